This is an optimization exercise on Yosys and OpenROAD, whose aim is small area, not a production implementation.
At most, simulation tests tie the RTL to the original design; equivalence was not proved.
Order is by start time. A run may have started before the one above it ended, and the first run may already hold edits.
Not every run is shown, and edits may drop behaviour that the tests do not exercise.
No functional check of the RTL was part of run 2.
The flow treats the clock pin as an ideal source, which a real chip does not have.
Power is estimated from default activity; no workload was simulated.

File: flow/run.sh
#!/bin/bash
# synth_recipe.tcl (not shown) runs the flow's synth.tcl, then flattens the netlist and writes it again
# the make line also repeats each setting of config.mk as NAME=value (left out here)
make -C /OpenROAD-flow-scripts/flow DESIGN_CONFIG=/design/flow/config.mk WORK_HOME=/design/flow/orfs CLKGATE_MAP_FILE= SYNTH_SCRIPT=/design/flow/synth_recipe.tcl finish
File: flow/config.mk
export PLATFORM = sky130hd
export DESIGN_NAME = yqc_jisuanqi
export DESIGN_NICKNAME = yqc_jisuanqi
export VERILOG_FILES = /design/flow/design.v
export SDC_FILE = /design/flow/constraint.sdc
export NUM_CORES = 4
export LEC_CHECK = 0
export CAP_MARGIN = 20
export CORE_MARGIN = 2
export CORE_UTILIZATION = 40
export CTS_BUF_LIST = sky130_fd_sc_hd__clkbuf_8
export SLEW_MARGIN = 20
export SYNTH_HIERARCHICAL = 1
File: flow/constraint.sdc
create_clock -name core_clock -period 33.0 [get_ports {clk}]
set_input_delay 6.6000 -clock core_clock [delete_from_list [all_inputs] [get_ports {clk}]]
set_output_delay 6.6000 -clock core_clock [all_outputs]
set_load 0.01 [all_outputs]
File: flow/design.v
module dp_fa(input x, input y, input ci, output s, output co);
    assign s  = x ^ y ^ ci;
    assign co = (x & y) | (x & ci) | (y & ci);
endmodule
module dp_maj(input x, input y, input z, output co);
    assign co = (x & y) | (x & z) | (y & z);
endmodule
module dp_nand(input a, input b, output y);
    assign y = ~(a & b);
endmodule
module dp_and(input a, input b, output y);
    assign y = a & b;
endmodule
module dp_or(input a, input b, output y);
    assign y = a | b;
endmodule
module dp_xor(input a, input b, output y);
    assign y = a ^ b;
endmodule
module dp_xnor(input a, input b, output y);
    assign y = ~(a ^ b);
endmodule
module dp_muxi(input s, input d1, input d0, output y);
    assign y = ~(s ? d1 : d0);
endmodule
module dp_a22o(input a1, input a2, input b1, input b2, output y);
    assign y = (a1 & a2) | (b1 & b2);
endmodule
module dp_a21o(input a1, input a2, input b1, output y);
    assign y = (a1 & a2) | b1;
endmodule
module dp_a222oi(input a1, input a2, input b1, input b2, input c1, input c2, output y);
    assign y = ~((a1 & a2) | (b1 & b2) | (c1 & c2));
endmodule
module dp_mul8(input [7:0] a, input [7:0] b, output [7:0] prod_lo, output [7:0] nprod_hi);
    genvar i, j;
    wire [63:0] npp;                 
    generate
        for (i = 0; i < 8; i = i + 1) begin : g_pi
            for (j = 0; j < 8; j = j + 1) begin : g_pj
                if (i == 0 && j == 0) begin : g_p0
                    dp_and u(.a(a[0]), .b(b[0]), .y(prod_lo[0]));
                end else begin : g_pn
                    dp_nand u(.a(a[j]), .b(b[i]), .y(npp[8*i+j]));
                end
            end
        end
    endgenerate
    wire [71:0] nc;                  
    wire [63:0] ns;                  
    generate
        for (i = 1; i < 8; i = i + 1) begin : g_row
            wire [7:0] nacc;
            if (i == 1) begin : g_a1
                assign nacc = {1'b1, npp[7:1]};
            end else begin : g_an
                assign nacc = {nc[9*(i-1)+8], ns[8*(i-1)+1 +: 7]};
            end
            dp_xor  ux(.a(nacc[0]), .b(npp[8*i]), .y(prod_lo[i]));
            dp_or   uo(.a(nacc[0]), .b(npp[8*i]), .y(nc[9*i+1]));
            for (j = 1; j < 7; j = j + 1) begin : g_col
                if (i == 7) begin : g_last
                    dp_fa u(.x(nacc[j]), .y(npp[8*i+j]), .ci(nc[9*i+j]),
                            .s(nprod_hi[j-1]), .co(nc[9*i+j+1]));
                end else begin : g_mid
                    dp_fa u(.x(nacc[j]), .y(npp[8*i+j]), .ci(nc[9*i+j]),
                            .s(ns[8*i+j]), .co(nc[9*i+j+1]));
                end
            end
            if (i == 1) begin : g_top1
                dp_xnor ux7(.a(npp[8*i+7]), .b(nc[9*i+7]), .y(ns[8*i+7]));
                dp_or   uo7(.a(npp[8*i+7]), .b(nc[9*i+7]), .y(nc[9*i+8]));
            end else if (i == 7) begin : g_top7
                dp_fa u7(.x(nacc[7]), .y(npp[8*i+7]), .ci(nc[9*i+7]),
                         .s(nprod_hi[6]), .co(nprod_hi[7]));
            end else begin : g_top
                dp_fa u7(.x(nacc[7]), .y(npp[8*i+7]), .ci(nc[9*i+7]),
                         .s(ns[8*i+7]), .co(nc[9*i+8]));
            end
        end
    endgenerate
endmodule
module dp_div8(input [7:0] a, input [7:0] b, output [7:0] q);
    genvar r, j;
    wire [7:0] nb = ~b;
    wire [8:0] hz;
    assign hz[8] = 1'b1;
    generate
        for (j = 7; j >= 0; j = j - 1) begin : g_hz
            assign hz[j] = hz[j+1] & ~b[j];
        end
    endgenerate
    wire bnz = ~hz[0];
    wire [63:0] rem;
    assign q[7] = a[7] & hz[1] & b[0];
    assign rem[8*7] = a[7] & ~(hz[1] & b[0]);
    generate
        for (r = 6; r >= 1; r = r - 1) begin : g_row
            localparam integer W = 8 - r;
            localparam integer POS = (r % 2 == 0);
            wire [W-1:0] t;
            wire [W:0]   c;
            wire [W-1:0] d;
            assign t = {rem[8*(r+1) +: W-1], a[r]};
            if (POS) begin : g_p
                assign c[1] = a[r] | ~b[0];
                for (j = 1; j < W; j = j + 1) begin : g_b
                    dp_fa u(.x(t[j]), .y(nb[j]), .ci(c[j]), .s(d[j]), .co(c[j+1]));
                end
                assign q[r] = hz[W] & c[W] & bnz;
                assign rem[8*r] = ~(a[r] ^ (q[r] & b[0]));
            end else begin : g_n
                assign c[1] = ~a[r] & b[0];
                for (j = 1; j < W; j = j + 1) begin : g_b
                    dp_fa u(.x(t[j]), .y(b[j]), .ci(c[j]), .s(d[j]), .co(c[j+1]));
                end
                assign q[r] = hz[W] & ~c[W] & bnz;
                assign rem[8*r] = a[r] ^ (q[r] & b[0]);
            end
            for (j = 1; j < W; j = j + 1) begin : g_m
                dp_muxi um(.s(q[r]), .d1(d[j]), .d0(t[j]), .y(rem[8*r+j]));
            end
        end
    endgenerate
    wire [8:0] c0;
    wire [7:0] t0 = {rem[8*1 +: 7], a[0]};
    assign c0[1] = a[0] | ~b[0];
    generate
        for (j = 1; j < 8; j = j + 1) begin : g_r0
            dp_maj u(.x(t0[j]), .y(nb[j]), .z(c0[j]), .co(c0[j+1]));
        end
    endgenerate
    assign q[0] = c0[8] & bnz;
endmodule
module dp_addsub8(input [7:0] a, input [7:0] b, input sub, output [7:0] s, output co);
    genvar j;
    wire [7:0] y;
    wire [7:0] c;
    generate
        for (j = 0; j < 8; j = j + 1) begin : g_b
            dp_xor ux(.a(b[j]), .b(sub), .y(y[j]));
            if (j == 0) begin : g_0
                dp_fa u(.x(a[j]), .y(y[j]), .ci(sub), .s(s[j]), .co(c[j]));
            end else if (j == 7) begin : g_7
                dp_fa u(.x(a[j]), .y(y[j]), .ci(c[j-1]), .s(s[j]), .co(co));
            end else begin : g_n
                dp_fa u(.x(a[j]), .y(y[j]), .ci(c[j-1]), .s(s[j]), .co(c[j]));
            end
        end
    endgenerate
endmodule
module operation_control(
    input clk,
    input rst,
    input [3:0] key,
    input [7:0] data_in,
    output reg [1:0] operation,
    output clear,
    output [7:0] as_sum,
    output as_co,
    output [7:0] prod_lo,
    output [7:0] nprod_hi,
    output [7:0] quo
);
    reg [7:0] num1;
    reg [7:0] num2;
    wire ld1  = (key == 4'b0000);
    wire ld2  = (key == 4'b0001);
    wire ldop = ~key[3] & (key[2] ^ key[1]);     
    assign clear = (key == 4'b1000);
    wire hold1  = ~(ld1 | clear);
    wire hold2  = ~(ld2 | clear);
    wire holdop = ~(ldop | clear);
    wire [7:0] num1_d, num2_d;
    wire [1:0] op_d;
    genvar j;
    generate
        for (j = 0; j < 8; j = j + 1) begin : g_d
            dp_a22o u1(.a1(ld1), .a2(data_in[j]), .b1(hold1), .b2(num1[j]), .y(num1_d[j]));
            dp_a22o u2(.a1(ld2), .a2(data_in[j]), .b1(hold2), .b2(num2[j]), .y(num2_d[j]));
        end
    endgenerate
    dp_a22o uo1(.a1(ldop), .a2(key[2]), .b1(holdop), .b2(operation[1]), .y(op_d[1]));
    dp_a22o uo0(.a1(ldop), .a2(key[0]), .b1(holdop), .b2(operation[0]), .y(op_d[0]));
    always @(posedge clk or posedge rst) begin
        if (rst) begin
            num1 <= 0;
            num2 <= 0;
            operation <= 0;
        end else begin
            num1 <= num1_d;
            num2 <= num2_d;
            operation <= op_d;
        end
    end
    dp_addsub8 u_as(.a(num1), .b(num2), .sub(operation[0]), .s(as_sum), .co(as_co));
    dp_mul8    u_mul(.a(num1), .b(num2), .prod_lo(prod_lo), .nprod_hi(nprod_hi));
    dp_div8    u_div(.a(num1), .b(num2), .q(quo));
endmodule
module nib_class(input [3:0] n, output reg [2:0] e);
    always @(*) begin
        case (n)
            4'd0: e = 3'b001;
            4'd2: e = 3'b010;
            4'd3: e = 3'b110;
            4'd4: e = 3'b101;
            4'd5, 4'd9: e = 3'b100;
            4'd6, 4'd8: e = 3'b000;
            default: e = 3'b111;
        endcase
    end
endmodule
module display_control(
    input clk,
    input rst,
    input [1:0] operation,
    input clear,
    input [7:0] as_sum,
    input as_co,
    input [7:0] prod_lo,
    input [7:0] nprod_hi,
    input [7:0] quo,
    output reg [7:0] data_out,
    output [3:0] seg,
    output [3:0] dig
);
    reg [7:0] dmask;
    reg       hi15;
    reg       overflow;
    reg [2:0] ncode;
    reg [2:0] dcode;
    reg [2:0] scode;
    reg [1:0] scan_count;
    reg       started;
    wire o1 = operation[1], o0 = operation[0];
    wire sel_as  = ~o1;
    wire sel_mul = o1 & ~o0;
    wire sel_div = o1 & o0;
    wire ovf_next = (~o1 & ~o0 & hi15) | (o1 & o0 & overflow & ~clear);
    wire hi15_next = (~o1 & o0 & ~as_co) | (o1 & ~o0 & ~nprod_hi[7]);
    wire [7:0] nres_lo, dmask_d;
    genvar j;
    generate
        for (j = 0; j < 8; j = j + 1) begin : g_lo
            dp_a222oi u(.a1(sel_as), .a2(as_sum[j]), .b1(sel_mul), .b2(prod_lo[j]),
                        .c1(sel_div), .c2(quo[j]), .y(nres_lo[j]));
            dp_nand   um(.a(~ovf_next), .b(nres_lo[j]), .y(dmask_d[j]));
        end
    endgenerate
    wire pick_b74  = (scan_count == 2'd0);
    wire pick_b118 = (scan_count == 2'd1);
    wire pick_hi   = scan_count[1] ^ scan_count[0];
    wire borrow    = ~o1 & o0 & ~as_co;                  
    wire carry8    = ~o1 & ~o0 & as_co & pick_b118;      
    wire [3:0] lo_nib, p_nib, hi_nib, nnib;
    generate
        for (j = 0; j < 4; j = j + 1) begin : g_nib
            dp_muxi ul(.s(pick_b74), .d1(nres_lo[4+j]), .d0(nres_lo[j]), .y(lo_nib[j]));
            dp_muxi up(.s(pick_b118), .d1(nprod_hi[j]), .d0(nprod_hi[4+j]), .y(p_nib[j]));
            if (j == 0) begin : g_h0
                dp_a21o uh(.a1(sel_mul), .a2(p_nib[j]), .b1(borrow | carry8), .y(hi_nib[j]));
            end else begin : g_hn
                dp_a21o uh(.a1(sel_mul), .a2(p_nib[j]), .b1(borrow), .y(hi_nib[j]));
            end
            dp_muxi un(.s(pick_hi), .d1(hi_nib[j]), .d0(lo_nib[j]), .y(nnib[j]));
        end
    endgenerate
    wire [2:0] ncode_d;
    nib_class u_class(.n(~nnib), .e(ncode_d));
    always @(posedge clk or posedge rst) begin
        if (rst) begin
            data_out <= 0;
            dmask <= 0;
            hi15 <= 0;
            overflow <= 0;
            ncode <= 3'b001;
            dcode <= 3'b001;
            scode <= 3'b000;
            scan_count <= 0;
            started <= 0;
        end else begin
            overflow <= ovf_next;
            dmask <= dmask_d;
            hi15 <= hi15_next;
            data_out <= dmask;
            ncode <= ncode_d;
            dcode <= ncode;
            scode <= dcode;
            scan_count <= scan_count + 1;
            started <= 1'b1;
        end
    end
    assign seg = {scode[2] & scode[0], scode[2], scode[1], scode[0] & (scode[1] | ~scode[2])};
    assign dig = {started & (scan_count != 2'd1), started & (scan_count != 2'd2),
                  started & (scan_count != 2'd3), started & (scan_count != 2'd0)};
endmodule
module yqc_jisuanqi(
    input clk,
    input rst,
    input [3:0] key,
    input [7:0] data_in,
    output wire [7:0] data_out,
    output wire [3:0] seg,
    output wire [3:0] dig
);
    wire [1:0]  operation;
    wire        clear;
    wire [7:0]  as_sum;
    wire        as_co;
    wire [7:0] prod_lo;
    wire [7:0] nprod_hi;
    wire [7:0]  quo;
    operation_control u_operation_control(
     .clk(clk),
     .rst(rst),
     .key(key),
     .data_in(data_in),
     .operation(operation),
     .clear(clear),
     .as_sum(as_sum),
     .as_co(as_co),
     .prod_lo(prod_lo),
     .nprod_hi(nprod_hi),
     .quo(quo)
    );
    display_control u_display_control(
     .clk(clk),
     .rst(rst),
     .operation(operation),
     .clear(clear),
     .as_sum(as_sum),
     .as_co(as_co),
     .prod_lo(prod_lo),
     .nprod_hi(nprod_hi),
     .quo(quo),
     .data_out(data_out),
     .seg(seg),
     .dig(dig)
    );
endmodule
==> metrics.csv, run 1 <==
metric,value,unit
wl_per_cell,17.1,um
dpl_worst_slack,17.85,ns
synth_edf_count,0,
grtUsageTotal,17.4,%
ant_nets,0,
coreArea,0.0113,mm2
end_kind,register,
hpwlAfterDp,7.80,mm
n_antenna_cell,0,
max-vdd-ir-drop,31.6,uV
synth_ff_type,dfrtp_1,
netlist_area,0.00460,mm2
initial_utilization,40.6,%
htree_levels,2,
period_minus_slack,15.26,ns
grt_busiest_layer,met2,
cts_buffer_depth,2,
layout_setup_ws,17.74,ns
slew_violations,0,
grt_max_degree,31,
cts_sinks,48,
drtPass1Iterations,5,
grt_pass1_wl,17.4,mm
crit_fanout,14,
synth_top_area_cell,fa_1,
die_h,111,um
setup-tns-final,0,ns
drc,0,
tightest_slew,0.878,ns
finalHoldViolCount,0,
worstSetupPathType,register to register,
area_growth,12.7,%
gp_congestion,0.787,
cts_setup_buffers,0,
power.total,324,uW
status,no timing/DRC/antenna violations,
setup_violations,0,
tritoncts,built,
synth_nets,499,
first_global_vias,3491,
grtUsageMet3,2.52,%
synth_top_area_share,33.5,%
cts_root_buffer,clkbuf_8,
cp.arrival,15.46,ns
seq_area_frac_synth,26.2,%
synthTopCellsByArea,"fa_1, dfrtp_1, mux2i_1",
antenna_found_initial,0,
use_met1,23.6,%
portBuffers,29,
fp.dieW,111,um
ys_ff_latch,48,
grt_setup_unrepaired,false,
ys_warn_count,9,
reg2regPathDepth,54,
slew_headroom,41.4,%
post-route-util,45.8,%
fp-row-count,39,
io-pin-count,30,
cpPeakStageDelay,0.71,ns
synth_cell_types,47,
power.density,62.4,mW/mm2
fin_skew,0.00740,ns
dr.first_iter.drc_count,167,
synthCells,401,
cpMostUsedCell,fa_1,
min_path_type,register to register,
min_path_cells,0,
finalCritPeriodShare,46.3,%
synth.most_common_cell,fa_1,
clkLatencyLatePin,0.30,ns
nNetsFinal,537,
wirelength,9.98,mm
cpMaxStageDelayCell,dfrtp_1,
ys_async_sr_fraction,100,%
overflow,0,
cts_made_buffers,5,
leakage,0.00194,uW
post_cts_resized,0,
die_area,0.0124,mm2
use_met2,30.3,%
vias,3128,
clock.fmax,65.5,MHz
syn_area_per_cell,11.5,um2
netlist_top_cells_count,"fa_1, nand2_1, dfrtp_1",
clk_pin_slew_worst_paths,0.09,ns
drt-vias-per-instance,5.37,
maxCapViolations,0,
ctsHoldBuffers,0,
worstPathRequired,33.20,ns
drive_gt1_share,7.50,%
startpoint_type,register,
[kinds of logic (layout without fill, tap and decap cells)]
family | after synthesis | count (layout) | share of synthesized area, %
compound gates | 42 | 42 | 7.84
xor+xnor | 25 | 25 | 4.76
fa+ha+maj | 91 | 91 | 37.1
buf+inv | 28 | 67 | 2.48
flops | 48 | 48 | 26.2
mux | 35 | 35 | 7.65
other cells | 1 | 1 | 0.0816
simple gates | 131 | 131 | 13.9
[state kept, by name, indices dropped and copies added, names as in the netlist]
register                       count
u_display_control.dmask            8
u_display_control.data_out         8
u_display_control.ncode            3
u_operation_control.num1           8
u_operation_control.operation      2
u_display_control.scan_count       2
u_display_control.overflow         1
u_display_control.dcode            3
u_display_control.started          1
u_operation_control.num2           8
u_display_control.hi15             1
u_display_control.scode            3
[per-module statistics from Yosys (local to each module, per instance), a selection]
module | cells inside | cell area (um2)
dp_xnor | 1 | 8.76
dp_a21o | 1 | 7.51
dp_and | 1 | 6.26
dp_maj | 1 | 11.3
display_control | 63 | 971
dp_a222oi | 1 | 10.0
dp_fa | 1 | 20.0
dp_div8 | 49 | 299
dp_nand | 1 | 3.75
dp_muxi | 1 | 10.0
[path summary, 6_finish.rpt]
check	startpoint	endpoint	slack [ns]
min reg2reg	u_display_control.ncode[1]	u_display_control.dcode[1]	0.35
max reg2reg	u_operation_control.num2[6]	u_display_control.ncode[1]	17.74
min	u_display_control.ncode[1]	u_display_control.dcode[1]	0.35
max in group asynchronous	rst	u_operation_control.num1[0]	25.78
min in group asynchronous	rst	u_display_control.hi15	6.71
max	u_operation_control.num2[6]	u_display_control.ncode[1]	17.74
[layout by cell type (no fill, tap or decap), types with 11 or more instances in the layout]
cell type / n
fa_1: 77
nand2_1: 76
dfrtp_1: 46
mux2i_1: 34
clkdlybuf4s50_1: 29
inv_1: 24
xor2_1: 19
a22o_1: 18
nor2_1: 11
[stage by stage]
stage	std cells	hold WS [ns]	cell area (um2)
3_3_place_gp	575	0.332	5090
5_1_grt	583	0.365	5180
4_1_cts	583	0.355	5180
6_report	583	0.354	5180
3_5_place_dp	575	0.335	5090
2_1_floorplan	401	0.331	4600
[routing by layer]
metal | part of all wire, % | wire length, um
met1 | 44 | 4350
met2 | 51 | 5120
met3 | 4.1 | 408
met4 | 1.0 | 101
met5 | 0 | 0
[worst max-delay path: cells and delay by family, from the launching register on]
family	cells	cell delay [ns]
compound gates	3	0.80
xor+xnor	5	0.74
fa+ha+maj	28	10.21
buf+inv	2	0.17
flops	1	0.71
mux	4	0.66
simple gates	12	1.83
[area by class of cell]
type | count | area (um2)
multi-input combinational | 325 | 3280
fill | 1102 | 6140
sequential | 48 | 1200
inverter | 24 | 90.1
tap | 143 | 179
timing repair buffer | 35 | 335
clock inverter | 2 | 12.5
clock buffer | 6 | 82.6
[where the power goes]
| part | total (uW) | switching, uW | leakage (uW) | internal, uW |
|---|---|---|---|---|
| registers | 92.9 | 15.0 | 0.000593 | 77.9 |
| clock network | 36.6 | 19.7 | 0.0000526 | 16.9 |
| logic | 194 | 101 | 0.00130 | 92.9 |
==> inputs of run 2 (changes only) <==
--- a/flow/design.v
+++ b/flow/design.v
@@ -32,6 +32,33 @@
 module dp_a222oi(input a1, input a2, input b1, input b2, input c1, input c2, output y);
     assign y = ~((a1 & a2) | (b1 & b2) | (c1 & c2));
 endmodule
+module dp_inv(input a, output y);
+    assign y = ~a;
+endmodule
+module dp_nor(input a, input b, output y);
+    assign y = ~(a | b);
+endmodule
+module dp_nor3(input a, input b, input c, output y);
+    assign y = ~(a | b | c);
+endmodule
+module dp_and3(input a, input b, input c, output y);
+    assign y = a & b & c;
+endmodule
+module dp_nand3(input a, input b, input c, output y);
+    assign y = ~(a & b & c);
+endmodule
+module dp_nand2b(input an, input b, output y);
+    assign y = an | ~b;
+endmodule
+module dp_o21ai(input a1, input a2, input b1, output y);
+    assign y = ~((a1 | a2) & b1);
+endmodule
+module dp_a21oi(input a1, input a2, input b1, output y);
+    assign y = ~((a1 & a2) | b1);
+endmodule
+module dp_o21a(input a1, input a2, input b1, output y);
+    assign y = (a1 | a2) & b1;
+endmodule
 module dp_mul8(input [7:0] a, input [7:0] b, output [7:0] prod_lo, output [7:0] nprod_hi);
     genvar i, j;
     wire [63:0] npp;                 
@@ -82,18 +109,27 @@
 endmodule
 module dp_div8(input [7:0] a, input [7:0] b, output [7:0] q);
     genvar r, j;
-    wire [7:0] nb = ~b;
-    wire [8:0] hz;
-    assign hz[8] = 1'b1;
+    wire [7:0] nb;
     generate
-        for (j = 7; j >= 0; j = j - 1) begin : g_hz
-            assign hz[j] = hz[j+1] & ~b[j];
+        for (j = 0; j < 8; j = j + 1) begin : g_nb
+            dp_inv u(.a(b[j]), .y(nb[j]));
         end
     endgenerate
-    wire bnz = ~hz[0];
+    wire hz6, nz5, hz4, nz3, hz2, nz1, bz, bnz;
+    dp_nor  uz6(.a(b[7]), .b(b[6]), .y(hz6));
+    dp_nand uz5(.a(hz6),  .b(nb[5]), .y(nz5));
+    dp_nor  uz4(.a(nz5),  .b(b[4]), .y(hz4));
+    dp_nand uz3(.a(hz4),  .b(nb[3]), .y(nz3));
+    dp_nor  uz2(.a(nz3),  .b(b[2]), .y(hz2));
+    dp_nand uz1(.a(hz2),  .b(nb[1]), .y(nz1));
+    dp_nor  uz0(.a(nz1),  .b(b[0]), .y(bz));
+    dp_inv  uzn(.a(bz), .y(bnz));
     wire [63:0] rem;
-    assign q[7] = a[7] & hz[1] & b[0];
-    assign rem[8*7] = a[7] & ~(hz[1] & b[0]);
+    wire b_is1, na7;
+    dp_nor  u7e(.a(nz1), .b(nb[0]), .y(b_is1));
+    dp_and  u7q(.a(a[7]), .b(b_is1), .y(q[7]));
+    dp_inv  u7i(.a(a[7]), .y(na7));
+    dp_nor  u7r(.a(na7), .b(b_is1), .y(rem[8*7]));
     generate
         for (r = 6; r >= 1; r = r - 1) begin : g_row
             localparam integer W = 8 - r;
@@ -101,21 +137,35 @@
             wire [W-1:0] t;
             wire [W:0]   c;
             wire [W-1:0] d;
+            wire         qb;
             assign t = {rem[8*(r+1) +: W-1], a[r]};
+            dp_nand uqb(.a(q[r]), .b(b[0]), .y(qb));
             if (POS) begin : g_p
-                assign c[1] = a[r] | ~b[0];
+                dp_or  uc(.a(a[r]), .b(nb[0]), .y(c[1]));
                 for (j = 1; j < W; j = j + 1) begin : g_b
                     dp_fa u(.x(t[j]), .y(nb[j]), .ci(c[j]), .s(d[j]), .co(c[j+1]));
                 end
-                assign q[r] = hz[W] & c[W] & bnz;
-                assign rem[8*r] = ~(a[r] ^ (q[r] & b[0]));
+                if (W == 2) begin : g_q2
+                    dp_and3 uq(.a(hz2), .b(c[W]), .c(bnz), .y(q[r]));
+                end else if (W == 4) begin : g_q4
+                    dp_and3 uq(.a(hz4), .b(c[W]), .c(bnz), .y(q[r]));
+                end else begin : g_q6
+                    dp_and3 uq(.a(hz6), .b(c[W]), .c(bnz), .y(q[r]));
+                end
+                dp_xor ur(.a(a[r]), .b(qb), .y(rem[8*r]));
             end else begin : g_n
-                assign c[1] = ~a[r] & b[0];
+                dp_nor uc(.a(a[r]), .b(nb[0]), .y(c[1]));
                 for (j = 1; j < W; j = j + 1) begin : g_b
                     dp_fa u(.x(t[j]), .y(b[j]), .ci(c[j]), .s(d[j]), .co(c[j+1]));
                 end
-                assign q[r] = hz[W] & ~c[W] & bnz;
-                assign rem[8*r] = a[r] ^ (q[r] & b[0]);
+                if (W == 3) begin : g_q3
+                    dp_nor3 uq(.a(nz3), .b(c[W]), .c(bz), .y(q[r]));
+                end else if (W == 5) begin : g_q5
+                    dp_nor3 uq(.a(nz5), .b(c[W]), .c(bz), .y(q[r]));
+                end else begin : g_q7
+                    dp_nor3 uq(.a(b[7]), .b(c[W]), .c(bz), .y(q[r]));
+                end
+                dp_xnor ur(.a(a[r]), .b(qb), .y(rem[8*r]));
             end
             for (j = 1; j < W; j = j + 1) begin : g_m
                 dp_muxi um(.s(q[r]), .d1(d[j]), .d0(t[j]), .y(rem[8*r+j]));
@@ -124,13 +174,13 @@
     endgenerate
     wire [8:0] c0;
     wire [7:0] t0 = {rem[8*1 +: 7], a[0]};
-    assign c0[1] = a[0] | ~b[0];
+    dp_or u0c(.a(a[0]), .b(nb[0]), .y(c0[1]));
     generate
         for (j = 1; j < 8; j = j + 1) begin : g_r0
             dp_maj u(.x(t0[j]), .y(nb[j]), .z(c0[j]), .co(c0[j+1]));
         end
     endgenerate
-    assign q[0] = c0[8] & bnz;
+    dp_and u0q(.a(c0[8]), .b(bnz), .y(q[0]));
 endmodule
 module dp_addsub8(input [7:0] a, input [7:0] b, input sub, output [7:0] s, output co);
     genvar j;
@@ -155,7 +205,7 @@
     input [3:0] key,
     input [7:0] data_in,
     output reg [1:0] operation,
-    output clear,
+    output nclear,
     output [7:0] as_sum,
     output as_co,
     output [7:0] prod_lo,
@@ -167,7 +217,8 @@
     wire ld1  = (key == 4'b0000);
     wire ld2  = (key == 4'b0001);
     wire ldop = ~key[3] & (key[2] ^ key[1]);     
-    assign clear = (key == 4'b1000);
+    wire clear = (key == 4'b1000);
+    assign nclear = ~clear;
     wire hold1  = ~(ld1 | clear);
     wire hold2  = ~(ld2 | clear);
     wire holdop = ~(ldop | clear);
@@ -197,24 +248,24 @@
     dp_mul8    u_mul(.a(num1), .b(num2), .prod_lo(prod_lo), .nprod_hi(nprod_hi));
     dp_div8    u_div(.a(num1), .b(num2), .q(quo));
 endmodule
-module nib_class(input [3:0] n, output reg [2:0] e);
-    always @(*) begin
-        case (n)
-            4'd0: e = 3'b001;
-            4'd2: e = 3'b010;
-            4'd3: e = 3'b110;
-            4'd4: e = 3'b101;
-            4'd5, 4'd9: e = 3'b100;
-            4'd6, 4'd8: e = 3'b000;
-            default: e = 3'b111;
-        endcase
-    end
+module nib_class(input [3:0] m, output [2:0] y);
+    wire p2, x1, n3, x0, y10, y11, x01;
+    dp_muxi   u2m(.s(m[1]), .d1(m[2]), .d0(m[3]), .y(p2));
+    dp_nand2b u2 (.an(p2), .b(m[0]), .y(y[2]));
+    dp_o21ai  u1a(.a1(m[1]), .a2(m[0]), .b1(m[3]), .y(x1));
+    dp_inv    u1i(.a(m[3]), .y(n3));
+    dp_o21ai  u1b(.a1(m[0]), .a2(n3), .b1(m[1]), .y(x0));
+    dp_muxi   u1m(.s(m[2]), .d1(x0), .d0(x1), .y(y[1]));
+    dp_xnor   u0a(.a(m[1]), .b(m[0]), .y(y10));
+    dp_nand2b u0b(.an(y10), .b(m[3]), .y(y11));
+    dp_xnor   u0c(.a(m[3]), .b(m[1]), .y(x01));
+    dp_muxi   u0m(.s(m[2]), .d1(x01), .d0(y11), .y(y[0]));
 endmodule
 module display_control(
     input clk,
     input rst,
     input [1:0] operation,
-    input clear,
+    input nclear,
     input [7:0] as_sum,
     input as_co,
     input [7:0] prod_lo,
@@ -233,49 +284,63 @@
     reg [1:0] scan_count;
     reg       started;
     wire o1 = operation[1], o0 = operation[0];
-    wire sel_as  = ~o1;
-    wire sel_mul = o1 & ~o0;
-    wire sel_div = o1 & o0;
-    wire ovf_next = (~o1 & ~o0 & hi15) | (o1 & o0 & overflow & ~clear);
-    wire hi15_next = (~o1 & o0 & ~as_co) | (o1 & ~o0 & ~nprod_hi[7]);
+    wire sc1 = scan_count[1], sc0 = scan_count[0];
+    wire no1, no0, is_add, nsel_mul, sel_mul, sel_div, nis_sub;
+    dp_inv  ud1(.a(o1), .y(no1));
+    dp_inv  ud0(.a(o0), .y(no0));
+    dp_nor  ud2(.a(o1), .b(o0), .y(is_add));
+    dp_nand ud3(.a(o1), .b(no0), .y(nsel_mul));
+    dp_inv  ud4(.a(nsel_mul), .y(sel_mul));
+    dp_and  ud5(.a(o1), .b(o0), .y(sel_div));
+    dp_nand ud6(.a(no1), .b(o0), .y(nis_sub));
+    wire ov_a, ov_d, novf_next, ovf_next, borrow, pm15, hi15_next;
+    dp_nand  uo1(.a(is_add), .b(hi15), .y(ov_a));
+    dp_nand3 uo2(.a(sel_div), .b(overflow), .c(nclear), .y(ov_d));
+    dp_and   uo3(.a(ov_a), .b(ov_d), .y(novf_next));
+    dp_inv   uo4(.a(novf_next), .y(ovf_next));
+    dp_nor   uh1(.a(nis_sub), .b(as_co), .y(borrow));
+    dp_nor   uh2(.a(nsel_mul), .b(nprod_hi[7]), .y(pm15));
+    dp_or    uh3(.a(borrow), .b(pm15), .y(hi15_next));
     wire [7:0] nres_lo, dmask_d;
     genvar j;
     generate
         for (j = 0; j < 8; j = j + 1) begin : g_lo
-            dp_a222oi u(.a1(sel_as), .a2(as_sum[j]), .b1(sel_mul), .b2(prod_lo[j]),
+            dp_a222oi u(.a1(no1), .a2(as_sum[j]), .b1(sel_mul), .b2(prod_lo[j]),
                         .c1(sel_div), .c2(quo[j]), .y(nres_lo[j]));
-            dp_nand   um(.a(~ovf_next), .b(nres_lo[j]), .y(dmask_d[j]));
+            dp_nand   um(.a(novf_next), .b(nres_lo[j]), .y(dmask_d[j]));
         end
     endgenerate
-    wire pick_b74  = (scan_count == 2'd0);
-    wire pick_b118 = (scan_count == 2'd1);
-    wire pick_hi   = scan_count[1] ^ scan_count[0];
-    wire borrow    = ~o1 & o0 & ~as_co;                  
-    wire carry8    = ~o1 & ~o0 & as_co & pick_b118;      
+    wire nsc0, sc1_next, pick_b74, pick_b118, carry8, bc8;
+    dp_inv  us0(.a(sc0), .y(nsc0));
+    dp_xor  us1(.a(sc1), .b(sc0), .y(sc1_next));      
+    dp_nor  up1(.a(sc1), .b(sc0), .y(pick_b74));
+    dp_nor  up2(.a(sc1), .b(nsc0), .y(pick_b118));
+    dp_and3 up3(.a(is_add), .b(as_co), .c(pick_b118), .y(carry8));
+    dp_or   up4(.a(borrow), .b(carry8), .y(bc8));
     wire [3:0] lo_nib, p_nib, hi_nib, nnib;
     generate
         for (j = 0; j < 4; j = j + 1) begin : g_nib
             dp_muxi ul(.s(pick_b74), .d1(nres_lo[4+j]), .d0(nres_lo[j]), .y(lo_nib[j]));
             dp_muxi up(.s(pick_b118), .d1(nprod_hi[j]), .d0(nprod_hi[4+j]), .y(p_nib[j]));
             if (j == 0) begin : g_h0
-                dp_a21o uh(.a1(sel_mul), .a2(p_nib[j]), .b1(borrow | carry8), .y(hi_nib[j]));
+                dp_a21o uh(.a1(sel_mul), .a2(p_nib[j]), .b1(bc8), .y(hi_nib[j]));
             end else begin : g_hn
                 dp_a21o uh(.a1(sel_mul), .a2(p_nib[j]), .b1(borrow), .y(hi_nib[j]));
             end
-            dp_muxi un(.s(pick_hi), .d1(hi_nib[j]), .d0(lo_nib[j]), .y(nnib[j]));
+            dp_muxi un(.s(sc1_next), .d1(hi_nib[j]), .d0(lo_nib[j]), .y(nnib[j]));
         end
     endgenerate
     wire [2:0] ncode_d;
-    nib_class u_class(.n(~nnib), .e(ncode_d));
+    nib_class u_class(.m(nnib), .y(ncode_d));
     always @(posedge clk or posedge rst) begin
         if (rst) begin
             data_out <= 0;
             dmask <= 0;
             hi15 <= 0;
             overflow <= 0;
-            ncode <= 3'b001;
-            dcode <= 3'b001;
-            scode <= 3'b000;
+            ncode <= 3'b010;         
+            dcode <= 3'b010;
+            scode <= 3'b011;         
             scan_count <= 0;
             started <= 0;
         end else begin
@@ -286,13 +351,22 @@
             ncode <= ncode_d;
             dcode <= ncode;
             scode <= dcode;
-            scan_count <= scan_count + 1;
+            scan_count <= {sc1_next, nsc0};
             started <= 1'b1;
         end
     end
-    assign seg = {scode[2] & scode[0], scode[2], scode[1], scode[0] & (scode[1] | ~scode[2])};
-    assign dig = {started & (scan_count != 2'd1), started & (scan_count != 2'd2),
-                  started & (scan_count != 2'd3), started & (scan_count != 2'd0)};
+    wire nx2;
+    dp_inv   ug2(.a(scode[2]), .y(nx2));
+    dp_nor   ug3(.a(nx2), .b(scode[0]), .y(seg[3]));
+    assign seg[2] = scode[2];
+    dp_inv   ug1(.a(scode[1]), .y(seg[1]));
+    dp_a21oi ug0(.a1(scode[1]), .a2(scode[2]), .b1(scode[0]), .y(seg[0]));
+    wire nsc1;
+    dp_inv   ui1(.a(sc1), .y(nsc1));
+    dp_o21a  ug7(.a1(sc1),  .a2(nsc0), .b1(started), .y(dig[3]));
+    dp_o21a  ug6(.a1(nsc1), .a2(sc0),  .b1(started), .y(dig[2]));
+    dp_o21a  ug5(.a1(nsc1), .a2(nsc0), .b1(started), .y(dig[1]));
+    dp_o21a  ug4(.a1(sc1),  .a2(sc0),  .b1(started), .y(dig[0]));
 endmodule
 module yqc_jisuanqi(
     input clk,
@@ -304,7 +378,7 @@
     output wire [3:0] dig
 );
     wire [1:0]  operation;
-    wire        clear;
+    wire        nclear;
     wire [7:0]  as_sum;
     wire        as_co;
     wire [7:0] prod_lo;
@@ -316,7 +390,7 @@
      .key(key),
      .data_in(data_in),
      .operation(operation),
-     .clear(clear),
+     .nclear(nclear),
      .as_sum(as_sum),
      .as_co(as_co),
      .prod_lo(prod_lo),
@@ -327,7 +401,7 @@
      .clk(clk),
      .rst(rst),
      .operation(operation),
-     .clear(clear),
+     .nclear(nclear),
      .as_sum(as_sum),
      .as_co(as_co),
      .prod_lo(prod_lo),
==> metrics.csv, run 2 <==
metric,value,unit
coreArea,0.0109,mm2
n_antenna_cell,0,
ctsHoldBuffers,0,
drive_gt1_share,6.05,%
netlist_area,0.00447,mm2
cts_sinks,48,
power.total,322,uW
cts_setup_buffers,0,
synth_edf_count,0,
cts_buffer_depth,2,
first_global_vias,3441,
cpMaxStageDelayCell,dfrtp_1,
io-pin-count,30,
worstSetupPathType,register to register,
fp.dieW,110,um
synth_top_area_share,34.5,%
cpPeakStageDelay,0.68,ns
final-seq-area,0.00121,mm2
worstPathRequired,33.22,ns
cts_root_buffer,clkbuf_8,
dpl_worst_slack,15.41,ns
grt_max_degree,31,
dp.cells,562,
ys_ff_latch,48,
switching_share,42.2,%
finalHoldViolCount,0,
leakage,0.00185,uW
crit_fanout,12,
reg2reg_slack,15.30,ns
vias,3050,
power.density,64.2,mW/mm2
synth_cell_types,33,
period_minus_slack,17.70,ns
post-route-util,46.1,%
die_h,110,um
overflow,0,
slew_violations,0,
timing.rr.end,u_display_control.ncode[0],
ys_warn_count,8,
hpwlAfterDp,7.24,mm
drc,0,
netlist_top_cells_count,"nand2_1, fa_1, dfrtp_1",
layout_setup_ws,15.30,ns
synth_nets,486,
gp_congestion,0.853,
cts_made_buffers,5,
startpoint_type,register,
startpoint,u_operation_control.num2[5],
end_kind,register,
layout_commonest_cell,nand2_1,
clock.fmax,56.5,MHz
tritoncts,built,
p_comb_share,58.3,%
grt_pass1_wl,16.9,mm
clkLatencyLatePin,0.29,ns
crit_end,u_display_control.ncode[0],
wl_per_cell,16.6,um
drtPass1Iterations,6,
wirelength,9.44,mm
dr.first_iter.drc_count,117,
fin_skew,0.00950,ns
stdcell_count,570,
synthTopCellsByArea,"fa_1, dfrtp_1, mux2i_1",
fp-row-count,38,
seqPwrFrac,30.2,%
timing.rr.start,u_operation_control.num2[5],
seq_area_frac_synth,27.0,%
initial_utilization,41.1,%
ys_async_sr_fraction,100,%
nFillCells,1026,
synth_top_area_cell,fa_1,
status,no timing/DRC/antenna violations,
die_area,0.0120,mm2
reg2regPathDepth,61,
synth_ff_type,dfrtp_1,
maxCapViolations,0,
p_int,186,uW
slew_headroom,44.0,%
portBuffers,29,
min_path_type,register to register,
cp.arrival,17.92,ns
max-vdd-ir-drop,31.7,uV
antenna_found_initial,0,
switchingPower,136,uW
post_cts_resized,0,
layout_common_cells,"nand2_1, fa_1, dfrtp_1, mux2i_1, clkdlybuf4s50_1",
p_clk_share,11.5,%
tightest_slew,0.837,ns
finalCritPeriodShare,53.6,%
multiInputGateArea,0.00316,mm2
setup_violations,0,
ant_nets,0,
drt-vias-per-instance,5.35,
cpMostUsedCell,fa_1,
area_growth,12.3,%
synth.most_common_cell,nand2_1,
clk_pin_slew_worst_paths,0.09,ns
grt_setup_unrepaired,false,
synthCells,395,
grtUsageTotal,18.3,%
htree_levels,2,
syn_area_per_cell,11.3,um2
setup-tns-final,0,ns
nNetsFinal,520,
[run 2: changes by cell type after synthesis, moves of 3 or more]
| cell | delta |
|---|---|
| ha_1 | -7 |
| nand2_1 | +8 |
| nand2b_1 | -4 |
| nand3_1 | -3 |
| nor2_1 | +5 |
| nor2b_1 | -7 |
| nor3_2 | +3 |
| o21a_1 | +3 |
| or2_1 | +6 |
[run 2: worst max-delay path: cells and delay by family, from the launching register on]
family          cells  cell delay (ns)
flops               1             0.68
compound gates      1             0.36
simple gates       21             4.21
fa+ha+maj          28            10.41
buf+inv             1             0.20
mux                 3             0.59
xor+xnor            7             1.15
[run 2: how the worst min path moves through the flow]
stage,start,to,slack [ns],depth (start not counted)
2_1_floorplan,u_display_control.dmask[0],u_display_control.data_out[0],0.33,0
3_3_place_gp,u_display_control.ncode[0],u_display_control.dcode[0],0.33,0
3_5_place_dp,u_display_control.ncode[0],u_display_control.dcode[0],0.33,0
4_1_cts,u_display_control.ncode[1],u_display_control.dcode[1],0.36,0
5_1_grt,u_display_control.ncode[1],u_display_control.dcode[1],0.35,0
6_report,u_display_control.ncode[1],u_display_control.dcode[1],0.35,0
[run 2: metrics by stage]
| stage | cell area [um2] | hold WS, ns |
|---|---|---|
| after floorplan | 4470 | 0.331 |
| after global placement | 4920 | 0.332 |
| after detailed placement | 4920 | 0.335 |
| after CTS | 5020 | 0.357 |
| after global routing | 5020 | 0.353 |
| final | 5020 | 0.353 |
[run 2: cell type report]
cell class | instances | share of cell area, %
Timing Repair Buffer | 30 | 5.93
Clock inverter | 2 | 0.274
Inverter | 22 | 1.64
Tap cell | 140 | 3.49
Sequential cell | 48 | 24.0
Multi-Input combinational cell | 322 | 63.0
Clock buffer | 6 | 1.64
[run 2: power groups by stage]
stage | Clock, uW | Sequential (uW) | Combinational (uW)
finish | 37.1 | 97.4 | 188
global route | 41.1 | 101 | 215
CTS | 39.0 | 98.0 | 189
detailed placement | 0 | 99.3 | 188
global placement | 0 | 98.3 | 181
floorplan | 0 | 94.1 | 140
[run 2: Yosys stat by module (local to each module, per instance), a selection]
module | flops+latches | cell area, um2
dp_nand3 | 0 | 5.00
dp_maj | 0 | 11.3
dp_a22o | 0 | 8.76
operation_control | 18 | 554
dp_inv | 0 | 3.75
dp_fa | 0 | 20.0
dp_o21ai | 0 | 5.00
display_control | 30 | 771
dp_nor3 | 0 | 10.0
dp_nand2b | 0 | 6.26
dp_a222oi | 0 | 10.0
dp_a21o | 0 | 7.51
dp_or | 0 | 6.26
dp_and | 0 | 6.26
[run 2: per-layer routing]
layer	up-vias	GRT usage, %	wire length, um
met1	1582	23.9	4160
met3	6	2.55	416
met5	-	0	0
li1	1387	-	-
met2	75	32.5	4760
met4	0	3.98	99
[run 2: cell families (layout without fill, tap and decap cells)]
| family | count (synthesis) | after routing | share of synthesized area [%] |
|---|---|---|---|
| simple gates | 135 | 135 | 13.7 |
| fa+ha+maj | 84 | 84 | 36.2 |
| flops | 48 | 48 | 27.0 |
| compound gates | 39 | 39 | 7.36 |
| mux | 36 | 36 | 8.06 |
| xor+xnor | 27 | 27 | 5.29 |
| buf+inv | 25 | 60 | 2.29 |
| other cells | 1 | 1 | 0.0839 |
==> inputs of run 3 (changes only) <==
--- a/flow/design.v
+++ b/flow/design.v
@@ -214,14 +214,20 @@
 );
     reg [7:0] num1;
     reg [7:0] num2;
-    wire ld1  = (key == 4'b0000);
-    wire ld2  = (key == 4'b0001);
-    wire ldop = ~key[3] & (key[2] ^ key[1]);     
-    wire clear = (key == 4'b1000);
-    assign nclear = ~clear;
-    wire hold1  = ~(ld1 | clear);
-    wire hold2  = ~(ld2 | clear);
-    wire holdop = ~(ldop | clear);
+    wire z21, nk0, nk3, hold1, ld1, nld2, ld2, hold2, xn21, ldop, clear, holdop;
+    dp_nor   uk0(.a(key[2]), .b(key[1]), .y(z21));
+    dp_inv   uk1(.a(key[0]), .y(nk0));
+    dp_inv   uk2(.a(key[3]), .y(nk3));
+    dp_nand  uk3(.a(z21), .b(nk0), .y(hold1));               
+    dp_nor   uk4(.a(key[3]), .b(hold1), .y(ld1));
+    dp_nand3 uk5(.a(z21), .b(key[3]), .c(nk0), .y(nclear));
+    dp_inv   uk6(.a(nclear), .y(clear));
+    dp_nand3 uk7(.a(z21), .b(nk3), .c(key[0]), .y(nld2));
+    dp_inv   uk8(.a(nld2), .y(ld2));
+    dp_and   uk9(.a(nld2), .b(nclear), .y(hold2));           
+    dp_xnor  uka(.a(key[2]), .b(key[1]), .y(xn21));
+    dp_nor   ukb(.a(key[3]), .b(xn21), .y(ldop));
+    dp_nor   ukc(.a(ldop), .b(clear), .y(holdop));
     wire [7:0] num1_d, num2_d;
     wire [1:0] op_d;
     genvar j;
--- a/flow/config.mk
+++ b/flow/config.mk
@@ -9,5 +9,7 @@
 export CORE_MARGIN = 2
 export CORE_UTILIZATION = 40
 export CTS_BUF_LIST = sky130_fd_sc_hd__clkbuf_8
+export CTS_CLUSTER_DIAMETER = 500
+export CTS_CLUSTER_SIZE = 50
 export SLEW_MARGIN = 20
 export SYNTH_HIERARCHICAL = 1
==> metrics.csv, run 3 <==
metric,value,unit
status,no timing/DRC/antenna violations,
slew_headroom,49.9,%
dr.first_iter.drc_count,159,
n_antenna_cell,0,
cts_sinks,48,
p_clk_share,11.0,%
clk_pin_slew_worst_paths,0.09,ns
p_comb_share,60.0,%
max-vdd-ir-drop,27.9,uV
synth_nets,484,
cp.arrival,17.74,ns
fp-row-count,38,
clock.fmax,57.1,MHz
grtUsageTotal,16.5,%
die_area,0.0119,mm2
first_global_vias,3061,
setup-tns-final,0,ns
worstPathRequired,33.23,ns
layout_common_cells,"nand2_1, fa_1, dfrtp_1, mux2i_1, clkdlybuf4s50_1",
startpoint_type,register,
gp_congestion,0.857,
postPlaceCellArea,0.00491,mm2
switchingPower,138,uW
tightest_slew,0.751,ns
drc,0,
die_h,109,um
power.density,65.5,mW/mm2
syn_area_per_cell,11.3,um2
drtPass1Iterations,5,
hpwlAfterDp,7.11,mm
io-pin-count,30,
clkLatencyLatePin,0.30,ns
worstSetupPathType,register to register,
cpMostUsedCell,fa_1,
end_kind,register,
p_int,191,uW
nNetsFinal,522,
ys_async_sr_fraction,100,%
drt-vias-per-instance,5.12,
grt_max_degree,31,
synth_edf_count,0,
finalCritPeriodShare,53.1,%
area_growth,13.0,%
maxCapViolations,0,
overflow,0,
cts_setup_buffers,0,
seqPwrFrac,28.9,%
cts_made_buffers,5,
wl_per_cell,15.5,um
tritoncts,built,
setup_violations,0,
cpMaxStageDelayCell,nor3_2,
synthTopCellsByArea,"fa_1, dfrtp_1, mux2i_1",
synth_top_area_cell,fa_1,
slew_violations,0,
initial_utilization,40.9,%
power.total,328,uW
grt_pass1_wl,15.2,mm
synth.most_common_cell,nand2_1,
fp.dieW,109,um
crit_fanout,13,
synthCells,393,
ant_nets,0,
cts_root_buffer,clkbuf_8,
portBuffers,29,
netlist_top_cells_count,"nand2_1, fa_1, dfrtp_1",
fin_skew,0.00369,ns
layout_setup_ws,15.48,ns
min_path_type,register to register,
netlist_area,0.00443,mm2
leakage,0.00187,uW
coreArea,0.0108,mm2
htree_levels,2,
post_cts_resized,0,
synth_cell_types,24,
ys_warn_count,8,
synth_ff_type,dfrtp_1,
synth_top_area_share,34.8,%
period_minus_slack,17.52,ns
vias,2928,
antenna_found_initial,0,
layout_commonest_cell,nand2_1,
seq_area_frac_synth,27.2,%
ys_ff_latch,48,
nFillCells,1030,
final_area,0.00501,mm2
grt_setup_unrepaired,false,
switching_share,42.0,%
ctsHoldBuffers,0,
finalHoldViolCount,0,
cpPeakStageDelay,0.62,ns
wirelength,8.87,mm
dpl_worst_slack,15.55,ns
cts_buffer_depth,2,
drive_gt1_share,6.25,%
-- run 3: path summary, 6_finish.rpt --
| kind | endpoint | cells after the start | slack (ns) | start |
|---|---|---|---|---|
| max | u_display_control.ncode[0] | 61 | 15.48 | u_operation_control.num2[6] |
| min | u_display_control.data_out[3] | 0 | 0.35 | u_display_control.dmask[3] |
| max reg2reg | u_display_control.ncode[0] | 61 | 15.48 | u_operation_control.num2[6] |
| min reg2reg | u_display_control.data_out[3] | 0 | 0.35 | u_display_control.dmask[3] |
| max in group asynchronous | u_operation_control.num1[1] | 2 | 25.83 | rst |
| min in group asynchronous | u_display_control.hi15 | 2 | 6.71 | rst |
-- run 3: power groups by stage --
stage	clock network [uW]	registers (uW)	logic (uW)
after global routing	40.9	98.4	223
final	36.2	95.0	197
after CTS	37.8	95.5	199
after floorplan	0	95.4	144
after detailed placement	0	96.8	198
after global placement	0	96.4	193
-- run 3: Yosys stat by module (local to each module, per instance), excerpt --
module / flops+latches / times used / cells inside
dp_and3: 0 / 4 / 1
dp_and: 0 / 6 / 1
dp_xnor: 0 / 7 / 1
dp_a21o: 0 / 4 / 1
dp_xor: 0 / 19 / 1
dp_muxi: 0 / 36 / 1
dp_o21a: 0 / 4 / 1
dp_a22o: 0 / 18 / 1
display_control: 30 / 1 / 33
-- run 3: cell type report --
class                           instances  area [um2]  share of cell area (%)
Multi-Input combinational cell        319        3120                    62.4
Sequential cell                        48        1210                    24.1
Timing Repair Buffer                   32         313                    6.25
Tap cell                              140         175                    3.50
Inverter                               25        93.8                    1.87
Clock buffer                            6        82.6                    1.65
Clock inverter                          2        15.0                   0.300
-- run 3: metal layers --
layer / track usage [%] / wire [um]
met5: 0 / 0
met4: 2.80 / 119
met3: 2.87 / 331
met2: 27.0 / 4270
met1: 23.6 / 4150
-- run 3: per-stage QoR --
stage | std cells | hold slack (ns) | util [%]
final | 572 | 0.352 | 46.2
after global placement | 564 | 0.336 | 45.3
after detailed placement | 564 | 0.337 | 45.3
after global routing | 572 | 0.365 | 46.2
after CTS | 572 | 0.356 | 46.2
after floorplan | 393 | 0.331 | -
-- run 3: kinds of logic after synthesis --
| family | share of synthesized area, % |
|---|---|
| fa+ha+maj | 36.6 |
| compound gates | 7.15 |
| xor+xnor | 5.14 |
| mux | 8.13 |
| simple gates | 13.4 |
| buf+inv | 2.29 |
| other cells | 0.0846 |
| flops | 27.2 |
-- run 3: critical path: cells and delay by family (launching register included) --
family                   cells  cell delay, ns
flip-flops                   1            0.57
AND/OR/NAND/NOR             22            4.36
AO/OA/AOI/OAI                1            0.36
adder cells (fa/ha/maj)     28           10.61
XOR/XNOR                     7            0.95
multiplexers                 3            0.59
==> inputs of run 4 (changes only) <==
==> flow/flow/run.sh (new file) <==
#!/bin/bash
export BUFFER_PORTS_ARGS="-buffer_cell sky130_fd_sc_hd__buf_1"
export CTS_ARGS="-repair_clock_nets -buf_list sky130_fd_sc_hd__clkbuf_16 -dont_use_dummy_load"
bash standard.sh > standard.log 2>&1
==> flow/standard.sh (new file) <==
#!/bin/bash
# synth_recipe.tcl (not shown) runs the flow's synth.tcl, then flattens the netlist and writes it again
# the make line also repeats each setting of config.mk as NAME=value (left out here)
make -C /OpenROAD-flow-scripts/flow DESIGN_CONFIG=/design/flow/config.mk WORK_HOME=/design/flow/orfs CLKGATE_MAP_FILE= SYNTH_SCRIPT=/design/flow/synth_recipe.tcl "${@:-finish}"
--- a/flow/config.mk
+++ b/flow/config.mk
@@ -8,8 +8,6 @@
 export CAP_MARGIN = 20
 export CORE_MARGIN = 2
 export CORE_UTILIZATION = 40
-export CTS_BUF_LIST = sky130_fd_sc_hd__clkbuf_8
-export CTS_CLUSTER_DIAMETER = 500
-export CTS_CLUSTER_SIZE = 50
+export GPL_TIMING_DRIVEN = 0
 export SLEW_MARGIN = 20
 export SYNTH_HIERARCHICAL = 1
removed: flow/run.sh
==> metrics.csv, run 4 <==
metric,value,unit
cpMostUsedCell,fa_1,
grt_setup_unrepaired,false,
wl_per_cell,15.4,um
cts_setup_buffers,0,
layout_common_cells,"nand2_1, fa_1, dfrtp_1, mux2i_1, buf_1",
period_minus_slack,17.90,ns
nNetsFinal,520,
coreArea,0.0108,mm2
grt_max_degree,31,
grt_pass1_wl,15.1,mm
timing.rr.end,u_display_control.ncode[0],
drtPass1Iterations,7,
tritoncts,built,
gp_congestion,0.841,
clkLatencyLatePin,0.29,ns
clock.fmax,55.9,MHz
synth_cell_types,24,
final_area,0.00484,mm2
seq_area_frac_synth,27.2,%
clk_pin_slew_worst_paths,0.07,ns
dr.first_iter.drc_count,114,
netlist_top_cells_count,"nand2_1, fa_1, dfrtp_1",
startpoint,u_operation_control.num2[5],
crit_end,u_display_control.ncode[0],
drc,0,
crit_fanout,12,
startpoint_type,register,
grtUsageTotal,16.4,%
layout_commonest_cell,nand2_1,
synthCells,393,
synthTopCellsByArea,"fa_1, dfrtp_1, mux2i_1",
max-vdd-ir-drop,29.2,uV
vias,2967,
cp.arrival,18.06,ns
maxCapViolations,0,
fin_skew,0.0138,ns
whs,0.347,ns
cts_sinks,48,
end_kind,register,
ys_async_sr_fraction,100,%
min_path_type,register to register,
synth_top_area_share,34.8,%
setup-tns-final,0,ns
cts_made_buffers,5,
reg2reg_slack,15.10,ns
syn_area_per_cell,11.3,um2
ctsHoldBuffers,0,
die_area,0.0119,mm2
postPlaceCellArea,0.00471,mm2
fp-row-count,38,
synth.most_common_cell,nand2_1,
cpPeakStageDelay,0.68,ns
hpwlAfterDp,7.06,mm
worstPathRequired,33.17,ns
post_cts_resized,0,
io-pin-count,30,
htree_levels,2,
die_h,109,um
synth_ff_type,dfrtp_1,
finalCritPeriodShare,54.2,%
portBuffers,29,
cts_root_buffer,clkbuf_16,
ys_ff_latch,48,
wirelength,8.74,mm
ys_warn_count,8,
synth_top_area_cell,fa_1,
setup_violations,0,
tightest_slew,0.791,ns
overflow,0,
drt-vias-per-instance,5.23,
cts_buffer_depth,2,
leakage,0.00180,uW
antenna_found_initial,0,
drive_gt1_share,5.15,%
worstSetupPathType,register to register,
timing.rr.start,u_operation_control.num2[5],
first_global_vias,3168,
ant_nets,0,
status,no timing/DRC/antenna violations,
slew_violations,0,
slew_headroom,46.9,%
cpMaxStageDelayCell,nor3_2,
netlist_area,0.00443,mm2
synth_edf_count,0,
power.total,324,uW
finalHoldViolCount,0,
synth_nets,484,
initial_utilization,40.9,%
n_antenna_cell,0,
fp.dieW,109,um
area_growth,9.23,%
power.density,66.9,mW/mm2
reg2regPathDepth,61,
[run 4: kinds of logic (layout without fill, tap and decap cells)]
group,count (synthesis),in the layout,share of synthesized area (%)
other,1,1,0.0846
multiplexers,36,36,8.13
XOR/XNOR,26,26,5.14
buffers and inverters,26,60,2.29
AO/OA/AOI/OAI,37,37,7.15
flip-flops,48,48,27.2
adder cells (fa/ha/maj),84,84,36.6
AND/OR/NAND/NOR,135,135,13.4
[run 4: where the power goes]
part,internal [uW],switching [uW],total [uW]
combinational,84.2,96.7,181
clock,26.7,18.4,45.1
sequential,78.8,19.0,97.8
[run 4: modules after synthesis, one instance, submodules excluded, a selection]
module | flops+latches | times used | cells
dp_nor3 | 0 | 3 | 1
dp_xnor | 0 | 7 | 1
dp_a22o | 0 | 18 | 1
dp_a21o | 0 | 4 | 1
dp_o21a | 0 | 4 | 1
dp_nor | 0 | 19 | 1
dp_inv | 0 | 23 | 1
[run 4: layout make-up]
| cell class | count | area [um2] |
|---|---|---|
| fillers | 1067 | 6000 |
| multi-input cells | 319 | 3120 |
| flip-flops and latches | 48 | 1210 |
| well taps | 140 | 175 |
| clock buffers | 5 | 125 |
| repair buffers | 29 | 109 |
| inverters | 25 | 93.8 |
| plain buffers | 1 | 7.51 |
[run 4: through the flow]
step	util, %	setup WS (ns)	cells
floorplan	-	17.01	393
global placement	43.5	15.26	562
detailed placement	43.5	15.00	562
CTS	44.6	14.94	567
global route	44.6	14.11	567
finish	44.6	15.10	567
[run 4: metal layers]
| metal | track usage [%] | share of wire, % | wire length, um |
|---|---|---|---|
| met4 | 4.25 | 1.0 | 90 |
| met5 | 0 | 0 | 0 |
| met1 | 22.1 | 46 | 4030 |
| met2 | 27.8 | 50 | 4360 |
| met3 | 2.57 | 2.9 | 256 |
[run 4: worst min-delay path by stage]
| stage | start | to | slack [ns] | cells past startpoint |
|---|---|---|---|---|
| detailed placement | u_display_control.dcode[2] | u_display_control.scode[2] | 0.33 | 0 |
| CTS | u_display_control.dmask[0] | u_display_control.data_out[0] | 0.35 | 0 |
| global placement | u_display_control.ncode[0] | u_display_control.dcode[0] | 0.33 | 0 |
| global route | u_display_control.dcode[1] | u_display_control.scode[1] | 0.36 | 0 |
| finish | u_display_control.dmask[0] | u_display_control.data_out[0] | 0.35 | 0 |
| floorplan | u_display_control.dmask[0] | u_display_control.data_out[0] | 0.33 | 0 |
[run 4: critical path: cells and delay by family (launching register included)]
| kind | cells | cell delay [ns] |
|---|---|---|
| adder cells (fa/ha/maj) | 28 | 10.73 |
| AND/OR/NAND/NOR | 21 | 4.30 |
| XOR/XNOR | 7 | 1.09 |
| flip-flops | 1 | 0.56 |
| multiplexers | 3 | 0.54 |
| AO/OA/AOI/OAI | 1 | 0.36 |
| buffers and inverters | 1 | 0.21 |
==> inputs of run 5 (changes only) <==
==> flow/flow/run.sh (replaced) <==
#!/bin/bash
export BUFFER_PORTS_ARGS="-buffer_cell sky130_fd_sc_hd__buf_1"
export CTS_ARGS="-sink_clustering_enable -repair_clock_nets -buf_list sky130_fd_sc_hd__clkbuf_8 -dont_use_dummy_load"
bash standard.sh > standard.log 2>&1
==> metrics.csv, run 5 <==
metric,value,unit
first_global_vias,3132,
min_path_type,register to register,
ys_async_sr_fraction,100,%
synthTopCellsByArea,"fa_1, dfrtp_1, mux2i_1",
synth_top_family_by_area,adder cells,
htree_levels,2,
cp.arrival,18.15,ns
ctsHoldBuffers,0,
setup-tns-final,0,ns
synth_ff_type,dfrtp_1,
finalCritPeriodShare,54.3,%
worstSetupPathType,register to register,
grt_max_degree,31,
cpMaxStageDelayCell,nor3_2,
route.met2.wl,4.28,mm
grtUsageTotal,16.2,%
finalHoldViolCount,0,
crit_fanout,12,
layout_commonest_cell,nand2_1,
initial_utilization,40.9,%
ant_nets,0,
synth_compound_area_share,7.14,%
drc,0,
max-vdd-ir-drop,29.1,uV
slew_headroom,47.1,%
synth_top_area_share,34.8,%
vias,2962,
top_layer,met4,
startpoint_type,register,
synth_nets,484,
grt_pass1_wl,14.9,mm
synth_top_area_cell,fa_1,
area_growth,7.96,%
worstPathRequired,33.24,ns
postPlaceCellArea,0.00471,mm2
critPathTopFamily,adder cells,
nNetsFinal,520,
maxCapViolations,0,
drt-vias-per-instance,5.22,
synth_edf_count,0,
dpl_worst_slack,15.00,ns
clkLatencyLatePin,0.30,ns
period_minus_slack,17.91,ns
grt_setup_unrepaired,false,
cts_sinks,48,
muxShareOfSynthArea,8.13,%
tightest_slew,0.790,ns
leakage,0.00177,uW
seq_area_frac_synth,27.2,%
layout_setup_ws,15.09,ns
dr.first_iter.drc_count,122,
cpMostUsedCell,fa_1,
wl_per_cell,15.2,um
tritoncts,built,
synthCells,393,
cpPeakStageDelay,0.67,ns
synth_xor_area_share,5.14,%
clock.fmax,55.8,MHz
post_cts_resized,0,
fp-row-count,38,
wirelength,8.60,mm
nFillCells,1070,
ys_ff_latch,48,
power.density,64.5,mW/mm2
fin_skew,0.0228,ns
layout_common_cells,"nand2_1, fa_1, dfrtp_1, mux2i_1, buf_1",
cts_root_buffer,clkbuf_8,
fp.dieW,109,um
status,no timing/DRC/antenna violations,
netlist_area,0.00443,mm2
drtPass1Iterations,4,
cts_buffer_depth,2,
portBuffers,29,
drive_gt1_share,5.15,%
io-pin-count,30,
gp_congestion,0.841,
cts_setup_buffers,0,
netlist_top_cells_count,"nand2_1, fa_1, dfrtp_1",
final_area,0.00478,mm2
end_kind,register,
die_h,109,um
syn_area_per_cell,11.3,um2
cts_made_buffers,5,
hpwlAfterDp,7.06,mm
setup_violations,0,
cp_num_buf_inv,1,
synth.most_common_cell,nand2_1,
slew_violations,0,
ys_warn_count,8,
synth_cell_types,24,
clk_pin_slew_worst_paths,0.09,ns
synth_simple_gate_area_share,13.4,%
synth-adder-area-share,36.6,%
wl_met3,295,um
power.total,308,uW
antenna_found_initial,0,
overflow,0,
die_area,0.0119,mm2
n_antenna_cell,0,
coreArea,0.0108,mm2
wl_met1,3.94,mm
whs,0.353,ns
-- run 5: layout make-up --
class | count | area [um2] | share of cell area (%)
Multi-Input combinational cell | 319 | 3120 | 65.3
Tap cell | 140 | 175 | 3.66
Inverter | 25 | 93.8 | 1.96
Buffer | 1 | 7.51 | 0.157
Timing Repair Buffer | 29 | 109 | 2.28
Clock buffer | 5 | 68.8 | 1.44
Sequential cell | 48 | 1210 | 25.2
-- run 5: worst reg2reg max path: cells and delay by family (launching register included) --
family          cells  cell delay (ns)
mux                 3             0.60
flops               1             0.57
fa+ha+maj          28            10.72
xor+xnor            7             1.04
simple gates       21             4.35
buf+inv             1             0.22
compound gates      1             0.37
-- run 5: power breakdown --
part	switching, uW	internal (uW)	leakage [uW]
Clock	16.6	13.7	0.0000359
Combinational	96.4	84.1	0.00114
Sequential	18.9	78.7	0.000592
Total	132	176	0.00177
-- run 5: cell families after synthesis --
family,count (synthesis)
simple gates,135
fa+ha+maj,84
flops,48
compound gates,37
mux,36
xor+xnor,26
buf+inv,26
other cells,1
-- run 5: worst paths after layout --
| kind | startpoint | cells past startpoint | endpoint | slack, ns |
|---|---|---|---|---|
| max in group asynchronous | rst | 2 | u_operation_control.num1[3] | 26.16 |
| setup / recovery | u_operation_control.num2[5] | 61 | u_display_control.ncode[0] | 15.09 |
| hold reg to reg | u_display_control.dmask[2] | 0 | u_display_control.data_out[2] | 0.35 |
| hold / removal | u_display_control.dmask[2] | 0 | u_display_control.data_out[2] | 0.35 |
| min in group asynchronous | rst | 2 | u_display_control.overflow | 6.34 |
| setup reg to reg | u_operation_control.num2[5] | 61 | u_display_control.ncode[0] | 15.09 |
-- run 5: per-layer routing --
metal,vias to the layer above,global-route usage (%)
met5,-,0
met4,0,3.35
met3,8,2.39
met2,59,27.6
met1,1532,22.0
li1,1363,-
-- run 5: per-module statistics from Yosys (local to each module, per instance), a selection --
module / cell area, um2 / copies in the design / flip-flops and latches / cells inside
display_control: 771 / 1 / 30 / 33
operation_control: 454 / 1 / 18 / 19
dp_a21oi: 8.76 / 1 / 0 / 1
dp_xor: 8.76 / 19 / 0 / 1
dp_a21o: 7.51 / 4 / 0 / 1
dp_o21a: 7.51 / 4 / 0 / 1
dp_nand2b: 6.26 / 2 / 0 / 1
dp_o21ai: 5.00 / 2 / 0 / 1
dp_nand: 3.75 / 84 / 0 / 1
dp_inv: 3.75 / 23 / 0 / 1
-- run 5: through the flow --
step,utilization (%),instances
6_report,44.1,567
3_3_place_gp,43.5,562
4_1_cts,44.1,567
2_1_floorplan,-,393
5_1_grt,44.1,567
3_5_place_dp,43.5,562
==> inputs of run 6 (changes only) <==
==> flow/flow/run.sh (replaced) <==
#!/bin/bash
export BUFFER_PORTS_ARGS="-buffer_cell sky130_fd_sc_hd__buf_1"
export CTS_ARGS="-sink_clustering_enable -sink_clustering_size 48 -sink_clustering_max_diameter 400 -repair_clock_nets -buf_list sky130_fd_sc_hd__clkbuf_8 -dont_use_dummy_load"
bash standard.sh > standard.log 2>&1
==> metrics.csv, run 6 <==
metric,value,unit
setup-tns-final,0,ns
synthTopCellsByArea,"fa_1, dfrtp_1, mux2i_1",
ant_nets,0,
netlist_area,0.00443,mm2
drive_gt1_share,5.15,%
fp-row-count,38,
coreArea,0.0108,mm2
die_area,0.0119,mm2
p_clk_share,9.8,%
grt_max_degree,31,
htree_levels,2,
end_kind,register,
ys_async_sr_fraction,100,%
wl_per_cell,15.2,um
status,no timing/DRC/antenna violations,
synthCells,393,
clkLatencyLatePin,0.30,ns
post_cts_resized,0,
worstSetupPathType,register to register,
cts_buffer_depth,2,
area_growth,7.96,%
startpoint_type,register,
antenna_found_initial,0,
drtPass1Iterations,4,
max-vdd-ir-drop,29.1,uV
holdCritStartpoint,u_display_control.dmask[2],
hpwlAfterDp,7.06,mm
p_int,176,uW
drt-vias-per-instance,5.22,
ctsHoldBuffers,0,
crit_fanout,12,
timing.rr.start,u_operation_control.num2[5],
seqPwrFrac,31.6,%
layout_common_cells,"nand2_1, fa_1, dfrtp_1, mux2i_1, buf_1",
synth_top_area_share,34.8,%
cts_made_buffers,5,
layout_commonest_cell,nand2_1,
synth_nets,484,
overflow,0,
ys_warn_count,8,
switchingPower,132,uW
ys_ff_latch,48,
layout_setup_ws,15.09,ns
cts_setup_buffers,0,
initial_utilization,40.9,%
synth_ff_type,dfrtp_1,
io-pin-count,30,
tritoncts,built,
fp.dieW,109,um
whs,0.353,ns
setup_violations,0,
netlist_top_cells_count,"nand2_1, fa_1, dfrtp_1",
period_minus_slack,17.91,ns
cts_sinks,48,
post-route-util,44.1,%
synth_top_area_cell,fa_1,
leakage,0.00177,uW
switching_share,42.8,%
cpPeakStageDelay,0.67,ns
power.density,64.5,mW/mm2
first_global_vias,3132,
slew_headroom,47.1,%
cpMostUsedCell,fa_1,
clock.fmax,55.8,MHz
grt_pass1_wl,14.9,mm
gp_congestion,0.841,
cp.arrival,18.15,ns
finalCritPeriodShare,54.3,%
cpMaxStageDelayCell,nor3_2,
maxCapViolations,0,
reg2regPathDepth,61,
p_comb_share,58.6,%
n_antenna_cell,0,
die_h,109,um
finalHoldViolCount,0,
slew_violations,0,
startpoint,u_operation_control.num2[5],
clk_pin_slew_worst_paths,0.09,ns
wirelength,8.60,mm
seq_area_frac_synth,27.2,%
portBuffers,29,
dr.first_iter.drc_count,122,
min_path_cells,0,
power.total,308,uW
grt_setup_unrepaired,false,
nNetsFinal,520,
grtUsageTotal,16.2,%
synth_cell_types,24,
syn_area_per_cell,11.3,um2
dpl_worst_slack,15.00,ns
cts_root_buffer,clkbuf_8,
tightest_slew,0.790,ns
drc,0,
synth.most_common_cell,nand2_1,
vias,2962,
worstPathRequired,33.24,ns
synth_edf_count,0,
fin_skew,0.0228,ns
min_path_type,register to register,
==> run 6: metrics by stage <==
step                      cells  cell area, um2
after floorplan             393            4430
after global placement      562            4710
after detailed placement    562            4710
after CTS                   567            4780
after global routing        567            4780
final                       567            4780
==> run 6: Yosys stat by module, one instance, submodules excluded, excerpt <==
module	flops+latches	area (um2)	cells inside
dp_xnor	0	8.76	1
dp_xor	0	8.76	1
operation_control	18	454	19
dp_o21ai	0	5.00	1
dp_fa	0	20.0	1
dp_or	0	6.26	1
dp_a21o	0	7.51	1
dp_a21oi	0	8.76	1
display_control	30	771	33
dp_o21a	0	7.51	1
dp_and	0	6.26	1
dp_and3	0	6.26	1
dp_inv	0	3.75	1
==> run 6: layout make-up <==
| class | count | area (um2) |
|---|---|---|
| clock buffers | 5 | 68.8 |
| inverters | 25 | 93.8 |
| multi-input cells | 319 | 3120 |
| fillers | 1070 | 6060 |
| plain buffers | 1 | 7.51 |
| repair buffers | 29 | 109 |
| well taps | 140 | 175 |
| flip-flops and latches | 48 | 1210 |
==> run 6: power by group through the flow <==
stage | Combinational [uW] | Clock [uW] | Sequential, uW
final | 181 | 30.3 | 97.5
after global routing | 208 | 34.2 | 101
after CTS | 185 | 31.7 | 97.9
after detailed placement | 184 | 0 | 99.2
after global placement | 179 | 0 | 98.6
after floorplan | 144 | 0 | 95.4
==> run 6: worst max-delay path, delay by kind of cell (launching register included) <==
kind	cells	cell delay [ns]
AOI/OAI and AO/OA	1	0.37
xor gates and xnor gates	7	1.04
muxes	3	0.60
adders and majority gates	28	10.72
DFF	1	0.57
and+or+nand+nor	21	4.35
buffers and inverters	1	0.21
==> run 6: path summary, 6_finish.rpt <==
path | endpoint | slack (ns)
max | u_display_control.ncode[0] | 15.09
min | u_display_control.data_out[2] | 0.35
max reg2reg | u_display_control.ncode[0] | 15.09
min reg2reg | u_display_control.data_out[2] | 0.35
max in group asynchronous | u_operation_control.num1[3] | 26.16
min in group asynchronous | u_display_control.overflow | 6.34
==> run 6: layer usage <==
layer	wire length, um	track usage, %	up-vias
met3	295	2.39	8
met4	82	3.35	0
met1	3940	22.0	1532
li1	-	-	1363
met2	4280	27.6	59
met5	0	0	-
==> run 6: kinds of logic after synthesis <==
logic type	Yosys count	share of synthesized area, %
buffers and inverters	26	2.29
other	1	0.0846
flip-flops	48	27.2
XOR/XNOR	26	5.14
adder cells (fa/ha/maj)	84	36.6
AO/OA/AOI/OAI	37	7.15
multiplexers	36	8.13
AND/OR/NAND/NOR	135	13.4
==> inputs of run 7 (changes only) <==
--- a/flow/design.v
+++ b/flow/design.v
@@ -205,6 +205,7 @@
     input [3:0] key,
     input [7:0] data_in,
     output reg [1:0] operation,
+    output add_next,             
     output nclear,
     output [7:0] as_sum,
     output as_co,
@@ -239,6 +240,7 @@
     endgenerate
     dp_a22o uo1(.a1(ldop), .a2(key[2]), .b1(holdop), .b2(operation[1]), .y(op_d[1]));
     dp_a22o uo0(.a1(ldop), .a2(key[0]), .b1(holdop), .b2(operation[0]), .y(op_d[0]));
+    dp_nor  uoa(.a(op_d[1]), .b(op_d[0]), .y(add_next));
     always @(posedge clk or posedge rst) begin
         if (rst) begin
             num1 <= 0;
@@ -271,6 +273,7 @@
     input clk,
     input rst,
     input [1:0] operation,
+    input add_next,
     input nclear,
     input [7:0] as_sum,
     input as_co,
@@ -282,8 +285,7 @@
     output [3:0] dig
 );
     reg [7:0] dmask;
-    reg       hi15;
-    reg       overflow;
+    reg       ovh;
     reg [2:0] ncode;
     reg [2:0] dcode;
     reg [2:0] scode;
@@ -299,14 +301,13 @@
     dp_inv  ud4(.a(nsel_mul), .y(sel_mul));
     dp_and  ud5(.a(o1), .b(o0), .y(sel_div));
     dp_nand ud6(.a(no1), .b(o0), .y(nis_sub));
-    wire ov_a, ov_d, novf_next, ovf_next, borrow, pm15, hi15_next;
-    dp_nand  uo1(.a(is_add), .b(hi15), .y(ov_a));
-    dp_nand3 uo2(.a(sel_div), .b(overflow), .c(nclear), .y(ov_d));
-    dp_and   uo3(.a(ov_a), .b(ov_d), .y(novf_next));
-    dp_inv   uo4(.a(novf_next), .y(ovf_next));
+    wire ov_t, novf_next, borrow, pm15, nhi15_next, ovh_next;
+    dp_a21o  uo1(.a1(sel_div), .a2(nclear), .b1(is_add), .y(ov_t));
+    dp_nand  uo2(.a(ovh), .b(ov_t), .y(novf_next));
     dp_nor   uh1(.a(nis_sub), .b(as_co), .y(borrow));
     dp_nor   uh2(.a(nsel_mul), .b(nprod_hi[7]), .y(pm15));
-    dp_or    uh3(.a(borrow), .b(pm15), .y(hi15_next));
+    dp_nor   uh3(.a(borrow), .b(pm15), .y(nhi15_next));
+    dp_muxi  uh4(.s(add_next), .d1(nhi15_next), .d0(novf_next), .y(ovh_next));
     wire [7:0] nres_lo, dmask_d;
     genvar j;
     generate
@@ -342,17 +343,15 @@
         if (rst) begin
             data_out <= 0;
             dmask <= 0;
-            hi15 <= 0;
-            overflow <= 0;
+            ovh <= 0;
             ncode <= 3'b010;         
             dcode <= 3'b010;
             scode <= 3'b011;         
             scan_count <= 0;
             started <= 0;
         end else begin
-            overflow <= ovf_next;
             dmask <= dmask_d;
-            hi15 <= hi15_next;
+            ovh <= ovh_next;
             data_out <= dmask;
             ncode <= ncode_d;
             dcode <= ncode;
@@ -384,6 +383,7 @@
     output wire [3:0] dig
 );
     wire [1:0]  operation;
+    wire        add_next;
     wire        nclear;
     wire [7:0]  as_sum;
     wire        as_co;
@@ -396,6 +396,7 @@
      .key(key),
      .data_in(data_in),
      .operation(operation),
+     .add_next(add_next),
      .nclear(nclear),
      .as_sum(as_sum),
      .as_co(as_co),
@@ -407,6 +408,7 @@
      .clk(clk),
      .rst(rst),
      .operation(operation),
+     .add_next(add_next),
      .nclear(nclear),
      .as_sum(as_sum),
      .as_co(as_co),
==> flow/flow/run.sh (replaced) <==
#!/bin/bash
export BUFFER_PORTS_ARGS="-buffer_cell sky130_fd_sc_hd__buf_1"
export CTS_ARGS="-sink_clustering_enable -repair_clock_nets -buf_list sky130_fd_sc_hd__clkbuf_8 -dont_use_dummy_load"
bash standard.sh > standard.log 2>&1
==> metrics.csv, run 7 <==
metric,value,unit
status,no timing/DRC/antenna violations,
cts_made_buffers,5,
ys_async_sr_fraction,100,%
synth_cell_types,24,
drive_gt1_share,5.16,%
crit_fanout,12,
grtUsageTotal,16.3,%
ys_ff_latch,47,
layout_commonest_cell,nand2_1,
netlist_area,0.00441,mm2
wl_per_cell,15.3,um
drc,0,
htree_levels,2,
die_h,109,um
cts_sinks,47,
min_path_type,register to register,
nNetsFinal,519,
grt_max_degree,30,
post_cts_resized,0,
fp.dieW,109,um
synthCells,392,
fin_skew,0.0213,ns
layout_setup_ws,15.13,ns
drtPass1Iterations,5,
period_minus_slack,17.87,ns
slew_headroom,48.1,%
layout_common_cells,"nand2_1, fa_1, dfrtp_1, mux2i_1, buf_1",
overflow,0,
worstSetupPathType,register to register,
syn_area_per_cell,11.2,um2
cpMostUsedCell,fa_1,
cpPeakStageDelay,0.66,ns
dp.cells,561,
antenna_found_initial,0,
slew_violations,0,
io-pin-count,30,
netlist_top_cells_count,"nand2_1, fa_1, dfrtp_1",
startpoint_type,register,
dr.first_iter.drc_count,181,
worstPathRequired,33.23,ns
startpoint,u_operation_control.num2[5],
seq_area_frac_synth,26.8,%
synthTopCellsByArea,"fa_1, dfrtp_1, mux2i_1",
grt_pass1_wl,14.9,mm
power.density,64.8,mW/mm2
clock.fmax,56.0,MHz
final_area,0.00476,mm2
fp-row-count,38,
grt_setup_unrepaired,false,
setup-tns-final,0,ns
drt-vias-per-instance,5.25,
synth_ff_type,dfrtp_1,
stdcell_count,566,
tritoncts,built,
initial_utilization,40.9,%
die_area,0.0119,mm2
tightest_slew,0.774,ns
portBuffers,29,
clk_pin_slew_worst_paths,0.09,ns
finalHoldViolCount,0,
coreArea,0.0108,mm2
synth_edf_count,0,
first_global_vias,3096,
cts_root_buffer,clkbuf_8,
ys_warn_count,8,
area_growth,8.00,%
synth_top_area_cell,fa_1,
cts_buffer_depth,2,
postPlaceCellArea,0.00469,mm2
vias,2970,
synth.most_common_cell,nand2_1,
leakage,0.00176,uW
gp_congestion,0.828,
n_antenna_cell,0,
cts_setup_buffers,0,
timing.rr.start,u_operation_control.num2[5],
cpMaxStageDelayCell,nor3_2,
synth_nets,483,
ant_nets,0,
finalCritPeriodShare,54.1,%
end_kind,register,
dpl_worst_slack,15.09,ns
holdCritStartpoint,u_display_control.dmask[7],
setup_violations,0,
ctsHoldBuffers,0,
post-route-util,44.1,%
synth_top_area_share,35.0,%
max-vdd-ir-drop,26.2,uV
hpwlAfterDp,7.01,mm
maxCapViolations,0,
wirelength,8.64,mm
clkLatencyLatePin,0.30,ns
cp.arrival,18.10,ns
run 7: path summary, 6_finish.rpt:
kind	to	slack [ns]	depth (start not counted)
min in group asynchronous	u_display_control.scan_count[0]	6.34	2
max in group asynchronous	u_operation_control.num1[3]	26.16	2
min	u_display_control.data_out[7]	0.35	0
max reg2reg	u_display_control.ncode[0]	15.13	61
min reg2reg	u_display_control.data_out[7]	0.35	0
max	u_display_control.ncode[0]	15.13	61
run 7: power breakdown:
group	switching (uW)	total (uW)	internal, uW
sequential	18.8	96.0	77.1
clock	16.0	29.7	13.6
combinational	98.1	183	85.0
total	133	309	176
run 7: layer usage:
| metal | part of all wire [%] | vias to the layer above | track usage, % |
|---|---|---|---|
| met1 | 46 | 1510 | 22.6 |
| li1 | - | 1369 | - |
| met3 | 4.7 | 11 | 2.57 |
| met2 | 48 | 80 | 26.9 |
| met4 | 1.5 | 0 | 3.85 |
| met5 | 0 | - | 0 |
run 7: worst max-delay path: cells and delay by family, from the launching register on:
kind	cells	cell delay (ns)
adder cells (fa/ha/maj)	28	10.71
AND/OR/NAND/NOR	21	4.29
XOR/XNOR	7	1.01
multiplexers	3	0.59
flip-flops	1	0.57
AO/OA/AOI/OAI	1	0.37
buffers and inverters	1	0.21
run 7: layout make-up:
type                            instances  area (um2)
Fill cell                            1022        6030
Multi-Input combinational cell        320        3130
Sequential cell                        47        1180
Tap cell                              140         175
Timing Repair Buffer                   29         109
Inverter                               24        90.1
Clock buffer                            5        68.8
Buffer                                  1        7.51
run 7: logic make-up after synthesis:
family	synth area share, %
mux	8.40
other cells	0.0850
fa+ha+maj	36.7
buf+inv	2.21
simple gates	13.3
compound gates	7.35
xor+xnor	5.16
flops	26.8
run 7: modules after synthesis (local to each module, per instance), excerpt:
module             flip-flops and latches  cell area, um2  cells  times used
dp_a222oi                               0            10.0      1           8
dp_nand                                 0            3.75      1          84
dp_a22o                                 0            8.76      1          18
dp_nand3                                0            5.00      1           2
dp_nor                                  0            3.75      1          21
dp_or                                   0            6.26      1          13
display_control                        29             746     32           1
operation_control                      18             454     19           1
dp_fa                                   0            20.0      1          77
dp_xor                                  0            8.76      1          19
dp_a21o                                 0            7.51      1           5
dp_and3                                 0            6.26      1           4
dp_nand2b                               0            6.26      1           2
dp_o21a                                 0            7.51      1           4
dp_muxi                                 0            10.0      1          37
run 7: metrics by stage:
stage	hold WS [ns]	power, uW
after global routing	0.360	345
final	0.349	309
after global placement	0.333	276
after CTS	0.353	315
after detailed placement	0.338	284
after floorplan	0.331	238
==> inputs of run 8 (changes only) <==
--- a/flow/design.v
+++ b/flow/design.v
@@ -281,14 +281,16 @@
     input [7:0] nprod_hi,
     input [7:0] quo,
     output reg [7:0] data_out,
-    output [3:0] seg,
+    output seg3,                 
+    output reg seg2,             
+    output [1:0] seg10,          
     output [3:0] dig
 );
     reg [7:0] dmask;
     reg       ovh;
     reg [2:0] ncode;
     reg [2:0] dcode;
-    reg [2:0] scode;
+    reg [1:0] scode;             
     reg [1:0] scan_count;
     reg       started;
     wire o1 = operation[1], o0 = operation[0];
@@ -346,7 +348,8 @@
             ovh <= 0;
             ncode <= 3'b010;         
             dcode <= 3'b010;
-            scode <= 3'b011;         
+            scode <= 2'b11;          
+            seg2 <= 1'b0;
             scan_count <= 0;
             started <= 0;
         end else begin
@@ -355,17 +358,17 @@
             data_out <= dmask;
             ncode <= ncode_d;
             dcode <= ncode;
-            scode <= dcode;
+            scode <= dcode[1:0];
+            seg2 <= dcode[2];
             scan_count <= {sc1_next, nsc0};
             started <= 1'b1;
         end
     end
     wire nx2;
-    dp_inv   ug2(.a(scode[2]), .y(nx2));
-    dp_nor   ug3(.a(nx2), .b(scode[0]), .y(seg[3]));
-    assign seg[2] = scode[2];
-    dp_inv   ug1(.a(scode[1]), .y(seg[1]));
-    dp_a21oi ug0(.a1(scode[1]), .a2(scode[2]), .b1(scode[0]), .y(seg[0]));
+    dp_inv   ug2(.a(seg2), .y(nx2));
+    dp_nor   ug3(.a(nx2), .b(scode[0]), .y(seg3));
+    dp_inv   ug1(.a(scode[1]), .y(seg10[1]));
+    dp_a21oi ug0(.a1(scode[1]), .a2(seg2), .b1(scode[0]), .y(seg10[0]));
     wire nsc1;
     dp_inv   ui1(.a(sc1), .y(nsc1));
     dp_o21a  ug7(.a1(sc1),  .a2(nsc0), .b1(started), .y(dig[3]));
@@ -416,7 +419,9 @@
      .nprod_hi(nprod_hi),
      .quo(quo),
      .data_out(data_out),
-     .seg(seg),
+     .seg3(seg[3]),
+     .seg2(seg[2]),
+     .seg10(seg[1:0]),
      .dig(dig)
     );
 endmodule
==> metrics.csv, run 8 <==
metric,value,unit
status,no timing/DRC/antenna violations,
cp.arrival,18.17,ns
io-pin-count,30,
final-seq-area,0.00118,mm2
vias,2914,
reg2regPathDepth,61,
cpMostUsedCell,fa_1,
wirelength,8.56,mm
min_path_cells,0,
hpwlAfterDp,7.00,mm
fp-row-count,38,
dpl_worst_slack,15.15,ns
critPathTopFamily,adder cells,
finalHoldViolCount,0,
cts_sinks,47,
drc,0,
ys_warn_count,8,
netlist_top_cells_count,"nand2_1, fa_1, dfrtp_1",
drive_gt1_share,4.94,%
startpoint_type,register,
ant_nets,0,
nNetsFinal,518,
ys_async_sr_fraction,100,%
cts_buffer_depth,2,
ctsHoldBuffers,0,
tritoncts,built,
grt_pass1_wl,15.1,mm
cp_num_buf_inv,1,
coreArea,0.0108,mm2
htree_levels,2,
timing.rr.start,u_operation_control.num2[5],
synth_top_area_cell,fa_1,
layout_setup_ws,15.07,ns
slew_violations,0,
max-vdd-ir-drop,27.2,uV
fin_skew,0.0245,ns
crit_fanout,12,
setup_violations,0,
antenna_found_initial,0,
overflow,0,
drt-vias-per-instance,5.16,
grt_setup_unrepaired,false,
layout_common_cells,"nand2_1, fa_1, dfrtp_1, mux2i_1, buf_1",
portBuffers,29,
worstPathRequired,33.24,ns
min_path_type,register to register,
synthCells,391,
synth.most_common_cell,nand2_1,
leakage,0.00176,uW
post_cts_resized,0,
worstSetupPathType,register to register,
synth_edf_count,0,
synth_top_area_share,35.0,%
die_h,109,um
synth_cell_types,23,
seq_area_frac_synth,26.8,%
grt_max_degree,30,
setup-tns-final,0,ns
muxShareOfSynthArea,8.41,%
holdCritStartpoint,u_display_control.dmask[6],
fp.dieW,109,um
multiInputGateArea,0.00313,mm2
grtUsageTotal,16.5,%
synth_ff_type,dfrtp_1,
initial_utilization,40.8,%
die_area,0.0119,mm2
timing.rr.end,u_display_control.ncode[0],
wl_per_cell,15.1,um
hold_end,u_display_control.data_out[6],
synth_compound_area_share,7.36,%
synth_top_family_by_area,adder cells,
cts_root_buffer,clkbuf_8,
area_growth,8.02,%
cts_made_buffers,5,
maxCapViolations,0,
end_kind,register,
synth-adder-area-share,36.8,%
synth_xor_area_share,5.17,%
startpoint,u_operation_control.num2[5],
gp_congestion,0.815,
drtPass1Iterations,4,
cpPeakStageDelay,0.69,ns
reg2reg_slack,15.07,ns
tightest_slew,0.809,ns
cpMaxStageDelayCell,nor3_2,
period_minus_slack,17.93,ns
netlist_area,0.00440,mm2
power.density,64.9,mW/mm2
synth_nets,482,
finalCritPeriodShare,54.3,%
first_global_vias,3216,
synthTopCellsByArea,"fa_1, dfrtp_1, mux2i_1",
clock.fmax,55.8,MHz
clk_pin_slew_worst_paths,0.09,ns
syn_area_per_cell,11.3,um2
synth_simple_gate_area_share,13.3,%
n_antenna_cell,0,
slew_headroom,45.7,%
layout_commonest_cell,nand2_1,
cts_setup_buffers,0,
ys_ff_latch,47,
nFillCells,1036,
clkLatencyLatePin,0.31,ns
dr.first_iter.drc_count,135,
==> run 8: cell types whose count changed after synthesis <==
cell   previous run  this run
buf_4             1         0
==> run 8: metal layers <==
layer,global-route usage (%),up-vias,routed length [um]
met4,4.30,0,104
li1,-,1365,-
met2,27.6,65,4160
met3,2.21,9,348
met5,0,-,0
met1,22.6,1475,3940
==> run 8: cell families after synthesis <==
| logic type | count (synthesis) |
|---|---|
| other cells | 1 |
| flops | 47 |
| simple gates | 134 |
| mux | 37 |
| compound gates | 38 |
| buf+inv | 24 |
| xor+xnor | 26 |
| fa+ha+maj | 84 |
==> run 8: final cells by class <==
cell class,count,area share (%)
Tap cell,140,3.68
Multi-Input combinational cell,320,65.8
Clock buffer,5,1.45
Sequential cell,47,24.8
Timing Repair Buffer,29,2.29
Inverter,24,1.89
==> run 8: worst max path at each step <==
stage | end | depth (start not counted)
after global placement | u_display_control.ncode[0] | 61
after CTS | u_display_control.ncode[0] | 61
after floorplan | u_display_control.ncode[0] | 61
after detailed placement | u_display_control.ncode[0] | 61
final | u_display_control.ncode[0] | 61
after global routing | u_display_control.ncode[0] | 61
==> run 8: power breakdown <==
part / total (uW) / switching [uW] / leakage [uW] / internal (uW)
Sequential: 96.0 / 18.9 / 0.000581 / 77.2
Combinational: 183 / 98.5 / 0.00114 / 84.3
Clock: 29.9 / 16.3 / 0.0000359 / 13.6
==> run 8: modules after synthesis (local to each module, per instance), excerpt <==
| module | flip-flops and latches | area, um2 | cells |
|---|---|---|---|
| dp_nand3 | 0 | 5.00 | 1 |
| dp_nor | 0 | 3.75 | 1 |
| dp_maj | 0 | 11.3 | 1 |
| dp_xor | 0 | 8.76 | 1 |
| operation_control | 18 | 454 | 19 |
| dp_a21oi | 0 | 8.76 | 1 |
| dp_nor3 | 0 | 10.0 | 1 |
| display_control | 29 | 738 | 31 |
| dp_and3 | 0 | 6.26 | 1 |
| dp_muxi | 0 | 10.0 | 1 |
| dp_nand2b | 0 | 6.26 | 1 |
| dp_xnor | 0 | 8.76 | 1 |
| dp_o21a | 0 | 7.51 | 1 |
| dp_a21o | 0 | 7.51 | 1 |
| dp_a222oi | 0 | 10.0 | 1 |
==> run 8: through the flow <==
| stage | cells | instance area (um2) | power [uW] | util [%] | hold WS (ns) |
|---|---|---|---|---|---|
| after floorplan | 391 | 4400 | 238 | - | 0.331 |
| after global placement | 560 | 4690 | 276 | 43.4 | 0.333 |
| after detailed placement | 560 | 4690 | 283 | 43.4 | 0.335 |
| after CTS | 565 | 4750 | 314 | 44.1 | 0.332 |
| after global routing | 565 | 4750 | 341 | 44.1 | 0.343 |
| final | 565 | 4750 | 309 | 44.1 | 0.330 |
==> inputs of run 9 (changes only) <==
--- a/flow/design.v
+++ b/flow/design.v
@@ -41,6 +41,9 @@
 module dp_nor3(input a, input b, input c, output y);
     assign y = ~(a | b | c);
 endmodule
+module dp_or3(input a, input b, input c, output y);
+    assign y = a | b | c;
+endmodule
 module dp_and3(input a, input b, input c, output y);
     assign y = a & b & c;
 endmodule
@@ -292,7 +295,6 @@
     reg [2:0] dcode;
     reg [1:0] scode;             
     reg [1:0] scan_count;
-    reg       started;
     wire o1 = operation[1], o0 = operation[0];
     wire sc1 = scan_count[1], sc0 = scan_count[0];
     wire no1, no0, is_add, nsel_mul, sel_mul, sel_div, nis_sub;
@@ -348,10 +350,9 @@
             ovh <= 0;
             ncode <= 3'b010;         
             dcode <= 3'b010;
-            scode <= 2'b11;          
+            scode <= 2'b00;          
             seg2 <= 1'b0;
             scan_count <= 0;
-            started <= 0;
         end else begin
             dmask <= dmask_d;
             ovh <= ovh_next;
@@ -361,14 +362,16 @@
             scode <= dcode[1:0];
             seg2 <= dcode[2];
             scan_count <= {sc1_next, nsc0};
-            started <= 1'b1;
         end
     end
-    wire nx2;
+    wire nx2, s1a, s0a, started;
     dp_inv   ug2(.a(seg2), .y(nx2));
     dp_nor   ug3(.a(nx2), .b(scode[0]), .y(seg3));
-    dp_inv   ug1(.a(scode[1]), .y(seg10[1]));
-    dp_a21oi ug0(.a1(scode[1]), .a2(seg2), .b1(scode[0]), .y(seg10[0]));
+    dp_nor   ug1a(.a(seg2), .b(scode[0]), .y(s1a));
+    dp_nor   ug1(.a(scode[1]), .b(s1a), .y(seg10[1]));
+    dp_xnor  ug0a(.a(scode[1]), .b(seg2), .y(s0a));
+    dp_nor   ug0(.a(scode[0]), .b(s0a), .y(seg10[0]));
+    dp_or3   ust(.a(seg2), .b(scode[1]), .c(scode[0]), .y(started));
     wire nsc1;
     dp_inv   ui1(.a(sc1), .y(nsc1));
     dp_o21a  ug7(.a1(sc1),  .a2(nsc0), .b1(started), .y(dig[3]));
==> metrics.csv, run 9 <==
metric,value,unit
status,no timing/DRC/antenna violations,
area_growth,8.05,%
cts_setup_buffers,0,
grtUsageTotal,16.5,%
synth_compound_area_share,7.19,%
nNetsFinal,519,
setup_violations,0,
finalHoldViolCount,0,
slew_headroom,43.4,%
leakage,0.00174,uW
period_minus_slack,17.80,ns
tritoncts,built,
drtPass1Iterations,5,
drive_gt1_share,4.23,%
end_kind,register,
synth_top_area_cell,fa_1,
stdcell_count,566,
grt_setup_unrepaired,false,
cpMostUsedCell,fa_1,
overflow,0,
synth_nets,483,
startpoint_type,register,
initial_utilization,40.8,%
wl_per_cell,15.6,um
drc,0,
clock.fmax,56.2,MHz
synthTopCellsByArea,"fa_1, dfrtp_1, mux2i_1",
synth_top_area_share,35.2,%
cts_made_buffers,5,
ctsHoldBuffers,0,
wirelength,8.81,mm
dr.first_iter.drc_count,164,
worstPathRequired,33.21,ns
tightest_slew,0.844,ns
cts_sinks,46,
synth_simple_gate_area_share,13.7,%
ys_ff_latch,46,
synth_xor_area_share,5.39,%
syn_area_per_cell,11.2,um2
portBuffers,29,
cp.arrival,18.01,ns
power.total,312,uW
cpMaxStageDelayCell,dfrtp_1,
muxShareOfSynthArea,8.45,%
grt_pass1_wl,15.2,mm
fin_skew,0.0152,ns
maxCapViolations,0,
power.density,65.8,mW/mm2
first_global_vias,3109,
worstSetupPathType,register to register,
coreArea,0.0107,mm2
grt_max_degree,29,
synth_ff_type,dfrtp_1,
clkLatencyLatePin,0.29,ns
synth.most_common_cell,nand2_1,
ys_async_sr_fraction,100,%
clk_pin_slew_worst_paths,0.07,ns
max-vdd-ir-drop,27.4,uV
post_cts_resized,0,
gp_congestion,0.835,
cpPeakStageDelay,0.75,ns
synth_edf_count,0,
drt-vias-per-instance,5.22,
die_h,109,um
ant_nets,0,
fp.dieW,109,um
layout_common_cells,"nand2_1, fa_1, dfrtp_1, mux2i_1, buf_1",
dp.cells,561,
io-pin-count,30,
cts_root_buffer,clkbuf_8,
fp-row-count,38,
hpwlAfterDp,7.01,mm
slew_violations,0,
antenna_found_initial,0,
setup-tns-final,0,ns
vias,2955,
n_antenna_cell,0,
layout_commonest_cell,nand2_1,
synth_top_family_by_area,adder cells,
synthCells,392,
seq_area_frac_synth,26.3,%
synth-adder-area-share,37.0,%
synth_cell_types,22,
cts_buffer_depth,2,
netlist_top_cells_count,"nand2_1, fa_1, dfrtp_1",
netlist_area,0.00438,mm2
finalCritPeriodShare,53.9,%
min_path_type,register to register,
die_area,0.0118,mm2
htree_levels,2,
crit_fanout,13,
ys_warn_count,8,
-- run 9: per-layer routing --
metal / share of wire [%] / track usage [%]
met4: 0.72 / 2.47
met1: 47 / 23.0
met2: 48 / 28.0
met3: 4.4 / 2.39
met5: 0 / 0
-- run 9: final cells by class --
cell class | count | area (um2)
Multi-Input combinational cell | 323 | 3140
Sequential cell | 46 | 1150
Tap cell | 140 | 175
Timing Repair Buffer | 29 | 109
Clock buffer | 5 | 68.8
Inverter | 23 | 86.3
Fill cell | 1063 | 6010
-- run 9: cells by family after synthesis --
logic type | after synthesis
compound gates | 37
simple gates | 138
fa+ha+maj | 84
mux | 37
flops | 46
xor+xnor | 27
buf+inv | 23
-- run 9: stage by stage --
step	setup WS [ns]	hold WS, ns	util (%)	instance area (um2)
2_1_floorplan	17.01	0.331	-	4380
3_3_place_gp	15.32	0.333	43.4	4670
3_5_place_dp	15.25	0.335	43.4	4670
4_1_cts	15.17	0.352	44.1	4740
5_1_grt	14.12	0.363	44.1	4740
6_report	15.20	0.351	44.1	4740
-- run 9: modules after synthesis, one instance, submodules excluded, excerpt --
module / cells / flops+latches / copies in the design
operation_control: 19 / 18 / 1
dp_and3: 1 / 0 / 4
dp_o21ai: 1 / 0 / 2
dp_a22o: 1 / 0 / 18
dp_and: 1 / 0 / 5
display_control: 29 / 28 / 1
dp_muxi: 1 / 0 / 37
dp_xnor: 1 / 0 / 8
-- run 9: worst paths after layout --
kind,start,slack (ns),cells after the start,endpoint
setup / recovery,u_operation_control.num2[3],15.20,59,u_display_control.ncode[0]
max in group asynchronous,rst,26.15,2,u_operation_control.num1[0]
hold / removal,u_display_control.ncode[2],0.35,0,u_display_control.dcode[2]
hold reg to reg,u_display_control.ncode[2],0.35,0,u_display_control.dcode[2]
min in group asynchronous,rst,6.35,2,u_display_control.scan_count[1]
setup reg to reg,u_operation_control.num2[3],15.20,59,u_display_control.ncode[0]
-- run 9: power breakdown --
group	leakage, uW	internal [uW]	switching [uW]
clock network	0.0000359	13.7	16.0
registers	0.000572	75.0	19.4
logic	0.00114	86.3	101
-- run 9: critical path, delay by kind of cell (launching register included) --
kind            cells  cell delay [ns]
flops               1             0.75
simple gates       19             4.05
xor+xnor            7             1.10
buf+inv             1             0.29
mux                 3             0.62
fa+ha+maj          28            10.54
compound gates      1             0.35
==> inputs of run 10 (changes only) <==
==> flow/flow/run.sh (replaced) <==
#!/bin/bash
export BUFFER_PORTS_ARGS="-buffer_cell sky130_fd_sc_hd__buf_1"
export PRE_CTS_TCL="$PWD/flow/pre_cts.tcl"
export CTS_ARGS="-sink_clustering_enable -repair_clock_nets -buf_list sky130_fd_sc_hd__clkbuf_8 -dont_use_dummy_load"
bash standard.sh > standard.log 2>&1
==> flow/flow/manual_cts.tcl (new file) <==
# Clock buffering for a small design: split the flip-flops into K groups by
# location (k-means) and drive each group from one clock buffer placed at its
# centre; the clock port feeds only these K buffers.
proc manual_cts { K bufcell } {
  set block [ord::get_db_block]
  set pts {}
  foreach i [$block getInsts] {
    if {[[$i getMaster] isSequential]} {
      set bb [$i getBBox]
      lappend pts [list $i [expr {([$bb xMin] + [$bb xMax]) / 2.0}] [expr {([$bb yMin] + [$bb yMax]) / 2.0}]]
    }
  }
  set pts [lsort -real -index 1 $pts]
  set n [llength $pts]
  # initial centres: spread along x
  set cs {}
  for {set k 0} {$k < $K} {incr k} {
    set p [lindex $pts [expr {int(($k + 0.5) * $n / $K)}]]
    lappend cs [list [lindex $p 1] [lindex $p 2]]
  }
  for {set it 0} {$it < 50} {incr it} {
    set groups {}
    for {set k 0} {$k < $K} {incr k} { lappend groups {} }
    foreach p $pts {
      set best 0; set bd 1e30
      for {set k 0} {$k < $K} {incr k} {
        set c [lindex $cs $k]
        set d [expr {abs([lindex $p 1] - [lindex $c 0]) + abs([lindex $p 2] - [lindex $c 1])}]
        if {$d < $bd} { set bd $d; set best $k }
      }
      lset groups $best [concat [lindex $groups $best] [list $p]]
    }
    set ncs {}
    for {set k 0} {$k < $K} {incr k} {
      set g [lindex $groups $k]
      if {[llength $g] == 0} { lappend ncs [lindex $cs $k]; continue }
      set sx 0; set sy 0
      foreach p $g { set sx [expr {$sx + [lindex $p 1]}]; set sy [expr {$sy + [lindex $p 2]}] }
      lappend ncs [list [expr {$sx / [llength $g]}] [expr {$sy / [llength $g]}]]
    }
    set cs $ncs
  }
  set dbu [$block getDbUnitsPerMicron]
  for {set k 0} {$k < $K} {incr k} {
    set g [lindex $groups $k]
    if {[llength $g] == 0} continue
    set pins {}
    foreach p $g {
      set inst [lindex $p 0]
      foreach it [$inst getITerms] {
        if {[[$it getMTerm] getName] eq "CLK"} {
          lappend pins [get_pins -of_objects [get_cells [$inst getName]] -filter "name == CLK"]
        }
      }
    }
    set c [lindex $cs $k]
    set x [expr {[lindex $c 0] / $dbu}]; set y [expr {[lindex $c 1] / $dbu}]
    puts "clock group $k: [llength $g] flip-flops, buffer at $x $y"
    insert_buffer -buffer_cell $bufcell -net clk -load_pins $pins -location [list $x $y] -buffer_name clkbuf_leaf_$k
  }
}
==> flow/flow/pre_cts.tcl (new file) <==
# Runs inside ORFS's cts.tcl before clock_tree_synthesis: buffer the clock
# with three clock buffers, one per group of nearby flip-flops, so that the
# tree builder finds every clock net already buffered and leaves it as is.
source [file join [file dirname [info script]] manual_cts.tcl]
manual_cts 3 sky130_fd_sc_hd__clkbuf_8
==> metrics.csv, run 10 <==
metric,value,unit
ctsHoldBuffers,0,
synth_edf_count,0,
synth_cell_types,22,
synth_ff_type,dfrtp_1,
ant_nets,0,
end_kind,register,
synthCells,392,
drt-vias-per-instance,5.18,
die_h,109,um
antenna_found_initial,0,
nNetsFinal,517,
netlist_area,0.00438,mm2
fin_skew,0.0299,ns
timing.rr.start,u_operation_control.num2[3],
fp.dieW,109,um
netlist_top_cells_count,"nand2_1, fa_1, dfrtp_1",
initial_utilization,40.8,%
coreArea,0.0107,mm2
overflow,0,
dr.first_iter.drc_count,153,
clkLatencyLatePin,0.17,ns
min_path_type,register to register,
syn_area_per_cell,11.2,um2
clk_pin_slew_worst_paths,0.11,ns
setup_violations,0,
cpMaxStageDelayCell,dfrtp_1,
wirelength,8.81,mm
grt_pass1_wl,15.1,mm
ys_async_sr_fraction,100,%
synth_top_area_share,35.2,%
finalCritPeriodShare,54.1,%
ys_ff_latch,46,
cpPeakStageDelay,0.76,ns
min_path_cells,0,
setup-tns-final,0,ns
wl_per_cell,15.6,um
startpoint_type,register,
synth_top_area_cell,fa_1,
period_minus_slack,17.87,ns
drive_gt1_share,3.77,%
crit_fanout,13,
status,no timing/DRC/antenna violations,
n_antenna_cell,0,
holdCritStartpoint,u_display_control.ncode[2],
layout_commonest_cell,nand2_1,
hold_end,u_display_control.dcode[2],
io-pin-count,30,
cp.arrival,17.93,ns
reg2reg_slack,15.13,ns
grt_setup_unrepaired,false,
post_cts_resized,0,
drtPass1Iterations,4,
grtUsageTotal,15.9,%
tightest_slew,0.859,ns
whs,0.351,ns
fp-row-count,38,
first_global_vias,3078,
gp_congestion,0.835,
hpwlAfterDp,7.01,mm
cpMostUsedCell,fa_1,
vias,2921,
portBuffers,29,
die_area,0.0118,mm2
finalHoldViolCount,0,
synthTopCellsByArea,"fa_1, dfrtp_1, mux2i_1",
drc,0,
synth.most_common_cell,nand2_1,
reg2regPathDepth,59,
grt_max_degree,29,
cts_setup_buffers,0,
worstSetupPathType,register to register,
slew_violations,0,
timing.rr.end,u_display_control.ncode[0],
worstPathRequired,33.07,ns
maxCapViolations,0,
slew_headroom,42.4,%
max-vdd-ir-drop,37.4,uV
area_growth,7.42,%
clock.fmax,56.0,MHz
seq_area_frac_synth,26.3,%
power.density,64.6,mW/mm2
ys_warn_count,8,
leakage,0.00173,uW
layout_common_cells,"nand2_1, fa_1, dfrtp_1, mux2i_1, buf_1",
synth_nets,483,
## run 10: cell counts after synthesis
Identical to the previous run, type by type.
## run 10: power by group
part / internal [uW] / switching [uW]
registers: 75.0 / 19.3
logic: 86.3 / 102
clock network: 8.40 / 13.4
total: 170 / 134
## run 10: kinds of logic (layout without fill, tap and decap cells)
group	count (synthesis)	count (layout)	synth area share, %
compound gates	37	37	7.19
simple gates	138	138	13.7
buf+inv	23	55	1.97
fa+ha+maj	84	84	37.0
mux	37	37	8.45
flops	46	46	26.3
xor+xnor	27	27	5.39
## run 10: cell type report, clock buffers not listed
type / count / area, um2
sequential: 46 / 1150
multi-input combinational: 323 / 3140
timing repair buffer: 29 / 109
fill: 1074 / 6040
inverter: 23 / 86.3
tap: 140 / 175
## run 10: how the worst max path moves through the flow
stage / start / to / slack (ns) / cells past startpoint
floorplan: u_operation_control.num2[6] / u_display_control.ncode[0] / 17.01 / 61
global placement: u_operation_control.num2[5] / u_display_control.ncode[0] / 15.32 / 61
detailed placement: u_operation_control.num2[3] / u_display_control.ncode[0] / 15.25 / 59
CTS: u_operation_control.num2[3] / u_display_control.ncode[0] / 15.17 / 59
global route: u_operation_control.num2[5] / u_display_control.ncode[0] / 14.08 / 61
finish: u_operation_control.num2[3] / u_display_control.ncode[0] / 15.13 / 59
## run 10: worst max-delay path, delay by kind of cell, from the launching register on
| kind | cells | cell delay [ns] |
|---|---|---|
| and+or+nand+nor | 19 | 4.03 |
| muxes | 3 | 0.65 |
| xor gates and xnor gates | 7 | 1.10 |
| adders and majority gates | 28 | 10.54 |
| AOI/OAI and AO/OA | 1 | 0.35 |
| DFF | 1 | 0.76 |
| buffers and inverters | 1 | 0.28 |
## run 10: Yosys stat by module (local to each module, per instance), excerpt
module,cell area [um2],flip-flops and latches
dp_fa,20.0,0
dp_a222oi,10.0,0
dp_or,6.26,0
dp_nor,3.75,0
dp_nand,3.75,0
dp_a21o,7.51,0
dp_o21a,7.51,0
dp_nand3,5.00,0
dp_nand2b,6.26,0
dp_and3,6.26,0
dp_o21ai,5.00,0
dp_nor3,10.0,0
dp_xnor,8.76,0
dp_inv,3.75,0
dp_maj,11.3,0
## run 10: per-layer routing
| metal | global-route usage, % | vias up | part of all wire, % |
|---|---|---|---|
| met4 | 1.19 | 0 | 0.39 |
| met5 | 0 | - | 0 |
| met3 | 0.717 | 4 | 3.8 |
| met2 | 27.9 | 59 | 48 |
| li1 | - | 1364 | - |
| met1 | 23.1 | 1494 | 47 |
## run 10: stage by stage
stage / setup slack (ns) / util (%) / total power, uW / std cells / area (um2)
2_1_floorplan: 17.01 / - / 239 / 392 / 4380
3_3_place_gp: 15.32 / 43.4 / 279 / 561 / 4670
3_5_place_dp: 15.25 / 43.4 / 286 / 561 / 4670
4_1_cts: 15.17 / 43.8 / 303 / 564 / 4710
5_1_grt: 14.08 / 43.8 / 335 / 564 / 4710
6_report: 15.13 / 43.8 / 304 / 564 / 4710
==> inputs of run 11 (changes only) <==
--- a/flow/config.mk
+++ b/flow/config.mk
@@ -7,7 +7,7 @@
 export LEC_CHECK = 0
 export CAP_MARGIN = 20
 export CORE_MARGIN = 2
-export CORE_UTILIZATION = 40
+export CORE_UTILIZATION = 65
 export GPL_TIMING_DRIVEN = 0
 export SLEW_MARGIN = 20
 export SYNTH_HIERARCHICAL = 1
==> metrics.csv, run 11 <==
metric,value,unit
synth_ff_type,dfrtp_1,
min_path_type,register to register,
drc,0,
synth_nets,483,
setup-tns-final,0,ns
drive_gt1_share,3.54,%
clk_pin_slew_worst_paths,0.10,ns
wl_per_cell,16.9,um
cpMostUsedCell,fa_1,
synth_edf_count,0,
syn_area_per_cell,11.2,um2
clkLatencyLatePin,0.16,ns
first_global_vias,3103,
leakage,0.00173,uW
cp.arrival,17.98,ns
die_area,0.00742,mm2
slew_violations,0,
antenna_found_initial,0,
startpoint_type,register,
critPathTopFamily,adder cells,
grt_setup_unrepaired,false,
layout_common_cells,"nand2_1, fa_1, dfrtp_1, mux2i_1, buf_1",
dr.first_iter.drc_count,225,
multiInputGateArea,0.00314,mm2
synth_top_area_share,35.2,%
post_cts_resized,0,
ys_warn_count,8,
end_kind,register,
crit_fanout,12,
seq_area_frac_synth,26.3,%
fin_skew,0.0335,ns
layout_setup_ws,15.02,ns
ys_async_sr_fraction,100,%
cp_num_buf_inv,1,
synthCells,392,
hpwlAfterDp,6.69,mm
slew_headroom,40.3,%
tightest_slew,0.890,ns
synth_top_area_cell,fa_1,
cpMaxStageDelayCell,nor3_2,
period_minus_slack,17.98,ns
setup_violations,0,
status,no timing/DRC/antenna violations,
area_growth,5.62,%
cpPeakStageDelay,0.70,ns
wirelength,8.47,mm
portBuffers,29,
coreArea,0.00642,mm2
initial_utilization,68.3,%
nNetsFinal,517,
clock.fmax,55.6,MHz
power.density,65.9,mW/mm2
fp-row-count,29,
fp.dieW,86.1,um
netlist_top_cells_count,"nand2_1, fa_1, dfrtp_1",
finalCritPeriodShare,54.5,%
ys_ff_latch,46,
ant_nets,0,
n_antenna_cell,0,
synth_cell_types,22,
gp_congestion,0.820,
drt-vias-per-instance,6.05,
worstSetupPathType,register to register,
maxCapViolations,0,
cts_setup_buffers,0,
grtUsageTotal,24.4,%
grt_max_degree,29,
synth.most_common_cell,nand2_1,
max-vdd-ir-drop,31.8,uV
finalHoldViolCount,0,
io-pin-count,30,
layout_commonest_cell,nand2_1,
nFillCells,469,
netlist_area,0.00438,mm2
final-seq-area,0.00115,mm2
synthTopCellsByArea,"fa_1, dfrtp_1, mux2i_1",
ctsHoldBuffers,0,
die_h,86.1,um
drtPass1Iterations,5,
dpl_worst_slack,15.18,ns
worstPathRequired,33.00,ns
vias,3030,
grt_pass1_wl,14.5,mm
overflow,0,
run 11: cell counts after synthesis:
No cell type changed its count.
run 11: layout make-up, clock buffers not listed:
type / count / share of cell area (%)
tap: 77 / 2.08
sequential: 46 / 24.9
inverter: 23 / 1.86
multi-input combinational: 323 / 67.9
timing repair buffer: 29 / 2.35
run 11: cell families after synthesis:
logic type               after synthesis  synth area share, %
XOR/XNOR                              27                 5.39
adder cells (fa/ha/maj)               84                 37.0
AND/OR/NAND/NOR                      138                 13.7
multiplexers                          37                 8.45
AO/OA/AOI/OAI                         37                 7.19
buffers and inverters                 23                 1.97
flip-flops                            46                 26.3
run 11: per-layer routing:
metal | wire length, um | vias to the layer above | part of all wire (%) | GRT usage, %
li1 | - | 1363 | - | -
met1 | 3640 | 1566 | 43 | 34.9
met2 | 4430 | 93 | 52 | 43.2
met3 | 352 | 8 | 4.2 | 1.54
met4 | 55 | 0 | 0.65 | 2.02
met5 | 0 | - | 0 | 0
run 11: final timing paths:
| check | end | slack, ns | cells past startpoint | start |
|---|---|---|---|---|
| max | u_display_control.ncode[0] | 15.02 | 61 | u_operation_control.num2[5] |
| min | u_display_control.scode[0] | 0.32 | 0 | u_display_control.dcode[0] |
| max reg2reg | u_display_control.ncode[0] | 15.02 | 61 | u_operation_control.num2[5] |
| min reg2reg | u_display_control.scode[0] | 0.32 | 0 | u_display_control.dcode[0] |
| max in group asynchronous | u_operation_control.operation[1] | 26.03 | 2 | rst |
| min in group asynchronous | u_display_control.scan_count[0] | 6.50 | 2 | rst |
run 11: worst register-to-register path: cells and delay by family (launching register included):
kind,cells,cell delay (ns)
xor+xnor,7,1.19
flops,1,0.68
fa+ha+maj,28,10.61
simple gates,21,4.23
buf+inv,1,0.21
mux,3,0.53
compound gates,1,0.37
run 11: report_power, final:
group / internal, uW / total, uW / leakage, uW / switching, uW
Sequential: 75.0 / 94.2 / 0.000572 / 19.2
Combinational: 87.3 / 190 / 0.00113 / 102
Clock: 8.38 / 21.1 / 0.0000216 / 12.7
run 11: per-stage QoR:
stage	hold slack, ns	power, uW	utilization (%)	instance area (um2)	std cells
2_1_floorplan	0.331	239	-	4380	392
3_3_place_gp	0.332	276	71.5	4590	498
3_5_place_dp	0.336	286	71.5	4590	498
4_1_cts	0.336	304	72.1	4630	501
5_1_grt	0.319	335	72.1	4630	501
6_report	0.323	305	72.1	4630	501
run 11: modules after synthesis (local to each module, per instance), a selection:
module	flip-flops and latches	cell area (um2)
dp_nor3	0	10.0
dp_a21o	0	7.51
dp_nand	0	3.75
operation_control	18	454
dp_a222oi	0	10.0
dp_and3	0	6.26
dp_nand2b	0	6.26
dp_fa	0	20.0
dp_muxi	0	10.0
dp_a22o	0	8.76
dp_nor	0	3.75
==> inputs of run 12 (changes only) <==
--- a/flow/design.v
+++ b/flow/design.v
@@ -26,6 +26,9 @@
 module dp_a22o(input a1, input a2, input b1, input b2, output y);
     assign y = (a1 & a2) | (b1 & b2);
 endmodule
+module dp_a31o(input a1, input a2, input a3, input b1, output y);
+    assign y = (a1 & a2 & a3) | b1;
+endmodule
 module dp_a21o(input a1, input a2, input b1, output y);
     assign y = (a1 & a2) | b1;
 endmodule
@@ -110,7 +113,7 @@
         end
     endgenerate
 endmodule
-module dp_div8(input [7:0] a, input [7:0] b, output [7:0] q);
+module dp_div8(input [7:0] a, input [7:0] b, output [7:0] q, output bnz);
     genvar r, j;
     wire [7:0] nb;
     generate
@@ -118,7 +121,7 @@
             dp_inv u(.a(b[j]), .y(nb[j]));
         end
     endgenerate
-    wire hz6, nz5, hz4, nz3, hz2, nz1, bz, bnz;
+    wire hz6, nz5, hz4, nz3, hz2, nz1, bz;
     dp_nor  uz6(.a(b[7]), .b(b[6]), .y(hz6));
     dp_nand uz5(.a(hz6),  .b(nb[5]), .y(nz5));
     dp_nor  uz4(.a(nz5),  .b(b[4]), .y(hz4));
@@ -149,11 +152,11 @@
                     dp_fa u(.x(t[j]), .y(nb[j]), .ci(c[j]), .s(d[j]), .co(c[j+1]));
                 end
                 if (W == 2) begin : g_q2
-                    dp_and3 uq(.a(hz2), .b(c[W]), .c(bnz), .y(q[r]));
+                    dp_and uq(.a(hz2), .b(c[W]), .y(q[r]));
                 end else if (W == 4) begin : g_q4
-                    dp_and3 uq(.a(hz4), .b(c[W]), .c(bnz), .y(q[r]));
+                    dp_and uq(.a(hz4), .b(c[W]), .y(q[r]));
                 end else begin : g_q6
-                    dp_and3 uq(.a(hz6), .b(c[W]), .c(bnz), .y(q[r]));
+                    dp_and uq(.a(hz6), .b(c[W]), .y(q[r]));
                 end
                 dp_xor ur(.a(a[r]), .b(qb), .y(rem[8*r]));
             end else begin : g_n
@@ -162,11 +165,11 @@
                     dp_fa u(.x(t[j]), .y(b[j]), .ci(c[j]), .s(d[j]), .co(c[j+1]));
                 end
                 if (W == 3) begin : g_q3
-                    dp_nor3 uq(.a(nz3), .b(c[W]), .c(bz), .y(q[r]));
+                    dp_nor uq(.a(nz3), .b(c[W]), .y(q[r]));
                 end else if (W == 5) begin : g_q5
-                    dp_nor3 uq(.a(nz5), .b(c[W]), .c(bz), .y(q[r]));
+                    dp_nor uq(.a(nz5), .b(c[W]), .y(q[r]));
                 end else begin : g_q7
-                    dp_nor3 uq(.a(b[7]), .b(c[W]), .c(bz), .y(q[r]));
+                    dp_nor uq(.a(b[7]), .b(c[W]), .y(q[r]));
                 end
                 dp_xnor ur(.a(a[r]), .b(qb), .y(rem[8*r]));
             end
@@ -180,10 +183,13 @@
     dp_or u0c(.a(a[0]), .b(nb[0]), .y(c0[1]));
     generate
         for (j = 1; j < 8; j = j + 1) begin : g_r0
-            dp_maj u(.x(t0[j]), .y(nb[j]), .z(c0[j]), .co(c0[j+1]));
+            if (j == 7) begin : g_last
+                dp_maj u(.x(t0[j]), .y(nb[j]), .z(c0[j]), .co(q[0]));
+            end else begin : g_mid
+                dp_maj u(.x(t0[j]), .y(nb[j]), .z(c0[j]), .co(c0[j+1]));
+            end
         end
     endgenerate
-    dp_and u0q(.a(c0[8]), .b(bnz), .y(q[0]));
 endmodule
 module dp_addsub8(input [7:0] a, input [7:0] b, input sub, output [7:0] s, output co);
     genvar j;
@@ -214,7 +220,8 @@
     output as_co,
     output [7:0] prod_lo,
     output [7:0] nprod_hi,
-    output [7:0] quo
+    output [7:0] quo,
+    output div_ok                
 );
     reg [7:0] num1;
     reg [7:0] num2;
@@ -257,7 +264,7 @@
     end
     dp_addsub8 u_as(.a(num1), .b(num2), .sub(operation[0]), .s(as_sum), .co(as_co));
     dp_mul8    u_mul(.a(num1), .b(num2), .prod_lo(prod_lo), .nprod_hi(nprod_hi));
-    dp_div8    u_div(.a(num1), .b(num2), .q(quo));
+    dp_div8    u_div(.a(num1), .b(num2), .q(quo), .bnz(div_ok));
 endmodule
 module nib_class(input [3:0] m, output [2:0] y);
     wire p2, x1, n3, x0, y10, y11, x01;
@@ -282,7 +289,8 @@
     input as_co,
     input [7:0] prod_lo,
     input [7:0] nprod_hi,
-    input [7:0] quo,
+    input [7:0] quo,             
+    input div_ok,
     output reg [7:0] data_out,
     output seg3,                 
     output reg seg2,             
@@ -303,10 +311,10 @@
     dp_nor  ud2(.a(o1), .b(o0), .y(is_add));
     dp_nand ud3(.a(o1), .b(no0), .y(nsel_mul));
     dp_inv  ud4(.a(nsel_mul), .y(sel_mul));
-    dp_and  ud5(.a(o1), .b(o0), .y(sel_div));
+    dp_and3 ud5(.a(o1), .b(o0), .c(div_ok), .y(sel_div));      
     dp_nand ud6(.a(no1), .b(o0), .y(nis_sub));
     wire ov_t, novf_next, borrow, pm15, nhi15_next, ovh_next;
-    dp_a21o  uo1(.a1(sel_div), .a2(nclear), .b1(is_add), .y(ov_t));
+    dp_a31o  uo1(.a1(o1), .a2(o0), .a3(nclear), .b1(is_add), .y(ov_t));
     dp_nand  uo2(.a(ovh), .b(ov_t), .y(novf_next));
     dp_nor   uh1(.a(nis_sub), .b(as_co), .y(borrow));
     dp_nor   uh2(.a(nsel_mul), .b(nprod_hi[7]), .y(pm15));
@@ -396,6 +404,7 @@
     wire [7:0] prod_lo;
     wire [7:0] nprod_hi;
     wire [7:0]  quo;
+    wire        div_ok;
     operation_control u_operation_control(
      .clk(clk),
      .rst(rst),
@@ -408,7 +417,8 @@
      .as_co(as_co),
      .prod_lo(prod_lo),
      .nprod_hi(nprod_hi),
-     .quo(quo)
+     .quo(quo),
+     .div_ok(div_ok)
     );
     display_control u_display_control(
      .clk(clk),
@@ -421,6 +431,7 @@
      .prod_lo(prod_lo),
      .nprod_hi(nprod_hi),
      .quo(quo),
+     .div_ok(div_ok),
      .data_out(data_out),
      .seg3(seg[3]),
      .seg2(seg[2]),
--- a/flow/config.mk
+++ b/flow/config.mk
@@ -7,7 +7,7 @@
 export LEC_CHECK = 0
 export CAP_MARGIN = 20
 export CORE_MARGIN = 2
-export CORE_UTILIZATION = 65
+export CORE_UTILIZATION = 40
 export GPL_TIMING_DRIVEN = 0
 export SLEW_MARGIN = 20
 export SYNTH_HIERARCHICAL = 1
==> metrics.csv, run 12 <==
metric,value,unit
leakage,0.00173,uW
tightest_slew,0.913,ns
dp.cells,560,
ys_async_sr_fraction,100,%
grt_setup_unrepaired,false,
finalHoldViolCount,0,
status,no timing/DRC/antenna violations,
synth.most_common_cell,nand2_1,
cp.arrival,17.52,ns
cpMaxStageDelayCell,nor2_1,
switching_share,44.3,%
fp-row-count,38,
stdcell_count,563,
postPlaceCellArea,0.00464,mm2
p_clk_share,6.9,%
drc,0,
grtUsageTotal,16.2,%
nFillCells,1071,
max-vdd-ir-drop,31.3,uV
slew_headroom,38.7,%
end_kind,register,
hpwlAfterDp,7.09,mm
synth_xor_area_share,5.42,%
power.density,65.7,mW/mm2
clkLatencyLatePin,0.15,ns
overflow,0,
synth_nets,482,
final-seq-area,0.00115,mm2
synth-adder-area-share,37.2,%
ctsHoldBuffers,0,
vias,2909,
synth_top_area_cell,fa_1,
synth_cell_types,22,
synth_edf_count,0,
n_antenna_cell,0,
fin_skew,0.0138,ns
die_area,0.0118,mm2
dpl_worst_slack,15.51,ns
slew_violations,0,
cpPeakStageDelay,0.61,ns
antenna_found_initial,0,
initial_utilization,40.6,%
coreArea,0.0107,mm2
fp.dieW,108,um
grt_pass1_wl,15.4,mm
synth_compound_area_share,7.26,%
die_h,108,um
synth_simple_gate_area_share,13.2,%
drtPass1Iterations,5,
min_path_type,register to register,
drt-vias-per-instance,5.17,
nNetsFinal,516,
switchingPower,136,uW
netlist_area,0.00436,mm2
gp_congestion,0.838,
grt_max_degree,29,
seqPwrFrac,30.7,%
multiInputGateArea,0.00312,mm2
final_area,0.00469,mm2
wl_per_cell,15.7,um
drive_gt1_share,2.84,%
period_minus_slack,17.45,ns
p_comb_share,62.4,%
synth_top_area_share,35.4,%
synth_top_family_by_area,adder cells,
portBuffers,29,
layout_commonest_cell,nand2_1,
worstPathRequired,33.07,ns
crit_fanout,12,
ys_ff_latch,46,
netlist_top_cells_count,"nand2_1, fa_1, dfrtp_1",
layout_common_cells,"nand2_1, fa_1, dfrtp_1, mux2i_1, buf_1",
muxShareOfSynthArea,8.49,%
startpoint_type,register,
wirelength,8.86,mm
layout_setup_ws,15.55,ns
dr.first_iter.drc_count,137,
synthCells,391,
clock.fmax,57.3,MHz
ys_warn_count,8,
seq_area_frac_synth,26.5,%
post_cts_resized,0,
ant_nets,0,
syn_area_per_cell,11.2,um2
io-pin-count,30,
area_growth,7.46,%
cpMostUsedCell,fa_1,
synth_ff_type,dfrtp_1,
finalCritPeriodShare,52.9,%
maxCapViolations,0,
first_global_vias,3236,
setup_violations,0,
synthTopCellsByArea,"fa_1, dfrtp_1, mux2i_1",
clk_pin_slew_worst_paths,0.10,ns
power.total,308,uW
p_int,172,uW
worstSetupPathType,register to register,
setup-tns-final,0,ns
cts_setup_buffers,0,
==> run 12: worst paths after layout <==
path                                             startpoint                          endpoint  slack (ns)  cells past startpoint
worst max-delay path            u_operation_control.num2[5]        u_display_control.ncode[0]       15.55                     60
worst min-delay path             u_display_control.dmask[2]     u_display_control.data_out[2]        0.35                      0
max in group asynchronous                               rst  u_operation_control.operation[0]       26.03                      2
worst max register to register  u_operation_control.num2[5]        u_display_control.ncode[0]       15.55                     60
worst min register to register   u_display_control.dmask[2]     u_display_control.data_out[2]        0.35                      0
min in group asynchronous                               rst        u_display_control.dmask[4]        6.53                      2
==> run 12: cells by family (layout without fill, tap and decap cells) <==
family / count (synthesis) / count (layout)
simple gates: 137 / 137
fa+ha+maj: 84 / 84
flops: 46 / 46
compound gates: 37 / 37
mux: 37 / 37
xor+xnor: 27 / 27
buf+inv: 23 / 55
==> run 12: power by group through the flow <==
stage                     Combinational (uW)  Clock (uW)  Sequential (uW)
after global routing                     223        24.2             97.7
final                                    192        21.2             94.5
after floorplan                          152           0             92.1
after global placement                   188           0             95.4
after detailed placement                 195           0             96.4
after CTS                                196        16.7             96.5
==> run 12: cell type report, clock buffers not listed <==
cell class,instances,share of cell area (%)
inverters,23,1.84
repair buffers,29,2.32
well taps,140,3.74
flip-flops and latches,46,24.6
multi-input cells,322,66.6
==> run 12: per-layer routing <==
layer,vias up,part of all wire (%),track usage (%)
met1,1501,48,23.1
li1,1355,-,-
met4,0,1.4,1.65
met2,43,48,28.2
met5,-,0,0
met3,10,2.6,1.21
==> run 12: per-module statistics from Yosys (local to each module, per instance), excerpt <==
| module | flip-flops and latches | times used |
|---|---|---|
| dp_muxi | 0 | 37 |
| display_control | 28 | 1 |
| dp_a222oi | 0 | 8 |
| dp_and | 0 | 6 |
| dp_maj | 0 | 7 |
| dp_or3 | 0 | 1 |
| dp_a31o | 0 | 1 |
| dp_nand | 0 | 84 |
| dp_xor | 0 | 19 |
| dp_nor | 0 | 27 |
==> run 12: through the flow <==
stage	utilization, %	hold WS [ns]
3_3_place_gp	43.2	0.334
4_1_cts	43.6	0.335
6_report	43.6	0.355
2_1_floorplan	-	0.331
3_5_place_dp	43.2	0.335
5_1_grt	43.6	0.364
==> run 12: worst max-delay path: cells and delay by family (launching register included) <==
kind / cells / cell delay, ns
AOI/OAI and AO/OA: 1 / 0.38
xor gates and xnor gates: 7 / 1.02
adders and majority gates: 28 / 10.64
and+or+nand+nor: 20 / 3.92
buffers and inverters: 1 / 0.22
DFF: 1 / 0.58
muxes: 3 / 0.61
==> inputs of run 13 (changes only) <==
--- a/flow/design.v
+++ b/flow/design.v
@@ -26,6 +26,9 @@
 module dp_a22o(input a1, input a2, input b1, input b2, output y);
     assign y = (a1 & a2) | (b1 & b2);
 endmodule
+module dp_o22ai(input a1, input a2, input b1, input b2, output y);
+    assign y = ~((a1 | a2) & (b1 | b2));
+endmodule
 module dp_a31o(input a1, input a2, input a3, input b1, output y);
     assign y = (a1 & a2 & a3) | b1;
 endmodule
@@ -267,17 +270,15 @@
     dp_div8    u_div(.a(num1), .b(num2), .q(quo), .bnz(div_ok));
 endmodule
 module nib_class(input [3:0] m, output [2:0] y);
-    wire p2, x1, n3, x0, y10, y11, x01;
-    dp_muxi   u2m(.s(m[1]), .d1(m[2]), .d0(m[3]), .y(p2));
-    dp_nand2b u2 (.an(p2), .b(m[0]), .y(y[2]));
-    dp_o21ai  u1a(.a1(m[1]), .a2(m[0]), .b1(m[3]), .y(x1));
-    dp_inv    u1i(.a(m[3]), .y(n3));
-    dp_o21ai  u1b(.a1(m[0]), .a2(n3), .b1(m[1]), .y(x0));
-    dp_muxi   u1m(.s(m[2]), .d1(x0), .d0(x1), .y(y[1]));
-    dp_xnor   u0a(.a(m[1]), .b(m[0]), .y(y10));
-    dp_nand2b u0b(.an(y10), .b(m[3]), .y(y11));
-    dp_xnor   u0c(.a(m[3]), .b(m[1]), .y(x01));
-    dp_muxi   u0m(.s(m[2]), .d1(x01), .d0(y11), .y(y[0]));
+    wire t01, t23, t21, mx, t012;
+    dp_nor    u0(.a(m[0]), .b(m[1]), .y(t01));
+    dp_nand2b u1(.an(m[2]), .b(m[3]), .y(t23));
+    dp_nand   u2(.a(m[2]), .b(m[1]), .y(t21));
+    dp_o22ai  u3(.a1(t01), .a2(t23), .b1(t21), .b2(m[3]), .y(y[0]));
+    dp_muxi   u4(.s(m[1]), .d1(m[2]), .d0(m[3]), .y(mx));
+    dp_nand2b u5(.an(mx), .b(m[0]), .y(y[2]));
+    dp_a21o   u6(.a1(m[0]), .a2(m[1]), .b1(m[2]), .y(t012));
+    dp_and3   u7(.a(m[3]), .b(t21), .c(t012), .y(y[1]));
 endmodule
 module display_control(
     input clk,
@@ -356,9 +357,9 @@
             data_out <= 0;
             dmask <= 0;
             ovh <= 0;
-            ncode <= 3'b010;         
-            dcode <= 3'b010;
-            scode <= 2'b00;          
+            ncode <= 3'b000;         
+            dcode <= 3'b000;
+            scode <= 2'b11;          
             seg2 <= 1'b0;
             scan_count <= 0;
         end else begin
@@ -372,20 +373,20 @@
             scan_count <= {sc1_next, nsc0};
         end
     end
-    wire nx2, s1a, s0a, started;
-    dp_inv   ug2(.a(seg2), .y(nx2));
-    dp_nor   ug3(.a(nx2), .b(scode[0]), .y(seg3));
-    dp_nor   ug1a(.a(seg2), .b(scode[0]), .y(s1a));
-    dp_nor   ug1(.a(scode[1]), .b(s1a), .y(seg10[1]));
-    dp_xnor  ug0a(.a(scode[1]), .b(seg2), .y(s0a));
-    dp_nor   ug0(.a(scode[0]), .b(s0a), .y(seg10[0]));
-    dp_or3   ust(.a(seg2), .b(scode[1]), .c(scode[0]), .y(started));
+    wire nx2, x01, x21, started;
+    dp_inv   ug0(.a(seg2), .y(nx2));
+    dp_nor   ug1(.a(scode[0]), .b(scode[1]), .y(seg10[0]));
+    dp_xor   ug2(.a(scode[0]), .b(scode[1]), .y(x01));
+    dp_nor   ug3(.a(nx2), .b(x01), .y(seg3));
+    dp_nand3 ug4(.a(nx2), .b(scode[0]), .c(scode[1]), .y(started));
+    dp_nor   ug5(.a(seg2), .b(scode[1]), .y(x21));
+    dp_nor   ug6(.a(scode[0]), .b(x21), .y(seg10[1]));
     wire nsc1;
     dp_inv   ui1(.a(sc1), .y(nsc1));
-    dp_o21a  ug7(.a1(sc1),  .a2(nsc0), .b1(started), .y(dig[3]));
-    dp_o21a  ug6(.a1(nsc1), .a2(sc0),  .b1(started), .y(dig[2]));
-    dp_o21a  ug5(.a1(nsc1), .a2(nsc0), .b1(started), .y(dig[1]));
-    dp_o21a  ug4(.a1(sc1),  .a2(sc0),  .b1(started), .y(dig[0]));
+    dp_o21a  uq7(.a1(sc1),  .a2(nsc0), .b1(started), .y(dig[3]));
+    dp_o21a  uq6(.a1(nsc1), .a2(sc0),  .b1(started), .y(dig[2]));
+    dp_o21a  uq5(.a1(nsc1), .a2(nsc0), .b1(started), .y(dig[1]));
+    dp_o21a  uq4(.a1(sc1),  .a2(sc0),  .b1(started), .y(dig[0]));
 endmodule
 module yqc_jisuanqi(
     input clk,
==> metrics.csv, run 13 <==
metric,value,unit
status,no timing/DRC/antenna violations,
slew_headroom,38.3,%
dr.first_iter.drc_count,133,
use_met2,27.4,%
timing.rr.end,u_display_control.ncode[1],
hold_end,u_display_control.dcode[1],
holdCritStartpoint,u_display_control.ncode[1],
grt_max_degree,29,
wirelength,8.59,mm
reg2reg_slack,15.74,ns
fp.dieW,108,um
clock.fmax,57.9,MHz
netlist_top_cells_count,"nand2_1, fa_1, dfrtp_1",
gp_congestion,0.830,
switchingPower,134,uW
cp.arrival,17.32,ns
drc,0,
layout_commonest_cell,nand2_1,
synth_nets,480,
portBuffers,29,
leakage,0.00172,uW
end_kind,register,
setup_violations,0,
ys_warn_count,8,
wl_per_cell,15.3,um
seq_area_frac_synth,26.6,%
die_h,108,um
crit_fanout,13,
n_antenna_cell,0,
cts_setup_buffers,0,
coreArea,0.0107,mm2
clkLatencyLatePin,0.16,ns
drive_gt1_share,2.85,%
antenna_found_initial,0,
postPlaceCellArea,0.00462,mm2
worstPathRequired,33.06,ns
multiInputGateArea,0.00310,mm2
grt_setup_unrepaired,false,
seqPwrFrac,30.6,%
cpMostUsedCell,fa_1,
slew_violations,0,
synthTopCellsByArea,"fa_1, dfrtp_1, mux2i_1",
final-seq-area,0.00115,mm2
nFillCells,1074,
startpoint_type,register,
synthCells,389,
power.density,65.1,mW/mm2
synth_cell_types,21,
ys_ff_latch,46,
ys_async_sr_fraction,100,%
synth_top_area_share,35.6,%
p_clk_share,6.9,%
max-vdd-ir-drop,31.5,uV
ctsHoldBuffers,0,
fp-row-count,38,
cpMaxStageDelayCell,nor2_1,
first_global_vias,3074,
finalHoldViolCount,0,
use_met1,22.0,%
grt_busiest_layer,met2,
p_comb_share,62.5,%
die_area,0.0117,mm2
synth_top_area_cell,fa_1,
drt-vias-per-instance,5.15,
ant_nets,0,
p_int,169,uW
post_cts_resized,0,
min_path_type,register to register,
syn_area_per_cell,11.1,um2
layout_common_cells,"nand2_1, fa_1, dfrtp_1, mux2i_1, buf_1",
drtPass1Iterations,4,
finalCritPeriodShare,52.3,%
tightest_slew,0.920,ns
hpwlAfterDp,7.04,mm
grtUsageTotal,15.5,%
synth_edf_count,0,
worstSetupPathType,register to register,
grt_pass1_wl,14.5,mm
timing.rr.start,u_operation_control.num2[6],
io-pin-count,30,
clk_pin_slew_worst_paths,0.11,ns
initial_utilization,40.5,%
min_path_cells,0,
reg2regPathDepth,59,
fin_skew,0.0384,ns
area_growth,7.50,%
switching_share,44.3,%
vias,2891,
synth.most_common_cell,nand2_1,
maxCapViolations,0,
netlist_area,0.00434,mm2
grtUsageMet3,0.784,%
setup-tns-final,0,ns
nNetsFinal,514,
synth_ff_type,dfrtp_1,
final_area,0.00466,mm2
overflow,0,
period_minus_slack,17.26,ns
cpPeakStageDelay,0.65,ns
-- run 13: final cells by class, clock buffers not listed --
| class | count | area share, % |
|---|---|---|
| flip-flops and latches | 46 | 24.8 |
| well taps | 140 | 3.76 |
| multi-input cells | 321 | 66.5 |
| repair buffers | 29 | 2.34 |
| inverters | 22 | 1.77 |
-- run 13: metal layers --
layer / part of all wire, % / vias to the layer above
met2: 50 / 46
met4: 0.47 / 0
met5: 0 / -
li1: - / 1346
met3: 3.2 / 4
met1: 46 / 1495
-- run 13: per-stage QoR --
| step | setup WS, ns | hold WS [ns] | instances | power, uW | util [%] |
|---|---|---|---|---|---|
| floorplan | 17.56 | 0.331 | 389 | 239 | - |
| global placement | 15.98 | 0.332 | 558 | 277 | 43.2 |
| detailed placement | 15.78 | 0.335 | 558 | 286 | 43.2 |
| CTS | 15.72 | 0.335 | 561 | 304 | 43.6 |
| global route | 14.71 | 0.298 | 561 | 339 | 43.6 |
| finish | 15.74 | 0.302 | 561 | 303 | 43.6 |
-- run 13: kinds of logic after synthesis --
| family | count (synthesis) | synth area share, % |
|---|---|---|
| AND/OR/NAND/NOR | 140 | 13.6 |
| adder cells (fa/ha/maj) | 84 | 37.4 |
| flip-flops | 46 | 26.6 |
| AO/OA/AOI/OAI | 37 | 7.39 |
| multiplexers | 35 | 8.08 |
| XOR/XNOR | 25 | 5.05 |
| buffers and inverters | 22 | 1.90 |
-- run 13: how the worst max path moves through the flow --
stage                                            from                    endpoint  slack, ns  cells past startpoint
after floorplan           u_operation_control.num2[6]  u_display_control.ncode[1]      17.56                     59
after global placement    u_operation_control.num2[5]  u_display_control.ncode[1]      15.98                     59
after detailed placement  u_operation_control.num2[5]  u_display_control.ncode[1]      15.78                     59
after CTS                 u_operation_control.num2[5]  u_display_control.ncode[1]      15.72                     59
after global routing      u_operation_control.num2[6]  u_display_control.ncode[1]      14.71                     59
final                     u_operation_control.num2[6]  u_display_control.ncode[1]      15.74                     59
-- run 13: power by group through the flow --
stage / clock (uW) / combinational, uW / sequential [uW]
after floorplan: 0 / 148 / 91.1
after global placement: 0 / 183 / 94.1
after detailed placement: 0 / 192 / 94.7
after CTS: 16.7 / 192 / 94.8
after global routing: 24.5 / 218 / 96.2
final: 21.0 / 189 / 92.8
-- run 13: modules after synthesis, one instance, submodules excluded, excerpt --
module / area (um2) / flip-flops and latches
operation_control: 454 / 18
dp_muxi: 10.0 / 0
dp_a222oi: 10.0 / 0
dp_xor: 8.76 / 0
dp_a22o: 8.76 / 0
dp_a21o: 7.51 / 0
dp_o21a: 7.51 / 0
dp_o22ai: 6.26 / 0
dp_or: 6.26 / 0
dp_nor: 3.75 / 0
dp_inv: 3.75 / 0
-- run 13: critical path: cells and delay by family (launching register included) --
family / cells / cell delay, ns
AOI/OAI and AO/OA: 2 / 0.53
xor gates and xnor gates: 6 / 0.90
adders and majority gates: 28 / 10.66
DFF: 1 / 0.58
muxes: 2 / 0.37
and+or+nand+nor: 21 / 4.14
==> inputs of run 14 (changes only) <==
--- a/flow/design.v
+++ b/flow/design.v
@@ -228,20 +228,18 @@
 );
     reg [7:0] num1;
     reg [7:0] num2;
-    wire z21, nk0, nk3, hold1, ld1, nld2, ld2, hold2, xn21, ldop, clear, holdop;
-    dp_nor   uk0(.a(key[2]), .b(key[1]), .y(z21));
-    dp_inv   uk1(.a(key[0]), .y(nk0));
-    dp_inv   uk2(.a(key[3]), .y(nk3));
-    dp_nand  uk3(.a(z21), .b(nk0), .y(hold1));               
-    dp_nor   uk4(.a(key[3]), .b(hold1), .y(ld1));
-    dp_nand3 uk5(.a(z21), .b(key[3]), .c(nk0), .y(nclear));
-    dp_inv   uk6(.a(nclear), .y(clear));
-    dp_nand3 uk7(.a(z21), .b(nk3), .c(key[0]), .y(nld2));
-    dp_inv   uk8(.a(nld2), .y(ld2));
-    dp_and   uk9(.a(nld2), .b(nclear), .y(hold2));           
-    dp_xnor  uka(.a(key[2]), .b(key[1]), .y(xn21));
-    dp_nor   ukb(.a(key[3]), .b(xn21), .y(ldop));
-    dp_nor   ukc(.a(ldop), .b(clear), .y(holdop));
+    wire nk3, z21, hold1, ld1, ld2, hold2, t13, ldop, clear, holdop;
+    dp_inv   uk0(.a(key[3]), .y(nk3));
+    dp_nor   uk1(.a(key[1]), .b(key[2]), .y(z21));
+    dp_or3   uk2(.a(key[0]), .b(key[1]), .c(key[2]), .y(hold1));    
+    dp_nor   uk3(.a(nk3), .b(hold1), .y(clear));
+    dp_inv   uk4(.a(clear), .y(nclear));
+    dp_nor   uk5(.a(key[3]), .b(hold1), .y(ld1));
+    dp_and3  uk6(.a(key[0]), .b(nk3), .c(z21), .y(ld2));
+    dp_nor   uk7(.a(clear), .b(ld2), .y(hold2));                      
+    dp_a21o  uk8(.a1(key[1]), .a2(key[2]), .b1(key[3]), .y(t13));
+    dp_nor   uk9(.a(z21), .b(t13), .y(ldop));
+    dp_nor   uka(.a(clear), .b(ldop), .y(holdop));
     wire [7:0] num1_d, num2_d;
     wire [1:0] op_d;
     genvar j;
==> metrics.csv, run 14 <==
metric,value,unit
timing.rr.end,u_display_control.ncode[1],
hold_end,u_display_control.dcode[0],
gp_congestion,0.825,
min_path_cells,0,
max-vdd-ir-drop,32.3,uV
area_growth,8.04,%
leakage,0.00172,uW
switchingPower,133,uW
clock.fmax,57.4,MHz
cp.arrival,17.50,ns
min_path_type,register to register,
drtPass1Iterations,5,
status,no timing/DRC/antenna violations,
ys_warn_count,8,
vias,2971,
holdCritStartpoint,u_display_control.ncode[0],
finalCritPeriodShare,52.8,%
netlist_top_cells_count,"nand2_1, fa_1, dfrtp_1",
ys_async_sr_fraction,100,%
initial_utilization,41.5,%
first_global_vias,3246,
fp.dieW,108,um
setup-tns-final,0,ns
drt-vias-per-instance,5.34,
dp.cells,552,
ctsHoldBuffers,0,
drc,0,
synth_nets,478,
ant_nets,0,
cpPeakStageDelay,0.63,ns
coreArea,0.0104,mm2
synth_edf_count,0,
crit_fanout,12,
synth.most_common_cell,nand2_1,
grt_pass1_wl,15.4,mm
reg2regPathDepth,59,
synthTopCellsByArea,"fa_1, dfrtp_1, mux2i_1",
worstPathRequired,33.07,ns
tightest_slew,0.794,ns
antenna_found_initial,0,
ys_ff_latch,46,
clkLatencyLatePin,0.16,ns
startpoint_type,register,
overflow,0,
cpMostUsedCell,fa_1,
synthCells,387,
synth_top_area_cell,fa_1,
slew_headroom,46.9,%
reg2reg_slack,15.57,ns
seqPwrFrac,30.8,%
grtUsageTotal,16.7,%
hpwlAfterDp,7.23,mm
setup_violations,0,
wirelength,9.00,mm
p_int,168,uW
power.density,64.4,mW/mm2
power.total,301,uW
drive_gt1_share,3.10,%
timing.rr.start,u_operation_control.num2[5],
post_cts_resized,0,
worstSetupPathType,register to register,
p_clk_share,7.0,%
slew_violations,0,
seq_area_frac_synth,26.7,%
switching_share,44.3,%
wl_per_cell,16.2,um
n_antenna_cell,0,
fin_skew,0.0356,ns
layout_common_cells,"nand2_1, fa_1, dfrtp_1, mux2i_1, nor2_1",
p_comb_share,62.2,%
period_minus_slack,17.43,ns
maxCapViolations,0,
nNetsFinal,513,
syn_area_per_cell,11.2,um2
io-pin-count,30,
grt_setup_unrepaired,false,
fp-row-count,37,
stdcell_count,556,
end_kind,register,
grt_max_degree,29,
clk_pin_slew_worst_paths,0.11,ns
dr.first_iter.drc_count,140,
netlist_area,0.00433,mm2
finalHoldViolCount,0,
die_area,0.0117,mm2
synth_ff_type,dfrtp_1,
layout_commonest_cell,nand2_1,
synth_top_area_share,35.6,%
die_h,108,um
cts_setup_buffers,0,
synth_cell_types,22,
portBuffers,29,
cpMaxStageDelayCell,nor2_1,
## run 14: cell count changes in the layout (fill, tap and decap cells not counted)
cell     delta
inv_1       -2
a21o_1      +1
buf_16      +1
nand3_1     -2
and3_1      +1
or3_1       +1
nor2_1      +2
xnor2_1     -1
and2_1      -1
nand2_1     -1
## run 14: logic make-up after synthesis
group                      share of synthesized area, %
muxes                                              8.10
AOI/OAI and AO/OA                                  7.58
xor gates and xnor gates                           4.86
DFF                                                26.7
adders and majority gates                          37.4
and+or+nand+nor                                    13.6
buffers and inverters                              1.74
## run 14: area by class of cell, clock buffers not listed
type | count | area (um2)
fillers | 1008 | 5740
inverters | 20 | 75.1
flip-flops and latches | 46 | 1150
multi-input cells | 321 | 3100
well taps | 136 | 170
repair buffers | 30 | 136
## run 14: routing by layer
metal  track usage (%)  part of all wire [%]  wire, um  vias to the layer above
met5                 0                     0         0                        -
met2              30.0                    51      4570                       63
met4              3.02                   1.6       143                        0
met3              1.21                   3.5       314                       12
li1                  -                     -         -                     1354
met1              22.4                    44      3970                     1542
## run 14: worst max-delay path, delay by kind of cell, from the launching register on
family / cells / cell delay (ns)
fa+ha+maj: 28 / 10.76
buf+inv: 1 / 0.22
xor+xnor: 6 / 0.89
compound gates: 2 / 0.51
simple gates: 20 / 3.95
flops: 1 / 0.58
mux: 2 / 0.40
## run 14: power groups by stage
stage          clock, uW  sequential [uW]  combinational [uW]
6_report            21.1             92.6                 188
3_3_place_gp           0             93.6                 179
2_1_floorplan          0             90.3                 145
4_1_cts             16.7             94.7                 190
5_1_grt             24.5             96.0                 219
3_5_place_dp           0             94.7                 190
## run 14: how the worst max path moves through the flow
stage          cells after the start                         end                   startpoint  slack (ns)
2_1_floorplan                     59  u_display_control.ncode[1]  u_operation_control.num2[6]       17.56
6_report                          59  u_display_control.ncode[1]  u_operation_control.num2[5]       15.57
3_3_place_gp                      59  u_display_control.ncode[1]  u_operation_control.num2[5]       15.98
5_1_grt                           59  u_display_control.ncode[1]  u_operation_control.num2[6]       14.60
3_5_place_dp                      59  u_display_control.ncode[1]  u_operation_control.num2[5]       15.69
4_1_cts                           59  u_display_control.ncode[1]  u_operation_control.num2[5]       15.62
## run 14: per-module statistics from Yosys, one instance, submodules excluded, a selection
module,flops+latches,cells
dp_o21a,0,1
dp_a31o,0,1
dp_or3,0,1
dp_inv,0,1
dp_nand,0,1
dp_xnor,0,1
dp_maj,0,1
dp_nand3,0,1
dp_nor,0,1
dp_and3,0,1
dp_nand2b,0,1
dp_xor,0,1
## run 14: stage by stage
stage | hold WS, ns | setup slack (ns) | instance area (um2) | utilization, %
final | 0.311 | 15.57 | 4670 | 44.9
after global routing | 0.319 | 14.60 | 4670 | 44.9
after CTS | 0.335 | 15.62 | 4650 | 44.6
after detailed placement | 0.335 | 15.69 | 4610 | 44.2
after global placement | 0.334 | 15.98 | 4610 | 44.2
after floorplan | 0.331 | 17.56 | 4330 | -
==> inputs of run 15 (changes only) <==
--- a/flow/design.v
+++ b/flow/design.v
@@ -278,6 +278,12 @@
     dp_a21o   u6(.a1(m[0]), .a2(m[1]), .b1(m[2]), .y(t012));
     dp_and3   u7(.a(m[3]), .b(t21), .c(t012), .y(y[1]));
 endmodule
+module dout_reg(input clk, input rst, input [7:0] d, output reg [7:0] q);
+    always @(posedge clk or posedge rst) begin
+        if (rst) q <= 0;
+        else q <= d;
+    end
+endmodule
 module display_control(
     input clk,
     input rst,
@@ -290,7 +296,7 @@
     input [7:0] nprod_hi,
     input [7:0] quo,             
     input div_ok,
-    output reg [7:0] data_out,
+    output [7:0] data_out,
     output seg3,                 
     output reg seg2,             
     output [1:0] seg10,          
@@ -352,7 +358,6 @@
     nib_class u_class(.m(nnib), .y(ncode_d));
     always @(posedge clk or posedge rst) begin
         if (rst) begin
-            data_out <= 0;
             dmask <= 0;
             ovh <= 0;
             ncode <= 3'b000;         
@@ -363,7 +368,6 @@
         end else begin
             dmask <= dmask_d;
             ovh <= ovh_next;
-            data_out <= dmask;
             ncode <= ncode_d;
             dcode <= ncode;
             scode <= dcode[1:0];
@@ -371,6 +375,7 @@
             scan_count <= {sc1_next, nsc0};
         end
     end
+    dout_reg u_dout(.clk(clk), .rst(rst), .d(dmask), .q(data_out));
     wire nx2, x01, x21, started;
     dp_inv   ug0(.a(seg2), .y(nx2));
     dp_nor   ug1(.a(scode[0]), .b(scode[1]), .y(seg10[0]));
==> metrics.csv, run 15 <==
metric,value,unit
status,no timing/DRC/antenna violations,
antenna_found_initial,0,
setup-tns-final,0,ns
first_global_vias,3120,
hpwlAfterDp,7.15,mm
period_minus_slack,17.25,ns
netlist_top_cells_count,"nand2_1, fa_1, dfrtp_1",
vias,2911,
ctsHoldBuffers,0,
drc,0,
leakage,0.00171,uW
dr.first_iter.drc_count,172,
grtUsageTotal,16.3,%
synthTopCellsByArea,"fa_1, dfrtp_1, mux2i_1",
slew_headroom,45.9,%
portBuffers,29,
setup_violations,0,
ys_ff_latch,46,
cpMostUsedCell,fa_1,
fp.dieW,108,um
wl_per_cell,16.0,um
grt_pass1_wl,15.4,mm
synth_cell_types,22,
clk_pin_slew_worst_paths,0.10,ns
synth_edf_count,0,
post_cts_resized,0,
wirelength,8.88,mm
finalHoldViolCount,0,
syn_area_per_cell,11.2,um2
clkLatencyLatePin,0.15,ns
finalCritPeriodShare,52.3,%
gp_congestion,0.860,
synth_top_area_share,35.6,%
synth.most_common_cell,nand2_1,
nNetsFinal,513,
synth_nets,479,
coreArea,0.0104,mm2
drt-vias-per-instance,5.24,
layout_commonest_cell,nand2_1,
grt_setup_unrepaired,false,
die_h,108,um
netlist_area,0.00433,mm2
post-route-util,44.6,%
min_path_type,register to register,
worstSetupPathType,register to register,
layout_common_cells,"nand2_1, fa_1, dfrtp_1, mux2i_1, nor2_1",
clock.fmax,58.0,MHz
synth_ff_type,dfrtp_1,
nFillCells,1001,
cts_setup_buffers,0,
slew_violations,0,
grt_max_degree,21,
startpoint_type,register,
drtPass1Iterations,5,
synthCells,388,
tightest_slew,0.809,ns
worstPathRequired,33.10,ns
area_growth,7.40,%
fp-row-count,37,
cp.arrival,17.35,ns
synth_top_area_cell,fa_1,
maxCapViolations,0,
io-pin-count,30,
fin_skew,0.0160,ns
overflow,0,
drive_gt1_share,2.86,%
ys_warn_count,9,
max-vdd-ir-drop,40.0,uV
cpMaxStageDelayCell,nor2_1,
end_kind,register,
ant_nets,0,
n_antenna_cell,0,
cpPeakStageDelay,0.64,ns
die_area,0.0117,mm2
crit_fanout,12,
power.density,64.4,mW/mm2
ys_async_sr_fraction,100,%
initial_utilization,41.6,%
seq_area_frac_synth,26.6,%
## run 15: changes by cell type in the layout (fill, tap and decap cells not counted)
| cell | delta |
|---|---|
| buf_16 | -1 |
| clkinv_1 | -1 |
| inv_1 | +2 |
## run 15: layer usage
| metal | GRT usage (%) | share of wire (%) | up-vias |
|---|---|---|---|
| met5 | 0 | 0 | - |
| met4 | 0.916 | 0.52 | 0 |
| met2 | 29.0 | 51 | 65 |
| met3 | 0.784 | 3.2 | 4 |
| li1 | - | - | 1351 |
| met1 | 23.2 | 46 | 1491 |
## run 15: path summary, 6_finish.rpt
kind	startpoint	to	slack (ns)	cells past startpoint
setup / recovery	u_operation_control.num2[5]	u_display_control.ncode[1]	15.75	59
hold / removal	u_display_control.ncode[1]	u_display_control.dcode[1]	0.36	0
setup reg to reg	u_operation_control.num2[5]	u_display_control.ncode[1]	15.75	59
hold reg to reg	u_display_control.ncode[1]	u_display_control.dcode[1]	0.36	0
max in group asynchronous	rst	u_operation_control.num2[2]	25.93	2
min in group asynchronous	rst	u_display_control.u_dout.q[2]	6.39	2
## run 15: report_power, final
group          internal (uW)  leakage (uW)  switching, uW
combinational           84.5       0.00112            101
sequential              73.8      0.000574           18.8
clock                   8.39     0.0000216           13.2
total                    167       0.00171            133
## run 15: logic make-up after synthesis
| group | count (synthesis) | synth area share (%) |
|---|---|---|
| buf+inv | 21 | 1.82 |
| mux | 35 | 8.09 |
| compound gates | 38 | 7.57 |
| simple gates | 140 | 13.6 |
| flops | 46 | 26.6 |
| fa+ha+maj | 84 | 37.4 |
| xor+xnor | 24 | 4.85 |
## run 15: through the flow
step	hold WS [ns]	instance area [um2]	std cells	setup WS (ns)	total power, uW
after floorplan	0.331	4330	388	17.56	235
after global placement	0.335	4610	553	16.04	274
after detailed placement	0.335	4610	553	15.91	282
after CTS	0.335	4650	556	15.79	299
after global routing	0.365	4650	556	14.64	335
final	0.356	4650	556	15.75	300
## run 15: Yosys stat by module, one instance, submodules excluded, a selection
module	area, um2	flops+latches	cells inside	times used
operation_control	454	18	19	1
dp_xnor	8.76	0	1	4
dp_a22o	8.76	0	1	18
dp_o21a	7.51	0	1	4
dp_a21o	7.51	0	1	6
dp_o22ai	6.26	0	1	1
dp_and	6.26	0	1	5
dp_nand3	5.00	0	1	1
dp_nand	3.75	0	1	84
## run 15: critical path, delay by kind of cell (launching register included)
family / cells / cell delay [ns]
AOI/OAI and AO/OA: 2 / 0.52
xor gates and xnor gates: 6 / 0.89
adders and majority gates: 28 / 10.65
buffers and inverters: 1 / 0.21
DFF: 1 / 0.58
muxes: 2 / 0.44
and+or+nand+nor: 20 / 3.90
## run 15: area by class of cell, clock buffers not listed
type	instances	area (um2)	area share, %
Timing Repair Buffer	29	109	2.34
Tap cell	136	170	3.66
Multi-Input combinational cell	321	3100	66.6
Sequential cell	46	1150	24.8
Inverter	21	78.8	1.69

[afterwards: timing with drivers on the ports]
The results above use ideal ports. As a check the final layouts listed here were re-extracted and re-timed, cells and wires unchanged.
Step 1: set_driving_cell puts a clkbuf_16 on clk and a buf_2 on each other input, an assumption about the parent block.
Step 2 times the ports against the registers' clock, not the clock port: input delays grow and output delays shrink by t, the midpoint of the rising clock arrivals with the driver on.
Three values: no drivers, after step 1, after step 2; two values: the first two.
run | t (ns) | slack for setup (ns) | worst register clock-pin slew, ns
run 1 | 0.329 | 17.736 / 17.736 / 17.736 | 0.09 / 0.09
run 2 | 0.323 | 15.302 / 15.302 / 15.302 | 0.09 / 0.09
run 3 | 0.325 | 15.481 / 15.481 / 15.481 | 0.09 / 0.09
run 4 | 0.317 | 15.104 / 15.104 / 15.104 | 0.07 / 0.07
run 5 | 0.322 | 15.089 / 15.089 / 15.089 | 0.09 / 0.09
run 6 | 0.322 | 15.089 / 15.089 / 15.089 | 0.09 / 0.09
run 7 | 0.320 | 15.133 / 15.133 / 15.133 | 0.09 / 0.09
run 8 | 0.323 | 15.065 / 15.065 / 15.065 | 0.09 / 0.09
run 9 | 0.311 | 15.203 / 15.203 / 15.203 | 0.08 / 0.08
run 10 | 0.202 | 15.134 / 15.134 / 15.134 | 0.11 / 0.11
run 11 | 0.188 | 15.018 / 15.018 / 15.018 | 0.10 / 0.10
run 12 | 0.198 | 15.545 / 15.545 / 15.545 | 0.10 / 0.10
run 13 | 0.197 | 15.742 / 15.742 / 15.742 | 0.11 / 0.11
run 14 | 0.197 | 15.568 / 15.568 / 15.568 | 0.11 / 0.11
run 15 | 0.197 | 15.750 / 15.750 / 15.750 | 0.10 / 0.10
After both steps every run listed still meets setup and hold.
